Background: an optimization exercise with open tools, aiming at small area, a short achievable clock period and few clock cycles per item. Do not read the settings as production practice. RTL that was checked went through simulation tests only; none was proved equivalent to the original. Order is by start time. A run may have started before the one above it ended, and the first run may already hold edits. The series may have gaps, and a smaller design here may also do less where the tests do not look. Function not checked in runs 3 to 5: the RTL went through the layout flow alone. Power figures rest on the tool's default switching activity, not on a simulated workload.

===== design/flow/config.mk =====
export PLATFORM = sky130hd
export DESIGN_NAME = gcd_coprocessor
export DESIGN_NICKNAME = gcd_coprocessor
export VERILOG_FILES = /design/flow/design.v
export SDC_FILE = /design/flow/constraint.sdc
export NUM_CORES = 4
export LEC_CHECK = 0
export CAP_MARGIN = 20
export CORE_MARGIN = 2
export CORE_UTILIZATION = 30
export SLEW_MARGIN = 20

===== design/flow/constraint.sdc =====
create_clock -name core_clock -period 4.0 [get_ports {clk}]
set_input_delay 0.8000 -clock core_clock [delete_from_list [all_inputs] [get_ports {clk}]]
set_output_delay 0.8000 -clock core_clock [all_outputs]
set_load 0.01 [all_outputs]

===== design/flow/design.v =====
module fifo #(parameter WIDTH = 8, parameter LOGDEPTH = 3) (
    input clk,
    input reset,
    input enq_val,
    input [WIDTH-1:0] enq_data,
    output enq_rdy,
    output deq_val,
    output [WIDTH-1:0] deq_data,
    input deq_rdy
);
localparam DEPTH = (1 << LOGDEPTH);
reg [WIDTH-1:0] buffer [DEPTH-1:0];
reg [LOGDEPTH-1:0] rptr, wptr;
reg full;
wire empty;
wire [LOGDEPTH-1:0] next;
wire behind = next == rptr;
wire enq_fire;
wire deq_fire;
assign enq_fire = enq_val & enq_rdy;
assign deq_fire = deq_val & deq_rdy;
assign next = wptr + 1;
assign empty = (rptr == wptr) && !full;
assign enq_rdy = !full;
assign deq_val = !empty;
assign deq_data = buffer[rptr];
always @(posedge clk) begin
    if (reset) begin
        wptr <= 0;
        rptr <= 0;
        full <= 0;
    end else begin
        if (enq_fire) begin
            buffer[wptr] <= enq_data;
            wptr <= wptr + 1;
        end
        if (deq_fire) begin
            rptr <= rptr + 1;
        end
        if (enq_fire && !deq_fire && behind) begin
            full <= 1;
        end
        if (!enq_fire && deq_fire) begin
            full <= 0;
        end
    end
end
endmodule
module gcd_datapath #( parameter W = 16 )
( 
	input [W-1:0] operands_bits_A,
	input [W-1:0] operands_bits_B,
	output [W-1:0] result_bits_data,
	input clk, reset,
	input B_mux_sel, A_en, B_en,
	input [1:0] A_mux_sel,
	output B_zero,
	output A_lt_B
);
reg [W-1:0] A_reg;
reg [W-1:0] B_reg;
wire [W-1:0] A_next;
wire [W-1:0] B_next;
wire [W-1:0] sub_out;
assign A_next
	= A_mux_sel == 0 ? operands_bits_A
	: A_mux_sel == 1 ? B_reg
	: A_mux_sel == 2 ? sub_out
	: {W{1'bx}};
assign B_next
	= B_mux_sel == 0 ? operands_bits_B
	: B_mux_sel == 1 ? A_reg
	: {W{1'bx}};
assign sub_out = A_reg - B_reg;
assign B_zero = (B_reg == 0) ? 1'b1 : 1'b0;
assign A_lt_B = (A_reg < B_reg) ? 1'b1 : 1'b0;
assign result_bits_data = A_reg;
always @ (posedge clk) begin
	if(reset) begin
		A_reg <= 0;
		B_reg <= 0;
	end else begin
		if (A_en) A_reg <= A_next;
		if (B_en) B_reg <= B_next;
	end
end
endmodule
module gcd_control
( 
	input clk, reset, operands_val, result_rdy,
	input B_zero, A_lt_B,
	output reg result_val, operands_rdy,
	output reg [1:0] A_mux_sel,
	output reg B_mux_sel, A_en, B_en
);
parameter CALC = 2'b00;
parameter IDLE = 2'b10;
parameter DONE = 2'b11;
reg [1:0] state;
reg [1:0] nextstate;
always @* begin
	nextstate = state; 
	A_en = 0;
	B_en = 0;
	result_val = 0;
	operands_rdy = 0;
	B_mux_sel = 0;
	A_mux_sel = 0;
	case (state)
		IDLE : begin
			operands_rdy = 1;
			if(operands_val == 1'b1) begin
				nextstate = CALC;
				A_en = 1;
				B_en = 1;
			end else begin
				nextstate = IDLE;
			end
		end
		CALC : begin
			if(A_lt_B == 1'b1) begin
				B_mux_sel = 1;
				A_mux_sel = 1;
				A_en = 1;
				B_en = 1;
				nextstate = CALC;
			end else if (B_zero == 1'b0) begin
				A_mux_sel = 2;
				A_en = 1;
				nextstate = CALC;
			end else begin
				nextstate = DONE;
			end
		end
		DONE : begin
      result_val = 1;
			if (result_rdy) begin
				nextstate = IDLE;
			end else begin
				nextstate = DONE;
			end
		end
	endcase
end
always @(posedge clk) begin
	if(reset)
		state <= IDLE;
	else
		state <= nextstate;
end
endmodule
module gcd_unit #( parameter W = 32 ) (
  input clk,
  input reset,
  input operands_val,
  input [W-1:0] operands_bits_A,
  input [W-1:0] operands_bits_B,
  output operands_rdy,
  output result_val,
  output [W-1:0] result_bits_data,
  input result_rdy
);
wire B_zero, A_lt_B, B_mux_sel, A_en, B_en;
wire [1:0] A_mux_sel;
gcd_datapath #(W) dpath (
  .clk(clk),
  .reset(reset),
  .B_mux_sel(B_mux_sel),
  .A_en(A_en),
  .B_en(B_en),
  .A_mux_sel(A_mux_sel),
  .B_zero(B_zero),
  .A_lt_B(A_lt_B),
  .operands_bits_A(operands_bits_A),
  .operands_bits_B(operands_bits_B),
  .result_bits_data(result_bits_data)
);
gcd_control ctrl (
  .clk(clk),
  .reset(reset),
  .operands_val(operands_val),
  .result_rdy(result_rdy),
  .B_zero(B_zero),
  .A_lt_B(A_lt_B),
  .result_val(result_val),
  .operands_rdy(operands_rdy),
  .A_mux_sel(A_mux_sel),
  .B_mux_sel(B_mux_sel),
  .A_en(A_en),
  .B_en(B_en)
);
endmodule
module gcd_arbiter #(parameter W = 32, parameter N = 2) (
  input clk,
  input reset,
  input operands_val,
  input [W-1:0] operands_bits_A,
  input [W-1:0] operands_bits_B,
  output operands_rdy,
  output [N-1:0] request_val,
  output [W-1:0] request_operands_bits_A,
  output [W-1:0] request_operands_bits_B,
  input [N-1:0] request_rdy,
  output result_val,
  output [W-1:0] result_bits_data,
  input result_rdy,
  input [N-1:0] response_val,
  input [N*W-1:0] response_result_bits_data,
  output [N-1:0] response_rdy
);
localparam U = $clog2(N);
genvar i, j;
wire enqueue;
wire dequeue;
wire can_enqueue;
wire can_dequeue;
wire [U-1:0] queue_input, queue_output;
wire [N-1:0] blocked;
wire [N-1:0] request_rdy_bus;
wire [N-1:0] active;
wire [U-1:0] ids [N-1:0];
wire [N-1:0] active_ids [U-1:0];
fifo#(U, U) queue (
  .clk(clk),
  .reset(reset),
  .enq_val(enqueue),
  .enq_data(queue_input),
  .enq_rdy(can_enqueue),
  .deq_val(can_dequeue),
  .deq_data(queue_output),
  .deq_rdy(dequeue)
);
wire operands_fire, result_fire;
assign blocked[0] = 0;
generate
  for (i = 1; i < N; i = i + 1) begin : blk
    assign blocked[i] = blocked[i-1] | request_rdy[i-1];
  end
endgenerate
generate
  for (i = 0; i < N; i = i + 1) begin : req
    assign request_rdy_bus[i] = request_rdy[i];
    assign request_val[i] = can_enqueue & !blocked[i] & operands_val;
    assign response_rdy[i] = (queue_output == i) & result_fire;
    assign active[i] = !blocked[i] & request_rdy[i] & operands_val;
    assign ids[i] = i;
    for (j = 0; j < U; j = j + 1) begin : bits
      assign active_ids[j][i] = active[i] & ids[i][j];
    end
  end
endgenerate
generate
  for (i = 0; i < U; i = i + 1) begin : qin
    assign queue_input[i] = |active_ids[i];
  end
endgenerate
assign operands_fire = (|request_rdy_bus) & can_enqueue;
assign operands_rdy = operands_fire;
assign result_val = result_fire;
assign request_operands_bits_A = operands_bits_A;
assign request_operands_bits_B = operands_bits_B;
assign result_fire = can_dequeue & response_val[queue_output] & result_rdy;
assign result_bits_data = response_result_bits_data[queue_output*W +: W];
assign enqueue = |active;
assign dequeue = result_fire;
endmodule
module gcd_coprocessor #( parameter W = 32, parameter P = 2 ) (
  input clk,
  input reset,
  input operands_val,
  input [W-1:0] operands_bits_A,
  input [W-1:0] operands_bits_B,
  output operands_rdy,
  output result_val,
  output [W-1:0] result_bits,
  input result_rdy
);
wire [P-1:0] execute;
wire [P-1:0] accepting;
wire [P-1:0] done;
wire [P-1:0] accepted;
wire [P*W-1:0] results;
wire [W-1:0] dispatch_A;
wire [W-1:0] dispatch_B;
genvar u;
generate
  for (u = 0; u < P; u = u + 1) begin : units
    gcd_unit#(W) unit (
      .clk(clk),
      .reset(reset),
      .operands_val(execute[u]),
      .operands_bits_A(dispatch_A),
      .operands_bits_B(dispatch_B),
      .operands_rdy(accepting[u]),
      .result_val(done[u]),
      .result_bits_data(results[u*W +: W]),
      .result_rdy(accepted[u])
    );
  end
endgenerate
gcd_arbiter#(W, P) arbiter(
  .clk(clk),
  .reset(reset),
  .operands_val(operands_val),
  .operands_bits_A(operands_bits_A),
  .operands_bits_B(operands_bits_B),
  .operands_rdy(operands_rdy),
  .request_val(execute),
  .request_operands_bits_A(dispatch_A),
  .request_operands_bits_B(dispatch_B),
  .request_rdy(accepting),
  .result_val(result_val),
  .result_bits_data(result_bits),
  .result_rdy(result_rdy),
  .response_val(done),
  .response_result_bits_data(results),
  .response_rdy(accepted)
);
endmodule

===== design/flow/run.sh =====
#!/bin/bash
# synth_recipe.tcl (not shown) runs the flow's synth.tcl, then flattens the netlist and writes it again
# the make line also repeats each setting of config.mk as NAME=value (left out here)
make -C /OpenROAD-flow-scripts/flow DESIGN_CONFIG=/design/flow/config.mk WORK_HOME=/design/flow/orfs CLKGATE_MAP_FILE= SYNTH_SCRIPT=/design/flow/synth_recipe.tcl finish

==> summary.md, run 1 <==
| Metric | Value |
|---|---|
| Netlist area before placement | ~11,000 sq um |
| Number of routed nets with antenna violations | 0 |
| Net count of the mapped netlist | 1,497 |
| Net count of the finished layout | 1,570 |
| Min cycle time layout | approximately 3.5 ns |
| Number of hold violations in the final report | 0 |
| Path type of the worst min-delay path | flip-flop to flip-flop |
| Result of the run | complete, no violations |
| Total half-perimeter wirelength after legalization and detailed placement | 28,600 um |
| Async S/R FF share, synth | 0 |
| Main flop type after synthesis | sky130_fd_sc_hd__dfxtp_1 |
| Number of buffers between clock root and the deepest sink | 2 |
| Antenna violations before repair | 0 |
| Clock tree root buffer cell | sky130_fd_sc_hd__clkbuf_16 |
| Total Power Consumption | 11.8 mW |
| Endpoint class of the critical path | flip-flop |
| RSZ-0062 raised after global routing | false |
| Post-cts sizing count | 0 |
| Remaining DRCs | 0 |
| Number of iterations in the first detailed-routing pass | 5 |
| WP data arrival | ~3.8 ns |
| Final non-filler cell total | 1,902 |
| Post-route design area | 12,900 sq um |
| Number of cells in the design after placement | 1,870 |
| TritonCTS clock tree | done |
| Max-capacitance violation count | 0 |
| Hold Buf Count CTS | 0 |
| Total I/O pin count | just over 100 |
| WL/cell | 19.5 um |
| Setup TNS | 0 ns |
| Worst-case vdd ir drop | 356 uV |
| CTS HTree Levels | 4 |
| Worst path required time | 4.31 ns |
| Sequential fraction of the synthesis area | 0.260 |
| Post-CTS setup buffers | 0 |
| Pin slew with the least headroom to its limit | 0.691 ns |
| Global placement routability congestion | 0.925 |
| Site row count | 69 |
| Worst setup SP type | flip-flop |
| Residual overflow from global routing | 0 |
| Std-Cell Core Area | 35,300 sq um |
| Via count of the first global-routing pass | 9,914 |
| Inserted Diodes | 0 |
| Height of the die | 193 um |
| Number of distinct library cells after synthesis | 66 |
| Vias post-DR | 10,500 |
| Starting utilization of the core area | 0.303 |
| Register clock-pin slew on the reported worst setup and hold paths | approximately 0.060 ns |
| Worst-path fanout max | 37 |
| Ratio of cells with drive above 1 in the final layout | 0.0978 |
| Horizontal die dimension | 193 um |
| Cell-by-cell trace of the critical path | ha_1 -> fa_1 -> nand2b_1 -> a21oi_1 -> o21ai_0 -> o21ai_1 -> buf_4 -> o2111ai_1 -> nand3_2 -> buf_12 -> buf_12 -> o221ai_1 -> a21oi_1 |
| Overall global routing resource usage | 0.200 |
| Post-synthesis cell count | 1,355 |
| Number of buffers added on ports | 101 |
| Wire length reported by the detailed router | 37,000 um |
| Leading post-synthesis cells by cell area | sky130_fd_sc_hd__dfxtp_1, sky130_fd_sc_hd__ha_1, sky130_fd_sc_hd__a211oi_1 |
| Cell with the biggest individual delay on the critical path | sky130_fd_sc_hd__dfxtp_1 |
| Cell accounting for the most synthesized area | sky130_fd_sc_hd__dfxtp_1 |
| Largest net degree at the start of global routing | 55 |
| Lkg Pwr | 5.19 nW |
| Share of Yosys cell area claimed by the top area cell type | 0.254 |
| Wire length of the first global-routing pass | 57,200 um |
| Synthesis-to-layout area growth | 20.8% |
| Worst-case headroom to the max-slew limit | 0.539 |
| Post-route worst hold slack | 0.504 ns |
| Number of clock sinks | roughly 140 |
| Count of state elements after synthesis | 138 |
| Final worst clock skew | between 0.01 and 0.015 ns |
| Number of enable-type register cells in the synthesized netlist | 2 |
| TritonCTS buffer count | 17 |
| Clock latency on the worst-skew pair | approximately 0.43 ns |
| Via/cell ratio | 5.52 |
| Fin. max-slew vios | 0 |
| Final Setup Violations | 0 |
| Top cells by instance count after synthesis | sky130_fd_sc_hd__nor2_1, sky130_fd_sc_hd__dfxtp_1, sky130_fd_sc_hd__a211oi_1 |
| Delay contributed by the slowest stage of the critical path | 0.47 ns |
| Final critical-path share of the clock period | 0.873 |
| Placed Area | 12,300 sq um |
| Warnings from Yosys | 4 |
| CP Class | flip-flop to flip-flop |
| Synthesized area per cell | 7.90 sq um |
| Power density cells | 913 nW/um^2 |
| Most common cell in the netlist | sky130_fd_sc_hd__nor2_1 |
| Max Freq | between 0.2 and 0.3 GHz |
| Number of DRC violations after detailed-routing iteration 0 | about 870 |
| Die area | 37,200 sq um |
==> critical path: cells and delay by family (launching register included) <==
| family | cells | cell delay (ns) |
|---|---|---|
| adders and majority gates | 2 | 0.47 |
| buffers and inverters | 3 | 0.62 |
| and+or+nand+nor | 2 | 0.50 |
| AOI/OAI and AO/OA | 6 | 1.30 |
| DFF | 1 | 0.47 |
==> per-layer routing <==
metal  part of all wire  up-vias  GRT usage
met1               0.46     4936      0.277
met2               0.45      356      0.310
li1                   -     5152          -
met4              0.034        0     0.0793
met3              0.056       62     0.0293
met5                  0        -          0
==> path summary, 6_finish.rpt <==
path / startpoint / endpoint / slack (ns) / cells after the start
hold reg to reg: units[0].unit.ctrl.state[0] / units[0].unit.ctrl.state[0] / 0.50 / 2
setup / recovery: units[0].unit.dpath.B_reg[0] / units[0].unit.dpath.A_reg[31] / 0.51 / 13
setup reg to reg: units[0].unit.dpath.B_reg[0] / units[0].unit.dpath.A_reg[31] / 0.51 / 13
hold / removal: units[0].unit.ctrl.state[0] / units[0].unit.ctrl.state[0] / 0.50 / 2
==> logic make-up after synthesis <==
kind of cell               share of synthesized area
AOI/OAI and AO/OA                              0.269
xor gates and xnor gates                      0.0385
adders and majority gates                     0.0879
buffers and inverters                         0.0607
DFF                                            0.260
muxes                                          0.109
and+or+nand+nor                                0.175
==> through the flow <==
stage | worst slack (ns) | utilization
after CTS | 0.498 | 0.366
final | 0.508 | 0.366
after global placement | 0.609 | 0.348
after global routing | 0.187 | 0.366
after detailed placement | 0.546 | 0.348
after floorplan | 1.10 | -
==> power breakdown <==
part	total, mW	leakage (nW)	internal, mW	switching, mW
combinational	7.75	3.74	3.30	4.45
clock	1.73	0.309	1.09	0.636
sequential	2.32	1.14	1.81	0.515
total	11.8	5.19	6.20	5.60
==> placed cells by master (no fill, tap or decap), types with 28 or more instances in the layout <==
cell and n:
sky130_fd_sc_hd__mux2_2 59, sky130_fd_sc_hd__a211oi_1 119, sky130_fd_sc_hd__nor2_1 173, sky130_fd_sc_hd__ha_1 72, sky130_fd_sc_hd__nor3_1 47, sky130_fd_sc_hd__nand2_1 63
sky130_fd_sc_hd__a21oi_1 82, sky130_fd_sc_hd__dfxtp_1 136, sky130_fd_sc_hd__clkdlybuf4s50_1 100, sky130_fd_sc_hd__o21ai_0 50, sky130_fd_sc_hd__o22ai_1 28, sky130_fd_sc_hd__inv_1 91
sky130_fd_sc_hd__mux2i_1 49
==> area by class of cell <==
cell class	count	area (sq um)
sequential	138	2780
multi-input combinational	1050	7300
clock inverter	11	168
clock buffer	21	470
timing repair buffer	130	1290
fill	3614	22400
inverter	91	342
tap	461	577
Testbench counts, summed over its fixed seeds: cycles 775,065, items 4,800.
==> run 2, diff against run 1 <==
==> design/flow/design.v (replaced) <==
module gcd_coprocessor #( parameter W = 32, parameter P = 2 ) (
  input clk,
  input reset,
  input operands_val,
  input [W-1:0] operands_bits_A,
  input [W-1:0] operands_bits_B,
  output operands_rdy,
  output result_val,
  output [W-1:0] result_bits,
  input result_rdy
);
localparam KW = $clog2(W);
reg [W-1:0] a, b;
reg [KW-1:0] k;
reg full;
wire za = (a == {W{1'b0}});
wire zb = (b == {W{1'b0}});
wire kz = (k == {KW{1'b0}});
wire fin = za | zb;
wire done = full & fin & kz;
wire take = done & result_rdy;
wire load = operands_val & (~full | take);
assign result_val = done;
assign result_bits = a | b;
assign operands_rdy = ~full | take;
wire [W:0] d_ab = {1'b0, a} - {1'b0, b};
wire [W-1:0] d_ba = b - a;
wire ge = ~d_ab[W];
wire [W-1:0] absd = ge ? d_ab[W-1:0] : d_ba;
wire a_odd = a[0];
wire b_odd = b[0];
wire s_both = a[1] | b[1];       
wire s_a = a[1];
wire s_b = b[1];
wire s_d = a[1] ^ b[1];
wire step = full & ~fin;
wire both_odd = a_odd & b_odd;
wire [W-1:0] a_src = both_odd ? absd : a;
wire a_sh1 = both_odd ? s_d : (b_odd ? s_a : s_both);
wire [W-1:0] a_shr = a_sh1 ? {1'b0, a_src[W-1:1]} : {2'b00, a_src[W-1:2]};
wire b_sh1 = a_odd ? s_b : s_both;
wire [W-1:0] b_shr = b_sh1 ? {1'b0, b[W-1:1]} : {2'b00, b[W-1:2]};
always @(posedge clk) begin
  if (reset) begin
    full <= 1'b0;
  end else if (load) begin
    full <= 1'b1;
  end else if (take) begin
    full <= 1'b0;
  end
end
always @(posedge clk) begin
  if (load) begin
    a <= operands_bits_A;
    b <= operands_bits_B;
    k <= {KW{1'b0}};
  end else if (step) begin
    if (~(a_odd & ~b_odd))
      a <= a_shr;
    if (~b_odd)
      b <= b_shr;
    else if (both_odd & ~ge)
      b <= a;
    if (~a_odd & ~b_odd)
      k <= k + (s_both ? 1 : 2);
  end else if (full & za & ~kz) begin
    b <= {b[W-2:0], 1'b0};
    k <= k - 1'b1;
  end
end
endmodule
==> run 2 against run 1 <==
Compared with the run above: sequential share of layout area fell by 3.8 points; power fell by 38%; final cell count fell by 9.7%; area after synthesis fell by 21%; synthesized cell count fell by 19%; count of clock-buffer cells in the layout fell by 12; wire length fell by 2.2%; clock power fell by 54%; maximum frequency fell by 10%; worst setup slack got worse by 0.39 ns; first-iteration DRC count fell by 11%; highest routed layer unchanged.
==> summary.md, run 2 <==
| Metric | Value |
|---|---|
| Height of the die | 172 um |
| Pin slew with the least headroom to its limit | about 1.1 ns |
| Starting utilization of the core area | 0.304 |
| Horizontal die dimension | 172 um |
| Delay contributed by the slowest stage of the critical path | around 0.57 ns |
| Number of buffers added on ports | 101 |
| Global placement routability congestion | slightly below 1 |
| Worst-case vdd ir drop | 277 uV |
| WL/cell | 21.1 um |
| Inserted Diodes | 0 |
| Synthesized area per cell | 7.67 sq um |
| Clock latency on the worst-skew pair | 0.36 ns |
| TritonCTS buffer count | 9 |
| Post-route worst hold slack | 0.516 ns |
| Max-capacitance violation count | 0 |
| Worst path required time | 4.11 ns |
| Number of distinct library cells after synthesis | 68 |
| Top cells by instance count after synthesis | sky130_fd_sc_hd__a21oi_1, sky130_fd_sc_hd__inv_1, sky130_fd_sc_hd__nor2_1 |
| Count of state elements after synthesis | 70 |
| Max Freq | 0.257 GHz |
| Most used cells in the layout excluding fill and tap cells | sky130_fd_sc_hd__buf_4, sky130_fd_sc_hd__a21oi_1, sky130_fd_sc_hd__inv_1, sky130_fd_sc_hd__nor2_1, sky130_fd_sc_hd__clkdlybuf4s50_1 |
| RSZ-0062 raised after global routing | true |
| Leading post-synthesis cells by cell area | sky130_fd_sc_hd__edfxtp_1, sky130_fd_sc_hd__ha_1, sky130_fd_sc_hd__a21oi_1 |
| CP most frequent cell | sky130_fd_sc_hd__or4_4 |
| Number of hold violations in the final report | 0 |
| Worst-case headroom to the max-slew limit | 0.250 |
| Met1 Usage GRT | 0.327 |
| Main flop type after synthesis | sky130_fd_sc_hd__edfxtp_1 |
| Register clock-pin slew on the reported worst setup and hold paths | roughly 0.070 ns |
| Remaining DRCs | 0 |
| Number of clock sinks | 70 |
| Post-synthesis cell count | between 1,000 and 1,500 |
| Ratio of cells with drive above 1 in the final layout | 0.172 |
| Async S/R FF share, synth | 0 |
| Antenna violations before repair | 0 |
| Most common cell in the netlist | sky130_fd_sc_hd__a21oi_1 |
| Cell-by-cell trace of the critical path | inv_2 -> ha_1 -> or2_1 -> or3_4 -> or4_4 -> a21oi_2 -> or4_4 -> nor2_4 -> mux2_4 -> a2111oi_4 -> xnor2_1 -> a221oi_1 -> mux2_2 |
| Warnings from Yosys | 1 |
| Number of buffers between clock root and the deepest sink | 2 |
| Synthesis-to-layout area growth | 36.4% |
| Largest net degree at the start of global routing | 60 |
| Cell with the biggest individual delay on the critical path | sky130_fd_sc_hd__or4_4 |
| Min cycle time layout | 3.88 ns |
| Crit path max-delay family | simple AND/OR/NAND/NOR gates |
| Std-Cell Core Area | 27,700 sq um |
| Number of enable-type register cells in the synthesized netlist | 64 |
| CP Class | flip-flop to flip-flop |
| Number of DRC violations after detailed-routing iteration 0 | roughly 770 |
| Final critical-path share of the clock period | 0.971 |
| Met2 track demand over resource | 0.405 |
| Number of cells in the design after placement | 1,699 |
| Final non-filler cell total | 1,718 |
| Layer with the highest usage after global routing | met2 |
| Wire length reported by the detailed router | 36,200 um |
| Net count of the finished layout | about 1,500 |
| Lkg Pwr | between 4 and 5 nW |
| Final Setup Violations | 0 |
| Site row count | 61 |
| Fin. max-slew vios | 0 |
| Overall global routing resource usage | 0.247 |
| Wire length of the first global-routing pass | 55,000 um |
| Via count of the first global-routing pass | 9,363 |
| Total I/O pin count | roughly 100 |
| Worst setup SP type | flip-flop |
| Path type of the worst min-delay path | flip-flop to flip-flop |
| Power density cells | between 600 and 700 nW/um^2 |
| Endpoint class of the critical path | flip-flop |
| Via/cell ratio | 5.39 |
| Netlist area before placement | ~8400 sq um |
| Number of routed nets with antenna violations | 0 |
| Worst-path fanout max | 5 |
| Sequential fraction of the synthesis area | 0.242 |
| Share of Yosys cell area claimed by the top area cell type | 0.228 |
| Die area | slightly below 30,000 sq um |
| Cell accounting for the most synthesized area | sky130_fd_sc_hd__edfxtp_1 |
| CTS HTree Levels | 3 |
| Residual overflow from global routing | 0 |
| Number of buffer and inverter instances along the worst setup path | 1 |
| TritonCTS clock tree | done |
| Net count of the mapped netlist | 1,267 |
| Result of the run | complete, no violations |
| Utilization after layout | 0.415 |
| Total half-perimeter wirelength after legalization and detailed placement | between 20,000 and 30,000 um |
| Final setup margin | 0.115 ns |
| Clock tree root buffer cell | sky130_fd_sc_hd__clkbuf_16 |
| Post-placement worst setup slack | -0.0168 ns |
| Number of iterations in the first detailed-routing pass | 7 |
| Vias post-DR | 9,255 |
| Commonest non-fill, non-tap cell in the layout | sky130_fd_sc_hd__buf_4 |
| WP data arrival | 4.00 ns |
| Final worst clock skew | 0.0102 ns |
| Met3 capacity usage during global routing | 0.0451 |
==> run 2: per-layer routing <==
layer | share of wire | up-vias
met5 | 0 | -
met4 | 0.031 | 0
met3 | 0.062 | 72
met2 | 0.46 | 327
met1 | 0.45 | 4412
li1 | - | 4444
==> run 2: worst paths after layout <==
| kind | start | to | slack (ns) | cells after the start |
|---|---|---|---|---|
| max | b[28] | a[29] | 0.12 | 13 |
| min | k[2] | k[2] | 0.52 | 2 |
| max reg2reg | b[28] | a[29] | 0.12 | 13 |
| min reg2reg | k[2] | k[2] | 0.52 | 2 |
==> run 2: logic make-up after synthesis <==
family          share of synthesized area
mux                                0.0429
fa+ha+maj                           0.150
buf+inv                            0.0880
flops                               0.242
compound gates                      0.291
simple gates                        0.152
xor+xnor                           0.0343
==> run 2: power breakdown <==
part	switching [mW]	internal [mW]	total [mW]	leakage, nW
sequential	0.106	1.05	1.16	0.675
clock	0.377	0.415	0.793	0.125
combinational	3.05	2.31	5.36	4.11
total	3.53	3.78	7.31	4.91
==> run 2: worst reg2reg max path, cell delays in order (launching register included) <==
cell and delay, ns:
sky130_fd_sc_hd__edfxtp_1 0.41, sky130_fd_sc_hd__inv_2 0.10, sky130_fd_sc_hd__ha_1 0.23, sky130_fd_sc_hd__or2_1 0.25, sky130_fd_sc_hd__or3_4 0.35, sky130_fd_sc_hd__or4_4 0.57
sky130_fd_sc_hd__a21oi_2 0.16, sky130_fd_sc_hd__or4_4 0.19, sky130_fd_sc_hd__nor2_4 0.06, sky130_fd_sc_hd__mux2_4 0.33, sky130_fd_sc_hd__a2111oi_4 0.36, sky130_fd_sc_hd__xnor2_1 0.19
sky130_fd_sc_hd__a221oi_1 0.13, sky130_fd_sc_hd__mux2_2 0.32
==> run 2: through the flow <==
| stage | instance area (sq um) | power [mW] | setup TNS, ns |
|---|---|---|---|
| floorplan | 8450 | 4.16 | 0 |
| global placement | 11200 | 6.37 | 0 |
| detailed placement | 11200 | 6.37 | -0.0168 |
| CTS | 11400 | 7.20 | 0 |
| global route | 11500 | 7.80 | -0.0360 |
| finish | 11500 | 7.31 | 0 |
==> run 2: cell type report <==
class	instances	area, sq um
well taps	378	473
multi-input cells	835	5760
clock buffers	9	225
inverters	139	522
flip-flops and latches	70	2040
fillers	2840	16200
clock inverters	7	41.3
repair buffers	280	2440
==> run 2: repair_timing <==
| action | 4_1_cts | 5_1_grt |
|---|---|---|
| hold buffers | 0 | 0 |
| setup endpoints to repair | 2 | 16 |
| setup buffers | 1 | 2 |
| pin swaps | 1 | 2 |
| resized for setup | 2 | 13 |
Testbench counts for the RTL of run 2, summed over its fixed seeds: cycles 127,348, items 4,800.
==> run 3, diff against run 2 <==
==> design/flow/design.v (replaced) <==
module gcd_coprocessor #( parameter W = 32, parameter P = 2 ) (
  input clk,
  input reset,
  input operands_val,
  input [W-1:0] operands_bits_A,
  input [W-1:0] operands_bits_B,
  output operands_rdy,
  output result_val,
  output [W-1:0] result_bits,
  input result_rdy
);
localparam KW = $clog2(W);
localparam S = 3;            
reg [W:0] a;                 
reg [W-1:0] b;
reg [KW-1:0] k;
reg full;
wire za = (a == {(W+1){1'b0}});
wire zb = (b == {W{1'b0}});
wire kz = (k == {KW{1'b0}});
wire fin = za | zb;
wire done = full & fin & kz;
wire take = done & result_rdy;
wire load = operands_val & (~full | take);
assign result_val = done;
assign result_bits = a[W-1:0] | b;
assign operands_rdy = ~full | take;
wire a_neg = a[W];
wire a_odd = a[0];
wire b_odd = b[0];
wire step = full & ~fin;
wire [W:0] bx = {1'b0, b} ^ {(W+1){~a_neg}};
wire [W:0] r = a + bx + {{W{1'b0}}, ~a_neg};
wire [W-1:0] a_abs = a[W-1:0] ^ {{(W-1){a_neg}}, 1'b0};
wire swap = r[W] ^ a_neg;
function [S-1:0] shsel;      
  input [S:0] v;             
  integer j;
  reg found;
  begin
    shsel = {S{1'b0}};
    found = 1'b0;
    for (j = 1; j < S; j = j + 1) begin
      if (!found && v[j]) begin
        shsel[j-1] = 1'b1;
        found = 1'b1;
      end
    end
    if (!found) shsel[S-1] = 1'b1;
  end
endfunction
wire [S-1:0] sh_r = shsel(r[S:0]);
wire [S-1:0] sh_a = shsel(a[S:0]);
wire [S-1:0] sh_b = shsel(b[S:0]);
wire [S-1:0] sh_ab = shsel(a[S:0] | b[S:0]);
function [W:0] shr_a;
  input [W:0] v;
  input [S-1:0] sel;
  integer j;
  begin
    shr_a = {(W+1){1'b0}};
    for (j = 1; j <= S; j = j + 1)
      if (sel[j-1]) shr_a = $signed(v) >>> j;
  end
endfunction
function [W-1:0] shr_b;
  input [W-1:0] v;
  input [S-1:0] sel;
  integer j;
  begin
    shr_b = {W{1'b0}};
    for (j = 1; j <= S; j = j + 1)
      if (sel[j-1]) shr_b = v >> j;
  end
endfunction
wire both_odd = a_odd & b_odd;
wire both_even = ~a_odd & ~b_odd;
wire [W:0] a_r = shr_a(r, sh_r);
wire [W:0] a_e = shr_a(a, both_even ? sh_ab : sh_a);
wire [W-1:0] b_e = shr_b(b, a_odd ? sh_b : sh_ab);
wire [2:0] k_inc = both_even ? (sh_ab[0] ? 3'd1 : sh_ab[1] ? 3'd2 : 3'd3) : 3'd0;
always @(posedge clk) begin
  if (reset) begin
    full <= 1'b0;
  end else if (load) begin
    full <= 1'b1;
  end else if (take) begin
    full <= 1'b0;
  end
end
always @(posedge clk) begin
  if (load) begin
    a <= {1'b0, operands_bits_A};
    b <= operands_bits_B;
    k <= {KW{1'b0}};
  end else if (step) begin
    if (both_odd)
      a <= a_r;
    else if (~a_odd)
      a <= a_e;
    if (~b_odd)
      b <= b_e;
    else if (both_odd & swap)
      b <= a_abs;
    k <= k + k_inc;
  end else if (full & za & ~kz) begin
    b <= {b[W-2:0], 1'b0};
    k <= k - 1'b1;
  end
end
endmodule
==> run 3 against run 2 <==
Compared with the run above: maximum frequency is 0.66% higher; register-to-register slack better by 0.21 ns; clock skew about the same; synthesized cell count rose by 7.8%; via count rose by 6.2%; sequential share of layout area up 1.2 points; highest routed layer unchanged; area after synthesis increased by 7.6%; utilization fell by 4.8 points; first-iteration DRC count up 89%; non-clock buffer count decreased by 123; hold slack better by 0.0089 ns; final cell count is 5.1% lower; critical path type is now flip-flop to output port.
==> summary.md, run 3 <==
| Metric | Value |
|---|---|
| Netlist area before placement | 9070 sq um |
| Total half-perimeter wirelength after legalization and detailed placement | 25,800 um |
| Most used cells in the layout excluding fill and tap cells | sky130_fd_sc_hd__o21ai_0, sky130_fd_sc_hd__clkdlybuf4s50_1, sky130_fd_sc_hd__nor2_1, sky130_fd_sc_hd__a21oi_1, sky130_fd_sc_hd__nand2_1 |
| Worst Reg-to-Reg Cells | 10 |
| Worst Hold Path EP | k[4] |
| TritonCTS clock tree | done |
| Hold Buf Count CTS | 0 |
| Final critical-path share of the clock period | 0.965 |
| Global placement routability congestion | around 0.96 |
| Ratio of cells with drive above 1 in the final layout | 0.0951 |
| Setup slack on the worst flop-to-flop path | about 0.33 ns |
| Top cells by instance count after synthesis | sky130_fd_sc_hd__o21ai_0, sky130_fd_sc_hd__nor2_1, sky130_fd_sc_hd__a21oi_1, sky130_fd_sc_hd__clkbuf_1, sky130_fd_sc_hd__nand2_1 |
| Max FFs per register | 33 |
| Number of buffers added on ports | a little over 100 |
| Path type of the worst min-delay path | flip-flop to flip-flop |
| Cell with the biggest individual delay on the critical path | sky130_fd_sc_hd__edfxtp_1 |
| Height of the die | 178 um |
| Crit path max-delay family | simple AND/OR/NAND/NOR gates |
| Number of distinct library cells after synthesis | 67 |
| Post-route design area | 10,900 sq um |
| Share of Yosys cell area claimed by the top area cell type | 0.212 |
| WP data arrival | between 3 and 4 ns |
| Total I/O pin count | 102 |
| Residual overflow from global routing | 0 |
| Std-Cell Core Area | 29,700 sq um |
| Crit Reg-Reg Endpoint | a[30] |
| Horizontal die dimension | approximately 180 um |
| Worst setup SP type | flip-flop |
| Number of gates on the worst path with buffers counted | 8 |
| Antenna violations before repair | 0 |
| Pin slew with the least headroom to its limit | 0.936 ns |
| Post-placement worst setup slack | 0.206 ns |
| Number of enable-type register cells in the synthesized netlist | 64 |
| Count of state elements after synthesis | 71 |
| Synthesis-to-layout area growth | 20.4% |
| Cell accounting for the most synthesized area | sky130_fd_sc_hd__edfxtp_1 |
| Via/cell ratio | 6.03 |
| Startpoint of the tightest hold check path | k[4] |
| Commonest non-fill, non-tap cell in the layout | sky130_fd_sc_hd__o21ai_0 |
| Setup TNS | 0 ns |
| Utilization after layout | 0.367 |
| Post-synthesis cell count | around 1,200 |
| Worst-case headroom to the max-slew limit | 0.376 |
| Number of DRC violations after detailed-routing iteration 0 | 1,451 |
| Min cycle time layout | about 3.9 ns |
| Site row count | between 60 and 70 |
| Net count of the finished layout | 1,341 |
| Most common cell in the netlist | sky130_fd_sc_hd__o21ai_0 |
| Final worst clock skew | 0.0100 ns |
| Clock tree root buffer cell | sky130_fd_sc_hd__clkbuf_16 |
| Net count of the mapped netlist | 1,291 |
| Inserted Diodes | 0 |
| RSZ-0062 raised after global routing | false |
| Warnings from Yosys | 1 |
| Max Freq | 0.259 GHz |
| Async S/R FF share, synth | 0 |
| Wire length reported by the detailed router | 35,100 um |
| Cell-by-cell trace of the critical path | nor4_2 -> nand3_1 -> nor3_1 -> nor2_1 -> nor2_1 -> nand2_1 -> nand2_1 -> clkdlybuf4s50_1 |
| Main flop type after synthesis | sky130_fd_sc_hd__edfxtp_1 |
| Result of the run | complete, no violations |
| Worst Hold Depth | 2 |
| Max-capacitance violation count | 0 |
| Number of iterations in the first detailed-routing pass | 6 |
| Sequential fraction of the synthesis area | 0.227 |
| TritonCTS buffer count | 9 |
| Wire length of the first global-routing pass | 53,800 um |
| Worst-path fanout max | 8 |
| Final setup margin | 0.141 ns |
| Launch instance of the worst register-to-register path | a[32] |
| Number of routed nets with antenna violations | 0 |
| Via count of the first global-routing pass | ~9,200 |
| CP Class | flip-flop to output port |
| Die area | around 32,000 sq um |
| Delay contributed by the slowest stage of the critical path | just under 0.6 ns |
| Leading post-synthesis cells by cell area | sky130_fd_sc_hd__edfxtp_1, sky130_fd_sc_hd__mux2i_1, sky130_fd_sc_hd__o21ai_0 |
| Largest net degree at the start of global routing | 62 |
| Number of hold violations in the final report | 0 |
| Number of buffer and inverter instances along the worst setup path | 1 |
| Endpoint class of the critical path | output port |
| Vias post-DR | 9,830 |
| Number of clock sinks | 71 |
| Starting utilization of the core area | 0.305 |
| Worst path required time | approximately 3.2 ns |
| CTS HTree Levels | 3 |
| Most flop-heavy register | a |
| Clock latency on the worst-skew pair | 0.35 ns |
| Synthesized area per cell | 7.65 sq um |
| Number of buffers between clock root and the deepest sink | 2 |
| Placed Area | 10,600 sq um |
| Register clock-pin slew on the reported worst setup and hold paths | 0.06 ns |
| Final Setup Violations | 0 |
| Overall global routing resource usage | 0.219 |
| WL/cell | approximately 22 um |
| Fin. max-slew vios | 0 |
| Remaining DRCs | 0 |
-- run 3: layer usage --
metal | global-route usage | vias to the layer above | share of wire
met5 | 0 | - | 0
met4 | 0.0977 | 0 | 0.040
met3 | 0.0283 | 77 | 0.084
met2 | 0.323 | 491 | 0.42
met1 | 0.315 | 4649 | 0.45
li1 | - | 4613 | -
-- run 3: metrics by stage --
stage	cells	hold slack, ns
after floorplan	1186	0.484
after global placement	1614	0.515
after detailed placement	1614	0.517
after CTS	1630	0.535
after global routing	1631	0.552
final	1631	0.525
-- run 3: final cells by class --
| type | count | area (sq um) |
|---|---|---|
| fill | 3031 | 18800 |
| tap | 390 | 488 |
| sequential | 71 | 2070 |
| multi-input combinational | 973 | 6510 |
| inverter | 24 | 90.1 |
| timing repair buffer | 157 | 1490 |
| clock inverter | 5 | 48.8 |
| clock buffer | 11 | 233 |
-- run 3: repair_timing --
action | CTS | global route
endpoints found under the setup margin | 2 | 13
gates resized for setup | 2 | 0
cloned | 0 | 0
setup buffers | 0 | 1
-- run 3: cells by family (layout without fill, tap and decap cells) --
group,after synthesis,count (layout),share of synthesized area
AO/OA/AOI/OAI,434,434,0.320
XOR/XNOR,53,53,0.0512
adder cells (fa/ha/maj),37,37,0.0527
buffers and inverters,142,197,0.0627
flip-flops,71,71,0.227
multiplexers,68,68,0.0750
AND/OR/NAND/NOR,381,381,0.211
-- run 3: worst reg2reg max path, cell delays in order, from the launching register on --
cell,delay [ns]
sky130_fd_sc_hd__dfxtp_4,0.70
sky130_fd_sc_hd__xnor2_1,0.18
sky130_fd_sc_hd__ha_1,0.37
sky130_fd_sc_hd__nand2_1,0.09
sky130_fd_sc_hd__a211o_1,0.31
sky130_fd_sc_hd__a21o_1,0.24
sky130_fd_sc_hd__a211o_1,0.38
sky130_fd_sc_hd__a211oi_4,0.42
sky130_fd_sc_hd__nor2_1,0.07
sky130_fd_sc_hd__o311ai_0,0.49
sky130_fd_sc_hd__o21ai_0,0.16
-- run 3: how the worst max path moves through the flow --
stage,start,endpoint,slack [ns]
6_report,a[22],operands_rdy,0.14
5_1_grt,a[22],operands_rdy,0.05
4_1_cts,a[22],operands_rdy,0.15
3_5_place_dp,a[32],a[30],0.21
3_3_place_gp,a[32],a[30],0.23
2_1_floorplan,a[32],b[10],0.007
Power of run 3 is not shown: the default activity estimate is doubtful for this run.
==> run 4, diff against run 3 <==
--- a/design/flow/config.mk
+++ b/design/flow/config.mk
@@ -9,3 +9,4 @@
 export CORE_MARGIN = 2
 export CORE_UTILIZATION = 30
+export SETUP_SLACK_MARGIN = 0.5
 export SLEW_MARGIN = 20
==> run 4 against run 3 <==
Compared with the run above: hold slack got worse by 0.00077 ns; count of clock-buffer cells in the layout decreased by 1; clock skew is essentially flat; register-to-register slack improved by 0.24 ns; die area is the same; synthesized cell count unchanged; final area increased by 5.8%; critical path depth shrank 1; sequential share of layout area shrank 1.0 points; via count increased by 2.3%; sequential cell count unchanged; final cell count grew 3.2%.
==> summary.md, run 4 <==
| Metric | Value |
|---|---|
| Worst setup SP type | flip-flop |
| CP Class | flip-flop to output port |
| Result of the run | complete, no violations |
| Max FFs per register | 33 |
| Worst-path fanout max | 5 |
| Ratio of cells with drive above 1 in the final layout | 0.154 |
| Min cycle time layout | approximately 3.5 ns |
| Clock tree root buffer cell | sky130_fd_sc_hd__clkbuf_16 |
| Number of buffers between clock root and the deepest sink | 2 |
| Setup TNS | 0 ns |
| Vias post-DR | 10,100 |
| Largest net degree at the start of global routing | 60 |
| Delay contributed by the slowest stage of the critical path | 0.53 ns |
| Fraction of the mapped netlist area in adder cells | 0.0527 |
| Share of synthesized cell area in and, or, nand and nor gates | 0.211 |
| Max-capacitance violation count | 0 |
| Remaining DRCs | 0 |
| Worst-case headroom to the max-slew limit | 0.316 |
| Worst path required time | roughly 3.2 ns |
| Final worst clock skew | just under 0.01 ns |
| Via count of the first global-routing pass | 9,200 |
| Share of Yosys cell area claimed by the top area cell type | 0.212 |
| Fillers | 3,015 |
| Residual overflow from global routing | 0 |
| Number of distinct library cells after synthesis | 67 |
| Sequential fraction of the synthesis area | 0.227 |
| Number of cells in the design after placement | 1,616 |
| TritonCTS clock tree | done |
| Cell-by-cell trace of the critical path | nor4_1 -> nand4_1 -> nor3_4 -> nor2_1 -> nor2_1 -> and2_1 -> clkdlybuf4s50_1 |
| Count of state elements after synthesis | 71 |
| Overall global routing resource usage | 0.223 |
| Total half-perimeter wirelength after legalization and detailed placement | 26,200 um |
| Path type of the worst min-delay path | flip-flop to flip-flop |
| Number of clock sinks | around 70 |
| Cell accounting for the most synthesized area | sky130_fd_sc_hd__edfxtp_1 |
| Post-synthesis cell count | 1,186 |
| CP most frequent cell | sky130_fd_sc_hd__nor2_1 |
| Global placement routability congestion | ~0.93 |
| Net count of the mapped netlist | 1,291 |
| Final setup margin | between 0.4 and 0.5 ns |
| Height of the die | 178 um |
| Antenna violations before repair | 0 |
| TritonCTS buffer count | 9 |
| Number of routed nets with antenna violations | 0 |
| Die area | approximately 32,000 sq um |
| Leading post-synthesis cells by cell area | sky130_fd_sc_hd__edfxtp_1, sky130_fd_sc_hd__mux2i_1, sky130_fd_sc_hd__o21ai_0 |
| Top cells by instance count after synthesis | sky130_fd_sc_hd__o21ai_0, sky130_fd_sc_hd__nor2_1, sky130_fd_sc_hd__a21oi_1, sky130_fd_sc_hd__clkbuf_1, sky130_fd_sc_hd__nand2_1 |
| Number of DRC violations after detailed-routing iteration 0 | about 1,300 |
| Synthesis-to-layout area growth | 27.3% |
| Via/cell ratio | about 6 |
| Warnings from Yosys | 1 |
| Most flop-heavy register | a |
| Area fraction in compound gates after synthesis | 0.320 |
| Final Setup Violations | 0 |
| Final critical-path share of the clock period | 0.876 |
| Setup slack on the worst flop-to-flop path | ~0.57 ns |
| Horizontal die dimension | 178 um |
| Post-placement worst setup slack | 0.244 ns |
| Wire length reported by the detailed router | 36,300 um |
| Total I/O pin count | 102 |
| Inserted Diodes | 0 |
| Fin. max-slew vios | 0 |
| Largest family of logic cells by synthesized area | compound AO/OA/AOI/OAI gates |
| Register clock-pin slew on the reported worst setup and hold paths | 0.07 ns |
| Netlist area before placement | between 9000 and 10,000 sq um |
| Most common cell in the netlist | sky130_fd_sc_hd__o21ai_0 |
| Commonest non-fill, non-tap cell in the layout | sky130_fd_sc_hd__o21ai_0 |
| Std-Cell Core Area | 29,700 sq um |
| Clock latency on the worst-skew pair | 0.35 ns |
| CTS HTree Levels | 3 |
| Endpoint class of the critical path | output port |
| Cell with the biggest individual delay on the critical path | sky130_fd_sc_hd__clkdlybuf4s50_1 |
| Number of buffers added on ports | 101 |
| Starting utilization of the core area | 0.305 |
| Synthesized area per cell | around 7.7 sq um |
| Final non-filler cell total | approximately 1,700 |
| Multiplexer fraction of the synthesized cell area | 0.0750 |
| Site row count | 63 |
| WP data arrival | 2.70 ns |
| Async S/R FF share, synth | 0 |
| Number of hold violations in the final report | 0 |
| Utilization after layout | 0.389 |
| Most used cells in the layout excluding fill and tap cells | sky130_fd_sc_hd__o21ai_0, sky130_fd_sc_hd__clkdlybuf4s50_1, sky130_fd_sc_hd__buf_4, sky130_fd_sc_hd__nor2_1, sky130_fd_sc_hd__a21oi_1 |
| Area share of xor/xnor cells in the synthesized design | 0.0512 |
| Main flop type after synthesis | sky130_fd_sc_hd__edfxtp_1 |
| Number of enable-type register cells in the synthesized netlist | 64 |
| Net count of the finished layout | roughly 1,400 |
| Number of iterations in the first detailed-routing pass | 6 |
| Max Freq | 0.285 GHz |
| Pin slew with the least headroom to its limit | 1.02 ns |
| RSZ-0062 raised after global routing | false |
| WL/cell | 21.5 um |
| Wire length of the first global-routing pass | around 54,000 um |
[run 4: per-stage QoR]
step,instance area (sq um),hold WS (ns)
after CTS,11100,0.527
after global routing,11600,0.571
after floorplan,9190,0.484
after global placement,10700,0.496
after detailed placement,10700,0.511
final,11600,0.524
[run 4: cell families (layout without fill, tap and decap cells)]
| kind of cell | count (synthesis) | count (layout) |
|---|---|---|
| AO/OA/AOI/OAI | 434 | 434 |
| multiplexers | 68 | 68 |
| adder cells (fa/ha/maj) | 37 | 37 |
| AND/OR/NAND/NOR | 381 | 381 |
| buffers and inverters | 142 | 250 |
| XOR/XNOR | 53 | 53 |
| flip-flops | 71 | 71 |
[run 4: layer usage]
layer,share of wire,vias to the layer above,GRT usage
met3,0.082,56,0.0285
li1,-,4722,-
met1,0.46,4797,0.327
met2,0.43,482,0.334
met5,0,-,0
met4,0.025,0,0.0731
[run 4: layout make-up]
cell class	instances	area (sq um)	area share
tap	390	488	0.0422
multi-input combinational	973	6670	0.577
inverter	24	90.1	0.00780
clock buffer	10	239	0.0207
clock inverter	6	41.3	0.00357
timing repair buffer	210	1960	0.170
sequential	71	2070	0.179
[run 4: worst paths after layout]
check	from	to	depth (start not counted)
max	a[9]	result_val	7
min	k[3]	k[3]	2
max reg2reg	b[4]	a[28]	11
min reg2reg	k[3]	k[3]	2
[run 4: worst max-delay path: cells and delay by family (launching register included)]
kind | cells | cell delay (ns)
buffers and inverters | 1 | 0.53
flip-flops | 1 | 0.52
AND/OR/NAND/NOR | 6 | 1.30
[run 4: repair_timing]
action	CTS	global route
setup buffers	8	41
cloned	0	3
pin swaps	1	8
endpoints found under the setup margin	43	78
hold buffers	0	0
gates resized for setup	7	22
Power of run 4 is not shown: the default activity estimate is doubtful for this run.
==> run 5, diff against run 4 <==
--- a/design/flow/config.mk
+++ b/design/flow/config.mk
@@ -9,4 +9,4 @@
 export CORE_MARGIN = 2
 export CORE_UTILIZATION = 30
-export SETUP_SLACK_MARGIN = 0.5
+export SETUP_SLACK_MARGIN = 1.0
 export SLEW_MARGIN = 20
==> run 5 against run 4 <==
Compared with the run above: still clean; utilization increased by 5.9 points; register-to-register slack better by 0.20 ns; die area unchanged; critical path depth increased by 5; area after synthesis unchanged; synthesized cell count did not move; clock skew up 0.0037 ns; hold slack gained 0.0091 ns; critical endpoint is now a[23].
==> summary.md, run 5 <==
| Metric | Value |
|---|---|
| Result of the run | complete, no violations |
| Register clock-pin slew on the reported worst setup and hold paths | 0.07 ns |
| Max FFs per register | 33 |
| Worst path required time | 4.11 ns |
| Net count of the finished layout | 1,488 |
| Number of hold violations in the final report | 0 |
| Setup slack on the worst flop-to-flop path | 0.77 ns |
| Fin. max-slew vios | 0 |
| Clock tree root buffer cell | sky130_fd_sc_hd__clkbuf_16 |
| WP data arrival | 3.33 ns |
| Via count of the first global-routing pass | 10,100 |
| Commonest non-fill, non-tap cell in the layout | sky130_fd_sc_hd__buf_4 |
| TritonCTS buffer count | 9 |
| Async S/R FF share, synth | 0 |
| Share of Yosys cell area claimed by the top area cell type | 0.212 |
| Number of routed nets with antenna violations | 0 |
| Remaining DRCs | 0 |
| Most common cell in the netlist | sky130_fd_sc_hd__o21ai_0 |
| Worst Reg-to-Reg Cells | 12 |
| Final non-filler cell total | 1,778 |
| Warnings from Yosys | 1 |
| Most used cells in the layout excluding fill and tap cells | sky130_fd_sc_hd__buf_4, sky130_fd_sc_hd__clkdlybuf4s50_1, sky130_fd_sc_hd__o21ai_0, sky130_fd_sc_hd__nor2_1, sky130_fd_sc_hd__a21oi_1 |
| Leading post-synthesis cells by cell area | sky130_fd_sc_hd__edfxtp_1, sky130_fd_sc_hd__mux2i_1, sky130_fd_sc_hd__o21ai_0 |
| Total I/O pin count | 102 |
| Max-capacitance violation count | 0 |
| Total half-perimeter wirelength after legalization and detailed placement | ~27,000 um |
| Sequential fraction of the synthesis area | 0.227 |
| WL/cell | 22.7 um |
| Worst setup SP type | flip-flop |
| Endpoint class of the critical path | flip-flop |
| Number of enable-type register cells in the synthesized netlist | 64 |
| Path type of the worst min-delay path | flip-flop to flip-flop |
| Final critical-path share of the clock period | 0.807 |
| Site row count | 63 |
| Net count of the mapped netlist | 1,291 |
| Number of distinct library cells after synthesis | 67 |
| Pin slew with the least headroom to its limit | 1.05 ns |
| Starting utilization of the core area | 0.305 |
| Crit Reg-Reg Endpoint | a[23] |
| Netlist area before placement | 9070 sq um |
| RSZ-0062 raised after global routing | true |
| Wire length reported by the detailed router | between 40,000 and 50,000 um |
| Inserted Diodes | 0 |
| Global placement routability congestion | about 0.93 |
| Residual overflow from global routing | 0 |
| Number of iterations in the first detailed-routing pass | 7 |
| Number of buffers added on ports | 101 |
| Worst Hold Path EP | k[4] |
| Most flop-heavy register | a |
| Clock latency on the worst-skew pair | 0.36 ns |
| Height of the die | 178 um |
| Main flop type after synthesis | sky130_fd_sc_hd__edfxtp_1 |
| Min cycle time layout | 3.23 ns |
| CTS HTree Levels | 3 |
| Number of buffers between clock root and the deepest sink | 2 |
| Count of state elements after synthesis | 71 |
| CP Class | flip-flop to flip-flop |
| Number of DRC violations after detailed-routing iteration 0 | 1,623 |
| Synthesis-to-layout area growth | 46.5% |
| Startpoint of the tightest hold check path | k[4] |
| Top cells by instance count after synthesis | sky130_fd_sc_hd__o21ai_0, sky130_fd_sc_hd__nor2_1, sky130_fd_sc_hd__a21oi_1, sky130_fd_sc_hd__clkbuf_1, sky130_fd_sc_hd__nand2_1 |
| TritonCTS clock tree | done |
| Final worst clock skew | 0.0136 ns |
| Wire length of the first global-routing pass | roughly 59,000 um |
| Antenna violations before repair | 0 |
| Vias post-DR | 10,900 |
| Cell accounting for the most synthesized area | sky130_fd_sc_hd__edfxtp_1 |
| Worst-case headroom to the max-slew limit | 0.299 |
| Setup TNS | 0 ns |
| Final Setup Violations | 0 |
| Number of clock sinks | 71 |
| Largest net degree at the start of global routing | between 50 and 60 |
| Max Freq | 0.310 GHz |
| Number of cells in the design after placement | ~1,600 |
| Die area | 31,700 sq um |
| Horizontal die dimension | roughly 180 um |
| Via/cell ratio | 6.11 |
| Post-synthesis cell count | 1,186 |
| Std-Cell Core Area | 29,700 sq um |
| Post-route worst hold slack | 0.533 ns |
| Worst-path fanout max | 8 |
| Ratio of cells with drive above 1 in the final layout | 0.298 |
| Synthesized area per cell | roughly 7.7 sq um |
| Overall global routing resource usage | 0.244 |
| Launch instance of the worst register-to-register path | a[32] |
| Hold Buf Count CTS | 0 |
| Worst Hold Depth | 2 |
[run 5: kinds of logic after synthesis]
family | after synthesis | share of synthesized area
flops | 71 | 0.227
fa+ha+maj | 37 | 0.0527
simple gates | 381 | 0.211
buf+inv | 142 | 0.0627
mux | 68 | 0.0750
xor+xnor | 53 | 0.0512
compound gates | 434 | 0.320
[run 5: repair_timing]
action,4_1_cts,5_1_grt
pin swaps,59,56
setup endpoints to repair,126,129
cloned,3,2
setup buffers,112,35
gates resized for setup,120,108
[run 5: worst max-delay path by stage]
stage          endpoint  slack, ns  start
2_1_floorplan     b[10]       0.57  a[32]
3_3_place_gp       b[8]       0.48  a[32]
3_5_place_dp       b[8]       0.42  a[32]
4_1_cts           b[31]       0.84  a[32]
5_1_grt           a[26]       0.66  b[10]
6_report          a[23]       0.77  a[32]
[run 5: cell type report]
| class | instances | area, sq um |
|---|---|---|
| well taps | 390 | 488 |
| repair buffers | 304 | 2810 |
| fillers | 2850 | 16400 |
| inverters | 24 | 90.1 |
| flip-flops and latches | 71 | 2070 |
| clock inverters | 6 | 92.6 |
| multi-input cells | 973 | 7520 |
| clock buffers | 10 | 229 |
[run 5: critical path, cell delays in order (launching register included)]
cell                       delay (ns)
sky130_fd_sc_hd__dfxtp_4         0.39
sky130_fd_sc_hd__buf_12          0.16
sky130_fd_sc_hd__xnor2_1         0.36
sky130_fd_sc_hd__ha_4            0.26
sky130_fd_sc_hd__nand2_1         0.13
sky130_fd_sc_hd__o21ai_1         0.28
sky130_fd_sc_hd__a21oi_2         0.14
sky130_fd_sc_hd__buf_4           0.15
sky130_fd_sc_hd__o211ai_1        0.29
sky130_fd_sc_hd__nor2_1          0.12
sky130_fd_sc_hd__xnor2_2         0.18
sky130_fd_sc_hd__a21o_1          0.19
sky130_fd_sc_hd__o32a_1          0.32
[run 5: metal layers]
layer / up-vias / GRT usage / wire (um)
met3: 94 / 0.0497 / 4210
met4: 0 / 0.0980 / 1560
met5: - / 0 / 0
met1: 5220 / 0.336 / 16800
li1: 4904 / - / -
met2: 643 / 0.369 / 17900
[run 5: per-stage QoR]
step | worst slack [ns] | area [sq um] | utilization
after floorplan | 0.568 | 9260 | -
after global placement | 0.481 | 10700 | 0.359
after detailed placement | 0.419 | 10700 | 0.359
after CTS | 0.835 | 12500 | 0.420
after global routing | 0.655 | 13300 | 0.447
final | 0.774 | 13300 | 0.447
Power of run 5 is not shown: the default activity estimate is doubtful for this run.
==> run 6, diff against run 5 <==
--- a/design/flow/design.v
+++ b/design/flow/design.v
@@ -16,8 +16,7 @@
 reg [KW-1:0] k;
 reg full;
-wire za = (a == {(W+1){1'b0}});
-wire zb = (b == {W{1'b0}});
+reg az, bz;                  
 wire kz = (k == {KW{1'b0}});
-wire fin = za | zb;
+wire fin = az | bz;
 wire done = full & fin & kz;
 wire take = done & result_rdy;
@@ -34,4 +33,5 @@
 wire [W-1:0] a_abs = a[W-1:0] ^ {{(W-1){a_neg}}, 1'b0};
 wire swap = r[W] ^ a_neg;
+wire r_zero = (a_abs == b);
 function [S-1:0] shsel;      
   input [S:0] v;             
@@ -50,8 +50,10 @@
   end
 endfunction
+wire both_odd = a_odd & b_odd;
+wire both_even = ~a_odd & ~b_odd;
+wire [S-1:0] sh_ab = shsel(a[S:0] | b[S:0]);
 wire [S-1:0] sh_r = shsel(r[S:0]);
-wire [S-1:0] sh_a = shsel(a[S:0]);
-wire [S-1:0] sh_b = shsel(b[S:0]);
-wire [S-1:0] sh_ab = shsel(a[S:0] | b[S:0]);
+wire [S-1:0] sh_a = both_even ? sh_ab : shsel(a[S:0]);
+wire [S-1:0] sh_b = a_odd ? shsel(b[S:0]) : sh_ab;
 function [W:0] shr_a;
   input [W:0] v;
@@ -61,5 +63,5 @@
     shr_a = {(W+1){1'b0}};
     for (j = 1; j <= S; j = j + 1)
-      if (sel[j-1]) shr_a = $signed(v) >>> j;
+      if (sel[j-1]) shr_a = (v >> j) | ({(W+1){v[W]}} << (W + 1 - j));
   end
 endfunction
@@ -74,10 +76,23 @@
   end
 endfunction
-wire both_odd = a_odd & b_odd;
-wire both_even = ~a_odd & ~b_odd;
-wire [W:0] a_r = shr_a(r, sh_r);
-wire [W:0] a_e = shr_a(a, both_even ? sh_ab : sh_a);
-wire [W-1:0] b_e = shr_b(b, a_odd ? sh_b : sh_ab);
-wire [2:0] k_inc = both_even ? (sh_ab[0] ? 3'd1 : sh_ab[1] ? 3'd2 : 3'd3) : 3'd0;
+wire [W:0] a_src = both_odd ? r : a;
+wire [S-1:0] sh_asrc = both_odd ? sh_r : sh_a;
+wire [W:0] a_sh = shr_a(a_src, sh_asrc);
+wire [W-1:0] b_sh = shr_b(b, sh_b);
+wire restore = full & az & ~kz;
+wire a_en = load | (step & ~(a_odd & ~b_odd));
+wire [W:0] a_nx = load ? {1'b0, operands_bits_A} : a_sh;
+wire b_en = load | (step & (~b_odd | (both_odd & swap))) | restore;
+wire [W-1:0] b_nx = load ? operands_bits_B
+                  : step ? (b_odd ? a_abs : b_sh)
+                  : {b[W-2:0], 1'b0};
+reg [KW-1:0] k_inc;
+integer ki;
+always @* begin
+  k_inc = {KW{1'b0}};
+  if (both_even)
+    for (ki = 1; ki <= S; ki = ki + 1)
+      if (sh_ab[ki-1]) k_inc = ki;
+end
 always @(posedge clk) begin
   if (reset) begin
@@ -90,20 +105,15 @@
 end
 always @(posedge clk) begin
+  if (a_en) a <= a_nx;
+  if (b_en) b <= b_nx;
   if (load) begin
-    a <= {1'b0, operands_bits_A};
-    b <= operands_bits_B;
     k <= {KW{1'b0}};
+    az <= (operands_bits_A == {W{1'b0}});
+    bz <= (operands_bits_B == {W{1'b0}});
   end else if (step) begin
     if (both_odd)
-      a <= a_r;
-    else if (~a_odd)
-      a <= a_e;
-    if (~b_odd)
-      b <= b_e;
-    else if (both_odd & swap)
-      b <= a_abs;
+      az <= r_zero;
     k <= k + k_inc;
-  end else if (full & za & ~kz) begin
-    b <= {b[W-2:0], 1'b0};
+  end else if (restore) begin
     k <= k - 1'b1;
   end
--- a/design/flow/config.mk
+++ b/design/flow/config.mk
@@ -9,4 +9,3 @@
 export CORE_MARGIN = 2
 export CORE_UTILIZATION = 30
-export SETUP_SLACK_MARGIN = 1.0
 export SLEW_MARGIN = 20
==> run 6 against run 5 <==
Compared with the run above: still clean; utilization shrank 8.2 points; clock skew hardly changed; count of clock-buffer cells in the layout unchanged; via count fell by 17%; hold slack about the same.
==> summary.md, run 6 <==
| Metric | Value |
|---|---|
| Final worst clock skew | 0.0134 ns |
| Cell-by-cell trace of the critical path | buf_12 -> xnor2_1 -> ha_1 -> and3_1 -> and3_1 -> o2111ai_1 -> a21oi_1 -> o21ai_0 -> mux2_2 -> a221oi_1 -> nor2_1 -> o32a_1 |
| Async S/R FF share, synth | 0 |
| Top cells by instance count after synthesis | sky130_fd_sc_hd__nor2_1, sky130_fd_sc_hd__a21oi_1, sky130_fd_sc_hd__clkbuf_1 |
| Register clock-pin slew on the reported worst setup and hold paths | about 0.070 ns |
| Worst Hold Path EP | k[3] |
| Horizontal die dimension | 174 um |
| Largest net degree at the start of global routing | 111 |
| Max FFs per register | 33 |
| Post-cts sizing count | 0 |
| Worst Hold Depth | 2 |
| Launch instance of the worst register-to-register path | a[32] |
| TritonCTS clock tree | done |
| Number of DRC violations after detailed-routing iteration 0 | 1,175 |
| Number of hold violations in the final report | 0 |
| Vias post-DR | 9,017 |
| Number of cells in the design after placement | 1,522 |
| Post-CTS setup buffers | 0 |
| Most common cell in the netlist | sky130_fd_sc_hd__nor2_1 |
| Remaining DRCs | 0 |
| Synthesized area per cell | 7.85 sq um |
| Post-synthesis cell count | 1,100 |
| Worst Reg-to-Reg Cells | 12 |
| Cell with the biggest individual delay on the critical path | sky130_fd_sc_hd__edfxtp_1 |
| Final non-filler cell total | 1,538 |
| Post-placement worst setup slack | 0.389 ns |
| Sequential standard cell area | 2130 sq um |
| Hold Buf Count CTS | 0 |
| Pin slew with the least headroom to its limit | 0.788 ns |
| Area of combinational cells with multiple inputs | 6060 sq um |
| Most flop-heavy register | a |
| Most used cells in the layout excluding fill and tap cells | sky130_fd_sc_hd__nor2_1, sky130_fd_sc_hd__a21oi_1, sky130_fd_sc_hd__clkdlybuf4s50_1, sky130_fd_sc_hd__edfxtp_1, sky130_fd_sc_hd__xnor2_1 |
| Number of distinct library cells after synthesis | 79 |
| WL/cell | between 20 and 25 um |
| Number of enable-type register cells in the synthesized netlist | 67 |
| Count of state elements after synthesis | 73 |
| Max Freq | 0.270 GHz |
| Starting utilization of the core area | 0.302 |
| Final critical-path share of the clock period | 0.925 |
| Endpoint class of the critical path | flip-flop |
| Ratio of cells with drive above 1 in the final layout | 0.104 |
| Via count of the first global-routing pass | 8,623 |
| TritonCTS buffer count | 9 |
| Antenna violations before repair | 0 |
| Clock tree root buffer cell | sky130_fd_sc_hd__clkbuf_16 |
| Sequential fraction of the synthesis area | 0.247 |
| Net count of the finished layout | 1,257 |
| Inserted Diodes | 0 |
| Number of buffers added on ports | 101 |
| Worst setup SP type | flip-flop |
| Final Setup Violations | 0 |
| Net count of the mapped netlist | about 1,200 |
| WP data arrival | between 3 and 4 ns |
| Max-capacitance violation count | 0 |
| Result of the run | complete, no violations |
| Setup slack on the worst flop-to-flop path | 0.30 ns |
| Height of the die | ~170 um |
| Wire length reported by the detailed router | between 30,000 and 40,000 um |
| Crit Reg-Reg Endpoint | a[10] |
| Number of iterations in the first detailed-routing pass | 8 |
| Clock latency on the worst-skew pair | 0.36 ns |
| Main flop type after synthesis | sky130_fd_sc_hd__edfxtp_1 |
| Global placement routability congestion | 0.952 |
| RSZ-0062 raised after global routing | false |
| Commonest non-fill, non-tap cell in the layout | sky130_fd_sc_hd__nor2_1 |
| Worst path required time | 4.10 ns |
| Fillers | 3,014 |
| Fin. max-slew vios | 0 |
| Cell accounting for the most synthesized area | sky130_fd_sc_hd__edfxtp_1 |
| Startpoint of the tightest hold check path | k[3] |
| Leading post-synthesis cells by cell area | sky130_fd_sc_hd__edfxtp_1, sky130_fd_sc_hd__a21oi_1, sky130_fd_sc_hd__xnor2_1 |
| Share of Yosys cell area claimed by the top area cell type | 0.233 |
| Number of buffers between clock root and the deepest sink | 2 |
| Warnings from Yosys | 1 |
| Worst-case headroom to the max-slew limit | 0.475 |
| CTS HTree Levels | 3 |
| Final setup margin | 0.300 ns |
| Number of clock sinks | 73 |
| Die area | 30,200 sq um |
| Setup TNS | 0 ns |
| Via/cell ratio | 5.86 |
| Total I/O pin count | 102 |
| Site row count | between 60 and 70 |
| Residual overflow from global routing | 0 |
| CP Class | flip-flop to flip-flop |
| Std-Cell Core Area | approximately 29,000 sq um |
| Synthesis-to-layout area growth | 20.9% |
| Worst-path fanout max | 20 |
| Wire length of the first global-routing pass | 50,500 um |
| Netlist area before placement | 8630 sq um |
| Number of routed nets with antenna violations | 0 |
| Delay contributed by the slowest stage of the critical path | between 0.4 and 0.5 ns |
| Total half-perimeter wirelength after legalization and detailed placement | 25,000 um |
| Overall global routing resource usage | 0.212 |
| CP most frequent cell | sky130_fd_sc_hd__and3_1 |
| Min cycle time layout | 3.70 ns |
| Path type of the worst min-delay path | flip-flop to flip-flop |
==> run 6: layer usage <==
layer | share of wire | wire length (um) | global-route usage | vias up
met5 | 0 | 0 | 0 | -
met4 | 0.036 | 1170 | 0.0868 | 0
met3 | 0.074 | 2400 | 0.0289 | 63
met2 | 0.45 | 14700 | 0.336 | 398
met1 | 0.44 | 14400 | 0.291 | 4330
li1 | - | - | - | 4226
==> run 6: final cells by class <==
cell class / count / share of cell area
tap: 384 / 0.0460
timing repair buffer: 139 / 0.130
clock inverter: 6 / 0.00647
clock buffer: 10 / 0.0229
sequential: 73 / 0.204
inverter: 27 / 0.00971
multi-input combinational: 899 / 0.581
==> run 6: critical path: cells and delay by family (launching register included) <==
family | cells | cell delay (ns)
simple gates | 3 | 0.48
buf+inv | 1 | 0.21
fa+ha+maj | 1 | 0.32
compound gates | 5 | 1.37
xor+xnor | 1 | 0.19
mux | 1 | 0.37
flops | 1 | 0.48
==> run 6: how the worst max path moves through the flow <==
stage           from    end  slack, ns
2_1_floorplan  a[32]   b[0]       0.03
3_3_place_gp   a[32]   b[0]       0.47
3_5_place_dp   a[32]  a[16]       0.39
4_1_cts        a[32]  a[16]       0.35
5_1_grt        a[32]  a[16]       0.12
6_report       a[32]  a[10]       0.30
==> run 6: cells by family after synthesis <==
kind of cell / after synthesis / synth area share
multiplexers: 26 / 0.0319
adder cells (fa/ha/maj): 40 / 0.0597
AO/OA/AOI/OAI: 368 / 0.294
buffers and inverters: 128 / 0.0578
flip-flops: 73 / 0.247
XOR/XNOR: 111 / 0.113
AND/OR/NAND/NOR: 354 / 0.197
==> run 6: per-stage QoR <==
stage          instance area, sq um  utilization  hold WS [ns]
2_1_floorplan                  8700            -         0.481
3_3_place_gp                  10100        0.355         0.502
3_5_place_dp                  10100        0.355         0.515
4_1_cts                       10400        0.366         0.533
5_1_grt                       10400        0.366         0.577
6_report                      10400        0.366         0.533
Testbench counts for the RTL of run 6, summed over its fixed seeds: cycles 111,616, items 4,800.
Power of run 6 is not shown: the default activity estimate is doubtful for this run.
==> run 7, diff against run 6 <==
==> design/flow/design.v (replaced) <==
module gcd_coprocessor #( parameter W = 32, parameter P = 2 ) (
  input clk,
  input reset,
  input operands_val,
  input [W-1:0] operands_bits_A,
  input [W-1:0] operands_bits_B,
  output operands_rdy,
  output result_val,
  output [W-1:0] result_bits,
  input result_rdy
);
localparam KW = $clog2(W);
localparam S = 4;            
reg [W:0] a, b;              
reg [KW-1:0] k;
reg full;
reg bz;                      
wire az = (a == {(W+1){1'b0}});
wire kz = (k == {KW{1'b0}});
wire fin = az | bz;
wire done = full & fin & kz;
wire take = done & result_rdy;
wire load = operands_val & (~full | take);
wire step = full & ~fin;
wire restore = full & az & ~kz;
assign result_val = done;
assign result_bits = a[W-1:0] | b[W-1:0];
assign operands_rdy = ~full | take;
wire a_odd = a[0];
wire b_odd = b[0];
wire both_odd = a_odd & b_odd;
wire both_even = ~a_odd & ~b_odd;
wire [W:0] y = {(W+1){a_odd}} & ~b;
wire [W:0] r = a + y + {{W{1'b0}}, a_odd};
wire [S:0] r_lo = a[S:0] + y[S:0] + {{S{1'b0}}, a_odd};
wire swap = r[W] ^ a[W];
reg [S-1:0] sh;              
integer j;
reg found;
always @* begin
  sh = {S{1'b0}};
  found = 1'b0;
  if (both_even) begin
    sh[0] = 1'b1;
  end else begin
    for (j = 1; j < S; j = j + 1)
      if (!found && r_lo[j]) begin
        sh[j-1] = 1'b1;
        found = 1'b1;
      end
    if (!found) sh[S-1] = 1'b1;
  end
end
wire [W:0] a_ld = {1'b0, operands_bits_A};
wire [W:0] a_nx_j [0:S];
assign a_nx_j[0] = {(W+1){load}} & a_ld;
genvar gj;
generate
  for (gj = 1; gj <= S; gj = gj + 1) begin : ash
    wire [W:0] r_s = {{gj{r[W]}}, r[W:gj]};
    assign a_nx_j[gj] = a_nx_j[gj-1] | ({(W+1){~load & sh[gj-1]}} & r_s);
  end
endgenerate
wire [W:0] a_nx = a_nx_j[S];
wire a_en = load | (step & ~(a_odd & ~b_odd));
wire [W:0] a_negd = {~a[W:1], 1'b1};
wire [W:0] b_nx = load ? {1'b0, operands_bits_B}
                : step ? (b_odd ? a_negd : {b[W], b[W:1]})
                : {b[W-1:0], 1'b0};
wire b_en = load | (step & (~b_odd | (both_odd & swap))) | restore;
always @(posedge clk) begin
  if (reset) begin
    full <= 1'b0;
  end else if (load) begin
    full <= 1'b1;
  end else if (take) begin
    full <= 1'b0;
  end
end
always @(posedge clk) begin
  if (a_en) a <= a_nx;
  if (b_en) b <= b_nx;
  if (load) begin
    k <= {KW{1'b0}};
    bz <= (operands_bits_B == {W{1'b0}});
  end else if (step) begin
    if (both_even)
      k <= k + 1'b1;
  end else if (restore) begin
    k <= k - 1'b1;
  end
end
endmodule
==> run 7 against run 6 <==
Compared with the run above: via count down 27%; wire length is 30% lower; final cell count is 22% lower; synthesized cell count shrank 24%; count of clock-buffer cells in the layout is 1 higher; final area decreased by 19%; critical path type is now flip-flop to output port; worst setup slack worse by 0.062 ns; non-clock buffer count fell by 20.
==> summary.md, run 7 <==
| Metric | Value |
|---|---|
| WL/cell | 19.0 um |
| Sequential fraction of the synthesis area | 0.315 |
| Vias post-DR | approximately 6,600 |
| Register clock-pin slew on the reported worst setup and hold paths | 0.06 ns |
| Most used cells in the layout excluding fill and tap cells | sky130_fd_sc_hd__clkdlybuf4s50_1, sky130_fd_sc_hd__nor2_1, sky130_fd_sc_hd__a21oi_1, sky130_fd_sc_hd__nand2_1, sky130_fd_sc_hd__edfxtp_1 |
| Most common cell in the netlist | sky130_fd_sc_hd__nor2_1 |
| Via count of the first global-routing pass | 6,252 |
| Final Setup Violations | 0 |
| Total half-perimeter wirelength after legalization and detailed placement | 17,300 um |
| Setup TNS | 0 ns |
| Net count of the finished layout | 1,023 |
| Fin. max-slew vios | 0 |
| Share of Yosys cell area claimed by the top area cell type | 0.297 |
| Commonest non-fill, non-tap cell in the layout | sky130_fd_sc_hd__clkdlybuf4s50_1 |
| WP data arrival | 2.96 ns |
| Max Freq | 0.266 GHz |
| CP Class | flip-flop to output port |
| Inserted Diodes | 0 |
| Max-capacitance violation count | 0 |
| Height of the die | 154 um |
| Via/cell ratio | ~5.5 |
| Worst setup SP type | flip-flop |
| Wire length reported by the detailed router | between 20,000 and 25,000 um |
| Endpoint class of the critical path | output port |
| Cell with the biggest individual delay on the critical path | sky130_fd_sc_hd__nor4_1 |
| Async S/R FF share, synth | 0 |
| Multiplexer fraction of the synthesized cell area | 0.0415 |
| Global placement routability congestion | 0.891 |
| Site row count | 54 |
| Fraction of the mapped netlist area in adder cells | 0.0687 |
| Antenna violations before repair | 0 |
| Fillers | 2,288 |
| Number of buffer and inverter instances along the worst setup path | 1 |
| Wire length of the first global-routing pass | 35,700 um |
| Largest net degree at the start of global routing | 105 |
| Synthesized area per cell | 8.12 sq um |
| Number of buffers added on ports | 101 |
| Number of iterations in the first detailed-routing pass | 5 |
| Largest family of logic cells by synthesized area | compound AO/OA/AOI/OAI gates |
| Total I/O pin count | 102 |
| Starting utilization of the core area | 0.308 |
| Number of buffers between clock root and the deepest sink | 2 |
| RSZ-0062 raised after global routing | false |
| Cell-by-cell trace of the critical path | nor4_1 -> and4_1 -> a31oi_2 -> o31ai_4 -> clkdlybuf4s50_1 |
| Final worst clock skew | 0.00779 ns |
| Clock latency on the worst-skew pair | 0.36 ns |
| Final critical-path share of the clock period | 0.940 |
| Leading post-synthesis cells by cell area | sky130_fd_sc_hd__edfxtp_1, sky130_fd_sc_hd__a21oi_1, sky130_fd_sc_hd__ha_1 |
| Top cells by instance count after synthesis | sky130_fd_sc_hd__nor2_1, sky130_fd_sc_hd__a21oi_1, sky130_fd_sc_hd__nand2_1 |
| Number of hold violations in the final report | 0 |
| Crit path max-delay family | simple AND/OR/NAND/NOR gates |
| Worst-path fanout max | 4 |
| Die area | around 24,000 sq um |
| Synthesis-to-layout area growth | 24.1% |
| Ratio of cells with drive above 1 in the final layout | 0.0855 |
| Number of DRC violations after detailed-routing iteration 0 | 645 |
| Share of synthesized cell area in and, or, nand and nor gates | 0.215 |
| Remaining DRCs | 0 |
| Result of the run | complete, no violations |
| Sequential standard cell area | 2130 sq um |
| Min cycle time layout | 3.76 ns |
| Area of combinational cells with multiple inputs | 4300 sq um |
| Number of routed nets with antenna violations | 0 |
| Setup slack on the worst flop-to-flop path | between 0.4 and 0.5 ns |
| Post-synthesis cell count | 835 |
| Warnings from Yosys | 1 |
| Path type of the worst min-delay path | flip-flop to flip-flop |
| Worst-case headroom to the max-slew limit | 0.269 |
| Horizontal die dimension | between 150 and 200 um |
| Main flop type after synthesis | sky130_fd_sc_hd__edfxtp_1 |
| Number of enable-type register cells in the synthesized netlist | 67 |
| TritonCTS clock tree | done |
| Std-Cell Core Area | 22,000 sq um |
| Area fraction in compound gates after synthesis | 0.258 |
| Netlist area before placement | 6780 sq um |
| TritonCTS buffer count | 9 |
| Post-cts sizing count | 0 |
| Worst path required time | between 3 and 4 ns |
| Pin slew with the least headroom to its limit | between 1 and 1.5 ns |
| Residual overflow from global routing | 0 |
| Area share of xor/xnor cells in the synthesized design | 0.0478 |
| Number of distinct library cells after synthesis | 59 |
| Clock tree root buffer cell | sky130_fd_sc_hd__clkbuf_16 |
| Hold Buf Count CTS | 0 |
| Delay contributed by the slowest stage of the critical path | 0.66 ns |
| Net count of the mapped netlist | about 940 |
| CTS HTree Levels | 3 |
| Post-CTS setup buffers | 0 |
| Number of clock sinks | 73 |
| Overall global routing resource usage | 0.190 |
| Cell accounting for the most synthesized area | sky130_fd_sc_hd__edfxtp_1 |
| Count of state elements after synthesis | 73 |
## run 7: layout make-up
| class | instances | share of cell area |
|---|---|---|
| Clock buffer | 11 | 0.0277 |
| Clock inverter | 5 | 0.00952 |
| Inverter | 40 | 0.0178 |
| Multi-Input combinational cell | 676 | 0.511 |
| Sequential cell | 73 | 0.253 |
| Tap cell | 280 | 0.0416 |
| Timing Repair Buffer | 119 | 0.139 |
## run 7: through the flow
stage	setup WS [ns]	area [sq um]	hold WS (ns)	cells	utilization
after global placement	0.558	8100	0.479	1188	0.368
after global routing	0.186	8410	0.535	1204	0.382
after floorplan	0.101	6780	0.458	835	-
final	0.238	8410	0.486	1204	0.382
after detailed placement	0.486	8100	0.488	1188	0.368
after CTS	0.340	8410	0.496	1204	0.382
## run 7: path summary, 6_finish.rpt
path,startpoint,end,cells past startpoint
max,a[13],operands_rdy,5
max reg2reg,a[0],b[16],13
min reg2reg,k[4],k[4],2
min,k[4],k[4],2
## run 7: cells by family after synthesis
logic type      count (synthesis)
buf+inv                        86
mux                            28
simple gates                  299
flops                          73
xor+xnor                       37
fa+ha+maj                      36
compound gates                276
## run 7: layer usage
layer	vias to the layer above	global-route usage	routed length, um
met4	0	0.0547	332
met2	231	0.298	10200
met5	-	0	0
met1	3130	0.274	11000
li1	3227	-	-
met3	18	0.0266	1360
## run 7: worst register-to-register path: stages (launching register included)
cell and delay [ns]:
sky130_fd_sc_hd__edfxtp_1 0.41, sky130_fd_sc_hd__buf_12 0.19, sky130_fd_sc_hd__nor2b_1 0.15, sky130_fd_sc_hd__ha_1 0.39, sky130_fd_sc_hd__a21oi_1 0.43, sky130_fd_sc_hd__o211ai_1 0.16
sky130_fd_sc_hd__a22oi_1 0.25, sky130_fd_sc_hd__nand2_1 0.12, sky130_fd_sc_hd__nor2_1 0.26, sky130_fd_sc_hd__o21ai_0 0.11, sky130_fd_sc_hd__a21oi_1 0.18, sky130_fd_sc_hd__xnor2_1 0.12
sky130_fd_sc_hd__o21ai_2 0.16, sky130_fd_sc_hd__buf_4 0.28
Testbench counts for the RTL of run 7, summed over its fixed seeds: cycles 107,856, items 4,800.
Power of run 7 is not shown: the default activity estimate is doubtful for this run.
==> run 8, diff against run 7 <==
==> design/flow/flow/run.sh (new file) <==
#!/bin/bash
# The standard layout (standard.sh, all ORFS steps), with the port
# buffers that ORFS's buffer_ports adds made of sky130_fd_sc_hd__buf_1.
# Every port still gets its own buffer; the resizer may upsize them.
# make's full output goes to standard.log; ORFS's per-step logs are under
# orfs/logs/.
set -euo pipefail
export BUFFER_PORTS_ARGS="-buffer_cell sky130_fd_sc_hd__buf_1"
bash standard.sh > standard.log 2>&1
==> design/flow/standard.sh (new file) <==
#!/bin/bash
# synth_recipe.tcl (not shown) runs the flow's synth.tcl, then flattens the netlist and writes it again
# the make line also repeats each setting of config.mk as NAME=value (left out here)
make -C /OpenROAD-flow-scripts/flow DESIGN_CONFIG=/design/flow/config.mk WORK_HOME=/design/flow/orfs CLKGATE_MAP_FILE= SYNTH_SCRIPT=/design/flow/synth_recipe.tcl "${@:-finish}"
--- a/design/flow/config.mk
+++ b/design/flow/config.mk
@@ -8,4 +8,5 @@
 export CAP_MARGIN = 20
 export CORE_MARGIN = 2
-export CORE_UTILIZATION = 30
+export CORE_UTILIZATION = 65
+export CTS_BUF_LIST = sky130_fd_sc_hd__clkbuf_8
 export SLEW_MARGIN = 20
removed: design/flow/run.sh
==> run 8 against run 7 <==
Compared with the run above: clock skew increased by 0.012 ns; final area decreased by 12%; utilization increased by 34 points; synthesized cell count unchanged; still clean on timing, DRC and antenna; critical path depth increased by 8; hold slack improved by 0.028 ns; sequential share of layout area increased by 3.5 points; maximum frequency increased by 2.6%; count of clock-buffer cells in the layout decreased by 2.
==> summary.md, run 8 <==
| Metric | Value |
|---|---|
| Result of the run | complete, no violations |
| WL/cell | roughly 20 um |
| Register clock-pin slew on the reported worst setup and hold paths | ~0.090 ns |
| Total I/O pin count | 102 |
| Sequential fraction of the synthesis area | 0.315 |
| Final worst clock skew | 0.0194 ns |
| Number of clock sinks | 73 |
| Residual overflow from global routing | 0 |
| Clock tree root buffer cell | sky130_fd_sc_hd__clkbuf_8 |
| Net count of the finished layout | 1,018 |
| Net count of the mapped netlist | 939 |
| Final Setup Violations | 0 |
| Die area | ~11,000 sq um |
| Main flop type after synthesis | sky130_fd_sc_hd__edfxtp_1 |
| Number of routed nets with antenna violations | 0 |
| Fin. max-slew vios | 0 |
| Async S/R FF share, synth | 0 |
| Post-cts sizing count | 0 |
| Number of hold violations in the final report | 0 |
| Pin slew with the least headroom to its limit | roughly 0.8 ns |
| Worst setup SP type | flip-flop |
| Min cycle time layout | around 3.7 ns |
| Fillers | 865 |
| Ratio of cells with drive above 1 in the final layout | 0.0849 |
| Max Freq | 0.273 GHz |
| Antenna violations before repair | 0 |
| TritonCTS clock tree | done |
| Worst-path fanout max | 34 |
| Hold Buf Count CTS | 0 |
| Overall global routing resource usage | 0.377 |
| Via count of the first global-routing pass | roughly 6,400 |
| Post-synthesis cell count | 835 |
| Count of state elements after synthesis | 73 |
| Synthesized area per cell | between 8 and 9 sq um |
| CP Class | flip-flop to flip-flop |
| Clock latency on the worst-skew pair | 0.39 ns |
| Wire length reported by the detailed router | 21,100 um |
| Via/cell ratio | 6.55 |
| Vias post-DR | approximately 6,900 |
| Final critical-path share of the clock period | 0.916 |
| Inserted Diodes | 0 |
| Number of distinct library cells after synthesis | 59 |
| Number of enable-type register cells in the synthesized netlist | 67 |
| Most common cell in the netlist | sky130_fd_sc_hd__nor2_1 |
| Leading post-synthesis cells by cell area | sky130_fd_sc_hd__edfxtp_1, sky130_fd_sc_hd__a21oi_1, sky130_fd_sc_hd__ha_1 |
| Number of iterations in the first detailed-routing pass | 8 |
| Worst path required time | approximately 4.1 ns |
| Synthesis-to-layout area growth | 9.21% |
| Height of the die | 106 um |
| Post-CTS setup buffers | 0 |
| Number of buffers between clock root and the deepest sink | 2 |
| Endpoint class of the critical path | flip-flop |
| Warnings from Yosys | 1 |
| Cell accounting for the most synthesized area | sky130_fd_sc_hd__edfxtp_1 |
| Number of buffers added on ports | 101 |
| Top cells by instance count after synthesis | sky130_fd_sc_hd__nor2_1, sky130_fd_sc_hd__a21oi_1, sky130_fd_sc_hd__nand2_1 |
| Number of DRC violations after detailed-routing iteration 0 | 888 |
| Most used cells in the layout excluding fill and tap cells | sky130_fd_sc_hd__buf_1, sky130_fd_sc_hd__nor2_1, sky130_fd_sc_hd__a21oi_1, sky130_fd_sc_hd__nand2_1, sky130_fd_sc_hd__edfxtp_1 |
| WP data arrival | 3.73 ns |
| Worst-case headroom to the max-slew limit | 0.469 |
| Netlist area before placement | 6780 sq um |
| Setup TNS | 0 ns |
| Site row count | 37 |
| Wire length of the first global-routing pass | 33,000 um |
| Max-capacitance violation count | 0 |
| Largest net degree at the start of global routing | 65 |
| TritonCTS buffer count | 9 |
| Horizontal die dimension | 106 um |
| Share of Yosys cell area claimed by the top area cell type | 0.297 |
| Global placement routability congestion | 1.02 |
| Std-Cell Core Area | 10,200 sq um |
| Starting utilization of the core area | 0.662 |
| Remaining DRCs | 0 |
| Commonest non-fill, non-tap cell in the layout | sky130_fd_sc_hd__buf_1 |
| Post-route worst hold slack | between 0.5 and 0.6 ns |
| Total half-perimeter wirelength after legalization and detailed placement | 16,000 um |
| RSZ-0062 raised after global routing | false |
| Path type of the worst min-delay path | flip-flop to flip-flop |
| CTS HTree Levels | 3 |
==> run 8: cell types whose count changed in the layout (fill, tap and decap cells not counted), moves of 2 or more <==
cell                              delta
sky130_fd_sc_hd__clkbuf_1            -2
sky130_fd_sc_hd__buf_1             +101
sky130_fd_sc_hd__clkinv_2            +4
sky130_fd_sc_hd__clkdlybuf4s50_1   -101
sky130_fd_sc_hd__bufinv_16           -2
sky130_fd_sc_hd__clkbuf_16           -9
sky130_fd_sc_hd__buf_4               -4
sky130_fd_sc_hd__clkbuf_8            +9
==> run 8: final timing paths <==
check / start / endpoint / slack (ns) / cells after the start
hold / removal: k[4] / k[4] / 0.51 / 2
setup reg to reg: a[0] / b[0] / 0.33 / 13
hold reg to reg: k[4] / k[4] / 0.51 / 2
setup / recovery: a[0] / b[0] / 0.33 / 13
==> run 8: critical path: stages, from the launching register on <==
cell	delay (ns)
sky130_fd_sc_hd__edfxtp_1	0.46
sky130_fd_sc_hd__buf_4	0.27
sky130_fd_sc_hd__nor2b_1	0.17
sky130_fd_sc_hd__ha_1	0.38
sky130_fd_sc_hd__a21oi_1	0.36
sky130_fd_sc_hd__o211ai_1	0.16
sky130_fd_sc_hd__a22oi_1	0.19
sky130_fd_sc_hd__nand2_1	0.11
sky130_fd_sc_hd__nor2_1	0.22
sky130_fd_sc_hd__o21ai_0	0.11
sky130_fd_sc_hd__a21oi_1	0.28
sky130_fd_sc_hd__xnor2_1	0.16
sky130_fd_sc_hd__o21ai_2	0.17
sky130_fd_sc_hd__buf_4	0.30
==> run 8: kinds of logic (layout without fill, tap and decap cells) <==
kind of cell    after synthesis  in the layout  synth area share
compound gates              276            276             0.258
xor+xnor                     37             37            0.0478
fa+ha+maj                    36             36            0.0687
buf+inv                      86            170            0.0537
flops                        73             73             0.315
mux                          28             28            0.0415
simple gates                299            299             0.215
==> run 8: per-stage QoR <==
step	instance area [sq um]	util	worst slack [ns]	instances
4_1_cts	7400	0.723	0.429	1055
2_1_floorplan	6780	-	0.101	835
3_3_place_gp	7230	0.707	0.594	1039
3_5_place_dp	7230	0.707	0.429	1039
6_report	7400	0.723	0.334	1055
5_1_grt	7400	0.723	0.0848	1055
==> run 8: final cells by class <==
class	count	area (sq um)	share of cell area
Inverter	40	150	0.0203
Tap cell	136	170	0.0230
Timing Repair Buffer	114	489	0.0661
Multi-Input combinational cell	676	4290	0.580
Clock inverter	7	45.0	0.00609
Clock buffer	9	124	0.0167
Sequential cell	73	2130	0.288
==> run 8: layer usage <==
layer  track usage  up-vias  share of wire
met5             0        -              0
met4         0.165        0          0.034
met3        0.0687       66           0.11
met2         0.537      496           0.42
met1         0.558     3128           0.44
li1              -     3220              -
Power of run 8 is not shown: the default activity estimate is doubtful for this run.
==> run 9, diff against run 8 <==
--- a/design/flow/config.mk
+++ b/design/flow/config.mk
@@ -10,3 +10,4 @@
 export CORE_UTILIZATION = 65
 export CTS_BUF_LIST = sky130_fd_sc_hd__clkbuf_8
+export SETUP_SLACK_MARGIN = 0.8
 export SLEW_MARGIN = 20
==> run 9 against run 8 <==
Compared with the run above: first-iteration DRC count rose by 27%; largest cell class unchanged; still clean on timing, DRC and antenna; critical endpoint is now a[30]; utilization grew 10 points; maximum frequency up 12%; non-clock buffer count rose by 41.
==> summary.md, run 9 <==
| Metric | Value |
|---|---|
| Min cycle time layout | 3.28 ns |
| Async S/R FF share, synth | 0 |
| Number of hold violations in the final report | 0 |
| Clock latency on the worst-skew pair | roughly 0.40 ns |
| Post-synthesis cell count | 835 |
| Top cells by instance count after synthesis | sky130_fd_sc_hd__nor2_1, sky130_fd_sc_hd__a21oi_1, sky130_fd_sc_hd__nand2_1 |
| Clock tree root buffer cell | sky130_fd_sc_hd__clkbuf_8 |
| Largest net degree at the start of global routing | 65 |
| Worst-case headroom to the max-slew limit | 0.427 |
| Count of state elements after synthesis | 73 |
| Warnings from Yosys | 1 |
| Number of buffers added on ports | 101 |
| Synthesized area per cell | between 8 and 9 sq um |
| Placed Area | 7270 sq um |
| Register clock-pin slew on the reported worst setup and hold paths | ~0.090 ns |
| Path type of the worst min-delay path | flip-flop to flip-flop |
| Net count of the mapped netlist | roughly 940 |
| CTS HTree Levels | 3 |
| Number of DRC violations after detailed-routing iteration 0 | 1,129 |
| Endpoint class of the critical path | flip-flop |
| Remaining DRCs | 0 |
| WL/cell | 20.9 um |
| Total I/O pin count | 102 |
| TritonCTS clock tree | done |
| Number of enable-type register cells in the synthesized netlist | 67 |
| Total half-perimeter wirelength after legalization and detailed placement | between 15,000 and 20,000 um |
| Result of the run | complete, no violations |
| Starting utilization of the core area | 0.662 |
| Antenna violations before repair | 0 |
| Fin. max-slew vios | 0 |
| Setup TNS | 0 ns |
| Hold Buf Count CTS | 0 |
| Number of clock sinks | 73 |
| Wire length of the first global-routing pass | 32,900 um |
| Synthesis-to-layout area growth | 24.4% |
| Number of buffers between clock root and the deepest sink | 2 |
| Via/cell ratio | 6.73 |
| Overall global routing resource usage | 0.373 |
| Netlist area before placement | roughly 6800 sq um |
| Ratio of cells with drive above 1 in the final layout | 0.213 |
| Main flop type after synthesis | sky130_fd_sc_hd__edfxtp_1 |
| Residual overflow from global routing | 0 |
| Leading post-synthesis cells by cell area | sky130_fd_sc_hd__edfxtp_1, sky130_fd_sc_hd__a21oi_1, sky130_fd_sc_hd__ha_1 |
| Sequential fraction of the synthesis area | 0.315 |
| Cell accounting for the most synthesized area | sky130_fd_sc_hd__edfxtp_1 |
| Worst setup SP type | flip-flop |
| Max Freq | 0.305 GHz |
| Inserted Diodes | 0 |
| Worst path required time | 4.14 ns |
| Worst-path fanout max | 6 |
| Share of Yosys cell area claimed by the top area cell type | 0.297 |
| Most used cells in the layout excluding fill and tap cells | sky130_fd_sc_hd__buf_1, sky130_fd_sc_hd__nor2_1, sky130_fd_sc_hd__a21oi_1, sky130_fd_sc_hd__nand2_1, sky130_fd_sc_hd__edfxtp_1 |
| Global placement routability congestion | 0.982 |
| Net count of the finished layout | 1,059 |
| Final worst clock skew | 0.0197 ns |
| Number of iterations in the first detailed-routing pass | 7 |
| Final Setup Violations | 0 |
| Height of the die | 106 um |
| Final critical-path share of the clock period | 0.820 |
| Pin slew with the least headroom to its limit | 0.859 ns |
| Most common cell in the netlist | sky130_fd_sc_hd__nor2_1 |
| Horizontal die dimension | roughly 110 um |
| Max-capacitance violation count | 0 |
| Die area | 11,300 sq um |
| Wire length reported by the detailed router | 23,000 um |
| WP data arrival | approximately 3.4 ns |
| Vias post-DR | about 7,400 |
| CP Class | flip-flop to flip-flop |
| Number of routed nets with antenna violations | 0 |
| Number of distinct library cells after synthesis | a little under 60 |
| RSZ-0062 raised after global routing | true |
| Std-Cell Core Area | 10,200 sq um |
| Via count of the first global-routing pass | 6,584 |
| Post-route design area | 8430 sq um |
| Commonest non-fill, non-tap cell in the layout | sky130_fd_sc_hd__buf_1 |
| TritonCTS buffer count | 9 |
| Site row count | 37 |
==> run 9: cell type report <==
| class | count | area [sq um] |
|---|---|---|
| clock buffers | 9 | 124 |
| inverters | 40 | 150 |
| clock inverters | 7 | 93.8 |
| flip-flops and latches | 73 | 2130 |
| repair buffers | 155 | 861 |
| multi-input cells | 676 | 4900 |
| fillers | 651 | 1800 |
| well taps | 136 | 170 |
==> run 9: final timing paths <==
check	depth (start not counted)	start	slack, ns	to
worst min register to register	2	k[4]	0.53	k[4]
worst min-delay path	2	k[4]	0.53	k[4]
worst max-delay path	14	a[0]	0.72	a[30]
worst max register to register	14	a[0]	0.72	a[30]
==> run 9: routing by layer <==
layer	GRT usage	vias to the layer above	wire length, um
li1	-	3303	-
met1	0.522	3374	9030
met2	0.561	601	10400
met3	0.0791	102	2640
met4	0.158	0	933
met5	0	-	0
==> run 9: stage by stage <==
stage / std cells / hold WS, ns / worst slack (ns) / util
finish: 1096 / 0.532 / 0.718 / 0.824
global route: 1096 / 0.581 / 0.627 / 0.824
CTS: 1071 / 0.542 / 0.806 / 0.756
detailed placement: 1039 / 0.514 / 0.357 / 0.711
global placement: 1039 / 0.471 / 0.462 / 0.711
floorplan: 835 / 0.458 / 0.625 / -
==> run 9: logic make-up (layout without fill, tap and decap cells) <==
group | Yosys count | count (layout) | share of synthesized area
xor+xnor | 37 | 37 | 0.0478
mux | 28 | 28 | 0.0415
fa+ha+maj | 36 | 36 | 0.0687
compound gates | 276 | 276 | 0.258
flops | 73 | 73 | 0.315
simple gates | 299 | 299 | 0.215
buf+inv | 86 | 211 | 0.0537
==> run 9: timing repair <==
action	in CTS	in global routing
endpoints found under the setup margin	122	120
gates cloned	1	1
setup buffers	15	24
pin swaps	13	35
resized for setup	18	101
==> run 9: worst max-delay path, stage by stage, from the launching register on <==
cell and delay, ns:
sky130_fd_sc_hd__edfxtp_1 0.44, sky130_fd_sc_hd__buf_6 0.16, sky130_fd_sc_hd__nor2b_4 0.13, sky130_fd_sc_hd__fa_2 0.37
sky130_fd_sc_hd__a211oi_2 0.27, sky130_fd_sc_hd__o211a_1 0.23, sky130_fd_sc_hd__a211oi_2 0.06, sky130_fd_sc_hd__o211a_1 0.30
sky130_fd_sc_hd__buf_4 0.16, sky130_fd_sc_hd__o21a_1 0.19, sky130_fd_sc_hd__o211ai_1 0.20, sky130_fd_sc_hd__buf_4 0.19
sky130_fd_sc_hd__o21ai_0 0.12, sky130_fd_sc_hd__a21oi_1 0.16, sky130_fd_sc_hd__nor2_1 0.05
Power of run 9 is not shown: the default activity estimate is doubtful for this run.
==> run 10, diff against run 9 <==
--- a/design/flow/design.v
+++ b/design/flow/design.v
@@ -53,20 +53,26 @@
 end
 wire [W:0] a_ld = {1'b0, operands_bits_A};
+wire a_en = load | (step & ~(a_odd & ~b_odd));
 wire [W:0] a_nx_j [0:S];
-assign a_nx_j[0] = {(W+1){load}} & a_ld;
+assign a_nx_j[0] = ({(W+1){load}} & a_ld) | ({(W+1){~a_en}} & a);
 genvar gj;
 generate
   for (gj = 1; gj <= S; gj = gj + 1) begin : ash
     wire [W:0] r_s = {{gj{r[W]}}, r[W:gj]};
-    assign a_nx_j[gj] = a_nx_j[gj-1] | ({(W+1){~load & sh[gj-1]}} & r_s);
+    assign a_nx_j[gj] = a_nx_j[gj-1] | ({(W+1){a_en & ~load & sh[gj-1]}} & r_s);
   end
 endgenerate
 wire [W:0] a_nx = a_nx_j[S];
-wire a_en = load | (step & ~(a_odd & ~b_odd));
 wire [W:0] a_negd = {~a[W:1], 1'b1};
-wire [W:0] b_nx = load ? {1'b0, operands_bits_B}
-                : step ? (b_odd ? a_negd : {b[W], b[W:1]})
-                : {b[W-1:0], 1'b0};
-wire b_en = load | (step & (~b_odd | (both_odd & swap))) | restore;
+wire b_ld = load;
+wire b_ng = ~load & step & both_odd & swap;
+wire b_sr = ~load & step & ~b_odd;
+wire b_sl = ~load & restore;
+wire b_hd = ~(b_ld | b_ng | b_sr | b_sl);
+wire [W:0] b_nx = ({(W+1){b_ld}} & {1'b0, operands_bits_B})
+                | ({(W+1){b_ng}} & a_negd)
+                | ({(W+1){b_sr}} & {b[W], b[W:1]})
+                | ({(W+1){b_sl}} & {b[W-1:0], 1'b0})
+                | ({(W+1){b_hd}} & b);
 always @(posedge clk) begin
   if (reset) begin
@@ -79,6 +85,6 @@
 end
 always @(posedge clk) begin
-  if (a_en) a <= a_nx;
-  if (b_en) b <= b_nx;
+  a <= a_nx;
+  b <= b_nx;
   if (load) begin
     k <= {KW{1'b0}};
--- a/design/flow/config.mk
+++ b/design/flow/config.mk
@@ -10,4 +10,3 @@
 export CORE_UTILIZATION = 65
 export CTS_BUF_LIST = sky130_fd_sc_hd__clkbuf_8
-export SETUP_SLACK_MARGIN = 0.8
 export SLEW_MARGIN = 20
==> run 10 against run 9 <==
Compared with the run above: critical path depth unchanged; still clean on timing, DRC and antenna; largest cell class unchanged; synthesized cell count fell by 9.9%; register-to-register slack got worse by 0.45 ns; area after synthesis fell by 13%; global-route usage grew 1.5 points; final cell count fell by 14%; sequential share of layout area decreased by 2.8 points; critical endpoint is now a[28].
==> summary.md, run 10 <==
| Metric | Value |
|---|---|
| Result of the run | complete, no violations |
| TritonCTS buffer count | 9 |
| Worst-path fanout max | 25 |
| Vias post-DR | 6,662 |
| Residual overflow from global routing | 0 |
| Leading post-synthesis cells by cell area | sky130_fd_sc_hd__dfxtp_1, sky130_fd_sc_hd__a222oi_1, sky130_fd_sc_hd__ha_1 |
| Global placement routability congestion | about 1 |
| Final critical-path share of the clock period | 0.934 |
| Clock latency on the worst-skew pair | 0.37 ns |
| Site row count | 34 |
| Number of hold violations in the final report | 0 |
| Main flop type after synthesis | sky130_fd_sc_hd__dfxtp_1 |
| Final worst clock skew | ~0.014 ns |
| Synthesis-to-layout area growth | 10.6% |
| Netlist area before placement | 5920 sq um |
| Setup TNS | 0 ns |
| Post-CTS setup buffers | 0 |
| Top cells by instance count after synthesis | sky130_fd_sc_hd__nand2_1, sky130_fd_sc_hd__dfxtp_1, sky130_fd_sc_hd__nor2_1 |
| Sequential fraction of the synthesis area | 0.249 |
| Post-cts sizing count | 0 |
| Path type of the worst min-delay path | flip-flop to flip-flop |
| Number of distinct library cells after synthesis | 66 |
| CTS HTree Levels | 3 |
| Worst Hold Depth | 2 |
| Min cycle time layout | 3.74 ns |
| Max-capacitance violation count | 0 |
| Remaining DRCs | 0 |
| Post-synthesis cell count | ~750 |
| Pin slew with the least headroom to its limit | 1.13 ns |
| Cell with the biggest individual delay on the critical path | sky130_fd_sc_hd__a211oi_4 |
| Std-Cell Core Area | 8760 sq um |
| Starting utilization of the core area | 0.675 |
| Number of enable-type register cells in the synthesized netlist | 1 |
| Worst setup SP type | flip-flop |
| Max Freq | 0.268 GHz |
| Wire length of the first global-routing pass | 30,800 um |
| Number of DRC violations after detailed-routing iteration 0 | 722 |
| Via/cell ratio | 7.06 |
| WP data arrival | 3.98 ns |
| Overall global routing resource usage | 0.389 |
| Most common cell in the netlist | sky130_fd_sc_hd__nand2_1 |
| Warnings from Yosys | 1 |
| Worst path required time | around 4.2 ns |
| Synthesized area per cell | 7.87 sq um |
| Total I/O pin count | 102 |
| Cell accounting for the most synthesized area | sky130_fd_sc_hd__dfxtp_1 |
| Clock tree root buffer cell | sky130_fd_sc_hd__clkbuf_8 |
| Cell-by-cell trace of the critical path | inv_1 -> buf_4 -> buf_4 -> nor2_1 -> ha_1 -> a211oi_1 -> nor2_1 -> o31ai_1 -> o311ai_2 -> o2bb2ai_1 -> a211oi_4 -> o21ai_0 -> xnor2_1 -> a211o_1 |
| Antenna violations before repair | 0 |
| Number of buffers added on ports | 101 |
| Count of state elements after synthesis | 73 |
| RSZ-0062 raised after global routing | false |
| Fin. max-slew vios | 0 |
| Largest net degree at the start of global routing | 41 |
| WL/cell | between 20 and 25 um |
| Number of iterations in the first detailed-routing pass | 6 |
| Worst-case headroom to the max-slew limit | 0.246 |
| TritonCTS clock tree | done |
| Horizontal die dimension | 99.4 um |
| Number of buffers between clock root and the deepest sink | 2 |
| Worst Reg-to-Reg Cells | 14 |
| Net count of the finished layout | 935 |
| Die area | between 9000 and 10,000 sq um |
| Share of Yosys cell area claimed by the top area cell type | 0.244 |
| Hold Buf Count CTS | 0 |
| Commonest non-fill, non-tap cell in the layout | sky130_fd_sc_hd__buf_1 |
| Endpoint class of the critical path | flip-flop |
| Ratio of cells with drive above 1 in the final layout | 0.0981 |
| Number of clock sinks | 73 |
| Final Setup Violations | 0 |
| Register clock-pin slew on the reported worst setup and hold paths | 0.09 ns |
| CP Class | flip-flop to flip-flop |
| Most used cells in the layout excluding fill and tap cells | sky130_fd_sc_hd__buf_1, sky130_fd_sc_hd__nand2_1, sky130_fd_sc_hd__dfxtp_1, sky130_fd_sc_hd__nor2_1, sky130_fd_sc_hd__o211ai_1 |
| Height of the die | 99.4 um |
| Via count of the first global-routing pass | 6,250 |
| Inserted Diodes | 0 |
| Wire length reported by the detailed router | 19,400 um |
| Net count of the mapped netlist | 856 |
| Delay contributed by the slowest stage of the critical path | 0.38 ns |
| Total half-perimeter wirelength after legalization and detailed placement | between 10,000 and 15,000 um |
| Number of routed nets with antenna violations | 0 |
| Async S/R FF share, synth | 0 |
-- run 10: cell type report --
cell class,instances,area [sq um]
clock buffer,10,138
clock inverter,6,36.3
fill,721,2220
inverter,9,33.8
multi-input combinational,619,4220
sequential,73,1470
tap,108,135
timing repair buffer,119,514
-- run 10: final timing paths --
check	startpoint	to	slack (ns)
max	a[0]	a[28]	0.26
max reg2reg	a[0]	a[28]	0.26
min	k[2]	k[2]	0.53
min reg2reg	k[2]	k[2]	0.53
-- run 10: logic make-up (layout without fill, tap and decap cells) --
kind of cell               count (synthesis)  count (layout)  share of synthesized area
AOI/OAI and AO/OA                        258             258                      0.334
xor gates and xnor gates                  35              35                     0.0518
adders and majority gates                 36              36                     0.0787
buffers and inverters                     60             144                     0.0419
DFF                                       73              73                      0.249
muxes                                      5               5                    0.00888
and+or+nand+nor                          285             285                      0.236
-- run 10: per-stage QoR --
stage                     hold slack (ns)  cell area (sq um)  setup WS, ns  instances  utilization
after floorplan                     0.460               5920         0.559        752            -
after global placement              0.496               6370         0.500        928        0.727
after detailed placement            0.516               6370         0.402        928        0.727
after CTS                           0.529               6540         0.375        944        0.747
after global routing                0.568               6540        0.0313        944        0.747
final                               0.534               6540         0.264        944        0.747
-- run 10: metal layers --
metal	track usage	routed length [um]	up-vias
li1	-	-	3099
met1	0.488	7360	3047
met4	0.202	788	0
met3	0.0864	2220	68
met5	0	0	-
met2	0.627	8980	448
-- run 10: worst max-delay path: cells and delay by family, from the launching register on --
family,cells,cell delay (ns)
DFF,1,0.32
buffers and inverters,3,0.60
adders and majority gates,1,0.36
and+or+nand+nor,2,0.17
AOI/OAI and AO/OA,7,1.96
xor gates and xnor gates,1,0.20
Testbench counts for the RTL of run 10, summed over its fixed seeds: cycles 107,856, items 4,800.
Power of run 10 is not shown: the default activity estimate is doubtful for this run.
==> run 11, diff against run 10 <==
--- a/design/flow/design.v
+++ b/design/flow/design.v
@@ -28,8 +28,10 @@
 assign operands_rdy = ~full | take;
 wire a_odd = a[0];
+reg a_even;
 wire b_odd = b[0];
 wire both_odd = a_odd & b_odd;
 wire both_even = ~a_odd & ~b_odd;
-wire [W:0] y = {(W+1){a_odd}} & ~b;
+localparam WH = (W + 1) / 2;
+wire [W:0] y = {{(W+1-WH){~a_even}}, {WH{a_odd}}} & ~b;
 wire [W:0] r = a + y + {{W{1'b0}}, a_odd};
 wire [S:0] r_lo = a[S:0] + y[S:0] + {{S{1'b0}}, a_odd};
@@ -86,4 +88,5 @@
 always @(posedge clk) begin
   a <= a_nx;
+  a_even <= ~a_nx[0];
   b <= b_nx;
   if (load) begin
==> run 11 against run 10 <==
Compared with the run above: worst setup slack improved by 0.10 ns; maximum frequency rose by 2.9%; first-iteration DRC count fell by 3.2%; still clean on timing, DRC and antenna; global-route usage fell by 1.0 points; final area fell by 1.7%; die area fell by 1.5%; wire length fell by 3.7%; synthesized cell count fell by 4.1%; utilization fell by 0.94 points.
==> summary.md, run 11 <==
| Metric | Value |
|---|---|
| Result of the run | complete, no violations |
| Post-CTS setup buffers | 0 |
| Max Freq | 0.275 GHz |
| Number of clock sinks | 74 |
| Main flop type after synthesis | sky130_fd_sc_hd__dfxtp_1 |
| Ratio of cells with drive above 1 in the final layout | 0.0986 |
| Max-capacitance violation count | 0 |
| Die area | 9730 sq um |
| Launch instance of the worst register-to-register path | a[0] |
| Clock latency on the worst-skew pair | approximately 0.37 ns |
| Via count of the first global-routing pass | between 6,000 and 7,000 |
| CP Class | flip-flop to flip-flop |
| Top cells by instance count after synthesis | sky130_fd_sc_hd__nand2_1, sky130_fd_sc_hd__dfxtp_1, sky130_fd_sc_hd__nor2_1 |
| Number of buffers between clock root and the deepest sink | 2 |
| Delay contributed by the slowest stage of the critical path | 0.40 ns |
| Synthesis-to-layout area growth | 10.4% |
| Hold Buf Count CTS | 0 |
| WL/cell | 20.5 um |
| Largest net degree at the start of global routing | 37 |
| Horizontal die dimension | 98.6 um |
| Commonest non-fill, non-tap cell in the layout | sky130_fd_sc_hd__buf_1 |
| Total I/O pin count | 102 |
| Cell accounting for the most synthesized area | sky130_fd_sc_hd__dfxtp_1 |
| Leading post-synthesis cells by cell area | sky130_fd_sc_hd__dfxtp_1, sky130_fd_sc_hd__a222oi_1, sky130_fd_sc_hd__ha_1 |
| Crit Reg-Reg Endpoint | a[22] |
| Starting utilization of the core area | 0.668 |
| Worst Reg-to-Reg Cells | 12 |
| Post-route design area | 6430 sq um |
| Number of enable-type register cells in the synthesized netlist | 1 |
| Worst Hold Path EP | k[4] |
| CP most frequent cell | sky130_fd_sc_hd__nor2_1 |
| Setup slack on the worst flop-to-flop path | between 0.3 and 0.4 ns |
| Net count of the mapped netlist | 825 |
| Min cycle time layout | 3.63 ns |
| Netlist area before placement | 5820 sq um |
| Number of buffers added on ports | 101 |
| WP data arrival | 3.89 ns |
| Std-Cell Core Area | 8720 sq um |
| Post-synthesis cell count | around 720 |
| Antenna violations before repair | 0 |
| Via/cell ratio | between 7 and 8 |
| Post-placement worst setup slack | 0.398 ns |
| Residual overflow from global routing | 0 |
| Fin. max-slew vios | 0 |
| Inserted Diodes | 0 |
| Final critical-path share of the clock period | 0.908 |
| Utilization after layout | 0.737 |
| Number of buffer and inverter instances along the worst setup path | 1 |
| Final worst clock skew | 0.0118 ns |
| Final setup margin | 0.369 ns |
| Site row count | 34 |
| RSZ-0062 raised after global routing | false |
| Net count of the finished layout | 900 |
| Remaining DRCs | 0 |
| Sequential fraction of the synthesis area | 0.256 |
| Number of distinct library cells after synthesis | 64 |
| Critical path origin | a[0] |
| Cell with the biggest individual delay on the critical path | sky130_fd_sc_hd__o41ai_1 |
| Worst-case headroom to the max-slew limit | 0.383 |
| Overall global routing resource usage | 0.379 |
| Wire length of the first global-routing pass | 30,000 um |
| Final Setup Violations | 0 |
| Number of DRC violations after detailed-routing iteration 0 | 699 |
| Vias post-DR | ~6,500 |
| TritonCTS clock tree | done |
| Worst path required time | 4.26 ns |
| TritonCTS buffer count | 9 |
| Global placement routability congestion | 1.02 |
| Worst Hold Depth | 2 |
| Number of iterations in the first detailed-routing pass | 9 |
| Height of the die | 98.6 um |
| Most common cell in the netlist | sky130_fd_sc_hd__nand2_1 |
| Cell-by-cell trace of the critical path | inv_1 -> nor2_1 -> ha_1 -> a211oi_1 -> nor2_1 -> o41ai_1 -> a21oi_1 -> a21oi_2 -> xnor2_1 -> a222oi_1 -> o21ai_0 -> a221o_1 |
| CTS HTree Levels | 3 |
| Placed Area | around 6200 sq um |
| Crit path max-delay family | compound AO/OA/AOI/OAI gates |
| Number of routed nets with antenna violations | 0 |
| Total half-perimeter wirelength after legalization and detailed placement | between 10,000 and 15,000 um |
| Startpoint of the tightest hold check path | k[4] |
| Worst setup SP type | flip-flop |
| Wire length reported by the detailed router | 18,600 um |
| Post-cts sizing count | 0 |
| Path type of the worst min-delay path | flip-flop to flip-flop |
| Setup TNS | 0 ns |
| Synthesized area per cell | 8.07 sq um |
| Warnings from Yosys | 1 |
| Clock tree root buffer cell | sky130_fd_sc_hd__clkbuf_8 |
| Register clock-pin slew on the reported worst setup and hold paths | 0.09 ns |
| Worst-path fanout max | 16 |
| Async S/R FF share, synth | 0 |
| Share of Yosys cell area claimed by the top area cell type | 0.251 |
| Endpoint class of the critical path | flip-flop |
| Pin slew with the least headroom to its limit | 0.925 ns |
| Most used cells in the layout excluding fill and tap cells | sky130_fd_sc_hd__buf_1, sky130_fd_sc_hd__nand2_1, sky130_fd_sc_hd__dfxtp_1, sky130_fd_sc_hd__nor2_1, sky130_fd_sc_hd__a222oi_1 |
| Count of state elements after synthesis | 74 |
| Number of hold violations in the final report | 0 |
==> run 11: changes by cell type after synthesis, moves of 4 or more <==
cell                       before  now
sky130_fd_sc_hd__nor2_1        70   63
sky130_fd_sc_hd__nand3_1       21   16
sky130_fd_sc_hd__xnor2_1       16   24
sky130_fd_sc_hd__a221oi_1      10    6
sky130_fd_sc_hd__nand2_1       88   75
sky130_fd_sc_hd__o211ai_1      50   40
sky130_fd_sc_hd__a21oi_1       33   29
sky130_fd_sc_hd__xor2_1        19   14
sky130_fd_sc_hd__a31oi_1        1    5
sky130_fd_sc_hd__a221o_1        7   18
sky130_fd_sc_hd__inv_1          9   13
==> run 11: per-stage QoR <==
step           cells  hold slack, ns
4_1_cts          909           0.536
5_1_grt          909           0.546
3_3_place_gp     893           0.500
3_5_place_dp     893           0.514
6_report         909           0.523
2_1_floorplan    721           0.481
==> run 11: routing by layer <==
metal | up-vias | share of wire | global-route usage
li1 | 2956 | - | -
met1 | 3008 | 0.40 | 0.481
met2 | 422 | 0.46 | 0.626
met3 | 74 | 0.093 | 0.0567
met4 | 0 | 0.041 | 0.191
met5 | - | 0 | 0
==> run 11: worst reg2reg max path, stage by stage (launching register included) <==
cell and delay [ns]:
sky130_fd_sc_hd__dfxtp_1 0.32, sky130_fd_sc_hd__inv_1 0.34, sky130_fd_sc_hd__nor2_1 0.12, sky130_fd_sc_hd__ha_1 0.36
sky130_fd_sc_hd__a211oi_1 0.25, sky130_fd_sc_hd__nor2_1 0.11, sky130_fd_sc_hd__o41ai_1 0.40, sky130_fd_sc_hd__a21oi_1 0.27
sky130_fd_sc_hd__a21oi_2 0.36, sky130_fd_sc_hd__xnor2_1 0.20, sky130_fd_sc_hd__a222oi_1 0.37, sky130_fd_sc_hd__o21ai_0 0.15
sky130_fd_sc_hd__a221o_1 0.29
==> run 11: how the worst max path moves through the flow <==
stage	cells after the start	slack, ns	end
after floorplan	16	0.57	b[10]
after global routing	12	0.11	a[28]
after global placement	13	0.56	b[32]
final	12	0.37	a[22]
after detailed placement	12	0.40	a[22]
after CTS	12	0.35	a[22]
==> run 11: logic make-up after synthesis <==
logic type               share of synthesized area
XOR/XNOR                                    0.0572
flip-flops                                   0.256
buffers and inverters                       0.0505
AND/OR/NAND/NOR                              0.208
adder cells (fa/ha/maj)                     0.0799
AO/OA/AOI/OAI                                0.338
multiplexers                                0.0105
==> run 11: final cells by class <==
type | count | area [sq um]
inverter | 13 | 48.8
fill | 714 | 2290
sequential | 74 | 1490
multi-input combinational | 581 | 4040
clock buffer | 11 | 151
clock inverter | 5 | 60.1
tap | 108 | 135
timing repair buffer | 117 | 499
Testbench counts for the RTL of run 11, summed over its fixed seeds: cycles 107,856, items 4,800.
Power of run 11 is not shown: the default activity estimate is doubtful for this run.
==> run 12, diff against run 11 <==
--- a/design/flow/design.v
+++ b/design/flow/design.v
@@ -28,10 +28,8 @@
 assign operands_rdy = ~full | take;
 wire a_odd = a[0];
-reg a_even;
 wire b_odd = b[0];
 wire both_odd = a_odd & b_odd;
 wire both_even = ~a_odd & ~b_odd;
-localparam WH = (W + 1) / 2;
-wire [W:0] y = {{(W+1-WH){~a_even}}, {WH{a_odd}}} & ~b;
+wire [W:0] y = {(W+1){a_odd}} & ~b;
 wire [W:0] r = a + y + {{W{1'b0}}, a_odd};
 wire [S:0] r_lo = a[S:0] + y[S:0] + {{S{1'b0}}, a_odd};
@@ -88,5 +86,4 @@
 always @(posedge clk) begin
   a <= a_nx;
-  a_even <= ~a_nx[0];
   b <= b_nx;
   if (load) begin
--- a/design/flow/config.mk
+++ b/design/flow/config.mk
@@ -10,3 +10,4 @@
 export CORE_UTILIZATION = 65
 export CTS_BUF_LIST = sky130_fd_sc_hd__clkbuf_8
+export SETUP_SLACK_MARGIN = 0.4
 export SLEW_MARGIN = 20
==> run 12 against run 11 <==
Compared with the run above: wire length rose by 4.1%; first-iteration DRC count up 6.7%; die area increased by 1.5%; critical endpoint is now a[16]; final cell count up 4.1%; count of clock-buffer cells in the layout fell by 1.
==> summary.md, run 12 <==
| Metric | Value |
|---|---|
| Final worst clock skew | 0.0156 ns |
| Final Setup Violations | 0 |
| Final setup margin | 0.535 ns |
| Antenna violations before repair | 0 |
| Top cells by instance count after synthesis | sky130_fd_sc_hd__nand2_1, sky130_fd_sc_hd__dfxtp_1, sky130_fd_sc_hd__nor2_1 |
| Synthesized area per cell | 7.87 sq um |
| Number of enable-type register cells in the synthesized netlist | 1 |
| Path type of the worst min-delay path | flip-flop to flip-flop |
| Register clock-pin slew on the reported worst setup and hold paths | around 0.090 ns |
| Height of the die | 99.4 um |
| Site row count | 34 |
| Remaining DRCs | 0 |
| Netlist area before placement | 5920 sq um |
| Number of hold violations in the final report | 0 |
| Global placement routability congestion | roughly 1 |
| Main flop type after synthesis | sky130_fd_sc_hd__dfxtp_1 |
| Die area | 9880 sq um |
| Vias post-DR | 6,697 |
| Clock latency on the worst-skew pair | 0.36 ns |
| Count of state elements after synthesis | 73 |
| Max Freq | 0.289 GHz |
| Number of clock sinks | 73 |
| Warnings from Yosys | 1 |
| Largest net degree at the start of global routing | 41 |
| Fin. max-slew vios | 0 |
| Placed Area | approximately 6400 sq um |
| Residual overflow from global routing | 0 |
| Most used cells in the layout excluding fill and tap cells | sky130_fd_sc_hd__buf_1, sky130_fd_sc_hd__nand2_1, sky130_fd_sc_hd__dfxtp_1, sky130_fd_sc_hd__nor2_1, sky130_fd_sc_hd__o211ai_1 |
| Min cycle time layout | 3.46 ns |
| Worst path required time | 4.24 ns |
| Number of buffers between clock root and the deepest sink | 2 |
| Cell accounting for the most synthesized area | sky130_fd_sc_hd__dfxtp_1 |
| Starting utilization of the core area | 0.675 |
| Clock tree root buffer cell | sky130_fd_sc_hd__clkbuf_8 |
| Pin slew with the least headroom to its limit | 0.888 ns |
| Sequential fraction of the synthesis area | 0.249 |
| Number of DRC violations after detailed-routing iteration 0 | 746 |
| Wire length reported by the detailed router | 19,400 um |
| Endpoint class of the critical path | flip-flop |
| TritonCTS clock tree | done |
| Number of buffers added on ports | slightly above 100 |
| Post-route design area | roughly 6600 sq um |
| Total I/O pin count | 102 |
| RSZ-0062 raised after global routing | false |
| WP data arrival | 3.70 ns |
| Setup TNS | 0 ns |
| Post-placement worst setup slack | 0.402 ns |
| Worst-path fanout max | 25 |
| Final critical-path share of the clock period | 0.866 |
| Max-capacitance violation count | 0 |
| Number of distinct library cells after synthesis | 66 |
| Worst setup SP type | flip-flop |
| Post-synthesis cell count | 752 |
| Post-route worst hold slack | 0.535 ns |
| WL/cell | 20.5 um |
| Worst-case headroom to the max-slew limit | 0.407 |
| Number of routed nets with antenna violations | 0 |
| Result of the run | complete, no violations |
| Net count of the mapped netlist | roughly 860 |
| Synthesis-to-layout area growth | 11.8% |
| Commonest non-fill, non-tap cell in the layout | sky130_fd_sc_hd__buf_1 |
| Net count of the finished layout | ~940 |
| Leading post-synthesis cells by cell area | sky130_fd_sc_hd__dfxtp_1, sky130_fd_sc_hd__a222oi_1, sky130_fd_sc_hd__ha_1 |
| CTS HTree Levels | 3 |
| Total half-perimeter wirelength after legalization and detailed placement | between 10,000 and 15,000 um |
| Via count of the first global-routing pass | 6,264 |
| CP Class | flip-flop to flip-flop |
| Inserted Diodes | 0 |
| Horizontal die dimension | 99.4 um |
| Number of iterations in the first detailed-routing pass | 8 |
| Ratio of cells with drive above 1 in the final layout | 0.110 |
| Std-Cell Core Area | 8760 sq um |
| TritonCTS buffer count | 9 |
| Via/cell ratio | 7.08 |
| Most common cell in the netlist | sky130_fd_sc_hd__nand2_1 |
| Overall global routing resource usage | 0.389 |
| Share of Yosys cell area claimed by the top area cell type | 0.244 |
| Async S/R FF share, synth | 0 |
| Wire length of the first global-routing pass | 30,900 um |
## run 12: cell count changes in the layout (fill, tap and decap cells not counted), moves of 5 or more
cell and delta:
sky130_fd_sc_hd__a21oi_1 +5, sky130_fd_sc_hd__xnor2_1 -8, sky130_fd_sc_hd__o211ai_1 +10, sky130_fd_sc_hd__a221o_1 -11
sky130_fd_sc_hd__nand3_1 +5, sky130_fd_sc_hd__nand2_1 +13, sky130_fd_sc_hd__nor2_1 +7
## run 12: timing repair
action                                 CTS  global route
pin swaps                                2             1
hold buffers                             0             0
setup endpoints to repair                8            42
endpoints found under the hold margin    0             0
buffers inserted                         1             1
gates resized for setup                  2            11
## run 12: logic make-up after synthesis
family	after synthesis	share of synthesized area
AO/OA/AOI/OAI	258	0.334
XOR/XNOR	35	0.0518
adder cells (fa/ha/maj)	36	0.0787
buffers and inverters	60	0.0419
flip-flops	73	0.249
multiplexers	5	0.00888
AND/OR/NAND/NOR	285	0.236
## run 12: metal layers
layer  GRT usage  routed length [um]  part of all wire  vias up
li1            -                   -                 -     3097
met5           0                   0                 0        -
met1       0.492                7490              0.39     3103
met3      0.0808                2140              0.11       66
met2       0.626                8950              0.46      431
met4       0.207                 804             0.041        0
## run 12: area by class of cell
cell class,count,area [sq um]
Clock inverter,6,36.3
Multi-Input combinational cell,619,4260
Fill cell,714,2150
Sequential cell,73,1470
Clock buffer,10,138
Tap cell,108,135
Inverter,9,33.8
Timing Repair Buffer,121,541
## run 12: metrics by stage
step / cells / utilization
4_1_cts: 945 / 0.748
3_5_place_dp: 928 / 0.727
5_1_grt: 946 / 0.755
3_3_place_gp: 928 / 0.727
2_1_floorplan: 752 / -
6_report: 946 / 0.755
## run 12: worst paths after layout
kind,start,end,slack (ns),cells past startpoint
max,a[0],a[16],0.54,14
min,k[2],k[2],0.53,2
max reg2reg,a[0],a[16],0.54,14
min reg2reg,k[2],k[2],0.53,2
## run 12: worst max-delay path, stage by stage, from the launching register on
cell and delay, ns:
sky130_fd_sc_hd__dfxtp_1 0.31, sky130_fd_sc_hd__inv_1 0.11, sky130_fd_sc_hd__buf_8 0.21, sky130_fd_sc_hd__buf_4 0.18, sky130_fd_sc_hd__nor2_1 0.06, sky130_fd_sc_hd__ha_1 0.36, sky130_fd_sc_hd__a211oi_2 0.25, sky130_fd_sc_hd__nor2_1 0.10
sky130_fd_sc_hd__o31ai_1 0.29, sky130_fd_sc_hd__o311ai_2 0.23, sky130_fd_sc_hd__o2bb2ai_2 0.21, sky130_fd_sc_hd__a211oi_1 0.35, sky130_fd_sc_hd__xnor2_1 0.20, sky130_fd_sc_hd__a222oi_1 0.38, sky130_fd_sc_hd__nand2_1 0.10
Testbench counts for the RTL of run 12, summed over its fixed seeds: cycles 107,856, items 4,800.
Power of run 12 is not shown: the default activity estimate is doubtful for this run.
==> run 13, diff against run 12 <==
--- a/design/flow/design.v
+++ b/design/flow/design.v
@@ -28,8 +28,10 @@
 assign operands_rdy = ~full | take;
 wire a_odd = a[0];
+reg a_even;
 wire b_odd = b[0];
 wire both_odd = a_odd & b_odd;
 wire both_even = ~a_odd & ~b_odd;
-wire [W:0] y = {(W+1){a_odd}} & ~b;
+localparam WH = (W + 1) / 2;
+wire [W:0] y = {{(W+1-WH){~a_even}}, {WH{a_odd}}} & ~b;
 wire [W:0] r = a + y + {{W{1'b0}}, a_odd};
 wire [S:0] r_lo = a[S:0] + y[S:0] + {{S{1'b0}}, a_odd};
@@ -86,4 +88,5 @@
 always @(posedge clk) begin
   a <= a_nx;
+  a_even <= ~a_nx[0];
   b <= b_nx;
   if (load) begin
==> run 13 against run 12 <==
Compared with the run above: wire length decreased by 2.5%; non-clock buffer count down 1; first-iteration DRC count grew 2.1%; count of clock-buffer cells in the layout increased by 1; synthesized cell count decreased by 4.1%; largest cell class unchanged; via count decreased by 3.0%; sequential share of layout area increased by 0.76 points; critical path depth fell by 1; clock skew barely moved; register-to-register slack better by 0.03 ns; critical endpoint is now b[32]; global-route usage shrank 1.1 points; critical path type unchanged.
==> summary.md, run 13 <==
| Metric | Value |
|---|---|
| Clock tree root buffer cell | sky130_fd_sc_hd__clkbuf_8 |
| Area fraction in compound gates after synthesis | 0.338 |
| Starting utilization of the core area | 0.668 |
| Worst-case headroom to the max-slew limit | 0.401 |
| Net count of the finished layout | between 900 and 1,000 |
| Worst setup SP type | flip-flop |
| Total half-perimeter wirelength after legalization and detailed placement | 13,600 um |
| Net count of the mapped netlist | 825 |
| Number of buffer and inverter instances along the worst setup path | 2 |
| Number of routed nets with antenna violations | 0 |
| Worst Reg-to-Reg Cells | 13 |
| Sequential standard cell area | approximately 1500 sq um |
| Area of combinational cells with multiple inputs | 4080 sq um |
| Largest net degree at the start of global routing | 37 |
| Crit Reg-Reg Endpoint | b[32] |
| TritonCTS clock tree | done |
| Endpoint class of the critical path | flip-flop |
| TritonCTS buffer count | 9 |
| Area share of xor/xnor cells in the synthesized design | 0.0572 |
| Result of the run | complete, no violations |
| Hold Buf Count CTS | 0 |
| Min cycle time layout | 3.44 ns |
| Launch instance of the worst register-to-register path | a[0] |
| Residual overflow from global routing | 0 |
| Worst-path fanout max | 17 |
| Final Setup Violations | 0 |
| Count of state elements after synthesis | 74 |
| Via/cell ratio | approximately 7 |
| Vias post-DR | 6,495 |
| Die area | 9730 sq um |
| Via count of the first global-routing pass | 6,129 |
| Final critical-path share of the clock period | 0.859 |
| Number of hold violations in the final report | 0 |
| Std-Cell Core Area | 8720 sq um |
| Synthesis-to-layout area growth | 11.7% |
| Max Freq | just under 0.3 GHz |
| Overall global routing resource usage | 0.379 |
| Number of buffers added on ports | 101 |
| Number of buffers between clock root and the deepest sink | 2 |
| Wire length of the first global-routing pass | 30,000 um |
| Final worst clock skew | between 0.015 and 0.02 ns |
| Cell with the biggest individual delay on the critical path | sky130_fd_sc_hd__o41ai_2 |
| Delay contributed by the slowest stage of the critical path | approximately 0.44 ns |
| Register clock-pin slew on the reported worst setup and hold paths | 0.09 ns |
| Number of clock sinks | 74 |
| Fraction of the mapped netlist area in adder cells | 0.0799 |
| Horizontal die dimension | 98.6 um |
| Startpoint of the tightest hold check path | k[4] |
| Number of enable-type register cells in the synthesized netlist | 1 |
| Total I/O pin count | 102 |
| Pin slew with the least headroom to its limit | 0.899 ns |
| Path type of the worst min-delay path | flip-flop to flip-flop |
| Share of Yosys cell area claimed by the top area cell type | 0.251 |
| Worst path required time | 4.25 ns |
| Post-synthesis cell count | 721 |
| Remaining DRCs | 0 |
| Multiplexer fraction of the synthesized cell area | 0.0105 |
| Antenna violations before repair | 0 |
| Cell-by-cell trace of the critical path | clkinvlp_4 -> nor2_1 -> ha_2 -> and4_1 -> nor2b_1 -> o41ai_2 -> o31ai_4 -> a31oi_2 -> mux2_2 -> and2_1 -> buf_4 -> o21ai_0 -> o211ai_1 |
| Number of distinct library cells after synthesis | 64 |
| Synthesized area per cell | 8.07 sq um |
| Ratio of cells with drive above 1 in the final layout | 0.114 |
| Top cells by instance count after synthesis | sky130_fd_sc_hd__nand2_1, sky130_fd_sc_hd__dfxtp_1, sky130_fd_sc_hd__nor2_1 |
| Max-capacitance violation count | 0 |
| Crit path max-delay family | compound AO/OA/AOI/OAI gates |
| Commonest non-fill, non-tap cell in the layout | sky130_fd_sc_hd__buf_1 |
| Share of synthesized cell area in and, or, nand and nor gates | 0.208 |
| Worst Hold Path EP | k[4] |
| Most used cells in the layout excluding fill and tap cells | sky130_fd_sc_hd__buf_1, sky130_fd_sc_hd__nand2_1, sky130_fd_sc_hd__dfxtp_1, sky130_fd_sc_hd__nor2_1, sky130_fd_sc_hd__a222oi_1 |
| Netlist area before placement | 5820 sq um |
| Number of iterations in the first detailed-routing pass | 9 |
| Main flop type after synthesis | sky130_fd_sc_hd__dfxtp_1 |
| WL/cell | 20.7 um |
| Setup slack on the worst flop-to-flop path | 0.56 ns |
| Inserted Diodes | 0 |
| CP Class | flip-flop to flip-flop |
| Fin. max-slew vios | 0 |
| Height of the die | ~99 um |
| RSZ-0062 raised after global routing | false |
| Wire length reported by the detailed router | about 19,000 um |
| Setup TNS | 0 ns |
| WP data arrival | 3.69 ns |
| Sequential fraction of the synthesis area | 0.256 |
| Leading post-synthesis cells by cell area | sky130_fd_sc_hd__dfxtp_1, sky130_fd_sc_hd__a222oi_1, sky130_fd_sc_hd__ha_1 |
| Clock latency on the worst-skew pair | 0.37 ns |
| Fillers | just over 700 |
| Cell accounting for the most synthesized area | sky130_fd_sc_hd__dfxtp_1 |
| Site row count | 34 |
| Worst Hold Depth | 2 |
| Largest family of logic cells by synthesized area | compound AO/OA/AOI/OAI gates |
| Async S/R FF share, synth | 0 |
| CTS HTree Levels | 3 |
| Global placement routability congestion | 1.02 |
| Warnings from Yosys | 1 |
| Number of DRC violations after detailed-routing iteration 0 | 762 |
| Most common cell in the netlist | sky130_fd_sc_hd__nand2_1 |
[run 13: cell count changes after synthesis, sizes merged, moves of 5 or more]
cell,before,now
a221o,7,18
nand2,88,75
nand3,21,16
nor2,70,64
o211ai,50,40
xnor2,16,24
xor2,19,14
[run 13: what timing repair did]
action / CTS / global route
pin swaps: 0 / 2
hold endpoints to repair: 0 / 0
gates resized for setup: 1 / 12
buffers inserted: 0 / 3
cloned: 0 / 1
endpoints found under the setup margin: 5 / 43
[run 13: logic make-up (layout without fill, tap and decap cells)]
kind of cell | Yosys count | in the layout
AND/OR/NAND/NOR | 251 | 251
AO/OA/AOI/OAI | 250 | 250
flip-flops | 74 | 74
buffers and inverters | 66 | 150
XOR/XNOR | 38 | 38
adder cells (fa/ha/maj) | 36 | 36
multiplexers | 6 | 6
[run 13: tightest hold or removal path, delay by kind of cell (launching register included)]
kind / cells / cell delay, ns
XOR/XNOR: 1 / 0.07
flip-flops: 1 / 0.35
AND/OR/NAND/NOR: 1 / 0.07
[run 13: cell type report]
type	count	share of cell area
well taps	108	0.0208
repair buffers	120	0.0802
repair inverters	1	0.00115
clock inverters	5	0.00923
inverters	13	0.00808
multi-input cells	581	0.627
flip-flops and latches	74	0.230
clock buffers	11	0.0233
[run 13: per-layer routing]
layer | routed length, um | GRT usage | share of wire | up-vias
li1 | - | - | - | 2963
met1 | 7350 | 0.481 | 0.39 | 2984
met2 | 8820 | 0.626 | 0.47 | 474
met3 | 1940 | 0.0567 | 0.10 | 74
met4 | 797 | 0.191 | 0.042 | 0
met5 | 0 | 0 | 0 | -
[run 13: how the worst max path moves through the flow]
stage,startpoint,end,depth (start not counted)
4_1_cts,a_even,b[32],13
5_1_grt,a[0],b[32],13
6_report,a[0],b[32],13
2_1_floorplan,a_even,b[10],16
3_3_place_gp,a_even,b[32],13
3_5_place_dp,a[0],a[22],12
[run 13: stage by stage]
stage	instance area [sq um]	cells	setup WS, ns	util	hold WS [ns]
2_1_floorplan	5820	721	0.568	-	0.481
4_1_cts	6430	909	0.450	0.737	0.536
6_report	6500	913	0.563	0.746	0.523
3_5_place_dp	6210	893	0.398	0.713	0.514
5_1_grt	6500	913	0.408	0.746	0.546
3_3_place_gp	6210	893	0.561	0.713	0.500
Testbench counts for the RTL of run 13, summed over its fixed seeds: cycles 107,856, items 4,800.
Power of run 13 is not shown: the default activity estimate is doubtful for this run.
==> run 14, diff against run 13 <==
--- a/design/flow/config.mk
+++ b/design/flow/config.mk
@@ -10,4 +10,4 @@
 export CORE_UTILIZATION = 65
 export CTS_BUF_LIST = sky130_fd_sc_hd__clkbuf_8
-export SETUP_SLACK_MARGIN = 0.4
+export SETUP_SLACK_MARGIN = 0.6
 export SLEW_MARGIN = 20
==> run 14 against run 13 <==
Compared with the run above: final area increased by 2.8%; first-iteration DRC count up 13%; clock skew is 0.0054 ns lower; global-route usage is 1.4 points higher; wire length grew 4.2%; sequential share of layout area fell by 0.60 points; sequential cell count did not move; synthesized cell count did not move; hold slack better by 0.013 ns; largest cell class unchanged; highest routed layer unchanged.
==> summary.md, run 14 <==
| Metric | Value |
|---|---|
| Sequential standard cell area | roughly 1500 sq um |
| Number of enable-type register cells in the synthesized netlist | 1 |
| Area of combinational cells with multiple inputs | 4210 sq um |
| Number of cells in the design after placement | 893 |
| Site row count | 34 |
| Result of the run | complete, no violations |
| Post-synthesis cell count | 721 |
| TritonCTS buffer count | 9 |
| TritonCTS clock tree | done |
| Worst-case headroom to the max-slew limit | 0.349 |
| Synthesized area per cell | 8.07 sq um |
| Warnings from Yosys | 1 |
| WP data arrival | between 3 and 4 ns |
| Wire length of the first global-routing pass | 31,200 um |
| RSZ-0062 raised after global routing | true |
| Utilization after layout | 0.767 |
| Hold Buf Count CTS | 0 |
| Max Freq | 0.300 GHz |
| Wire length reported by the detailed router | 19,700 um |
| Fillers | 629 |
| Remaining DRCs | 0 |
| Post-route worst hold slack | between 0.5 and 0.6 ns |
| Final worst clock skew | 0.00972 ns |
| Register clock-pin slew on the reported worst setup and hold paths | roughly 0.090 ns |
| Global placement routability congestion | between 1 and 1.5 |
| Clock tree root buffer cell | sky130_fd_sc_hd__clkbuf_8 |
| Total I/O pin count | 102 |
| Vias post-DR | 6,682 |
| Number of clock sinks | 74 |
| Final non-filler cell total | slightly above 900 |
| Via/cell ratio | 7.28 |
| Worst path required time | between 4 and 5 ns |
| Worst-path fanout max | 6 |
| CP Class | flip-flop to flip-flop |
| Starting utilization of the core area | 0.668 |
| Final critical-path share of the clock period | 0.834 |
| Path type of the worst min-delay path | flip-flop to flip-flop |
| Number of buffers added on ports | 101 |
| CTS HTree Levels | 3 |
| WL/cell | 21.5 um |
| Synthesis-to-layout area growth | 14.9% |
| Top cells by instance count after synthesis | sky130_fd_sc_hd__nand2_1, sky130_fd_sc_hd__dfxtp_1, sky130_fd_sc_hd__nor2_1 |
| Async S/R FF share, synth | 0 |
| Number of iterations in the first detailed-routing pass | 8 |
| Leading post-synthesis cells by cell area | sky130_fd_sc_hd__dfxtp_1, sky130_fd_sc_hd__a222oi_1, sky130_fd_sc_hd__ha_1 |
| Height of the die | 98.6 um |
| Netlist area before placement | 5820 sq um |
| Commonest non-fill, non-tap cell in the layout | sky130_fd_sc_hd__buf_1 |
| Via count of the first global-routing pass | 6,358 |
| Number of distinct library cells after synthesis | 64 |
| Cell accounting for the most synthesized area | sky130_fd_sc_hd__dfxtp_1 |
| Overall global routing resource usage | 0.393 |
| Net count of the finished layout | 909 |
| Horizontal die dimension | approximately 100 um |
| Endpoint class of the critical path | flip-flop |
| Worst setup SP type | flip-flop |
| Most used cells in the layout excluding fill and tap cells | sky130_fd_sc_hd__buf_1, sky130_fd_sc_hd__nand2_1, sky130_fd_sc_hd__dfxtp_1, sky130_fd_sc_hd__nor2_1, sky130_fd_sc_hd__a222oi_1 |
| Share of Yosys cell area claimed by the top area cell type | 0.251 |
| Clock latency on the worst-skew pair | 0.36 ns |
| Number of buffers between clock root and the deepest sink | 2 |
| Die area | 9730 sq um |
| Most common cell in the netlist | sky130_fd_sc_hd__nand2_1 |
| Std-Cell Core Area | 8720 sq um |
| Largest net degree at the start of global routing | 38 |
| Fin. max-slew vios | 0 |
| Setup TNS | 0 ns |
| Number of DRC violations after detailed-routing iteration 0 | 862 |
| Min cycle time layout | approximately 3.3 ns |
| Inserted Diodes | 0 |
| Count of state elements after synthesis | between 70 and 80 |
| Total half-perimeter wirelength after legalization and detailed placement | around 14,000 um |
| Sequential fraction of the synthesis area | 0.256 |
| Net count of the mapped netlist | 825 |
| Number of routed nets with antenna violations | 0 |
| Ratio of cells with drive above 1 in the final layout | 0.141 |
| Residual overflow from global routing | 0 |
| Final Setup Violations | 0 |
| Number of hold violations in the final report | 0 |
| Antenna violations before repair | 0 |
| Pin slew with the least headroom to its limit | 0.977 ns |
| Main flop type after synthesis | sky130_fd_sc_hd__dfxtp_1 |
| Max-capacitance violation count | 0 |
| Setup slack on the worst flop-to-flop path | ~0.66 ns |
-- run 14: cell types whose count changed in the layout (fill, tap and decap cells not counted), moves of 3 or more --
cell,before,now
sky130_fd_sc_hd__clkinv_4,0,3
sky130_fd_sc_hd__ha_1,33,28
sky130_fd_sc_hd__ha_4,0,4
sky130_fd_sc_hd__nor2_1,62,58
sky130_fd_sc_hd__buf_4,19,23
-- run 14: final timing paths --
check / start / to / cells past startpoint
worst max-delay path: a[0] / a[21] / 13
worst min-delay path: k[4] / k[4] / 2
worst max register to register: a[0] / a[21] / 13
worst min register to register: k[4] / k[4] / 2
-- run 14: routing by layer --
metal	track usage	routed length (um)
met5	0	0
met4	0.175	753
met3	0.0780	2310
met2	0.651	9230
met1	0.495	7430
-- run 14: worst max-delay path, stage by stage, from the launching register on --
cell and delay, ns:
sky130_fd_sc_hd__dfxtp_4 0.39, sky130_fd_sc_hd__clkinvlp_4 0.18, sky130_fd_sc_hd__buf_4 0.18, sky130_fd_sc_hd__nor2_1 0.10, sky130_fd_sc_hd__ha_1 0.31, sky130_fd_sc_hd__a211oi_2 0.22, sky130_fd_sc_hd__nor2_1 0.10, sky130_fd_sc_hd__o41ai_2 0.45
sky130_fd_sc_hd__a21oi_4 0.16, sky130_fd_sc_hd__a41oi_2 0.26, sky130_fd_sc_hd__o221ai_1 0.16, sky130_fd_sc_hd__a21oi_1 0.19, sky130_fd_sc_hd__xnor2_1 0.15, sky130_fd_sc_hd__a221o_1 0.38
-- run 14: stage by stage --
step           setup slack [ns]  cell area (sq um)
2_1_floorplan             0.659               5820
3_3_place_gp              0.541               6210
3_5_place_dp              0.449               6210
4_1_cts                   0.649               6490
5_1_grt                   0.535               6690
6_report                  0.663               6690
-- run 14: cells by family after synthesis --
| kind of cell | synth area share |
|---|---|
| flops | 0.256 |
| xor+xnor | 0.0572 |
| simple gates | 0.208 |
| buf+inv | 0.0505 |
| mux | 0.0105 |
| compound gates | 0.338 |
| fa+ha+maj | 0.0799 |
-- run 14: timing repair --
item                       in CTS  in global routing
pin swaps                       0                 10
buffers inserted                2                  6
cloned                          1                  0
setup endpoints to repair      42                 44
resized for setup              10                 33
-- run 14: cell type report --
| cell class | instances | area share |
|---|---|---|
| well taps | 108 | 0.0202 |
| multi-input cells | 581 | 0.630 |
| clock buffers | 9 | 0.0185 |
| clock inverters | 7 | 0.0142 |
| flip-flops and latches | 74 | 0.224 |
| inverters | 13 | 0.00786 |
| repair inverters | 1 | 0.00112 |
| repair buffers | 125 | 0.0842 |
Power of run 14 is not shown: the default activity estimate is doubtful for this run.
==> run 15, diff against run 14 <==
--- a/design/flow/config.mk
+++ b/design/flow/config.mk
@@ -8,6 +8,6 @@
 export CAP_MARGIN = 20
 export CORE_MARGIN = 2
-export CORE_UTILIZATION = 65
+export CORE_UTILIZATION = 45
 export CTS_BUF_LIST = sky130_fd_sc_hd__clkbuf_8
-export SETUP_SLACK_MARGIN = 0.6
+export SETUP_SLACK_MARGIN = 0.5
 export SLEW_MARGIN = 20
==> run 15 against run 14 <==
Compared with the run above: worst setup slack got worse by 0.12 ns; synthesized cell count unchanged; critical path depth fell by 1; count of clock-buffer cells in the layout up 1; hold slack got worse by 0.00076 ns; first-iteration DRC count rose by 4.3%; final cell count grew 6.6%; non-clock buffer count is 2 lower; final area shrank 0.49%; critical endpoint is now a[24].
==> summary.md, run 15 <==
| Metric | Value |
|---|---|
| Antenna violations before repair | 0 |
| Worst setup SP type | flip-flop |
| Most common cell in the netlist | sky130_fd_sc_hd__nand2_1 |
| Endpoint class of the critical path | flip-flop |
| Cell with the biggest individual delay on the critical path | sky130_fd_sc_hd__o41ai_2 |
| CTS HTree Levels | 3 |
| Starting utilization of the core area | 0.461 |
| Min cycle time layout | 3.46 ns |
| Number of routed nets with antenna violations | 0 |
| Number of hold violations in the final report | 0 |
| Commonest non-fill, non-tap cell in the layout | sky130_fd_sc_hd__buf_1 |
| Via/cell ratio | around 6.5 |
| Most used cells in the layout excluding fill and tap cells | sky130_fd_sc_hd__buf_1, sky130_fd_sc_hd__nand2_1, sky130_fd_sc_hd__dfxtp_1, sky130_fd_sc_hd__nor2_1, sky130_fd_sc_hd__a222oi_1 |
| Placed Area | about 6300 sq um |
| Count of state elements after synthesis | 74 |
| Synthesis-to-layout area growth | 14.3% |
| Horizontal die dimension | 118 um |
| Startpoint of the tightest hold check path | k[4] |
| Hold Buf Count CTS | 0 |
| Post-route design area | ~6700 sq um |
| Inserted Diodes | 0 |
| Fin. max-slew vios | 0 |
| Setup slack on the worst flop-to-flop path | between 0.5 and 0.6 ns |
| Overall global routing resource usage | 0.283 |
| Main flop type after synthesis | sky130_fd_sc_hd__dfxtp_1 |
| Number of buffers added on ports | 101 |
| Number of clock sinks | 74 |
| Number of DRC violations after detailed-routing iteration 0 | 899 |
| Number of distinct library cells after synthesis | 64 |
| Uppermost layer routed | met4 |
| Site row count | a little over 40 |
| Worst-case headroom to the max-slew limit | 0.362 |
| Netlist area before placement | 5820 sq um |
| Ratio of cells with drive above 1 in the final layout | 0.116 |
| Max Freq | between 0.2 and 0.3 GHz |
| Setup TNS | 0 ns |
| Final critical-path share of the clock period | 0.865 |
| Total I/O pin count | 102 |
| Path type of the worst min-delay path | flip-flop to flip-flop |
| Wire length reported by the detailed router | 19,900 um |
| Register clock-pin slew on the reported worst setup and hold paths | approximately 0.090 ns |
| Number of buffers between clock root and the deepest sink | 2 |
| Share of Yosys cell area claimed by the top area cell type | 0.251 |
| Utilization after layout | 0.527 |
| Warnings from Yosys | 1 |
| Worst Hold Depth | 2 |
| Wire length of the first global-routing pass | 32,000 um |
| Final worst clock skew | about 0.011 ns |
| Clock latency on the worst-skew pair | between 0.3 and 0.4 ns |
| Worst path required time | 4.27 ns |
| CP Class | flip-flop to flip-flop |
| Worst Reg-to-Reg Cells | 12 |
| Net count of the mapped netlist | 825 |
| WP data arrival | 3.73 ns |
| Largest net degree at the start of global routing | 55 |
| TritonCTS clock tree | done |
| Height of the die | ~120 um |
| Met2 wirelength from detailed routing | 9570 um |
| Number of enable-type register cells in the synthesized netlist | 1 |
| Synthesized area per cell | just over 8 sq um |
| Met1 wire length | 8700 um |
| RSZ-0062 raised after global routing | true |
| WL/cell | 20.4 um |
| Total length of routed met3 wires | 1300 um |
| Post-route worst hold slack | 0.535 ns |
| Global placement routability congestion | 0.933 |
| Die area | 13,900 sq um |
| Net count of the finished layout | 907 |
| Number of buffer and inverter instances along the worst setup path | 1 |
| Crit Reg-Reg Endpoint | a[24] |
| Launch instance of the worst register-to-register path | a[0] |
| Std-Cell Core Area | 12,600 sq um |
| Top cells by instance count after synthesis | sky130_fd_sc_hd__nand2_1, sky130_fd_sc_hd__dfxtp_1, sky130_fd_sc_hd__nor2_1 |
| Cell-by-cell trace of the critical path | clkinvlp_4 -> nor2_1 -> ha_2 -> a21oi_1 -> o21ai_0 -> o41ai_2 -> o31ai_4 -> a21boi_1 -> o21bai_1 -> xor2_1 -> a221o_1 -> a211o_1 |
| Number of iterations in the first detailed-routing pass | 9 |
| Delay contributed by the slowest stage of the critical path | 0.43 ns |
| Vias post-DR | 6,334 |
| Max-capacitance violation count | 0 |
| Remaining DRCs | 0 |
| Final Setup Violations | 0 |
| TritonCTS buffer count | 9 |
| Post-synthesis cell count | 721 |
| Total half-perimeter wirelength after legalization and detailed placement | 14,400 um |
| Via count of the first global-routing pass | 6,000 |
| Pin slew with the least headroom to its limit | 0.956 ns |
| Residual overflow from global routing | 0 |
| Clock tree root buffer cell | sky130_fd_sc_hd__clkbuf_8 |
| Leading post-synthesis cells by cell area | sky130_fd_sc_hd__dfxtp_1, sky130_fd_sc_hd__a222oi_1, sky130_fd_sc_hd__ha_1 |
| Sequential fraction of the synthesis area | 0.256 |
| Crit path max-delay family | compound AO/OA/AOI/OAI gates |
| Async S/R FF share, synth | 0 |
| Worst-path fanout max | 8 |
| Cell accounting for the most synthesized area | sky130_fd_sc_hd__dfxtp_1 |
| Result of the run | complete, no violations |
| Worst Hold Path EP | k[4] |
run 15: cell counts after synthesis:
No cell type changed its count.
run 15: cell type report:
type                            instances  area (sq um)
Clock buffer                           10           138
Clock inverter                          5           103
Fill cell                            1285          5960
Inverter                               13          52.6
Multi-Input combinational cell        581          4100
Sequential cell                        74          1490
Tap cell                              172           215
Timing Repair Buffer                  123           548
Timing Repair inverter                  1          7.51
run 15: metal layers:
layer / global-route usage / up-vias
li1: - / 2984
met4: 0.0836 / 0
met5: 0 / -
met3: 0.0552 / 28
met2: 0.465 / 270
met1: 0.377 / 3052
run 15: stage by stage:
stage | setup slack [ns] | std cells
6_report | 0.540 | 979
2_1_floorplan | 0.568 | 721
5_1_grt | 0.392 | 979
3_3_place_gp | 0.332 | 960
3_5_place_dp | 0.335 | 960
4_1_cts | 0.501 | 975
run 15: how the worst max path moves through the flow:
stage	from	to	slack (ns)	cells past startpoint
2_1_floorplan	a_even	b[10]	0.57	16
3_5_place_dp	a[0]	b[19]	0.33	13
5_1_grt	a[0]	a[19]	0.39	13
6_report	a[0]	a[24]	0.54	12
3_3_place_gp	a[0]	a[28]	0.33	12
4_1_cts	a[0]	b[19]	0.50	13
run 15: kinds of logic (layout without fill, tap and decap cells):
| logic type | count (synthesis) | in the layout | synth area share |
|---|---|---|---|
| AOI/OAI and AO/OA | 250 | 250 | 0.338 |
| xor gates and xnor gates | 38 | 38 | 0.0572 |
| adders and majority gates | 36 | 36 | 0.0799 |
| buffers and inverters | 66 | 152 | 0.0505 |
| DFF | 74 | 74 | 0.256 |
| muxes | 6 | 6 | 0.0105 |
| and+or+nand+nor | 251 | 251 | 0.208 |
run 15: tightest hold or removal path, cell delays in order, from the launching register on:
cell and delay (ns):
sky130_fd_sc_hd__dfxtp_1 0.36, sky130_fd_sc_hd__xor2_1 0.07, sky130_fd_sc_hd__nor2_1 0.07
run 15: timing repair:
action                     in CTS  in global routing
resized for setup               4                 12
gates cloned                    0                  1
buffers inserted                0                  3
setup endpoints to repair      37                 51
pin swaps                       0                  4
Power of run 15 is not shown: the default activity estimate is doubtful for this run.
==> run 16, diff against run 15 <==
--- a/design/flow/config.mk
+++ b/design/flow/config.mk
@@ -8,5 +8,5 @@
 export CAP_MARGIN = 20
 export CORE_MARGIN = 2
-export CORE_UTILIZATION = 45
+export CORE_UTILIZATION = 80
 export CTS_BUF_LIST = sky130_fd_sc_hd__clkbuf_8
 export SETUP_SLACK_MARGIN = 0.5
==> run 16 against run 15 <==
Compared with the run above: die area is 42% lower; final area is 3.3% lower; sequential cell count stayed put; critical path depth is 1 higher; sequential share of layout area is 0.79 points higher; maximum frequency is 1.2% lower; clock skew is 0.00051 ns higher; synthesized cell count stayed put; first-iteration DRC count is 37% higher; global-route usage is 21 points higher; count of clock-buffer cells in the layout stayed put.
==> summary.md, run 16 <==
| Metric | Value |
|---|---|
| Overall global routing resource usage | 0.489 |
| Starting utilization of the core area | 0.816 |
| Most used cells in the layout excluding fill and tap cells | sky130_fd_sc_hd__buf_1, sky130_fd_sc_hd__nand2_1, sky130_fd_sc_hd__dfxtp_1, sky130_fd_sc_hd__nor2_1, sky130_fd_sc_hd__a222oi_1 |
| Clock latency on the worst-skew pair | about 0.38 ns |
| WL/cell | roughly 22 um |
| Number of clock sinks | 74 |
| Residual overflow from global routing | 0 |
| Number of hold violations in the final report | 0 |
| Number of enable-type register cells in the synthesized netlist | 1 |
| Antenna violations before repair | 0 |
| Worst setup SP type | flip-flop |
| Number of iterations in the first detailed-routing pass | 10 |
| Leading post-synthesis cells by cell area | sky130_fd_sc_hd__dfxtp_1, sky130_fd_sc_hd__a222oi_1, sky130_fd_sc_hd__ha_1 |
| Number of distinct library cells after synthesis | 64 |
| Register clock-pin slew on the reported worst setup and hold paths | 0.08 ns |
| Max Freq | roughly 0.29 GHz |
| Via count of the first global-routing pass | 6,376 |
| Count of state elements after synthesis | 74 |
| Total length of routed met3 wires | 2790 um |
| Commonest non-fill, non-tap cell in the layout | sky130_fd_sc_hd__buf_1 |
| Via/cell ratio | 7.78 |
| Wire length of the first global-routing pass | approximately 30,000 um |
| Synthesized area per cell | 8.07 sq um |
| Path type of the worst min-delay path | flip-flop to flip-flop |
| Clock tree root buffer cell | sky130_fd_sc_hd__clkbuf_8 |
| Final critical-path share of the clock period | 0.875 |
| Worst path required time | ~4.3 ns |
| Synthesis-to-layout area growth | 10.6% |
| Most common cell in the netlist | sky130_fd_sc_hd__nand2_1 |
| Height of the die | roughly 89 um |
| Hold Buf Count CTS | 0 |
| Std-Cell Core Area | just over 7000 sq um |
| Horizontal die dimension | a little under 90 um |
| Ratio of cells with drive above 1 in the final layout | 0.110 |
| Setup TNS | 0 ns |
| Die area | 7980 sq um |
| WP data arrival | approximately 3.8 ns |
| Worst-path fanout max | 12 |
| TritonCTS clock tree | done |
| Worst-case headroom to the max-slew limit | 0.353 |
| Warnings from Yosys | 1 |
| Result of the run | complete, no violations |
| Main flop type after synthesis | sky130_fd_sc_hd__dfxtp_1 |
| Met2 wirelength from detailed routing | 8760 um |
| Total I/O pin count | 102 |
| Number of buffers added on ports | 101 |
| CTS HTree Levels | 3 |
| Site row count | 31 |
| Min cycle time layout | ~3.5 ns |
| TritonCTS buffer count | 9 |
| CP Class | flip-flop to flip-flop |
| Top cells by instance count after synthesis | sky130_fd_sc_hd__nand2_1, sky130_fd_sc_hd__dfxtp_1, sky130_fd_sc_hd__nor2_1 |
| Wire length reported by the detailed router | around 20,000 um |
| Net count of the finished layout | 900 |
| Post-synthesis cell count | 721 |
| Number of buffers between clock root and the deepest sink | 2 |
| Share of Yosys cell area claimed by the top area cell type | 0.251 |
| Max-capacitance violation count | 0 |
| Inserted Diodes | 0 |
| Uppermost layer routed | met4 |
| Vias post-DR | between 6,000 and 7,000 |
| Remaining DRCs | 0 |
| Async S/R FF share, synth | 0 |
| Number of DRC violations after detailed-routing iteration 0 | 1,234 |
| Global placement routability congestion | approximately 1.1 |
| Fin. max-slew vios | 0 |
| Largest net degree at the start of global routing | 40 |
| Net count of the mapped netlist | 825 |
| Pin slew with the least headroom to its limit | about 0.97 ns |
| Cell accounting for the most synthesized area | sky130_fd_sc_hd__dfxtp_1 |
| RSZ-0062 raised after global routing | true |
| Sequential fraction of the synthesis area | 0.256 |
| Utilization after layout | 0.902 |
| Endpoint class of the critical path | flip-flop |
| Number of routed nets with antenna violations | 0 |
| Final Setup Violations | 0 |
| Final worst clock skew | roughly 0.011 ns |
| Total half-perimeter wirelength after legalization and detailed placement | between 10,000 and 15,000 um |
| Netlist area before placement | 5820 sq um |
| Met1 wire length | 6850 um |
==> run 16: cell count changes in the layout (fill, tap and decap cells not counted), sizes merged <==
cell,change
buf,-6
bufinv,-3
clkinv,+1
clkinvlp,-1
inv,+2
==> run 16: layout make-up <==
class	count	area, sq um
Multi-Input combinational cell	581	4100
Timing Repair Buffer	117	503
Sequential cell	74	1500
Clock buffer	10	138
Inverter	13	48.8
Tap cell	99	124
Clock inverter	5	32.5
Fill cell	361	701
==> run 16: kinds of logic (layout without fill, tap and decap cells) <==
logic type / count (synthesis) / in the layout / share of synthesized area
compound gates: 250 / 250 / 0.338
xor+xnor: 38 / 38 / 0.0572
fa+ha+maj: 36 / 36 / 0.0799
buf+inv: 66 / 145 / 0.0505
flops: 74 / 74 / 0.256
mux: 6 / 6 / 0.0105
simple gates: 251 / 251 / 0.208
==> run 16: path summary, 6_finish.rpt <==
path | slack (ns) | end | cells after the start | start
setup / recovery | 0.50 | a[27] | 13 | a[0]
hold / removal | 0.53 | k[2] | 2 | k[2]
hold reg to reg | 0.53 | k[2] | 2 | k[2]
setup reg to reg | 0.50 | a[27] | 13 | a[0]
==> run 16: repair_timing <==
action | in CTS | in global routing
gates cloned | 0 | 0
endpoints found under the setup margin | 24 | 34
pin swaps | 0 | 3
gates resized for setup | 4 | 13
setup buffers | 0 | 2
==> run 16: critical path, cell delays in order, from the launching register on <==
cell and delay [ns]:
sky130_fd_sc_hd__dfxtp_1 0.32, sky130_fd_sc_hd__inv_1 0.17, sky130_fd_sc_hd__buf_4 0.23, sky130_fd_sc_hd__nor2_1 0.09, sky130_fd_sc_hd__ha_1 0.36, sky130_fd_sc_hd__a211oi_1 0.26, sky130_fd_sc_hd__nor2_1 0.13, sky130_fd_sc_hd__o41ai_2 0.34
sky130_fd_sc_hd__a21oi_2 0.17, sky130_fd_sc_hd__a21oi_2 0.30, sky130_fd_sc_hd__o21ai_0 0.17, sky130_fd_sc_hd__xnor2_1 0.36, sky130_fd_sc_hd__o221ai_1 0.17, sky130_fd_sc_hd__a221o_1 0.30
==> run 16: metrics by stage <==
step | instance area (sq um) | hold slack (ns) | instances | setup WS, ns
finish | 6440 | 0.534 | 899 | 0.498
global route | 6440 | 0.558 | 899 | 0.456
CTS | 6370 | 0.534 | 897 | 0.458
detailed placement | 6190 | 0.502 | 882 | 0.305
global placement | 6190 | 0.497 | 882 | 0.452
floorplan | 5820 | 0.481 | 721 | 0.568
==> run 16: per-layer routing <==
layer  up-vias  GRT usage
li1       2968          -
met1      3106      0.588
met2       721      0.745
met3       198      0.145
met4         0      0.346
met5         -          0
Power of run 16 is not shown: the default activity estimate is doubtful for this run.

-- static timing again, ports no longer ideal --
Ports are ideal in the flow. The routed layouts listed here were re-timed in OpenROAD.
Step 1 assumes that a clkbuf_16 drives the clock port and a buf_2 every other input.
Step 2 moves the port delays by t, midway between the first and last clock arrival at a register: inputs arrive t later, outputs are due t later. That takes back most of the time a late clock gives input paths.
Slacks: ideal ports / drivers / drivers and shift; pairs: ideal ports / drivers.
| run | t (ns) | slack for setup (ns) | worst setup path at the end | pins driven straight from the clock port |
|---|---|---|---|---|
| run 1 | 0.480 | 0.508 / 0.508 / 0.508 | register to register | 1 |
| run 2 | 0.402 | 0.115 / 0.115 / 0.115 | register to register | 1 |
| run 3 | 0.391 | 0.141 / 0.096 / 0.330 | register to register | 1 |
| run 4 | 0.395 | 0.495 / 0.450 / 0.508 | input to register | 1 |
| run 5 | 0.406 | 0.774 / 0.774 / 0.717 | input to register | 1 |
| run 6 | 0.399 | 0.300 / 0.300 / 0.300 | register to register | 1 |
| run 7 | 0.395 | 0.238 / 0.195 / 0.435 | register to register | 1 |
| run 8 | 0.413 | 0.334 / 0.334 / 0.334 | register to register | 1 |
| run 9 | 0.425 | 0.718 / 0.718 / 0.718 | register to register | 1 |
| run 10 | 0.396 | 0.264 / 0.264 / 0.264 | register to register | 1 |
| run 11 | 0.401 | 0.369 / 0.369 / 0.369 | register to register | 1 |
| run 12 | 0.390 | 0.535 / 0.535 / 0.535 | register to register | 1 |
| run 13 | 0.404 | 0.563 / 0.563 / 0.563 | register to register | 1 |
| run 14 | 0.395 | 0.663 / 0.663 / 0.663 | register to register | 1 |
| run 15 | 0.413 | 0.540 / 0.540 / 0.540 | register to register | 1 |
| run 16 | 0.406 | 0.498 / 0.498 / 0.498 | register to register | 1 |
After both steps every run listed still meets setup and hold. For run 5, which loses most, drivers alone change the setup slack by 0.000 ns; drivers and shift together by -0.057 ns.
